Background: an optimization exercise with open tools, aiming at small area, a short achievable clock period and few clock cycles per item. Do not read the settings as production practice. In this exercise RTL edits were held to simulation tests only and were not proved equivalent to the original. Runs are listed by start time; runs that overlapped did not see each other's results, and the first one shown may already differ from the original design. The series may have gaps, and a smaller design here may also do less where the tests do not look. Power is estimated from default activity; no workload was simulated.

### flow/run.sh
#!/bin/bash
# synth_recipe.tcl (not shown) runs the flow's synth.tcl, then flattens the netlist and writes it again
# the make line also repeats each setting of config.mk as NAME=value (left out here)
make -C /OpenROAD-flow-scripts/flow DESIGN_CONFIG=/design/flow/config.mk WORK_HOME=/design/flow/orfs CLKGATE_MAP_FILE= SYNTH_SCRIPT=/design/flow/synth_recipe.tcl finish
### flow/config.mk
export PLATFORM = sky130hd
export DESIGN_NAME = decision_tree_pipelined
export DESIGN_NICKNAME = decision_tree_pipelined
export VERILOG_FILES = /design/flow/design.v
export SDC_FILE = /design/flow/constraint.sdc
export NUM_CORES = 4
export LEC_CHECK = 0
export CAP_MARGIN = 20
export CORE_MARGIN = 2
export CORE_UTILIZATION = 40
export SLEW_MARGIN = 20
### flow/constraint.sdc
create_clock -name core_clock -period 6.0 [get_ports {clk}]
set_input_delay 1.2000 -clock core_clock [delete_from_list [all_inputs] [get_ports {clk}]]
set_output_delay 1.2000 -clock core_clock [all_outputs]
set_load 0.01 [all_outputs]
### flow/design.v
`timescale 1ns / 1ps
module decision_tree_pipelined #(
    parameter MAX_NODES  = 64,
    parameter MAX_DEPTH  = 6,                     
    parameter ADDR_WIDTH = $clog2(MAX_NODES)
)(
    input  logic         clk,
    input  logic         rst,
    input  logic  [7:0]  market_input,
    input  logic         start,
    output logic  [1:0]  action,
    output logic         action_valid,
    input  logic                  sw_we,
    input  logic [ADDR_WIDTH-1:0] sw_addr,
    input  logic                  sw_data_is_leaf,
    input  logic [7:0]            sw_data_threshold,
    input  logic                  sw_data_less_than,
    input  logic [ADDR_WIDTH-1:0] sw_data_left_idx,
    input  logic [ADDR_WIDTH-1:0] sw_data_right_idx,
    input  logic [1:0]            sw_data_action
);
typedef struct packed {
    logic                  is_leaf;
    logic [7:0]            threshold;
    logic                  less_than;
    logic [ADDR_WIDTH-1:0] left_idx;
    logic [ADDR_WIDTH-1:0] right_idx;
    logic [1:0]            action;
} node_t;
localparam NODE_W = 1 + 8 + 1 + 2*ADDR_WIDTH + 2;           
logic [NODE_W-1:0] tree_mem [0:MAX_NODES-1];    
always_ff @(posedge clk) begin
    if (sw_we) begin
        tree_mem[sw_addr] <= {sw_data_is_leaf, sw_data_threshold,
                              sw_data_less_than, sw_data_left_idx,
                              sw_data_right_idx, sw_data_action};
    end
end
logic                  pipe_valid    [0:MAX_DEPTH];
logic                  pipe_resolved [0:MAX_DEPTH];
logic [ADDR_WIDTH-1:0] pipe_node_idx [0:MAX_DEPTH];
logic [7:0]            pipe_input    [0:MAX_DEPTH];
logic [1:0]            pipe_result   [0:MAX_DEPTH];
always_ff @(posedge clk or posedge rst) begin
    if (rst) begin
        pipe_valid[0]    <= 1'b0;
        pipe_resolved[0] <= 1'b0;
        pipe_node_idx[0] <= '0;
        pipe_input[0]    <= '0;
        pipe_result[0]   <= '0;
    end else begin
        pipe_valid[0]    <= start;
        pipe_resolved[0] <= 1'b0;            
        pipe_node_idx[0] <= '0;              
        pipe_input[0]    <= market_input;    
        pipe_result[0]   <= '0;
    end
end
genvar s;
generate
    for (s = 1; s <= MAX_DEPTH; s++) begin : stage
        node_t                  cur_node;
        logic                   cond;
        logic [ADDR_WIDTH-1:0]  next_idx;
        always_comb begin
            cur_node = tree_mem[pipe_node_idx[s-1]];
            cond     = cur_node.less_than
                         ? (pipe_input[s-1] < cur_node.threshold)
                         : (pipe_input[s-1] > cur_node.threshold);
            next_idx = cond ? cur_node.left_idx : cur_node.right_idx;
        end
        always_ff @(posedge clk or posedge rst) begin
            if (rst) begin
                pipe_valid[s]    <= 1'b0;
                pipe_resolved[s] <= 1'b0;
                pipe_node_idx[s] <= '0;
                pipe_input[s]    <= '0;
                pipe_result[s]   <= '0;
            end else begin
                pipe_valid[s]    <= pipe_valid[s-1];
                pipe_input[s]    <= pipe_input[s-1];
                if (!pipe_valid[s-1]) begin
                    pipe_resolved[s] <= 1'b0;
                    pipe_node_idx[s] <= '0;
                    pipe_result[s]   <= '0;
                end
                else if (pipe_resolved[s-1]) begin
                    pipe_resolved[s] <= 1'b1;
                    pipe_node_idx[s] <= pipe_node_idx[s-1];
                    pipe_result[s]   <= pipe_result[s-1];
                end
                else if (cur_node.is_leaf) begin
                    pipe_resolved[s] <= 1'b1;
                    pipe_node_idx[s] <= pipe_node_idx[s-1];
                    pipe_result[s]   <= cur_node.action;
                end
                else begin
                    pipe_resolved[s] <= 1'b0;
                    pipe_node_idx[s] <= next_idx;
                    pipe_result[s]   <= '0;
                end
            end
        end
    end
endgenerate
always_ff @(posedge clk or posedge rst) begin
    if (rst) begin
        action       <= '0;
        action_valid <= 1'b0;
    end else begin
        action_valid <= pipe_valid[MAX_DEPTH] & pipe_resolved[MAX_DEPTH];
        action       <= pipe_result[MAX_DEPTH];
    end
end
endmodule
==> summary.txt, run 1 <==
- The run finished with no timing, DRC or antenna violations.
- The pin slew with the least headroom to its limit is 1.189 ns.
- The post-route clock skew is 0.03614 ns.
- The number of gates resized after CTS was 0.
- From synthesis to final layout, the design area changed by 11.54%.
- Synthesis inferred 1,634 register bits.
- The tool flagged a number of max-cap violations equal to 0.
- The number of endpoints with negative hold slack in the final report is 0.
- The cell at the slowest stage of the critical path is sky130_fd_sc_hd__dfrtp_4.
- At the end of routability-driven placement, the weighted congestion stood at 0.8751.
- The final HPWL from detailed placement is 219,900 um.
- The library cell used most frequently in the layout, excluding fill and tap cells, is sky130_fd_sc_hd__mux4_2.
- The number of detailed-routing iterations run before antenna repair is 6.
- In this run, placement finished with an instance count of 7,781.
- The floorplan step defined a die boundary enclosing 0.2557 sq mm.
- The worst-case vdd ir drop is 0.3403 mV.
- The signal on the critical path passes through buf_4 -> mux4_2 -> mux4_2 -> mux4_2 -> inv_1 -> ha_1 -> nor2b_1 -> o21a_1 -> o21a_1 -> o21bai_1 -> a21oi_1 -> a21oi_4 -> mux2_2 -> o211a_1.
- The number of buffers inserted by post-CTS setup repair is 0.
- The most used routing layer in global routing is met2.
- The via count of the first global-routing pass is 60,320.
- Dividing total power by cell area gives a power density of 322.9 mW/mm^2.
- The number of distinct library cells after synthesis is 58.
- The met1 layer usage reported by global route is 39.83%.
- No sink is reached through more buffers than the 3 on the longest clock path.
- After the last flow step, the layout net total stands at 4,702.
- The most used flip-flop cell after synthesis is sky130_fd_sc_hd__edfxtp_1.
- In the synthesized netlist the async set-or-reset flop fraction comes to 5.998%.
- The Yosys step of the flow raised 6 warnings.
- The maximum level of the CTS H-tree is 4.
- In this run the most critical hold path is launched from pipe_result[6][0]$_DFF_PP0_.
- Setup violations remaining at the end of the flow were counted as 0.
- The die boundary width is 505.6 um.
- Input and output buffers added on the ports amount to 44.
- The number of DRC markers after the initial detailed-route iteration is 10,400.
- Data arrives at the worst endpoint at 6.01 ns.
- The initial antenna violation count is 25.
- 45 I/O pins were placed.
- Setup repair after global routing left no endpoint under its margin.
- The most numerous cell type found on the critical path is sky130_fd_sc_hd__mux4_2.
- The average wire per cell in the routed design is 47.64 um.
- The met2 track utilization from global routing is 45.58%.
- The filler cell count in the final layout is 20,820.
- The normalized max-slew margin is 20.74%.
- The hold buffer count at CTS is 0.
- Entering global routing, the biggest net connects 111 pins.
- After floorplanning, the core was divided into 184 placement rows.
- The leftover overflow at the end of global routing is 0.
- The post-synth design cell area is 0.1007 sq mm.
- The type of the worst setup path is reg -> reg.
- The count of cells in the finished layout, fillers not included, comes to 8,144.
- The post-place instance area is 0.1060 sq mm.
- The TritonCTS clock tree is built.
- In this run the worst path has a maximum fanout of 18.
- The routed via count divided by cell count is 7.592.
- The largest stage delay on the critical path is 0.73 ns.
- The final instance area is 0.1123 sq mm.
- The remaining antenna violation count after routing is 0.
- The total clock sinks is 1,634.
- The number of flops mapped to enable cells by yosys is 1,536.
- The root buffer selected by CTS is sky130_fd_sc_hd__clkbuf_16.
- The endpoint kind of the worst setup timing path is a flop.
- Clock-pin slew was measured on the worst setup and hold paths at 0.06 ns.
- For this configuration, the core starts out at a cell density of 40.15%.
- The synthesized area per cell is 21.56 sq um.
- The synthesized netlist net count is 4,750.
- The count of mapped cells out of synthesis is 4,668.
- The highest clock frequency the design can meet is 188.8 MHz.
- The launch instance of the worst register-to-register path is pipe_node_idx[3][0]$_DFF_PP0_.
- Leaving out fill and tap cells, the most frequent cells in the layout are sky130_fd_sc_hd__mux4_2 (2,020), sky130_fd_sc_hd__edfxtp_1 (1,536), sky130_fd_sc_hd__clkbuf_16 (187).
- The number of buffers created by CTS is 185.
- In this run the worst setup path begins at pipe_node_idx[3][0]$_DFF_PP0_.
- The required arrival time at the worst endpoint is 6.71 ns.
- For this design the static power due to leakage is 32.27 nW.
- The path class of the tightest hold or removal check is reg -> reg.
- Counting I/O delays and the setup requirement, the final critical path takes 5.297 ns.
- Cells with a size suffix above 1 make up 55.69% of the layout.
- The core outline area is 0.2507 sq mm.
- The clock latency at the later pin of the worst-skew pair is 0.86 ns.
- The global routing usage summed across all routing layers is 30.25%.
- The worst path uses 88.28% of the clock period.
- The count of vias placed by the detailed router is 61,830.
- The die is 505.6 um tall.
- The remaining routing DRC violations is 0.
- Wires add up to 388,000 um.
- The first global-routing pass estimated 526,400 um of wire.
- The worst setup path is launched from a flop.
- After routing, the total negative slack on setup checks comes to 0 ns.
- The met3 global-route usage is 9.665%.
- The sequential share of the synthesized area is 48.26%.
- The number of max-slew violations in the final report is 0.
[flip-flops by register name, summed over array words and instances, names as in the netlist]
| signal | count |
|---|---|
| action | 2 |
| action_valid | 1 |
| pipe_input | 40 |
| pipe_node_idx | 30 |
| pipe_resolved | 6 |
| pipe_result | 12 |
| pipe_valid | 7 |
| tree_mem | 1536 |
[cells by family after synthesis]
| kind of cell | after synthesis | synth area share (%) |
|---|---|---|
| compound gates | 131 | 0.9498 |
| fa+ha+maj | 40 | 0.4972 |
| simple gates | 221 | 1.058 |
| buf+inv | 531 | 2.591 |
| mux | 2111 | 46.64 |
| flops | 1634 | 48.26 |
[Yosys cell counts, types with 2 or more instances]
cell | n | share of area (%)
sky130_fd_sc_hd__mux4_2 | 2020 | 45
sky130_fd_sc_hd__edfxtp_1 | 1536 | 46
sky130_fd_sc_hd__clkbuf_1 | 232 | 0.87
sky130_fd_sc_hd__buf_2 | 131 | 0.65
sky130_fd_sc_hd__dfrtp_1 | 98 | 2.4
sky130_fd_sc_hd__nor2_1 | 81 | 0.30
sky130_fd_sc_hd__buf_1 | 53 | 0.20
sky130_fd_sc_hd__inv_1 | 45 | 0.17
sky130_fd_sc_hd__nand2_1 | 43 | 0.16
sky130_fd_sc_hd__buf_6 | 41 | 0.46
sky130_fd_sc_hd__ha_1 | 40 | 0.50
sky130_fd_sc_hd__mux2i_1 | 37 | 0.37
sky130_fd_sc_hd__a21oi_1 | 25 | 0.12
sky130_fd_sc_hd__mux4_1 | 25 | 0.65
sky130_fd_sc_hd__nand2b_1 | 25 | 0.16
sky130_fd_sc_hd__buf_4 | 23 | 0.17
sky130_fd_sc_hd__mux2_2 | 21 | 0.23
sky130_fd_sc_hd__nor2b_1 | 20 | 0.12
sky130_fd_sc_hd__o21ai_0 | 15 | 0.075
sky130_fd_sc_hd__nand4_1 | 12 | 0.075
sky130_fd_sc_hd__and2_1 | 11 | 0.068
sky130_fd_sc_hd__nand3_1 | 11 | 0.055
sky130_fd_sc_hd__o21a_1 | 11 | 0.082
sky130_fd_sc_hd__a211oi_1 | 10 | 0.075
sky130_fd_sc_hd__o211a_1 | 10 | 0.099
sky130_fd_sc_hd__o211ai_1 | 9 | 0.067
sky130_fd_sc_hd__a21boi_0 | 7 | 0.052
sky130_fd_sc_hd__a22o_1 | 7 | 0.061
sky130_fd_sc_hd__a21o_1 | 6 | 0.045
sky130_fd_sc_hd__mux4_4 | 6 | 0.15
sky130_fd_sc_hd__nor3_1 | 6 | 0.030
sky130_fd_sc_hd__buf_8 | 5 | 0.075
sky130_fd_sc_hd__a22oi_1 | 4 | 0.030
sky130_fd_sc_hd__and3_1 | 4 | 0.025
sky130_fd_sc_hd__a221oi_1 | 3 | 0.026
sky130_fd_sc_hd__nand3b_1 | 3 | 0.022
sky130_fd_sc_hd__o21bai_1 | 3 | 0.022
sky130_fd_sc_hd__o31a_1 | 3 | 0.026
sky130_fd_sc_hd__a211o_1 | 2 | 0.017
sky130_fd_sc_hd__a21boi_1 | 2 | 0.015
sky130_fd_sc_hd__a21oi_4 | 2 | 0.032
sky130_fd_sc_hd__a31oi_1 | 2 | 0.012
sky130_fd_sc_hd__and4b_1 | 2 | 0.020
sky130_fd_sc_hd__o21ai_1 | 2 | 0.0099
[layout make-up]
type / count / area, sq um / area share, %
Clock buffer: 234 / 4976 / 4.432
Clock inverter: 111 / 1237 / 1.102
Antenna cell: 18 / 45.04 / 0.04012
Sequential cell: 1634 / 48670 / 43.35
Tap cell: 3348 / 4189 / 3.731
Inverter: 46 / 178.9 / 0.1594
Multi-Input combinational cell: 2503 / 49950 / 44.49
Timing Repair Buffer: 250 / 3023 / 2.693
[critical path: cells and delay by family, from the launching register on]
| family | cells | cell delay [ns] |
|---|---|---|
| multiplexers | 4 | 2.05 |
| AO/OA/AOI/OAI | 6 | 1.45 |
| flip-flops | 1 | 0.73 |
| buffers and inverters | 2 | 0.53 |
| adder cells (fa/ha/maj) | 1 | 0.23 |
| AND/OR/NAND/NOR | 1 | 0.14 |
[report_power, final]
group	switching, W	total (W)	internal (W)
combinational	0.00555	0.0110	0.00549
clock	0.00497	0.0118	0.00680
sequential	0.000796	0.0134	0.0126
total	0.0113	0.0363	0.0249
[worst paths after layout]
path	to	slack [ns]	cells after the start
hold reg to reg	action[0]$_DFF_PP0_	0.35	0
min in group asynchronous	action[1]$_DFF_PP0_	0.82	2
max in group asynchronous	pipe_input[4][3]$_DFF_PP0_	3.93	3
setup / recovery	pipe_node_idx[4][1]$_DFF_PP0_	0.70	14
setup reg to reg	pipe_node_idx[4][1]$_DFF_PP0_	0.70	14
hold / removal	action[0]$_DFF_PP0_	0.35	0
[metrics by stage]
stage | power (W) | util [%] | setup WS, ns | hold WS (ns)
floorplan | 0.02086 | - | 1.084 | 0.3312
global placement | 0.02456 | 42.26 | 0.8973 | 0.3349
detailed placement | 0.02453 | 42.27 | 0.8462 | 0.3432
CTS | 0.03619 | 44.75 | 0.8036 | 0.3560
global route | 0.03709 | 44.77 | 0.6824 | 0.3638
finish | 0.03625 | 44.78 | 0.7034 | 0.3515
[routing by layer]
layer	part of all wire, %	vias to the layer above
met5	0.023	-
met2	46	5043
met3	13	952
li1	-	21780
met4	5.6	14
met1	35	34040
Testbench counts, summed over its fixed seeds: cycles 21,040, items 20,480.
==> inputs of run 2 (changes only) <==
==> flow/design.v (replaced) <==
`timescale 1ns / 1ps
module decision_tree_pipelined #(
    parameter MAX_NODES  = 64,
    parameter MAX_DEPTH  = 6,
    parameter ADDR_WIDTH = $clog2(MAX_NODES)
)(
    input  logic         clk,
    input  logic         rst,
    input  logic  [7:0]  market_input,
    input  logic         start,
    output logic  [1:0]  action,
    output logic         action_valid,
    input  logic                  sw_we,
    input  logic [ADDR_WIDTH-1:0] sw_addr,
    input  logic                  sw_data_is_leaf,
    input  logic [7:0]            sw_data_threshold,
    input  logic                  sw_data_less_than,
    input  logic [ADDR_WIDTH-1:0] sw_data_left_idx,
    input  logic [ADDR_WIDTH-1:0] sw_data_right_idx,
    input  logic [1:0]            sw_data_action
);
localparam AW = ADDR_WIDTH;
localparam W  = 1 + 8 + 2*AW;           
localparam LV = MAX_DEPTH - 2;          
logic [W-1:0] mem [0:MAX_NODES-1];
logic         w_swap;
logic [7:0]   w_t;
logic [AW-1:0] w_a, w_b;
always_comb begin
    w_swap = !sw_data_less_than && (sw_data_threshold != 8'hff);
    w_t    = sw_data_less_than ? sw_data_threshold : sw_data_threshold + 8'd1;
    w_a    = w_swap ? sw_data_right_idx : sw_data_left_idx;
    w_b    = w_swap ? sw_data_left_idx  : sw_data_right_idx;
    if (sw_data_is_leaf) w_b[1:0] = sw_data_action;
end
genvar i;
generate
    for (i = 0; i < MAX_NODES; i++) begin : word
        always_ff @(posedge clk) begin
            if (sw_we && sw_addr == i)
                mem[i] <= {sw_data_is_leaf, w_t, w_a, w_b};
        end
    end
endgenerate
logic       v_in;
logic [7:0] x_in;
always_ff @(posedge clk or posedge rst) begin
    if (rst) v_in <= 1'b0;
    else     v_in <= start;
end
always_ff @(posedge clk) x_in <= market_input;
logic          c_v   [0:LV];
logic          c_r   [0:LV];      
logic [1:0]    c_act [0:LV];
logic [AW-1:0] c_n   [0:LV];
logic [7:0]    c_x   [0:LV];
logic [W-1:0] n0;
assign n0 = mem[0];
always_ff @(posedge clk or posedge rst) begin
    if (rst) c_v[0] <= 1'b0;
    else     c_v[0] <= v_in;
end
always_ff @(posedge clk) begin
    c_r[0]   <= n0[W-1];
    c_act[0] <= n0[1:0];
    c_n[0]   <= (x_in < n0[W-2 -: 8]) ? n0[2*AW-1 -: AW] : n0[AW-1:0];
    c_x[0]   <= x_in;
end
genvar s;
generate
    for (s = 1; s <= LV; s++) begin : lvl
        logic [MAX_NODES-1:0] sel;
        logic [W-1:0]         rd;
        always_comb begin
            sel = '0;
            sel[c_n[s-1]] = 1'b1;
            rd = '0;
            for (int k = 0; k < MAX_NODES; k++)
                rd = rd | (mem[k] & {W{sel[k]}});
        end
        logic          r_v;
        logic          r_r;
        logic [1:0]    r_act;
        logic [7:0]    r_x;
        logic [W-1:0]  r_d;
        always_ff @(posedge clk or posedge rst) begin
            if (rst) r_v <= 1'b0;
            else     r_v <= c_v[s-1];
        end
        always_ff @(posedge clk) begin
            r_r   <= c_r[s-1];
            r_act <= c_act[s-1];
            r_x   <= c_x[s-1];
            r_d   <= rd;
        end
        always_ff @(posedge clk or posedge rst) begin
            if (rst) c_v[s] <= 1'b0;
            else     c_v[s] <= r_v;
        end
        always_ff @(posedge clk) begin
            c_r[s]   <= r_r | r_d[W-1];
            c_act[s] <= r_r ? r_act : r_d[1:0];
            c_n[s]   <= (r_x < r_d[W-2 -: 8]) ? r_d[2*AW-1 -: AW] : r_d[AW-1:0];
            c_x[s]   <= r_x;
        end
    end
endgenerate
logic [MAX_NODES-1:0] l_sel;
logic                 l_leaf;
logic [1:0]           l_act;
always_comb begin
    l_sel = '0;
    l_sel[c_n[LV]] = 1'b1;
    l_leaf = 1'b0;
    l_act  = '0;
    for (int k = 0; k < MAX_NODES; k++) begin
        l_leaf = l_leaf | (mem[k][W-1] & l_sel[k]);
        l_act  = l_act  | (mem[k][1:0] & {2{l_sel[k]}});
    end
end
always_ff @(posedge clk or posedge rst) begin
    if (rst) begin
        action       <= '0;
        action_valid <= 1'b0;
    end else begin
        action_valid <= c_v[LV] & (c_r[LV] | l_leaf);
        action       <= c_r[LV] ? c_act[LV] : l_act;
    end
end
endmodule
==> run 2 against run 1 <==
Effect of this change: the run now fails in global routing; area after synthesis down 17%; synthesized cell count up 57%.
==> summary.txt, run 2 <==
- In the synthesized netlist, the cells that appear most often are sky130_fd_sc_hd__edfxtp_1 (1,344), sky130_fd_sc_hd__a22oi_1 (1,259), sky130_fd_sc_hd__clkbuf_1 (528), sky130_fd_sc_hd__nand2_1 (452), sky130_fd_sc_hd__a22o_1 (421).
- The leftover overflow at the end of global routing is 5,921.
- The root buffer cell chosen for the clock tree is sky130_fd_sc_hd__clkbuf_16.
- The count of state elements after synthesis was 1,570 (-3.9%).
- The synthesized netlist net count is 7,446 (+57%).
- The count of mapped cells out of synthesis is 7,348 (+57%).
- By instance count, the leading cell after synthesis is sky130_fd_sc_hd__edfxtp_1.
- The count of input and output buffers was 44 (unchanged).
- The synthesized area per cell came to 11.43 sq um (-47%).
- The number of buffers created by CTS came to 181 (-2.2%).
- The post-synth design cell area was 0.08398 sq mm (-17%).
- The first-pass GRT wire length is 1,377,000 um.
- The total of warnings raised by yosys is 7 (+1).
- The maximum level of the CTS H-tree is 4 (unchanged).
- The hold buffer count at CTS is 0 (unchanged).
- The number of buffers inserted by post-CTS setup repair came to 0 (unchanged).
- The die span in y was 462.2 um (-8.6%).
- The final HPWL from detailed placement was 641,500 um (+190%).
- The final weighted congestion in routability-driven placement is 1.429 (+63%).
- The number of distinct library cells after synthesis is 108 (+86%).
- The number of resized instances in the post-cts repair step is 0 (unchanged).
- The number of placed I/O pins is 45 (unchanged).
- The cell type with the largest total area after synthesis is sky130_fd_sc_hd__edfxtp_1.
- The total clock sinks came to 1,570 (-3.9%).
- The last stage reached is global routing.
- The async set-or-reset flop fraction in the synthesized netlist is 0.8280% (-5.2 points).
- The via count of the first global-routing pass was 116,900.
- Across every metal layer, demand over resource in global routing totals 96.13%.
- The flow did not finish.
- By area the synthesized netlist is led by sky130_fd_sc_hd__edfxtp_1 (48%), sky130_fd_sc_hd__a22oi_1 (11%), sky130_fd_sc_hd__dfxtp_1 (5.1%).
- The commonest register cell after synthesis is sky130_fd_sc_hd__edfxtp_1.
- The sequential share of the synthesized area is 53.52% (+5.3 points).
- The number of flops mapped to enable cells by yosys came to 1,344 (-13%).
- The starting density of the core was 40.15% (about the same).
- The first error in the log reads "[ERROR GRT-0116] Global routing finished with congestion. Check the congestion regions in the DRC Viewer".
- The die boundary width is 462.2 um (-8.6%).
- The share of Yosys cell area claimed by the top area cell type is 48.06% (+2.2 points).
- The number of placement rows is 168 (-8.7%).
- The pin count of the biggest net entering global routing is 68.
- The maximum clock path buffer count is 3 (unchanged).
## run 2: logic make-up after synthesis
group	Yosys count	synth area share, %
compound gates	2985	28.49
simple gates	1877	11.99
flops	1570	53.52
buf+inv	716	3.372
mux	119	1.535
fa+ha+maj	56	0.8343
xor+xnor	25	0.2607
## run 2: how the worst min path moves through the flow
stage                             start                       to  slack [ns]  cells past startpoint
CTS                   c_x[0][3]$_DFF_P_    lvl[1].r_x[3]$_DFF_P_        0.33                      0
detailed placement    c_x[1][0]$_DFF_P_    lvl[2].r_x[0]$_DFF_P_        0.31                      0
global placement      c_x[3][2]$_DFF_P_    lvl[4].r_x[2]$_DFF_P_        0.31                      0
floorplan           c_act[0][0]$_DFF_P_  lvl[1].r_act[0]$_DFF_P_        0.31                      0
## run 2: power by group through the flow
stage	combinational (W)	clock, W	sequential, W
global placement	0.0206	0	0.0136
floorplan	0.00824	0	0.0129
detailed placement	0.0207	0	0.0136
CTS	0.0207	0.0122	0.0133
## run 2: per-layer routing
metal	overflow	track usage [%]
met3	1111	92.80
met2	2342	101.3
met4	1253	92.94
met5	170	84.12
met1	1045	96.20
## run 2: through the flow
step | utilization (%) | cells | area (sq um) | worst slack [ns] | hold slack, ns
2_1_floorplan | - | 7348 | 83980 | 0.6434 | 0.3096
3_3_place_gp | 45.30 | 10360 | 94750 | 0.5540 | 0.3103
3_5_place_dp | 45.51 | 10380 | 95190 | 1.011 | 0.3121
4_1_cts | 48.63 | 10730 | 101700 | 1.021 | 0.3251
Testbench counts for the RTL of run 2, summed over its fixed seeds: cycles 21,280, items 20,480.
==> inputs of run 3 (changes only) <==
==> flow/design.v (replaced) <==
`timescale 1ns / 1ps
module decision_tree_pipelined #(
    parameter MAX_NODES  = 64,
    parameter MAX_DEPTH  = 6,
    parameter ADDR_WIDTH = $clog2(MAX_NODES)
)(
    input  logic         clk,
    input  logic         rst,
    input  logic  [7:0]  market_input,
    input  logic         start,
    output logic  [1:0]  action,
    output logic         action_valid,
    input  logic                  sw_we,
    input  logic [ADDR_WIDTH-1:0] sw_addr,
    input  logic                  sw_data_is_leaf,
    input  logic [7:0]            sw_data_threshold,
    input  logic                  sw_data_less_than,
    input  logic [ADDR_WIDTH-1:0] sw_data_left_idx,
    input  logic [ADDR_WIDTH-1:0] sw_data_right_idx,
    input  logic [1:0]            sw_data_action
);
localparam AW = ADDR_WIDTH;               
localparam W  = 1 + 8 + 2*AW;             
localparam LF = W - 1;                    
localparam TH = W - 2;                    
localparam FA = 2*AW - 1;                 
localparam FB = AW - 1;                   
logic [W-1:0] mem [0:MAX_NODES-1];
logic          w_swap;
logic [7:0]    w_t;
logic [AW-1:0] w_a, w_b;
logic [W-1:0]  w_d;
always_comb begin
    w_swap = !sw_data_less_than && (sw_data_threshold != 8'hff);
    w_t    = sw_data_less_than ? sw_data_threshold : sw_data_threshold + 8'd1;
    w_a    = w_swap ? sw_data_right_idx : sw_data_left_idx;
    w_b    = w_swap ? sw_data_left_idx  : sw_data_right_idx;
    if (sw_data_is_leaf) w_b[1:0] = sw_data_action;
    w_d    = {sw_data_is_leaf, w_t, w_a, w_b};
end
genvar i;
generate
    for (i = 0; i < MAX_NODES; i++) begin : word
        always_ff @(posedge clk) begin
            if (sw_we && sw_addr == i)
                mem[i] <= w_d;
        end
    end
endgenerate
logic [15:0] a3, a4, a5;                  
logic [W-1:0] rd3, rd4;
logic [2:0]   rd5;                        
logic [W-1:0] g3, g4;
logic [2:0]   g5;
always_comb begin
    rd3 = '0; rd4 = '0; rd5 = '0;
    for (int h = 0; h < 8; h++) begin
        g3 = '0; g4 = '0; g5 = '0;
        for (int l = 0; l < 8; l++) begin
            g3 = g3 | (mem[8*h+l] & {W{a3[l]}});
            g4 = g4 | (mem[8*h+l] & {W{a4[l]}});
            g5 = g5 | ({mem[8*h+l][LF], mem[8*h+l][1:0]} & {3{a5[l]}});
        end
        rd3 = rd3 | (g3 & {W{a3[8+h]}});
        rd4 = rd4 | (g4 & {W{a4[8+h]}});
        rd5 = rd5 | (g5 & {3{a5[8+h]}});
    end
end
logic q1, q2, q3, q4;
always_ff @(posedge clk) begin
    q1 <= sw_we;
    q2 <= q1 & !sw_we;
    q3 <= q2 & !sw_we;
    q4 <= q3 & !sw_we;
end
logic [W-1:0] c1a, c1b;                   
logic [W-1:0] c2aa, c2ab, c2ba, c2bb;     
always_ff @(posedge clk) begin
    if (q1) begin c1a  <= rd3; c1b  <= rd4; end
    if (q3) begin c2aa <= rd3; c2ab <= rd4; end
    if (q4) begin c2ba <= rd3; c2bb <= rd4; end
end
logic       v_in;
logic [7:0] x_in;
always_ff @(posedge clk or posedge rst) begin
    if (rst) v_in <= 1'b0;
    else     v_in <= start;
end
always_ff @(posedge clk) x_in <= market_input;
logic       e1_c0, e1_c1, e1_r;
logic [1:0] e1_act;
logic [W-1:0] n0, d1;
always_comb begin
    n0 = mem[0];
    e1_c0 = x_in < n0[TH -: 8];
    d1 = e1_c0 ? c1a : c1b;
    e1_c1 = e1_c0 ? (x_in < c1a[TH -: 8]) : (x_in < c1b[TH -: 8]);
    if (n0[LF]) begin
        e1_r = 1'b1; e1_act = n0[1:0];
    end else begin
        e1_r = d1[LF]; e1_act = d1[1:0];
    end
end
logic       s1_v [0:2];
logic       s1_r [0:2];
logic [1:0] s1_act [0:2];
logic [7:0] s1_x [0:2];
logic [1:0] s1_k [0:2];
always_ff @(posedge clk or posedge rst) begin
    if (rst) begin
        s1_v[0] <= 1'b0; s1_v[1] <= 1'b0; s1_v[2] <= 1'b0;
    end else begin
        s1_v[0] <= v_in; s1_v[1] <= s1_v[0]; s1_v[2] <= s1_v[1];
    end
end
always_ff @(posedge clk) begin
    s1_r[0] <= e1_r; s1_act[0] <= e1_act; s1_x[0] <= x_in; s1_k[0] <= {e1_c0, e1_c1};
    for (int k = 1; k < 3; k++) begin
        s1_r[k] <= s1_r[k-1]; s1_act[k] <= s1_act[k-1];
        s1_x[k] <= s1_x[k-1]; s1_k[k] <= s1_k[k-1];
    end
end
logic          e2_r;
logic [1:0]    e2_act;
logic [AW-1:0] e2_n;
logic [W-1:0]  d2;
always_comb begin
    case (s1_k[2])
        2'b11:   d2 = c2aa;
        2'b10:   d2 = c2ab;
        2'b01:   d2 = c2ba;
        default: d2 = c2bb;
    endcase
    e2_n   = (s1_x[2] < d2[TH -: 8]) ? d2[FA -: AW] : d2[FB -: AW];
    e2_r   = s1_r[2] | d2[LF];
    e2_act = s1_r[2] ? s1_act[2] : d2[1:0];
end
logic       s3_v, s3_r;
logic [1:0] s3_act;
logic [7:0] s3_x;
logic       r3_v, r3_r;
logic [1:0] r3_act;
logic [7:0] r3_x;
logic [W-1:0] r3_d;
logic       s4_v, s4_r;
logic [1:0] s4_act;
logic [7:0] s4_x;
logic       r4_v, r4_r;
logic [1:0] r4_act;
logic [7:0] r4_x;
logic [W-1:0] r4_d;
logic       s5_v, s5_r;
logic [1:0] s5_act;
always_ff @(posedge clk or posedge rst) begin
    if (rst) begin
        s3_v <= 1'b0; r3_v <= 1'b0; s4_v <= 1'b0; r4_v <= 1'b0; s5_v <= 1'b0;
    end else begin
        s3_v <= s1_v[2]; r3_v <= s3_v; s4_v <= r3_v; r4_v <= s4_v; s5_v <= r4_v;
    end
end
always_ff @(posedge clk) begin
    s3_r <= e2_r; s3_act <= e2_act; s3_x <= s1_x[2];
    r3_r <= s3_r; r3_act <= s3_act; r3_x <= s3_x; r3_d <= rd3;
    s4_r <= r3_r | r3_d[LF];
    s4_act <= r3_r ? r3_act : r3_d[1:0];
    s4_x <= r3_x;
    r4_r <= s4_r; r4_act <= s4_act; r4_x <= s4_x; r4_d <= rd4;
    s5_r <= r4_r | r4_d[LF];
    s5_act <= r4_r ? r4_act : r4_d[1:0];
end
logic [AW-1:0] n3_nx, n4_nx, n5_nx;
always_comb begin
    if (sw_we) begin
        n3_nx = (sw_addr == '0) ? w_a : mem[0][FA -: AW];
        n4_nx = (sw_addr == '0) ? w_b : mem[0][FB -: AW];
    end else if (q2) begin
        n3_nx = c1a[FA -: AW];
        n4_nx = c1a[FB -: AW];
    end else if (q3) begin
        n3_nx = c1b[FA -: AW];
        n4_nx = c1b[FB -: AW];
    end else begin
        n3_nx = e2_n;
        n4_nx = (r3_x < r3_d[TH -: 8]) ? r3_d[FA -: AW] : r3_d[FB -: AW];
    end
    n5_nx = (r4_x < r4_d[TH -: 8]) ? r4_d[FA -: AW] : r4_d[FB -: AW];
end
always_ff @(posedge clk) begin
    a3 <= {8'd1 << n3_nx[5:3], 8'd1 << n3_nx[2:0]};
    a4 <= {8'd1 << n4_nx[5:3], 8'd1 << n4_nx[2:0]};
    a5 <= {8'd1 << n5_nx[5:3], 8'd1 << n5_nx[2:0]};
end
always_ff @(posedge clk or posedge rst) begin
    if (rst) begin
        action       <= '0;
        action_valid <= 1'b0;
    end else begin
        action_valid <= s5_v & (s5_r | rd5[2]);
        action       <= s5_r ? s5_act : rd5[1:0];
    end
end
endmodule
--- a/flow/config.mk
+++ b/flow/config.mk
@@ -7,5 +7,6 @@
 export LEC_CHECK = 0
 export CAP_MARGIN = 20
 export CORE_MARGIN = 2
-export CORE_UTILIZATION = 40
+export CORE_UTILIZATION = 30
+export SETUP_SLACK_MARGIN = 3.3
 export SLEW_MARGIN = 20
==> run 3 against run 2 <==
Effect of this change: the run now finishes clean; area after synthesis is 19% lower; synthesized cell count decreased by 37%.
==> summary.txt, run 3 <==
- The final weighted congestion in routability-driven placement came to 0.9610 (-33%).
- The routed via count divided by cell count is 6.758.
- The die covers 0.2304 sq mm.
- After detailed routing, the number of remaining DRC violations is 0.
- The post-synthesis adder-cell area fraction is 0.7914% (-0.043 points).
- The met1 routed wirelength after detailed routing is 102,100 um.
- The TritonCTS clock tree is built.
- The total leakage power is 25.65 nW.
- Setup violations remaining at the end of the flow were counted as 0.
- The end of the worst hold path is r3_act[1]$_DFF_P_.
- For this block, the initial DRC count from the detailed router was 12,360.
- Among the stages of the critical path, the cell type that occurs most often is sky130_fd_sc_hd__buf_12.
- The share of the synthesized netlist area taken by xor and xnor gates is 0.09018% (-0.17 points).
- The worst hold path begins at s3_act[1]$_DFF_P_.
- The number of buffer and inverter stages on the critical path is 4.
- The library cell used most frequently in the layout, excluding fill and tap cells, is sky130_fd_sc_hd__a22oi_1.
- In this run the critical register-to-register path is captured at a3[2]$_SDFF_PP0_.
- The cell type with the largest total area after synthesis is sky130_fd_sc_hd__edfxtp_1.
- The post-synth design cell area is 0.06799 sq mm (-19%).
- The synthesized area per cell was 14.77 sq um (+29%).
- The async set-or-reset flop fraction in the synthesized netlist is 0.7186% (-0.11 points).
- The share of Yosys cell area claimed by the top area cell type is 64.93% (+17 points).
- The largest stage delay on the critical path is 0.49 ns.
- Wires add up to 309,400 um.
- Across the routed clock network, the largest skew measured is 0.04557 ns.
- The number of flops mapped to enable cells by yosys is 1,470 (+9.4%).
- After synthesis, the largest family of logic cells by area is compound AO/OA/AOI/OAI gates.
- In the global route stage, overall resource usage came out at 24.52%.
- The number of detailed-routing iterations run before antenna repair is 13.
- Power spread over the standard cell area amounts to 432.3 mW/mm^2.
- Walking the worst path, the cells encountered are buf_12 -> buf_6 -> mux4_2 -> inv_2 -> ha_4 -> nand4_1 -> a21oi_1 -> a211oi_4 -> buf_12 -> mux2i_2 -> a21oi_2 -> a221o_1 -> nor3_2.
- The clock latency at the later pin of the worst-skew pair is 0.87 ns.
- Once detail routing completed, the nets flagged for antenna violations numbered 0.
- The fraction of the mapped netlist area in simple logic gates is 5.580% (-6.4 points).
- In the detailed route, the total length drawn on met2 is 121,500 um.
- The type of the worst setup path is reg -> reg.
- Among all flip-flop cells after synthesis, the most frequent one is sky130_fd_sc_hd__edfxtp_1.
- The launch instance of the worst register-to-register path is s1_k[2][0]$_DFF_P_.
- Setup repair after global routing could not meet its margin everywhere.
- The die boundary width is 480.0 um (+3.9%).
- The total of warnings raised by yosys is 7 (unchanged).
- The initial antenna violation count is 21.
- The largest registers in the layout are mem x1344, s1_x x24.
- From synthesis to final layout, the design area changed by 22.51%.
- By count the netlist is led by sky130_fd_sc_hd__a22oi_1 (1,625), sky130_fd_sc_hd__edfxtp_1 (1,470), sky130_fd_sc_hd__nand4_1 (408), sky130_fd_sc_hd__clkbuf_1 (345), sky130_fd_sc_hd__dfxtp_1 (188).
- In the layout the commonest cells are sky130_fd_sc_hd__a22oi_1 (1,551), sky130_fd_sc_hd__edfxtp_1 (1,470), sky130_fd_sc_hd__nand4_1 (408).
- The number of buffers created by CTS was 171 (-5.5%).
- The core outline area is 0.2251 sq mm.
- The maximum clock path buffer count is 3 (unchanged).
- The run finished with no timing, DRC or antenna violations.
- CTS placed an instance of sky130_fd_sc_hd__clkbuf_16 at the clock tree root.
- At the pin with the least slew margin, the transition time is 1.085 ns.
- The met3 layer wire length in the routed design is 59,150 um.
- The die span in y came to 480.0 um (+3.9%).
- The via count of the first global-routing pass is 48,880.
- The required arrival time at the worst endpoint is 6.76 ns.
- The type of the worst min-delay path is reg -> reg.
- The maximum level of the CTS H-tree is 4 (unchanged).
- The sequential share of the synthesized area is 70.91% (+17 points).
- sky130_fd_sc_hd__a22oi_1 is the most common cell in the netlist.
- The number of placement rows came to 174 (+3.6%).
- After filler insertion, the fill cell instance count of the layout stands at 20,810.
- The synthesized netlist net count is 4,689 (-37%).
- The count of mapped cells out of synthesis is 4,604 (-37%).
- The average wire per cell in the routed design is 38.37 um.
- Clock-pin slew was measured on the worst setup and hold paths at 0.06 ns.
- The worst setup margin is 3.035 ns.
- In this run the worst path has a maximum fanout of 6.
- The highest signal layer in the routed design is met5.
- The final HPWL from detailed placement is 159,900 um (-75%).
- The cell class contributing the biggest share of worst-path delay is compound AO/OA/AOI/OAI gates.
- Entering global routing, the biggest net connects 82 pins.
- Sorting the synthesized cells by area gives the leading types as sky130_fd_sc_hd__edfxtp_1 (65%), sky130_fd_sc_hd__a22oi_1 (18%), sky130_fd_sc_hd__dfxtp_1 (5.5%).
- Data on the critical path arrives at its endpoint at 3.72 ns.
- The routed design could run at a clock period as short as 2.965 ns.
- The normalized max-slew margin is 27.68%.
- The number of distinct library cells after synthesis is 59 (-45%).
- The number of flip-flops in the largest register is 1,344.
- The worst setup slack after placement was 1.512 ns (+0.5013 ns).
- The most flop-heavy register is mem.
- Across all register-to-register paths, the minimum setup slack is 3.04 ns.
- The tool flagged a number of max-cap violations equal to 0.
- STA classifies the critical path startpoint as a flop.
- The starting density of the core was 30.20% (-10 points).
- The first-pass GRT wire length is 399,800 um.
- The number of endpoints with negative hold slack in the final report is 0.
- The total clock sinks is 1,670 (+6.4%).
- The number of placed I/O pins is 45 (unchanged).
- The worst-case vdd ir drop is 0.3377 mV.
- The count of state elements after synthesis came to 1,670 (+6.4%).
- The post-route netlist has 20.42% of its cells at a drive strength greater than 1.
- The complex-gate fraction of the synthesized area was 18.95% (-9.5 points).
- Counting cells, the worst reg-to-reg path comes to 13.
- The final critical path takes up 49.41% of the cycle.
- Counting instances, the worst hold path has a depth of 0.
- The cell at the slowest stage of the critical path is sky130_fd_sc_hd__mux4_2.
- The number of max-slew violations in the final report came to 0.
- Timing would allow up to 337.3 MHz.
- The mux cell area share after synthesis came to 1.294% (-0.24 points).
- The endpoint kind of the worst setup timing path is a flop.
- The count of vias placed by the detailed router is 54,490.
- The final-stage net count is 4,995.
- The count of input and output buffers is 44 (unchanged).
- After routing, the total negative slack on setup checks comes to 0 ns.
- After global routing the overflow that remains totals 0.
[run 3: cell count changes after synthesis, moves of 211 or more]
cell	change
sky130_fd_sc_hd__a22oi_1	+366
sky130_fd_sc_hd__a221oi_1	-358
sky130_fd_sc_hd__a222oi_1	-211
sky130_fd_sc_hd__a22o_1	-421
sky130_fd_sc_hd__nand3_1	-243
sky130_fd_sc_hd__nand2_1	-393
[run 3: per-layer routing]
layer,track usage [%],vias up
met4,14.40,22
met3,11.65,1430
met1,31.01,26700
met5,0.7249,-
met2,33.79,6095
li1,-,20250
[run 3: stage by stage]
stage	util (%)	instances	cell area [sq um]	power, W	hold WS (ns)
after floorplan	-	4604	68510	0.01831	0.3096
after CTS	35.83	7886	80650	0.03410	0.3154
after global routing	36.98	8051	83250	0.03624	0.3187
after global placement	32.35	7412	72820	0.02287	0.3102
final	37.00	8064	83290	0.03601	0.3197
after detailed placement	32.35	7412	72820	0.02295	0.3121
[run 3: cell type report]
cell class              count  area [sq um]  share of cell area (%)
repair inverters            2         15.01                 0.01803
diodes                     18         45.04                 0.05408
well taps                2992          3744                   4.495
clock buffers             220          4712                   5.658
inverters                  52         202.7                  0.2434
flip-flops and latches   1670         48300                   57.99
multi-input cells        2563         20100                   24.13
clock inverters            97         842.1                   1.011
repair buffers            450          5335                   6.406
[run 3: how the worst max path moves through the flow]
stage                          from                    end  slack, ns  cells after the start
5_1_grt          s1_k[2][0]$_DFF_P_       a3[2]$_SDFF_PP0_       2.94                     12
3_3_place_gp                  sw_we   mem[0][12]$_DFFE_PP_       1.60                      5
4_1_cts                       sw_we  mem[53][10]$_DFFE_PP_       2.96                      4
2_1_floorplan  sw_data_threshold[0]       a4[4]$_SDFF_PN0_       2.61                      8
6_report         s1_k[2][0]$_DFF_P_       a3[2]$_SDFF_PP0_       3.04                     13
3_5_place_dp                  sw_we   mem[0][13]$_DFFE_PP_       1.51                      5
[run 3: logic make-up (layout without fill, tap and decap cells)]
group | count (synthesis) | in the layout
muxes | 59 | 64
other | 0 | 18
DFF | 1670 | 1670
adders and majority gates | 43 | 43
buffers and inverters | 425 | 821
AOI/OAI and AO/OA | 1720 | 1721
xor gates and xnor gates | 7 | 9
and+or+nand+nor | 680 | 726
[run 3: what timing repair did]
action	4_1_cts	5_1_grt
endpoints found under the setup margin	2337	1518
cloned	54	25
hold buffers	0	0
setup buffers	103	135
resized for setup	186	172
pin swaps	125	66
[run 3: worst reg2reg max path: stages (launching register included)]
cell	delay (ns)
sky130_fd_sc_hd__dfxtp_4	0.37
sky130_fd_sc_hd__buf_12	0.12
sky130_fd_sc_hd__buf_6	0.09
sky130_fd_sc_hd__mux4_2	0.49
sky130_fd_sc_hd__inv_2	0.08
sky130_fd_sc_hd__ha_4	0.19
sky130_fd_sc_hd__nand4_1	0.10
sky130_fd_sc_hd__a21oi_1	0.09
sky130_fd_sc_hd__a211oi_4	0.25
sky130_fd_sc_hd__buf_12	0.17
sky130_fd_sc_hd__mux2i_2	0.23
sky130_fd_sc_hd__a21oi_2	0.10
sky130_fd_sc_hd__a221o_1	0.38
sky130_fd_sc_hd__nor3_2	0.23
[run 3: where the power goes]
part / internal, W / total, W / switching, W
Clock: 0.00603 / 0.0107 / 0.00465
Sequential: 0.0135 / 0.0140 / 0.000494
Combinational: 0.00328 / 0.0113 / 0.00802
Testbench counts for the RTL of run 3, summed over its fixed seeds: cycles 21,200, items 20,480.
==> inputs of run 4 (changes only) <==
--- a/flow/design.v
+++ b/flow/design.v
@@ -25,6 +25,22 @@
 localparam TH = W - 2;                    
 localparam FA = 2*AW - 1;                 
 localparam FB = AW - 1;                   
+function automatic logic lt8(input logic [7:0] x, input logic [7:0] t);
+    logic [7:0] l1, g1;
+    logic [3:0] l2, g2;
+    logic [1:0] l3, g3;
+    l1 = ~x & t;
+    g1 = x & ~t;
+    for (int b = 0; b < 4; b++) begin
+        l2[b] = l1[2*b+1] | (~g1[2*b+1] & l1[2*b]);
+        g2[b] = g1[2*b+1] | (~l1[2*b+1] & g1[2*b]);
+    end
+    for (int b = 0; b < 2; b++) begin
+        l3[b] = l2[2*b+1] | (~g2[2*b+1] & l2[2*b]);
+        g3[b] = g2[2*b+1] | (~l2[2*b+1] & g2[2*b]);
+    end
+    lt8 = l3[1] | (~g3[1] & l3[0]);
+endfunction
 logic [W-1:0] mem [0:MAX_NODES-1];
 logic          w_swap;
 logic [7:0]    w_t;
@@ -38,12 +54,23 @@
     if (sw_data_is_leaf) w_b[1:0] = sw_data_action;
     w_d    = {sw_data_is_leaf, w_t, w_a, w_b};
 end
+logic          wr_v;
+logic [AW-1:0] wr_addr;
+logic [7:0]    wr_hi, wr_lo;
+logic [W-1:0]  wr_d;
+always_ff @(posedge clk) begin
+    wr_v    <= sw_we;
+    wr_addr <= sw_addr;
+    wr_hi   <= sw_we ? (8'd1 << sw_addr[5:3]) : 8'd0;
+    wr_lo   <= 8'd1 << sw_addr[2:0];
+    wr_d    <= w_d;
+end
 genvar i;
 generate
     for (i = 0; i < MAX_NODES; i++) begin : word
         always_ff @(posedge clk) begin
-            if (sw_we && sw_addr == i)
-                mem[i] <= w_d;
+            if (wr_hi[i/8] && wr_lo[i%8])
+                mem[i] <= wr_d;
         end
     end
 endgenerate
@@ -68,10 +95,10 @@
 end
 logic q1, q2, q3, q4;
 always_ff @(posedge clk) begin
-    q1 <= sw_we;
-    q2 <= q1 & !sw_we;
-    q3 <= q2 & !sw_we;
-    q4 <= q3 & !sw_we;
+    q1 <= wr_v;
+    q2 <= q1 & !wr_v;
+    q3 <= q2 & !wr_v;
+    q4 <= q3 & !wr_v;
 end
 logic [W-1:0] c1a, c1b;                   
 logic [W-1:0] c2aa, c2ab, c2ba, c2bb;     
@@ -87,14 +114,21 @@
     else     v_in <= start;
 end
 always_ff @(posedge clk) x_in <= market_input;
+logic       v_w;
+logic [7:0] x_w;
+always_ff @(posedge clk or posedge rst) begin
+    if (rst) v_w <= 1'b0;
+    else     v_w <= v_in;
+end
+always_ff @(posedge clk) x_w <= x_in;
 logic       e1_c0, e1_c1, e1_r;
 logic [1:0] e1_act;
 logic [W-1:0] n0, d1;
 always_comb begin
     n0 = mem[0];
-    e1_c0 = x_in < n0[TH -: 8];
+    e1_c0 = lt8(x_w, n0[TH -: 8]);
     d1 = e1_c0 ? c1a : c1b;
-    e1_c1 = e1_c0 ? (x_in < c1a[TH -: 8]) : (x_in < c1b[TH -: 8]);
+    e1_c1 = e1_c0 ? lt8(x_w, c1a[TH -: 8]) : lt8(x_w, c1b[TH -: 8]);
     if (n0[LF]) begin
         e1_r = 1'b1; e1_act = n0[1:0];
     end else begin
@@ -110,30 +144,48 @@
     if (rst) begin
         s1_v[0] <= 1'b0; s1_v[1] <= 1'b0; s1_v[2] <= 1'b0;
     end else begin
-        s1_v[0] <= v_in; s1_v[1] <= s1_v[0]; s1_v[2] <= s1_v[1];
-    end
-end
-always_ff @(posedge clk) begin
-    s1_r[0] <= e1_r; s1_act[0] <= e1_act; s1_x[0] <= x_in; s1_k[0] <= {e1_c0, e1_c1};
+        s1_v[0] <= v_w; s1_v[1] <= s1_v[0]; s1_v[2] <= s1_v[1];
+    end
+end
+always_ff @(posedge clk) begin
+    s1_r[0] <= e1_r; s1_act[0] <= e1_act; s1_x[0] <= x_w; s1_k[0] <= {e1_c0, e1_c1};
     for (int k = 1; k < 3; k++) begin
         s1_r[k] <= s1_r[k-1]; s1_act[k] <= s1_act[k-1];
         s1_x[k] <= s1_x[k-1]; s1_k[k] <= s1_k[k-1];
     end
 end
+logic [3:0]    e2_cmp;         
+always_comb begin
+    e2_cmp[3] = lt8(s1_x[2], c2aa[TH -: 8]);
+    e2_cmp[2] = lt8(s1_x[2], c2ab[TH -: 8]);
+    e2_cmp[1] = lt8(s1_x[2], c2ba[TH -: 8]);
+    e2_cmp[0] = lt8(s1_x[2], c2bb[TH -: 8]);
+end
+logic       t2_v, t2_r, t2_c;
+logic [1:0] t2_act, t2_k;
+logic [7:0] t2_x;
+always_ff @(posedge clk or posedge rst) begin
+    if (rst) t2_v <= 1'b0;
+    else     t2_v <= s1_v[2];
+end
+always_ff @(posedge clk) begin
+    t2_r <= s1_r[2]; t2_act <= s1_act[2]; t2_x <= s1_x[2]; t2_k <= s1_k[2];
+    t2_c <= e2_cmp[s1_k[2]];
+end
 logic          e2_r;
 logic [1:0]    e2_act;
 logic [AW-1:0] e2_n;
-logic [W-1:0]  d2;
-always_comb begin
-    case (s1_k[2])
+logic [W-1:0]  d2;             
+always_comb begin
+    case (t2_k)
         2'b11:   d2 = c2aa;
         2'b10:   d2 = c2ab;
         2'b01:   d2 = c2ba;
         default: d2 = c2bb;
     endcase
-    e2_n   = (s1_x[2] < d2[TH -: 8]) ? d2[FA -: AW] : d2[FB -: AW];
-    e2_r   = s1_r[2] | d2[LF];
-    e2_act = s1_r[2] ? s1_act[2] : d2[1:0];
+    e2_n   = t2_c ? d2[FA -: AW] : d2[FB -: AW];
+    e2_r   = t2_r | d2[LF];
+    e2_act = t2_r ? t2_act : d2[1:0];
 end
 logic       s3_v, s3_r;
 logic [1:0] s3_act;
@@ -155,11 +207,11 @@
     if (rst) begin
         s3_v <= 1'b0; r3_v <= 1'b0; s4_v <= 1'b0; r4_v <= 1'b0; s5_v <= 1'b0;
     end else begin
-        s3_v <= s1_v[2]; r3_v <= s3_v; s4_v <= r3_v; r4_v <= s4_v; s5_v <= r4_v;
-    end
-end
-always_ff @(posedge clk) begin
-    s3_r <= e2_r; s3_act <= e2_act; s3_x <= s1_x[2];
+        s3_v <= t2_v; r3_v <= s3_v; s4_v <= r3_v; r4_v <= s4_v; s5_v <= r4_v;
+    end
+end
+always_ff @(posedge clk) begin
+    s3_r <= e2_r; s3_act <= e2_act; s3_x <= t2_x;
     r3_r <= s3_r; r3_act <= s3_act; r3_x <= s3_x; r3_d <= rd3;
     s4_r <= r3_r | r3_d[LF];
     s4_act <= r3_r ? r3_act : r3_d[1:0];
@@ -170,9 +222,9 @@
 end
 logic [AW-1:0] n3_nx, n4_nx, n5_nx;
 always_comb begin
-    if (sw_we) begin
-        n3_nx = (sw_addr == '0) ? w_a : mem[0][FA -: AW];
-        n4_nx = (sw_addr == '0) ? w_b : mem[0][FB -: AW];
+    if (wr_v) begin
+        n3_nx = (wr_addr == '0) ? wr_d[FA -: AW] : mem[0][FA -: AW];
+        n4_nx = (wr_addr == '0) ? wr_d[FB -: AW] : mem[0][FB -: AW];
     end else if (q2) begin
         n3_nx = c1a[FA -: AW];
         n4_nx = c1a[FB -: AW];
@@ -181,9 +233,9 @@
         n4_nx = c1b[FB -: AW];
     end else begin
         n3_nx = e2_n;
-        n4_nx = (r3_x < r3_d[TH -: 8]) ? r3_d[FA -: AW] : r3_d[FB -: AW];
-    end
-    n5_nx = (r4_x < r4_d[TH -: 8]) ? r4_d[FA -: AW] : r4_d[FB -: AW];
+        n4_nx = lt8(r3_x, r3_d[TH -: 8]) ? r3_d[FA -: AW] : r3_d[FB -: AW];
+    end
+    n5_nx = lt8(r4_x, r4_d[TH -: 8]) ? r4_d[FA -: AW] : r4_d[FB -: AW];
 end
 always_ff @(posedge clk) begin
     a3 <= {8'd1 << n3_nx[5:3], 8'd1 << n3_nx[2:0]};
--- a/flow/config.mk
+++ b/flow/config.mk
@@ -8,5 +8,7 @@
 export CAP_MARGIN = 20
 export CORE_MARGIN = 2
 export CORE_UTILIZATION = 30
-export SETUP_SLACK_MARGIN = 3.3
+export CTS_CLUSTER_DIAMETER = 300
+export CTS_CLUSTER_SIZE = 20
+export SETUP_SLACK_MARGIN = 3.6
 export SLEW_MARGIN = 20
==> run 4 against run 3 <==
Effect of this change: sequential power is 6% higher; worst setup slack better by 0.45 ns; routed wire length fell by 7.2%; worst hold slack improved by 0.0018 ns; die area up 2.0%; non-clock buffer count decreased by 186; utilization shrank 3.0 points; clock-buffer cell count shrank 42; fmax up 18%; critical path type unchanged; critical endpoint is now c1b[5]$_DFFE_PP_; largest cell class unchanged.
==> summary.txt, run 4 <==
- The worst-case vdd ir drop was 0.2539 mV (-25%).
- The top cell types in the final layout, fill and taps aside, are sky130_fd_sc_hd__a22oi_1 (1,567), sky130_fd_sc_hd__edfxtp_1 (1,470), sky130_fd_sc_hd__nand4_1 (407).
- The worst setup path is of the reg -> reg kind.
- The synthesized netlist net count is 4,705 (+0.34%).
- The filler cell count in the final layout is 21,890 (+5.2%).
- The normalized max-slew margin is 19.93% (-7.8 points).
- The total clock sinks was 1,738 (+4.1%).
- The hold buffer count at CTS is 0 (unchanged).
- The initial antenna violation count is 21 (unchanged).
- The required arrival time at the worst endpoint is 6.42 ns (-0.34 ns).
- The nature of the critical path startpoint is a flop.
- The via count of the first global-routing pass is 48,350 (-1.1%).
- The die boundary width was 484.9 um (+1.0%).
- The largest registers in the layout are mem x1344, s1_x x24.
- The number of placed I/O pins is 45 (unchanged).
- The post-route setup TNS was 0 ns (unchanged).
- The leftover overflow at the end of global routing is 0 (unchanged).
- The number of flip-flops in the largest register is 1,344 (unchanged).
- The highest clock frequency the design can meet came to 397.4 MHz (+18%).
- After synthesis, the most frequently instantiated cells are sky130_fd_sc_hd__a22oi_1 (1,619), sky130_fd_sc_hd__edfxtp_1 (1,470), sky130_fd_sc_hd__nand4_1 (407), sky130_fd_sc_hd__clkbuf_1 (348), sky130_fd_sc_hd__dfxtp_1 (254).
- The remaining routing DRC violations is 0 (unchanged).
- The power after layout came to 0.03071 W (-15%).
- The number of DRC markers after the initial detailed-route iteration is 10,700 (-13%).
- Setup repair after global routing could not meet its margin everywhere.
- The arrival time of data at the critical path endpoint came to 2.93 ns (-0.79 ns).
- The areal power density over the cells is 392.4 mW/mm^2 (-9.2%).
- The count of input and output buffers came to 44 (unchanged).
- The async set-or-reset flop fraction in the synthesized netlist is 0.8055% (+0.087 points).
- The register clock-pin slew on the reported worst setup and hold paths is 0.09 ns (+0.03 ns).
- The count of state elements after synthesis came to 1,738 (+4.1%).
- The full die area was 0.2351 sq mm (+2.0%).
- The remaining antenna violation count after routing is 0 (unchanged).
- In the post-synthesis netlist, the cell with the most instances is sky130_fd_sc_hd__a22oi_1.
- The proportion of layout cells with a drive suffix above 1 was 10.79% (-9.6 points).
- Relative to the synthesized area, the layout overhead comes to 12.82%.
- Leaving out fill and tap cells, the most frequent cell in the layout is sky130_fd_sc_hd__a22oi_1.
- The number of flops mapped to enable cells by yosys is 1,470 (unchanged).
- The total leakage power is 23.46 nW (-8.5%).
- The worst-path maximum fanout came to 51 (+45).
- The pin count of the biggest net entering global routing came to 82 (unchanged).
- The shortest clock period the worst path allows after layout came to 2.516 ns (-0.4485 ns).
- The synthesized area per cell is 14.88 sq um (+0.78%).
- The final-stage net count is 4,695 (-6.0%).
- The final weighted congestion in routability-driven placement is 0.9389 (-2.3%).
- The flow ran to the end and the layout has no timing, DRC or antenna violations.
- The post-synth design cell area is 0.06938 sq mm (+2.0%).
- The number of distinct library cells after synthesis came to 67 (+14%).
- The number of endpoints with negative hold slack in the final report is 0 (unchanged).
- The type of the worst min-delay path is reg -> reg.
- The commonest register cell after synthesis is sky130_fd_sc_hd__edfxtp_1.
- The final HPWL from detailed placement is 152,500 um (-4.6%).
- The most flop-heavy register is mem.
- The core outline area came to 0.2299 sq mm (+2.1%).
- The cell sitting at the root of the clock tree is a sky130_fd_sc_hd__clkbuf_16.
- The worst setup path is captured at a flop.
- The TritonCTS clock tree is built.
- The cell type with the largest total area after synthesis is sky130_fd_sc_hd__edfxtp_1.
- The number of placement rows is 176 (+1.1%).
- The complex-gate fraction of the synthesized area is 18.56% (-0.39 points).
- The maximum clock path buffer count is 3 (unchanged).
- The count of mapped cells out of synthesis was 4,662 (+1.3%).
- The clock latency at the later pin of the worst-skew pair was 0.77 ns (-0.10 ns).
- The routed via count divided by cell count is 6.640 (-1.7%).
- The pin slew with the least headroom to its limit is 1.201 ns (+0.1163 ns).
- The maximum level of the CTS H-tree is 3 (-1).
- The share of Yosys cell area claimed by the top area cell type is 63.63% (-1.3 points).
- The post-route clock skew came to 0.03746 ns (-0.008113 ns).
- The final instance area is 0.07827 sq mm (-6.0%).
- The die span in y is 484.9 um (+1.0%).
- The count of vias placed by the detailed router came to 51,570 (-5.4%).
- The number of max-slew violations in the final report was 0 (unchanged).
- The first-pass GRT wire length was 383,700 um (-4.0%).
- The average wire per cell in the routed design is 36.99 um (-3.6%).
- The number of detailed-routing iterations run before antenna repair was 8 (-5).
- The number of buffers created by CTS is 96 (-44%).
- The total length of routed wires is 287,300 um (-7.2%).
- The total of warnings raised by yosys is 7 (unchanged).
- By area, the combinational part of the netlist is dominated by compound AO/OA/AOI/OAI gates.
- By area the synthesized netlist is led by sky130_fd_sc_hd__edfxtp_1 (64%), sky130_fd_sc_hd__a22oi_1 (18%), sky130_fd_sc_hd__dfxtp_1 (7.3%).
- The global routing usage summed across all routing layers is 22.84% (-1.7 points).
- The mux cell area share after synthesis is 1.495% (+0.20 points).
- The sequential share of the synthesized area is 71.46% (+0.55 points).
- The post-synthesis adder-cell area fraction is 0.3697% (-0.42 points).
- The starting density of the core is 30.18% (about the same).
- The post-route fraction of the period consumed by the critical path is 41.94% (-7.5 points).
- The share of the synthesized netlist area taken by xor and xnor gates came to 0.08837% (-0.0018 points).
- The setup violation total in the final timing report is 0 (unchanged).
- The post-place instance area was 0.07365 sq mm (+1.1%).
- The fraction of the mapped netlist area in simple logic gates is 5.804% (+0.22 points).
- The number of max-capacitance violations reported is 0 (unchanged).
## run 4: changes by cell type in the layout (fill, tap and decap cells not counted), moves of 46 or more
cell | before | now
sky130_fd_sc_hd__buf_4 | 241 | 136
sky130_fd_sc_hd__clkbuf_16 | 198 | 107
sky130_fd_sc_hd__nor2_4 | 87 | 0
sky130_fd_sc_hd__and2_1 | 1 | 59
sky130_fd_sc_hd__buf_12 | 70 | 23
sky130_fd_sc_hd__clkbuf_1 | 32 | 78
## run 4: repair_timing
| action | CTS | global route |
|---|---|---|
| resized for setup | 86 | 53 |
| endpoints found under the setup margin | 202 | 159 |
| buffers inserted | 28 | 28 |
| pin swaps | 19 | 31 |
| cloned | 9 | 7 |
## run 4: worst paths after layout
kind                                       end  depth (start not counted)  slack [ns]             start
setup / recovery              c1b[5]$_DFFE_PP_                          5        3.48  a4[5]$_SDFF_PN0_
hold / removal                 r4_x[6]$_DFF_P_                          0        0.32   s4_x[6]$_DFF_P_
setup reg to reg              c1b[5]$_DFFE_PP_                          5        3.48  a4[5]$_SDFF_PN0_
hold reg to reg                r4_x[6]$_DFF_P_                          0        0.32   s4_x[6]$_DFF_P_
max in group asynchronous       s4_v$_DFF_PP0_                          2        4.90               rst
min in group asynchronous  action[0]$_DFF_PP0_                          2        0.75               rst
## run 4: metal layers
metal | GRT usage [%] | part of all wire, %
met5 | 0 | 0.056
met4 | 12.48 | 6.6
met3 | 7.627 | 16
met2 | 33.29 | 42
met1 | 29.84 | 35
## run 4: area by class of cell
type | instances | area, sq um | share of cell area, %
diodes | 6 | 15.01 | 0.01918
clock buffers | 178 | 2795 | 3.571
multi-input cells | 2516 | 18610 | 23.78
flip-flops and latches | 1738 | 49710 | 63.51
inverters | 36 | 135.1 | 0.1726
well taps | 3026 | 3786 | 4.837
repair buffers | 264 | 3184 | 4.068
clock inverters | 2 | 33.78 | 0.04316
## run 4: cells by family after synthesis
family	count (synthesis)
compound gates	1721
xor+xnor	7
fa+ha+maj	25
buf+inv	408
flops	1738
mux	84
simple gates	679
## run 4: stage by stage
step,std cells,utilization [%],setup slack (ns),hold slack [ns]
floorplan,4662,-,3.583,0.3096
global placement,7508,32.03,2.602,0.3101
detailed placement,7508,32.04,2.643,0.3121
CTS,7725,33.72,3.414,0.3167
global route,7760,34.04,3.446,0.3192
finish,7766,34.05,3.484,0.3215
## run 4: power breakdown
group / internal, W / leakage, nW / switching, W / total, W
Combinational: 0.00267 / 6.56 / 0.00595 / 0.00862
Clock: 0.00316 / 1.34 / 0.00400 / 0.00716
Sequential: 0.0140 / 15.6 / 0.000918 / 0.0149
Total: 0.0198 / 23.5 / 0.0109 / 0.0307
## run 4: worst max-delay path: stages (launching register included)
cell	delay [ns]
sky130_fd_sc_hd__dfxtp_4	0.51
sky130_fd_sc_hd__buf_12	0.26
sky130_fd_sc_hd__a22oi_1	0.28
sky130_fd_sc_hd__nand4_1	0.12
sky130_fd_sc_hd__a22oi_1	0.47
sky130_fd_sc_hd__nand4_1	0.37
Testbench counts for the RTL of run 4, summed over its fixed seeds: cycles 21,360, items 20,480.
==> inputs of run 5 (changes only) <==
--- a/flow/design.v
+++ b/flow/design.v
@@ -20,39 +20,50 @@
     input  logic [1:0]            sw_data_action
 );
 localparam AW = ADDR_WIDTH;               
-localparam W  = 1 + 8 + 2*AW;             
-localparam LF = W - 1;                    
-localparam TH = W - 2;                    
+localparam W  = 8 + 2*AW;                 
+localparam TH = W - 1;                    
 localparam FA = 2*AW - 1;                 
 localparam FB = AW - 1;                   
 function automatic logic lt8(input logic [7:0] x, input logic [7:0] t);
-    logic [7:0] l1, g1;
-    logic [3:0] l2, g2;
-    logic [1:0] l3, g3;
-    l1 = ~x & t;
-    g1 = x & ~t;
-    for (int b = 0; b < 4; b++) begin
-        l2[b] = l1[2*b+1] | (~g1[2*b+1] & l1[2*b]);
-        g2[b] = g1[2*b+1] | (~l1[2*b+1] & g1[2*b]);
-    end
-    for (int b = 0; b < 2; b++) begin
-        l3[b] = l2[2*b+1] | (~g2[2*b+1] & l2[2*b]);
-        g3[b] = g2[2*b+1] | (~l2[2*b+1] & g2[2*b]);
-    end
-    lt8 = l3[1] | (~g3[1] & l3[0]);
+    logic [7:0] l, e;
+    logic       r, p;
+    l = ~x & t;
+    e = ~(x ^ t);
+    r = 1'b0;
+    for (int i = 0; i < 8; i++) begin
+        p = l[i];
+        for (int j = i + 1; j < 8; j++)
+            p = p & e[j];
+        r = r | p;
+    end
+    lt8 = r;
 endfunction
 logic [W-1:0] mem [0:MAX_NODES-1];
-logic          w_swap;
+logic          w_never;
 logic [7:0]    w_t;
 logic [AW-1:0] w_a, w_b;
 logic [W-1:0]  w_d;
 always_comb begin
-    w_swap = !sw_data_less_than && (sw_data_threshold != 8'hff);
-    w_t    = sw_data_less_than ? sw_data_threshold : sw_data_threshold + 8'd1;
-    w_a    = w_swap ? sw_data_right_idx : sw_data_left_idx;
-    w_b    = w_swap ? sw_data_left_idx  : sw_data_right_idx;
-    if (sw_data_is_leaf) w_b[1:0] = sw_data_action;
-    w_d    = {sw_data_is_leaf, w_t, w_a, w_b};
+    w_never = sw_data_less_than ? (sw_data_threshold == 8'h00)
+                                : (sw_data_threshold == 8'hff);
+    if (sw_data_is_leaf) begin
+        w_t = 8'h00;
+        w_a = sw_data_left_idx;
+        w_b = {sw_data_right_idx[AW-1:2], sw_data_action};
+    end else if (w_never) begin
+        w_t = 8'hff;
+        w_a = sw_data_right_idx;
+        w_b = sw_data_right_idx;
+    end else if (sw_data_less_than) begin
+        w_t = sw_data_threshold;
+        w_a = sw_data_left_idx;
+        w_b = sw_data_right_idx;
+    end else begin
+        w_t = sw_data_threshold + 8'd1;
+        w_a = sw_data_right_idx;
+        w_b = sw_data_left_idx;
+    end
+    w_d = {w_t, w_a, w_b};
 end
 logic          wr_v;
 logic [AW-1:0] wr_addr;
@@ -86,7 +97,7 @@
         for (int l = 0; l < 8; l++) begin
             g3 = g3 | (mem[8*h+l] & {W{a3[l]}});
             g4 = g4 | (mem[8*h+l] & {W{a4[l]}});
-            g5 = g5 | ({mem[8*h+l][LF], mem[8*h+l][1:0]} & {3{a5[l]}});
+            g5 = g5 | ({mem[8*h+l][TH -: 8] == 8'd0, mem[8*h+l][1:0]} & {3{a5[l]}});
         end
         rd3 = rd3 | (g3 & {W{a3[8+h]}});
         rd4 = rd4 | (g4 & {W{a4[8+h]}});
@@ -129,10 +140,10 @@
     e1_c0 = lt8(x_w, n0[TH -: 8]);
     d1 = e1_c0 ? c1a : c1b;
     e1_c1 = e1_c0 ? lt8(x_w, c1a[TH -: 8]) : lt8(x_w, c1b[TH -: 8]);
-    if (n0[LF]) begin
+    if ((n0[TH -: 8] == 8'd0)) begin
         e1_r = 1'b1; e1_act = n0[1:0];
     end else begin
-        e1_r = d1[LF]; e1_act = d1[1:0];
+        e1_r = (d1[TH -: 8] == 8'd0); e1_act = d1[1:0];
     end
 end
 logic       s1_v [0:2];
@@ -161,7 +172,8 @@
     e2_cmp[1] = lt8(s1_x[2], c2ba[TH -: 8]);
     e2_cmp[0] = lt8(s1_x[2], c2bb[TH -: 8]);
 end
-logic       t2_v, t2_r, t2_c;
+logic       t2_v, t2_r;
+logic [3:0] t2_cmp;
 logic [1:0] t2_act, t2_k;
 logic [7:0] t2_x;
 always_ff @(posedge clk or posedge rst) begin
@@ -170,7 +182,7 @@
 end
 always_ff @(posedge clk) begin
     t2_r <= s1_r[2]; t2_act <= s1_act[2]; t2_x <= s1_x[2]; t2_k <= s1_k[2];
-    t2_c <= e2_cmp[s1_k[2]];
+    t2_cmp <= e2_cmp;
 end
 logic          e2_r;
 logic [1:0]    e2_act;
@@ -183,8 +195,8 @@
         2'b01:   d2 = c2ba;
         default: d2 = c2bb;
     endcase
-    e2_n   = t2_c ? d2[FA -: AW] : d2[FB -: AW];
-    e2_r   = t2_r | d2[LF];
+    e2_n   = t2_cmp[t2_k] ? d2[FA -: AW] : d2[FB -: AW];
+    e2_r   = t2_r | (d2[TH -: 8] == 8'd0);
     e2_act = t2_r ? t2_act : d2[1:0];
 end
 logic       s3_v, s3_r;
@@ -213,11 +225,11 @@
 always_ff @(posedge clk) begin
     s3_r <= e2_r; s3_act <= e2_act; s3_x <= t2_x;
     r3_r <= s3_r; r3_act <= s3_act; r3_x <= s3_x; r3_d <= rd3;
-    s4_r <= r3_r | r3_d[LF];
+    s4_r <= r3_r | (r3_d[TH -: 8] == 8'd0);
     s4_act <= r3_r ? r3_act : r3_d[1:0];
     s4_x <= r3_x;
     r4_r <= s4_r; r4_act <= s4_act; r4_x <= s4_x; r4_d <= rd4;
-    s5_r <= r4_r | r4_d[LF];
+    s5_r <= r4_r | (r4_d[TH -: 8] == 8'd0);
     s5_act <= r4_r ? r4_act : r4_d[1:0];
 end
 logic [AW-1:0] n3_nx, n4_nx, n5_nx;
==> run 5 against run 4 <==
Effect of this change: die area down 1.9%; routed wire length down 1.3%; global-route usage up 0.24 points.
==> summary.txt, run 5 <==
- The starting density of the core is 30.23% (+0.048 points).
- The worst setup path is of the reg -> reg kind.
- The initial antenna violation count is 6 (-71%).
- The worst hold path belongs to the class reg -> reg.
- The maximum level of the CTS H-tree is 3 (unchanged).
- The count of vias placed by the detailed router came to 52,040 (+0.91%).
- The average wire per cell in the routed design is 36.26 um (-2.0%).
- The largest registers in the layout are mem x1280, s1_x x24.
- The filler cell count in the final layout is 21,450 (-2.0%).
- The core outline area was 0.2251 sq mm (-2.1%).
- The worst-path maximum fanout is 13 (-75%).
- sky130_fd_sc_hd__edfxtp_1 takes more of the synthesized area than any other cell.
- The leftover overflow at the end of global routing is 0 (unchanged).
- The most used flip-flop cell after synthesis is sky130_fd_sc_hd__edfxtp_1.
- The remaining routing DRC violations is 0 (unchanged).
- The number of max-slew violations in the final report is 0 (unchanged).
- The die span in y is 480.2 um (-0.96%).
- The total clock sinks is 1,668 (-4.0%).
- In this run the critical register-to-register path is launched from a3[7]$_SDFF_PN0_.
- The proportion of layout cells with a drive suffix above 1 came to 12.41% (+1.6 points).
- The setup slack of the worst register-to-register path is 3.45 ns (-0.03 ns).
- The hold buffer count at CTS is 0 (unchanged).
- The number of detailed-routing iterations run before antenna repair was 10 (+2).
- The post-route clock skew is 0.05497 ns (+0.01752 ns).
- The number of placement rows is 174 (-1.1%).
- The number of max-capacitance violations reported is 0 (unchanged).
- The setup violation total in the final timing report came to 0 (unchanged).
- The register clock-pin slew on the reported worst setup and hold paths is 0.09 ns (about the same).
- The global routing usage summed across all routing layers is 23.09% (+0.24 points).
- The number of instances in the placed design is 7,522 (+0.19%).
- The synthesized netlist net count is 4,838 (+2.8%).
- The pin slew with the least headroom to its limit was 1.177 ns (-0.02421 ns).
- The start point of the critical path is a3[7]$_SDFF_PN0_.
- The arrival time of data at the critical path endpoint is 3.06 ns (+0.13 ns).
- The pin count of the biggest net entering global routing came to 77 (-6.1%).
- The number of distinct library cells after synthesis is 58 (-13%).
- The number of buffers created by CTS is 93 (-3.1%).
- STA classifies the critical path startpoint as a flop.
- The remaining antenna violation count after routing is 0 (unchanged).
- The sequential share of the synthesized area is 69.78% (-1.7 points).
- The number of placed I/O pins is 45 (unchanged).
- The required arrival time at the worst endpoint is 6.52 ns (+0.10 ns).
- The count of mapped cells out of synthesis is 4,731 (+1.5%).
- By instance count, the leading cell after synthesis is sky130_fd_sc_hd__a22oi_1.
- The post-route setup TNS is 0 ns (unchanged).
- The post-synthesis to final-layout area growth is 13.73%.
- The worst hold path begins at s4_x[1]$_DFF_P_.
- The area of the multi-input gates came to 0.01984 sq mm (+6.6%).
- The post-route fraction of the period consumed by the critical path was 42.43% (+0.50 points).
- The normalized max-slew margin is 21.54% (+1.6 points).
- The number of DRC markers after the initial detailed-route iteration came to 11,080 (+3.6%).
- The worst-case vdd ir drop was 0.2896 mV (+14%).
- The final-stage net count is 4,852 (+3.3%).
- The root buffer selected by CTS is sky130_fd_sc_hd__clkbuf_16.
- The clock latency at the later pin of the worst-skew pair was 0.80 ns (+0.03 ns).
- The number of flops mapped to enable cells by yosys came to 1,400 (-4.8%).
- The total of warnings raised by yosys was 7 (unchanged).
- After synthesis, the cell types taking the most area are sky130_fd_sc_hd__edfxtp_1 (62%), sky130_fd_sc_hd__a22oi_1 (17%), sky130_fd_sc_hd__dfxtp_1 (7.5%).
- The async set-or-reset flop fraction in the synthesized netlist is 0.8393% (+0.034 points).
- The areal power density over the cells came to 388.9 mW/mm^2 (-0.90%).
- The leading cell type in the layout, fill and taps excluded is sky130_fd_sc_hd__a22oi_1.
- The number of standard cells in the layout, taps in and fillers out was 7,816 (+0.64%).
- The synthesized area per cell came to 14.38 sq um (-3.4%).
- Setup repair after global routing could not meet its margin everywhere.
- The die boundary width is 480.2 um (-0.96%).
- The routed via count divided by cell count was 6.658 (+0.26%).
- The shortest clock period the worst path allows after layout is 2.546 ns (+0.02971 ns).
- The number of instances on the worst hold path was 0 (unchanged).
- The number of flip-flops in the largest register is 1,280 (-4.8%).
- The first-pass GRT wire length was 381,800 um (-0.49%).
- The via count of the first global-routing pass came to 48,880 (+1.1%).
- The total leakage power was 22.87 nW (-2.5%).
- The share of Yosys cell area claimed by the top area cell type came to 61.79% (-1.8 points).
- The end of the worst hold path is r4_x[1]$_DFF_P_.
- The endpoint of the lowest-slack register-to-register path is c2ba[15]$_DFFE_PP_.
- The number of endpoints with negative hold slack in the final report is 0 (unchanged).
- The count of state elements after synthesis came to 1,668 (-4.0%).
- The flip-flop and latch area was 0.04761 sq mm (-4.2%).
- The TritonCTS clock tree is built.
- In the layout the commonest cells are sky130_fd_sc_hd__a22oi_1 (1,449), sky130_fd_sc_hd__edfxtp_1 (1,400), sky130_fd_sc_hd__nand4_1 (458).
- The most flop-heavy register is mem.
- STA classifies the critical path endpoint as a flop.
- The highest clock frequency the design can meet is 392.8 MHz (-1.2%).
- By count the netlist is led by sky130_fd_sc_hd__a22oi_1 (1,514), sky130_fd_sc_hd__edfxtp_1 (1,400), sky130_fd_sc_hd__nand4_1 (458), sky130_fd_sc_hd__clkbuf_1 (341), sky130_fd_sc_hd__dfxtp_1 (254).
- The total length of routed wires is 283,400 um (-1.3%).
- The full die area is 0.2306 sq mm (-1.9%).
- The count of input and output buffers is 44 (unchanged).
- The post-synth design cell area came to 0.06804 sq mm (-1.9%).
- The final HPWL from detailed placement is 159,100 um (+4.3%).
- The depth of the worst register-to-register path came to 6 (+1).
- The final weighted congestion in routability-driven placement is 0.9842 (+4.8%).
- The maximum clock path buffer count came to 3 (unchanged).
- The run finished with no timing, DRC or antenna violations.
-- run 5: changes by cell type in the layout (fill, tap and decap cells not counted), moves of 45 or more --
cell                       before   now
sky130_fd_sc_hd__a22oi_1     1567  1449
sky130_fd_sc_hd__edfxtp_1    1470  1400
sky130_fd_sc_hd__and2_1        59    14
sky130_fd_sc_hd__nor2_1        45   158
sky130_fd_sc_hd__nor4_1         1    81
sky130_fd_sc_hd__ha_1           0    63
sky130_fd_sc_hd__nand4_1      407   458
-- run 5: cell type report --
class,count,share of cell area [%]
diodes,6,0.01940
clock buffers,163,3.430
clock inverters,5,0.1374
inverters,33,0.1601
multi-input cells,2677,25.63
flip-flops and latches,1668,61.52
well taps,2992,4.838
repair buffers,272,4.259
-- run 5: stage by stage --
stage	util [%]	hold WS (ns)	area, sq um	setup WS (ns)	total power, W
after floorplan	-	0.3096	68100	3.298	0.01785
after global placement	32.00	0.3097	72040	2.496	0.02136
after detailed placement	32.00	0.3121	72040	2.514	0.02147
after CTS	33.83	0.3166	76160	3.484	0.02886
after global routing	34.37	0.3215	77370	3.472	0.03047
final	34.37	0.3136	77380	3.454	0.03009
-- run 5: worst max path at each step --
stage | end | cells past startpoint
detailed placement | wr_d[8]$_DFF_P_ | 7
finish | c2ba[15]$_DFFE_PP_ | 6
global route | action_valid | 1
floorplan | wr_d[2]$_DFF_P_ | 8
global placement | wr_d[6]$_DFF_P_ | 7
CTS | action_valid | 1
-- run 5: worst max-delay path: stages, from the launching register on --
cell and delay (ns):
sky130_fd_sc_hd__dfxtp_4 0.49, sky130_fd_sc_hd__buf_12 0.23, sky130_fd_sc_hd__a22oi_1 0.14, sky130_fd_sc_hd__nand4_1 0.50
sky130_fd_sc_hd__a22oi_2 0.55, sky130_fd_sc_hd__nand4_1 0.16, sky130_fd_sc_hd__buf_6 0.17
-- run 5: routing by layer --
metal	GRT usage, %	up-vias	wire length [um]
met5	0.2900	-	26
met1	29.81	25520	98700
met4	12.92	4	20010
met3	8.879	1172	47030
li1	-	19940	-
met2	32.98	5402	117700
-- run 5: kinds of logic (layout without fill, tap and decap cells) --
kind of cell	after synthesis	after routing	synth area share (%)
buffers and inverters	386	473	2.177
XOR/XNOR	7	7	0.09011
multiplexers	68	68	1.293
AND/OR/NAND/NOR	892	892	7.427
AO/OA/AOI/OAI	1645	1645	18.04
other	0	6	0
adder cells (fa/ha/maj)	65	65	1.195
flip-flops	1668	1668	69.78
-- run 5: report_power, final --
| group | internal (W) | total, W | switching, W | leakage (nW) |
|---|---|---|---|---|
| logic | 0.00283 | 0.00888 | 0.00605 | 7.21 |
| clock network | 0.00305 | 0.00695 | 0.00391 | 1.31 |
| registers | 0.0134 | 0.0143 | 0.000851 | 14.3 |
| total | 0.0193 | 0.0301 | 0.0108 | 22.9 |
-- run 5: what timing repair did --
item / 4_1_cts / 5_1_grt
pin swaps: 46 / 51
setup buffers: 63 / 49
endpoints found under the setup margin: 208 / 174
gates cloned: 3 / 5
gates resized for setup: 125 / 111
Testbench counts for the RTL of run 5, summed over its fixed seeds: cycles 21,360, items 20,480.
==> inputs of run 6 (changes only) <==
--- a/flow/design.v
+++ b/flow/design.v
@@ -66,12 +66,12 @@
     w_d = {w_t, w_a, w_b};
 end
 logic          wr_v;
-logic [AW-1:0] wr_addr;
+logic          wr_is0;          
 logic [7:0]    wr_hi, wr_lo;
 logic [W-1:0]  wr_d;
 always_ff @(posedge clk) begin
     wr_v    <= sw_we;
-    wr_addr <= sw_addr;
+    wr_is0  <= (sw_addr == '0);
     wr_hi   <= sw_we ? (8'd1 << sw_addr[5:3]) : 8'd0;
     wr_lo   <= 8'd1 << sw_addr[2:0];
     wr_d    <= w_d;
@@ -111,10 +111,12 @@
     q3 <= q2 & !wr_v;
     q4 <= q3 & !wr_v;
 end
-logic [W-1:0] c1a, c1b;                   
+logic [7:0]   c1a_t;                      
+logic [1:0]   c1a_act;                    
+logic [W-1:0] c1b;                        
 logic [W-1:0] c2aa, c2ab, c2ba, c2bb;     
 always_ff @(posedge clk) begin
-    if (q1) begin c1a  <= rd3; c1b  <= rd4; end
+    if (q1) begin c1a_t <= rd3[TH -: 8]; c1a_act <= rd3[1:0]; c1b <= rd4; end
     if (q3) begin c2aa <= rd3; c2ab <= rd4; end
     if (q4) begin c2ba <= rd3; c2bb <= rd4; end
 end
@@ -134,16 +136,19 @@
 always_ff @(posedge clk) x_w <= x_in;
 logic       e1_c0, e1_c1, e1_r;
 logic [1:0] e1_act;
-logic [W-1:0] n0, d1;
+logic [W-1:0] n0;
+logic [7:0]   d1_t;
+logic [1:0]   d1_act;
 always_comb begin
     n0 = mem[0];
     e1_c0 = lt8(x_w, n0[TH -: 8]);
-    d1 = e1_c0 ? c1a : c1b;
-    e1_c1 = e1_c0 ? lt8(x_w, c1a[TH -: 8]) : lt8(x_w, c1b[TH -: 8]);
+    d1_t   = e1_c0 ? c1a_t   : c1b[TH -: 8];
+    d1_act = e1_c0 ? c1a_act : c1b[1:0];
+    e1_c1 = e1_c0 ? lt8(x_w, c1a_t) : lt8(x_w, c1b[TH -: 8]);
     if ((n0[TH -: 8] == 8'd0)) begin
         e1_r = 1'b1; e1_act = n0[1:0];
     end else begin
-        e1_r = (d1[TH -: 8] == 8'd0); e1_act = d1[1:0];
+        e1_r = (d1_t == 8'd0); e1_act = d1_act;
     end
 end
 logic       s1_v [0:2];
@@ -235,11 +240,11 @@
 logic [AW-1:0] n3_nx, n4_nx, n5_nx;
 always_comb begin
     if (wr_v) begin
-        n3_nx = (wr_addr == '0) ? wr_d[FA -: AW] : mem[0][FA -: AW];
-        n4_nx = (wr_addr == '0) ? wr_d[FB -: AW] : mem[0][FB -: AW];
+        n3_nx = wr_is0 ? wr_d[FA -: AW] : mem[0][FA -: AW];
+        n4_nx = wr_is0 ? wr_d[FB -: AW] : mem[0][FB -: AW];
     end else if (q2) begin
-        n3_nx = c1a[FA -: AW];
-        n4_nx = c1a[FB -: AW];
+        n3_nx = r3_d[FA -: AW];
+        n4_nx = r3_d[FB -: AW];
     end else if (q3) begin
         n3_nx = c1b[FA -: AW];
         n4_nx = c1b[FB -: AW];
@@ -254,13 +259,19 @@
     a4 <= {8'd1 << n4_nx[5:3], 8'd1 << n4_nx[2:0]};
     a5 <= {8'd1 << n5_nx[5:3], 8'd1 << n5_nx[2:0]};
 end
+logic       o_v;
+logic [1:0] o_act;
 always_ff @(posedge clk or posedge rst) begin
     if (rst) begin
+        o_v          <= 1'b0;
+        o_act        <= '0;
         action       <= '0;
         action_valid <= 1'b0;
     end else begin
-        action_valid <= s5_v & (s5_r | rd5[2]);
-        action       <= s5_r ? s5_act : rd5[1:0];
+        o_v          <= s5_v & (s5_r | rd5[2]);
+        o_act        <= s5_r ? s5_act : rd5[1:0];
+        action       <= o_act;
+        action_valid <= o_v;
     end
 end
 endmodule
==> run 6 against run 5 <==
Effect of this change: routed wire length grew 1.7%; design area increased by 0.43%; utilization increased by 0.21 points; critical endpoint is now c2bb[4]$_DFFE_PP_; cell count grew 0.79%; sequential share of layout area is 0.70 points lower; still clean; largest cell class unchanged; clock-buffer cell count is 17 lower; first-iteration DRC count rose by 3.4%.
==> summary.txt, run 6 <==
- The post-route fraction of the period consumed by the critical path is 41.96% (-0.48 points).
- The share of Yosys cell area claimed by the top area cell type is 61.56% (-0.22 points).
- The post-route clock skew is 0.04701 ns (-0.007964 ns).
- The register clock-pin slew on the reported worst setup and hold paths is 0.09 ns (about the same).
- The most flop-heavy register is mem.
- The number of max-capacitance violations reported is 0 (unchanged).
- In this run the worst setup path begins at a4[2]$_SDFF_PP0_.
- The total leakage power is 23.10 nW (+1.0%).
- The worst-case vdd ir drop is 0.2464 mV (-15%).
- The number of max-slew violations in the final report is 0 (unchanged).
- The synthesized area per cell is 14.32 sq um (-0.42%).
- The proportion of layout cells with a drive suffix above 1 is 13.78% (+1.4 points).
- The number of detailed-routing iterations run before antenna repair is 10 (unchanged).
- The post-synthesis to final-layout area growth is 14.62%.
- Of all cell types, the one taking the most synthesized area is sky130_fd_sc_hd__edfxtp_1.
- The die span in y is 479.4 um (-0.18%).
- The library cell used most frequently in the layout, excluding fill and tap cells, is sky130_fd_sc_hd__a22oi_1.
- CTS placed an instance of sky130_fd_sc_hd__clkbuf_16 at the clock tree root.
- The global routing usage summed across all routing layers came to 23.46% (+0.37 points).
- The setup violation total in the final timing report came to 0 (unchanged).
- The number of placed I/O pins was 45 (unchanged).
- The starting density of the core came to 30.18% (-0.049 points).
- TritonCTS built the clock tree.
- The internal power consumption came to 0.01952 W (+1.2%).
- The average wire per cell in the routed design was 36.59 um (+0.90%).
- The areal power density over the cells is 397.0 mW/mm^2 (+2.1%).
- The largest registers in the layout are mem x1280, s1_x x24.
- The net switching power was 0.01133 W (+4.8%).
- The clock latency at the later pin of the worst-skew pair came to 0.80 ns (about the same).
- The initial antenna violation count is 14 (+8).
- The count of vias placed by the detailed router is 52,140 (+0.20%).
- The pin count of the biggest net entering global routing is 95 (+23%).
- The remaining antenna violation count after routing came to 0 (unchanged).
- The remaining routing DRC violations is 0 (unchanged).
- The post-synth design cell area came to 0.06780 sq mm (-0.35%).
- The normalized max-slew margin came to 14.71% (-6.8 points).
- The highest clock frequency the design can meet was 397.2 MHz (+1.1%).
- The number of flip-flops in the largest register was 1,280 (unchanged).
- The filler cell count in the final layout is 21,410 (-0.20%).
- The post-place instance area is 0.07210 sq mm (about the same).
- The most frequently used cell type in the post-synthesis netlist is sky130_fd_sc_hd__a22oi_1.
- The shortest clock period the worst path allows after layout is 2.517 ns (-0.02850 ns).
- The portion of total power attributed to the clock network is 21.8% (-1.3 points).
- The number of DRC markers after the initial detailed-route iteration came to 11,460 (+3.4%).
- The flow ran to the end and the layout has no timing, DRC or antenna violations.
- The largest stage delay on the critical path came to 0.50 ns (-0.05 ns).
- The critical path in this run is classified as reg -> reg.
- The count of mapped cells out of synthesis was 4,734 (+0.063%).
- The total length of routed wires is 288,200 um (+1.7%).
- The total of warnings raised by yosys was 7 (unchanged).
- The count of input and output buffers is 44 (unchanged).
- The number of buffers created by CTS came to 92 (-1.1%).
- The number of instances on the worst hold path came to 0 (unchanged).
- The sequential share of the synthesized area is 69.54% (-0.23 points).
- The largest individual stage delay along the critical path comes from the cell sky130_fd_sc_hd__a22oi_2.
- The number of placement rows is 174 (unchanged).
- The depth of the worst register-to-register path is 7 (+1).
- The final instance area is 0.07771 sq mm (+0.43%).
- The post-route setup TNS was 0 ns (unchanged).
- The die boundary width is 479.4 um (-0.18%).
- The startpoint identified for the worst hold timing path is s1_act[1][0]$_DFF_P_.
- The total clock sinks is 1,656 (-0.72%).
- The worst-path maximum fanout came to 58 (+45).
- The synthesized netlist net count is 4,841 (+0.062%).
- The count of state elements after synthesis came to 1,656 (-0.72%).
- The worst hold slack after final layout is 0.3192 ns (+0.005645 ns).
- The power share of the sequential group is 44.9% (-2.5 points).
- The launch instance of the worst register-to-register path is a4[2]$_SDFF_PP0_.
- The full die area came to 0.2298 sq mm (-0.35%).
- The signal on the critical path passes through buf_6 -> buf_12 -> a22oi_1 -> nand4_1 -> a22oi_2 -> nand4_1 -> buf_4.
- By area the synthesized netlist is led by sky130_fd_sc_hd__edfxtp_1 (62%), sky130_fd_sc_hd__a22oi_1 (17%), sky130_fd_sc_hd__dfxtp_1 (7.4%).
- The number of endpoints with negative hold slack in the final report is 0 (unchanged).
- The routed via count divided by cell count is 6.618 (-0.59%).
- The via count of the first global-routing pass is 48,320 (-1.1%).
- The maximum clock path buffer count came to 3 (unchanged).
- The final weighted congestion in routability-driven placement came to 1.002 (+1.8%).
- The power after layout is 0.03085 W (+2.5%).
- After synthesis, the most frequently instantiated cells are sky130_fd_sc_hd__a22oi_1 (1,518), sky130_fd_sc_hd__edfxtp_1 (1,390), sky130_fd_sc_hd__nand4_1 (458), sky130_fd_sc_hd__clkbuf_1 (339), sky130_fd_sc_hd__dfxtp_1 (249).
- In the layout the commonest cells are sky130_fd_sc_hd__a22oi_1 (1,432), sky130_fd_sc_hd__edfxtp_1 (1,390), sky130_fd_sc_hd__nand4_1 (458).
- The async set-or-reset flop fraction in the synthesized netlist is 1.027% (+0.19 points).
- The final-stage net count came to 4,927 (+1.5%).
- The first-pass GRT wire length is 386,300 um (+1.2%).
- The pin slew with the least headroom to its limit is 1.274 ns (+0.09680 ns).
- The type of the worst min-delay path is reg -> reg.
- The worst setup path is captured at a flop.
- The share of total power consumed by net switching is 36.74% (+0.81 points).
- The cell occurring most often along the worst timing path is sky130_fd_sc_hd__nand4_1.
- The core outline area is 0.2247 sq mm (-0.19%).
- The final HPWL from detailed placement is 166,700 um (+4.8%).
- The part of the power in combinational logic was 33.2% (+3.7 points).
- The maximum level of the CTS H-tree was 3 (unchanged).
- Setup repair after global routing could not meet its margin everywhere.
- The number of flops mapped to enable cells by yosys was 1,390 (-0.71%).
- The number of distinct library cells after synthesis is 61 (+5.2%).
- The arrival time of data at the critical path endpoint is 3.03 ns (-0.03 ns).
- The commonest register cell after synthesis is sky130_fd_sc_hd__edfxtp_1.
- The leftover overflow at the end of global routing is 0 (unchanged).
- The required arrival time at the worst endpoint was 6.51 ns (about the same).
- The worst setup path is launched from a flop.
==> run 6: layout make-up <==
type / count / area [sq um] / share of cell area, %
inverter: 33 / 123.9 / 0.1594
timing repair buffer: 347 / 4049 / 5.210
antenna: 10 / 25.02 / 0.03220
tap: 2992 / 3744 / 4.817
multi-input combinational: 2690 / 19870 / 25.57
clock inverter: 4 / 88.84 / 0.1143
sequential: 1656 / 47260 / 60.82
clock buffer: 146 / 2547 / 3.278
==> run 6: path summary, 6_finish.rpt <==
path | end | slack, ns
worst min-delay path | s1_act[2][0]$_DFF_P_ | 0.32
worst max-delay path | c2bb[4]$_DFFE_PP_ | 3.48
worst max register to register | c2bb[4]$_DFFE_PP_ | 3.48
max in group asynchronous | action[0]$_DFF_PP0_ | 4.80
min in group asynchronous | v_in$_DFF_PP0_ | 0.80
worst min register to register | s1_act[2][0]$_DFF_P_ | 0.32
==> run 6: cell families (layout without fill, tap and decap cells) <==
group | after synthesis | in the layout | share of synthesized area [%]
xor+xnor | 7 | 7 | 0.09043
buf+inv | 388 | 530 | 2.198
mux | 69 | 69 | 1.343
flops | 1656 | 1656 | 69.54
simple gates | 904 | 904 | 7.524
other cells | 0 | 10 | 0
compound gates | 1645 | 1645 | 18.10
fa+ha+maj | 65 | 65 | 1.200
==> run 6: metal layers <==
layer  GRT usage (%)  up-vias  wire, um
met4           13.69        6     20960
li1                -    20050         -
met1           30.00    25530    100900
met3           8.935     1138     47310
met5               0        -        35
met2           33.71     5419    119100
==> run 6: worst max-delay path, delay by kind of cell, from the launching register on <==
kind	cells	cell delay, ns
DFF	1	0.40
and+or+nand+nor	2	0.36
buffers and inverters	3	0.54
AOI/OAI and AO/OA	2	0.78
==> run 6: timing repair <==
item,4_1_cts,5_1_grt
cloned,4,10
hold buffers,0,0
endpoints found under the hold margin,0,0
setup buffers,86,63
setup endpoints to repair,214,166
pin swaps,81,61
gates resized for setup,160,106
==> run 6: metrics by stage <==
step	util (%)	instances	setup WS, ns
6_report	34.59	7878	3.483
5_1_grt	34.58	7868	3.472
4_1_cts	33.96	7795	3.487
3_5_place_dp	32.09	7555	2.431
3_3_place_gp	32.09	7555	2.412
2_1_floorplan	-	4734	3.153
==> run 6: power by group through the flow <==
stage	Clock [W]	Sequential (W)	Combinational (W)
after global routing	0.00718	0.0139	0.0102
after detailed placement	0	0.0143	0.00784
after global placement	0	0.0143	0.00775
after CTS	0.00679	0.0139	0.00887
final	0.00674	0.0139	0.0102
after floorplan	0	0.0139	0.00415
Testbench counts for the RTL of run 6, summed over its fixed seeds: cycles 21,440, items 20,480.
==> inputs of run 7 (changes only) <==
--- a/flow/config.mk
+++ b/flow/config.mk
@@ -9,6 +9,7 @@
 export CORE_MARGIN = 2
 export CORE_UTILIZATION = 30
 export CTS_CLUSTER_DIAMETER = 300
-export CTS_CLUSTER_SIZE = 20
+export CTS_CLUSTER_SIZE = 25
+export PLACE_DENSITY = 0.75
 export SETUP_SLACK_MARGIN = 3.6
 export SLEW_MARGIN = 20
==> run 7 against run 6 <==
Effect of this change: clock power down 8.8%; sequential share of layout area up 0.73 points; worst setup slack worse by 0.31 ns; synthesized cell count unchanged; sequential power about the same; critical path depth down 1; power down 1.7%; utilization down 0.41 points; register-to-register slack worse by 0.31 ns; routed wire length down 3.6%; critical endpoint is now c2bb[17]$_DFFE_PP_; largest power group unchanged.
==> summary.txt, run 7 <==
- The async set-or-reset flop fraction in the synthesized netlist came to 1.027% (unchanged).
- The total clock sinks was 1,656 (unchanged).
- The maximum clock path buffer count is 3 (unchanged).
- The post-synth design cell area came to 0.06780 sq mm (unchanged).
- The most common cell in the synthesized netlist is sky130_fd_sc_hd__a22oi_1.
- The post-route clock skew is 0.08034 ns (+0.03333 ns).
- The number of flip-flops in the largest register is 1,280 (unchanged).
- The total of warnings raised by yosys was 7 (unchanged).
- The worst setup path is of the reg -> reg kind.
- The pin slew with the least headroom to its limit is 1.279 ns (+0.005366 ns).
- The number of distinct library cells after synthesis was 61 (unchanged).
- The total length of routed wires was 277,900 um (-3.6%).
- The final weighted congestion in routability-driven placement is 1.071 (+7.0%).
- The share of Yosys cell area claimed by the top area cell type is 61.56% (unchanged).
- The flow ran to the end and the layout has no timing, DRC or antenna violations.
- The average wire per cell in the routed design came to 35.57 um (-2.8%).
- The path class of the tightest hold or removal check is reg -> reg.
- The number of placed I/O pins is 45 (unchanged).
- The starting density of the core is 30.18% (unchanged).
- The highest clock frequency the design can meet is 353.9 MHz (-11%).
- The full die area is 0.2298 sq mm (unchanged).
- The count of vias placed by the detailed router came to 53,730 (+3.1%).
- The number of buffers created by CTS came to 76 (-17%).
- Among cell families on the critical path, the largest total delay comes from compound AO/OA/AOI/OAI gates.
- The hold buffer count at CTS is 0 (unchanged).
- The die boundary width is 479.4 um (unchanged).
- The leftover overflow at the end of global routing was 0 (unchanged).
- The nature of the critical path startpoint is a flop.
- The synthesized netlist net count came to 4,841 (unchanged).
- Setup repair after global routing could not meet its margin everywhere.
- The clock latency at the later pin of the worst-skew pair is 0.80 ns (about the same).
- The routed via count divided by cell count is 6.877 (+3.9%).
- The arrival time of data at the critical path endpoint is 3.31 ns (+0.28 ns).
- The worst-case vdd ir drop is 0.2353 mV (-4.5%).
- The count of input and output buffers is 44 (unchanged).
- The maximum level of the CTS H-tree came to 3 (unchanged).
- The number of endpoints with negative hold slack in the final report is 0 (unchanged).
- Walking the worst path, the cells encountered are buf_6 -> a22oi_1 -> nand4_1 -> a22oi_1 -> nand4_1 -> buf_4.
- The setup violation total in the final timing report is 0 (unchanged).
- The post-route setup TNS came to 0 ns (unchanged).
- The number of max-slew violations in the final report was 0 (unchanged).
- The total leakage power is 22.65 nW (-1.9%).
- The die span in y is 479.4 um (unchanged).
- The proportion of layout cells with a drive suffix above 1 is 12.68% (-1.1 points).
- The worst hold slack after final layout came to 0.2987 ns (-0.02052 ns).
- The number of placement rows is 174 (unchanged).
- The most flop-heavy register is mem.
- The endpoint kind of the worst setup timing path is a flop.
- The commonest register cell after synthesis is sky130_fd_sc_hd__edfxtp_1.
- The remaining routing DRC violations was 0 (unchanged).
- The TritonCTS clock tree is built.
- The synthesized area per cell was 14.32 sq um (unchanged).
- The final-stage net count is 4,880 (-0.95%).
- Yosys attributes the largest share of cell area to sky130_fd_sc_hd__edfxtp_1 (62%), sky130_fd_sc_hd__a22oi_1 (17%), sky130_fd_sc_hd__dfxtp_1 (7.4%).
- The leading cell type in the layout, fill and taps excluded is sky130_fd_sc_hd__a22oi_1.
- The largest registers in the layout are mem x1280, s1_x x24.
- The post-route fraction of the period consumed by the critical path is 47.09% (+5.1 points).
- The initial antenna violation count came to 11 (-3).
- The cell type with the largest total area after synthesis is sky130_fd_sc_hd__edfxtp_1.
- The count of state elements after synthesis is 1,656 (unchanged).
- The number of flops mapped to enable cells by yosys is 1,390 (unchanged).
- The shortest clock period the worst path allows after layout was 2.826 ns (+0.3082 ns).
- The largest stage delay on the critical path was 0.71 ns (+0.21 ns).
- The global routing usage summed across all routing layers was 22.08% (-1.4 points).
- The sequential share of the synthesized area is 69.54% (unchanged).
- The worst-path maximum fanout is 26 (-55%).
- Leaving out fill and tap cells, the most frequent cells in the layout are sky130_fd_sc_hd__a22oi_1 (1,435), sky130_fd_sc_hd__edfxtp_1 (1,390), sky130_fd_sc_hd__nand4_1 (458).
- The core outline area is 0.2247 sq mm (unchanged).
- The normalized max-slew margin is 14.35% (-0.36 points).
- The via count of the first global-routing pass is 49,750 (+3.0%).
- The pin count of the biggest net entering global routing is 107 (+13%).
- The number of DRC markers after the initial detailed-route iteration came to 12,790 (+12%).
- Ranked by instance count, the synthesized netlist is headed by sky130_fd_sc_hd__a22oi_1 (1,518), sky130_fd_sc_hd__edfxtp_1 (1,390), sky130_fd_sc_hd__nand4_1 (458), sky130_fd_sc_hd__clkbuf_1 (339), sky130_fd_sc_hd__dfxtp_1 (249).
- The areal power density over the cells is 394.9 mW/mm^2 (-0.53%).
- The remaining antenna violation count after routing is 0 (unchanged).
- The cell at the slowest stage of the critical path is sky130_fd_sc_hd__a22oi_1.
- The required arrival time at the worst endpoint is 6.49 ns (-0.02 ns).
- Clock tree synthesis selected as its root buffer the cell sky130_fd_sc_hd__clkbuf_16.
- The first-pass GRT wire length is 370,300 um (-4.2%).
- From synthesis to final layout, the design area changed by 13.24%.
- The count of mapped cells out of synthesis was 4,734 (unchanged).
- The register clock-pin slew on the reported worst setup and hold paths is 0.11 ns (+0.02 ns).
- The number of detailed-routing iterations run before antenna repair was 17 (+7).
- The number of buffer and inverter stages on the critical path is 2 (-1).
- The number of max-capacitance violations reported was 0 (unchanged).
- The final HPWL from detailed placement is 153,400 um (-8.0%).
==> run 7: changes by cell type in the layout (fill, tap and decap cells not counted), moves of 6 or more <==
cell and change:
sky130_fd_sc_hd__buf_12 -13, sky130_fd_sc_hd__buf_4 -11, sky130_fd_sc_hd__diode_2 -6, sky130_fd_sc_hd__and2_2 -15, sky130_fd_sc_hd__dfxtp_2 -7, sky130_fd_sc_hd__clkbuf_16 -20, sky130_fd_sc_hd__dfxtp_1 +7, sky130_fd_sc_hd__and2_1 +15
sky130_fd_sc_hd__clkbuf_1 -14
==> run 7: report_power, final <==
group / leakage, nW / internal [W] / switching, W
clock network: 1.06 / 0.00247 / 0.00368
registers: 14.2 / 0.0133 / 0.000639
logic: 7.36 / 0.00309 / 0.00712
total: 22.7 / 0.0189 / 0.0114
==> run 7: path summary, 6_finish.rpt <==
kind,from,endpoint,slack [ns],depth (start not counted)
min,s3_act[0]$_DFF_P_,r3_act[0]$_DFF_P_,0.30,0
max in group asynchronous,rst,s4_v$_DFF_PP0_,4.76,2
max,a4[1]$_SDFF_PP0_,c2bb[17]$_DFFE_PP_,3.17,6
min in group asynchronous,rst,v_in$_DFF_PP0_,0.82,2
max reg2reg,a4[1]$_SDFF_PP0_,c2bb[17]$_DFFE_PP_,3.17,6
min reg2reg,s3_act[0]$_DFF_P_,r3_act[0]$_DFF_P_,0.30,0
==> run 7: worst reg2reg max path, cell delays in order, from the launching register on <==
cell and delay, ns:
sky130_fd_sc_hd__dfxtp_4 0.53, sky130_fd_sc_hd__buf_6 0.34, sky130_fd_sc_hd__a22oi_1 0.27, sky130_fd_sc_hd__nand4_1 0.23, sky130_fd_sc_hd__a22oi_1 0.71, sky130_fd_sc_hd__nand4_1 0.20
sky130_fd_sc_hd__buf_4 0.25
==> run 7: timing repair <==
item / 4_1_cts / 5_1_grt
gates resized for setup: 103 / 137
endpoints found under the setup margin: 215 / 182
pin swaps: 50 / 62
cloned: 3 / 6
setup buffers: 55 / 72
==> run 7: layout make-up <==
type                            instances  area, sq um
Antenna cell                            4        10.01
Clock buffer                          116         2095
Clock inverter                          6        115.1
Fill cell                           21180       147900
Inverter                               33        123.9
Multi-Input combinational cell       2690        19890
Sequential cell                      1656        47260
Tap cell                             2992         3744
Timing Repair Buffer                  316         3543
==> run 7: cells by family after synthesis <==
logic type	count (synthesis)	share of synthesized area, %
flip-flops	1656	69.54
AO/OA/AOI/OAI	1645	18.10
AND/OR/NAND/NOR	904	7.524
buffers and inverters	388	2.198
multiplexers	69	1.343
adder cells (fa/ha/maj)	65	1.200
XOR/XNOR	7	0.09043
==> run 7: metrics by stage <==
stage,instances,utilization [%],setup WS (ns),total power [W],instance area [sq um]
global placement,7551,32.05,2.356,0.02171,72000
global route,7809,34.17,3.278,0.03042,76770
detailed placement,7551,32.05,2.411,0.02189,72000
CTS,7731,33.49,3.527,0.02843,75230
floorplan,4734,-,3.153,0.01801,67840
finish,7813,34.17,3.174,0.03032,76780
==> run 7: per-layer routing <==
layer | routed length (um) | part of all wire [%] | up-vias | track usage, %
li1 | - | - | 19940 | -
met1 | 87540 | 32 | 25560 | 27.17
met2 | 109200 | 39 | 6469 | 30.96
met3 | 55100 | 20 | 1744 | 10.79
met4 | 25410 | 9.1 | 20 | 13.08
met5 | 621 | 0.22 | - | 1.222
==> inputs of run 8 (changes only) <==
--- a/flow/design.v
+++ b/flow/design.v
@@ -104,21 +104,25 @@
         rd5 = rd5 | (g5 & {3{a5[8+h]}});
     end
 end
-logic q1, q2, q3, q4;
+logic q1, q2, q3, q4, q5;
 always_ff @(posedge clk) begin
     q1 <= wr_v;
     q2 <= q1 & !wr_v;
     q3 <= q2 & !wr_v;
     q4 <= q3 & !wr_v;
-end
-logic [7:0]   c1a_t;                      
-logic [1:0]   c1a_act;                    
-logic [W-1:0] c1b;                        
+    q5 <= q4 & !wr_v;
+end
+logic [W-1:0] r3_d, r4_d;                 
+logic [7:0]   c1a_t, c1b_t;               
+logic [1:0]   c1a_act, c1b_act;           
 logic [W-1:0] c2aa, c2ab, c2ba, c2bb;     
 always_ff @(posedge clk) begin
-    if (q1) begin c1a_t <= rd3[TH -: 8]; c1a_act <= rd3[1:0]; c1b <= rd4; end
-    if (q3) begin c2aa <= rd3; c2ab <= rd4; end
-    if (q4) begin c2ba <= rd3; c2bb <= rd4; end
+    if (q2) begin
+        c1a_t <= r3_d[TH -: 8]; c1a_act <= r3_d[1:0];
+        c1b_t <= r4_d[TH -: 8]; c1b_act <= r4_d[1:0];
+    end
+    if (q4) begin c2aa <= r3_d; c2ba <= r4_d; end
+    if (q5) begin c2ab <= r3_d; c2bb <= r4_d; end
 end
 logic       v_in;
 logic [7:0] x_in;
@@ -127,13 +131,18 @@
     else     v_in <= start;
 end
 always_ff @(posedge clk) x_in <= market_input;
-logic       v_w;
-logic [7:0] x_w;
-always_ff @(posedge clk or posedge rst) begin
-    if (rst) v_w <= 1'b0;
-    else     v_w <= v_in;
-end
-always_ff @(posedge clk) x_w <= x_in;
+logic       v_w0, v_w;
+logic [7:0] x_w0, x_w;
+always_ff @(posedge clk or posedge rst) begin
+    if (rst) begin
+        v_w0 <= 1'b0; v_w <= 1'b0;
+    end else begin
+        v_w0 <= v_in; v_w <= v_w0;
+    end
+end
+always_ff @(posedge clk) begin
+    x_w0 <= x_in; x_w <= x_w0;
+end
 logic       e1_c0, e1_c1, e1_r;
 logic [1:0] e1_act;
 logic [W-1:0] n0;
@@ -142,9 +151,9 @@
 always_comb begin
     n0 = mem[0];
     e1_c0 = lt8(x_w, n0[TH -: 8]);
-    d1_t   = e1_c0 ? c1a_t   : c1b[TH -: 8];
-    d1_act = e1_c0 ? c1a_act : c1b[1:0];
-    e1_c1 = e1_c0 ? lt8(x_w, c1a_t) : lt8(x_w, c1b[TH -: 8]);
+    d1_t   = e1_c0 ? c1a_t   : c1b_t;
+    d1_act = e1_c0 ? c1a_act : c1b_act;
+    e1_c1 = e1_c0 ? lt8(x_w, c1a_t) : lt8(x_w, c1b_t);
     if ((n0[TH -: 8] == 8'd0)) begin
         e1_r = 1'b1; e1_act = n0[1:0];
     end else begin
@@ -210,14 +219,12 @@
 logic       r3_v, r3_r;
 logic [1:0] r3_act;
 logic [7:0] r3_x;
-logic [W-1:0] r3_d;
 logic       s4_v, s4_r;
 logic [1:0] s4_act;
 logic [7:0] s4_x;
 logic       r4_v, r4_r;
 logic [1:0] r4_act;
 logic [7:0] r4_x;
-logic [W-1:0] r4_d;
 logic       s5_v, s5_r;
 logic [1:0] s5_act;
 always_ff @(posedge clk or posedge rst) begin
@@ -239,15 +246,15 @@
 end
 logic [AW-1:0] n3_nx, n4_nx, n5_nx;
 always_comb begin
-    if (wr_v) begin
-        n3_nx = wr_is0 ? wr_d[FA -: AW] : mem[0][FA -: AW];
-        n4_nx = wr_is0 ? wr_d[FB -: AW] : mem[0][FB -: AW];
+    if (wr_v || q1) begin
+        n3_nx = (wr_v && wr_is0) ? wr_d[FA -: AW] : mem[0][FA -: AW];
+        n4_nx = (wr_v && wr_is0) ? wr_d[FB -: AW] : mem[0][FB -: AW];
     end else if (q2) begin
         n3_nx = r3_d[FA -: AW];
-        n4_nx = r3_d[FB -: AW];
+        n4_nx = r4_d[FA -: AW];
     end else if (q3) begin
-        n3_nx = c1b[FA -: AW];
-        n4_nx = c1b[FB -: AW];
+        n3_nx = r3_d[FB -: AW];
+        n4_nx = r4_d[FB -: AW];
     end else begin
         n3_nx = e2_n;
         n4_nx = lt8(r3_x, r3_d[TH -: 8]) ? r3_d[FA -: AW] : r3_d[FB -: AW];
--- a/flow/config.mk
+++ b/flow/config.mk
@@ -11,5 +11,5 @@
 export CTS_CLUSTER_DIAMETER = 300
 export CTS_CLUSTER_SIZE = 25
 export PLACE_DENSITY = 0.75
-export SETUP_SLACK_MARGIN = 3.6
+export SETUP_SLACK_MARGIN = 3.5
 export SLEW_MARGIN = 20
==> run 8 against run 7 <==
Effect of this change: via count is 3.5% lower; sequential share of layout area grew 1.4 points; die area shrank 0.19%; utilization fell by 0.80 points; first-iteration DRC count is 3.9% lower; combinational power is 55% lower; power is 19% lower; fmax grew 4.1%; clock power up 0.7%; non-clock buffer count down 131; area after synthesis is 0.19% lower; sequential cell count did not move; largest power group unchanged; highest routed layer unchanged.
==> summary.txt, run 8 <==
- The run finished with no timing, DRC or antenna violations.
- The shortest clock period the worst path allows after layout is 2.716 ns (-0.1100 ns).
- The core outline area is 0.2245 sq mm (about the same).
- The final HPWL from detailed placement is 147,700 um (-3.7%).
- The die boundary width came to 478.9 um (about the same).
- The type of the worst setup path is reg -> reg.
- After synthesis, the largest family of logic cells by area is compound AO/OA/AOI/OAI gates.
- The leftover overflow at the end of global routing came to 0 (unchanged).
- The maximum clock path buffer count is 3 (unchanged).
- The highest clock frequency the design can meet is 368.2 MHz (+4.1%).
- The worst hold path begins at s1_k[1][0]$_DFF_P_.
- The total clock sinks is 1,656 (unchanged).
- The routed via count divided by cell count is 6.724 (-2.2%).
- The power after layout is 0.02458 W (-19%).
- The number of placed I/O pins came to 45 (unchanged).
- The total leakage power is 21.82 nW (-3.7%).
- The type of the worst min-delay path is reg -> reg.
- The number of flops mapped to enable cells by yosys is 1,380 (-0.72%).
- The post-synthesis adder-cell area fraction is 1.202% (+0.0023 points).
- The average wire per cell in the routed design is 34.50 um (-3.0%).
- The number of DRC markers after the initial detailed-route iteration is 12,290 (-3.9%).
- The launch instance of the worst register-to-register path is a3[1]$_SDFF_PP0_.
- STA classifies the critical path endpoint as a flop.
- The start point of the critical path is a3[1]$_SDFF_PP0_.
- The synthesized netlist net count is 4,840 (-0.021%).
- In the post-synthesis netlist, the cell with the most instances is sky130_fd_sc_hd__a22oi_1.
- The synthesized area per cell is 14.30 sq um (-0.17%).
- The areal power density over the cells is 328.1 mW/mm^2 (-17%).
- The post-synth design cell area came to 0.06767 sq mm (-0.19%).
- The number of max-capacitance violations reported is 0 (unchanged).
- The final weighted congestion in routability-driven placement is 1.017 (-5.1%).
- The total of warnings raised by yosys is 7 (unchanged).
- The clock latency at the later pin of the worst-skew pair is 0.78 ns (-0.02 ns).
- The number of buffers created by CTS is 76 (unchanged).
- The hold buffer count at CTS came to 0 (unchanged).
- The final-stage net count was 4,751 (-2.6%).
- The worst-case vdd ir drop is 0.2766 mV (+18%).
- The post-route clock skew is 0.04689 ns (-0.03344 ns).
- The pin slew with the least headroom to its limit is 1.281 ns (+0.002287 ns).
- By area the synthesized netlist is led by sky130_fd_sc_hd__edfxtp_1 (61%), sky130_fd_sc_hd__a22oi_1 (17%), sky130_fd_sc_hd__dfxtp_1 (7.6%).
- Setup repair after global routing could not meet its margin everywhere.
- The post-place instance area is 0.07175 sq mm (-0.35%).
- The arrival time of data at the critical path endpoint is 3.33 ns (+0.02 ns).
- The setup violation total in the final timing report is 0 (unchanged).
- The fraction of the mapped netlist area in simple logic gates is 7.483% (-0.041 points).
- The TritonCTS clock tree is built.
- The number of flip-flops in the largest register is 1,280 (unchanged).
- The count of vias placed by the detailed router is 51,880 (-3.5%).
- The remaining antenna violation count after routing is 0 (unchanged).
- The number of placement rows is 174 (unchanged).
- The number of distinct library cells after synthesis is 55 (-9.8%).
- The global routing usage summed across all routing layers is 21.48% (-0.60 points).
- The starting density of the core is 30.15% (about the same).
- The final instance area is 0.07492 sq mm (-2.4%).
- The cell type with the largest total area after synthesis is sky130_fd_sc_hd__edfxtp_1.
- The number of endpoints with negative hold slack in the final report is 0 (unchanged).
- The share of the synthesized netlist area taken by xor and xnor gates is 0.09060% (+0.00017 points).
- The first-pass GRT wire length is 359,500 um (-2.9%).
- The most flop-heavy register is mem.
- The initial antenna violation count came to 13 (+2).
- The required arrival time at the worst endpoint is 6.61 ns (+0.12 ns).
- The normalized max-slew margin is 13.67% (-0.68 points).
- The complex-gate fraction of the synthesized area was 18.04% (-0.062 points).
- The full die area was 0.2294 sq mm (-0.19%).
- The number of detailed-routing iterations run before antenna repair came to 17 (unchanged).
- The async set-or-reset flop fraction in the synthesized netlist came to 1.087% (+0.060 points).
- By count the netlist is led by sky130_fd_sc_hd__a22oi_1 (1,512), sky130_fd_sc_hd__edfxtp_1 (1,380), sky130_fd_sc_hd__nand4_1 (459), sky130_fd_sc_hd__clkbuf_1 (339), sky130_fd_sc_hd__dfxtp_1 (258).
- The count of mapped cells out of synthesis is 4,733 (-0.021%).
- The worst-path maximum fanout is 68 (+160%).
- The commonest register cell after synthesis is sky130_fd_sc_hd__edfxtp_1.
- Leaving out fill and tap cells, the most frequent cell in the layout is sky130_fd_sc_hd__a22oi_1.
- The nature of the critical path startpoint is a flop.
- The mux cell area share after synthesis was 1.487% (+0.14 points).
- The post-synthesis to final-layout area growth is 10.71%.
- The pin count of the biggest net entering global routing was 139 (+30%).
- The sequential share of the synthesized area is 69.54% (about the same).
- The largest registers in the layout are mem x1280, s1_x x24.
- The share of Yosys cell area claimed by the top area cell type is 61.24% (-0.33 points).
- The root buffer selected by CTS is sky130_fd_sc_hd__clkbuf_16.
- The count of input and output buffers is 44 (unchanged).
- The total length of routed wires is 266,200 um (-4.2%).
- The count of state elements after synthesis is 1,656 (unchanged).
- The die span in y is 478.9 um (about the same).
- The remaining routing DRC violations was 0 (unchanged).
- The post-route fraction of the period consumed by the critical path is 45.26% (-1.8 points).
- The maximum level of the CTS H-tree is 3 (unchanged).
- In the layout the commonest cells are sky130_fd_sc_hd__a22oi_1 (1,489), sky130_fd_sc_hd__edfxtp_1 (1,380), sky130_fd_sc_hd__nand4_1 (459).
- The register clock-pin slew on the reported worst setup and hold paths came to 0.10 ns (about the same).
- The proportion of layout cells with a drive suffix above 1 is 8.390% (-4.3 points).
- The via count of the first global-routing pass is 48,280 (-3.0%).
- The number of max-slew violations in the final report was 0 (unchanged).
- The post-route setup TNS is 0 ns (unchanged).
## run 8: cell type report
class	instances	area [sq um]
sequential	1656	47180
timing repair buffer	185	2101
clock buffer	134	2120
clock inverter	8	160.2
multi-input combinational	2692	19460
antenna	15	37.54
tap	2992	3744
fill	21190	149500
inverter	33	123.9
## run 8: path summary, 6_finish.rpt
check / cells past startpoint / slack, ns / to
max in group asynchronous: 2 / 4.60 / o_v$_DFF_PP0_
hold reg to reg: 0 / 0.33 / s1_k[2][0]$_DFF_P_
hold / removal: 0 / 0.33 / s1_k[2][0]$_DFF_P_
setup / recovery: 5 / 3.28 / r3_d[4]$_DFF_P_
min in group asynchronous: 2 / 0.90 / v_in$_DFF_PP0_
setup reg to reg: 5 / 3.28 / r3_d[4]$_DFF_P_
## run 8: layer usage
layer	track usage, %	part of all wire (%)	up-vias
li1	-	-	19680
met3	9.112	19	1444
met1	27.03	33	24840
met5	0.06214	0.14	-
met4	12.12	8.1	16
met2	30.88	40	5903
## run 8: through the flow
stage	utilization [%]	hold WS (ns)	setup slack, ns	instances
floorplan	-	0.3096	3.255	4733
global placement	31.96	0.3102	2.599	7527
detailed placement	31.96	0.3121	2.570	7527
CTS	33.07	0.3233	3.471	7678
global route	33.36	0.3348	3.431	7701
finish	33.38	0.3260	3.284	7715
## run 8: power by group
part           internal (W)  leakage (nW)  switching, W  total (W)
combinational       0.00135          6.53       0.00319    0.00455
sequential           0.0130          14.2      0.000877     0.0138
clock               0.00248          1.07       0.00371    0.00619
total                0.0168          21.8       0.00778     0.0246
## run 8: cells by family (layout without fill, tap and decap cells)
kind of cell,Yosys count,count (layout)
adder cells (fa/ha/maj),65,65
XOR/XNOR,7,7
flip-flops,1656,1656
AND/OR/NAND/NOR,902,902
AO/OA/AOI/OAI,1638,1638
other,0,15
buffers and inverters,385,360
multiplexers,80,80
## run 8: critical path, stage by stage (launching register included)
cell                      delay, ns
sky130_fd_sc_hd__dfxtp_4       0.56
sky130_fd_sc_hd__buf_16        0.29
sky130_fd_sc_hd__a22oi_1       0.35
sky130_fd_sc_hd__nand4_1       0.31
sky130_fd_sc_hd__a22oi_1       0.60
sky130_fd_sc_hd__nand4_1       0.23
## run 8: timing repair
action | 4_1_cts | 5_1_grt
resized for setup | 34 | 50
pin swaps | 4 | 15
endpoints found under the setup margin | 82 | 61
setup buffers | 8 | 13
gates cloned | 1 | 9
Testbench counts for the RTL of run 8, summed over its fixed seeds: cycles 21,520, items 20,480.
==> inputs of run 9 (changes only) <==
--- a/flow/config.mk
+++ b/flow/config.mk
@@ -9,7 +9,6 @@
 export CORE_MARGIN = 2
 export CORE_UTILIZATION = 30
 export CTS_CLUSTER_DIAMETER = 300
-export CTS_CLUSTER_SIZE = 25
-export PLACE_DENSITY = 0.75
-export SETUP_SLACK_MARGIN = 3.5
+export CTS_CLUSTER_SIZE = 20
+export SETUP_SLACK_MARGIN = 3.6
 export SLEW_MARGIN = 20
==> run 9 against run 8 <==
Effect of this change: sequential power is essentially flat; clock power grew 11%; still clean on timing, DRC and antenna; worst setup slack gained 0.020 ns; critical endpoint is now r4_d[17]$_DFF_P_; fmax grew 0.75%; sequential cell count is the same; largest cell class unchanged.
==> summary.txt, run 9 <==
- The flow ran to the end and the layout has no timing, DRC or antenna violations.
- The number of max-slew violations in the final report is 0 (unchanged).
- The synthesized netlist net count is 4,840 (unchanged).
- Yosys attributes the largest share of cell area to sky130_fd_sc_hd__edfxtp_1 (61%), sky130_fd_sc_hd__a22oi_1 (17%), sky130_fd_sc_hd__dfxtp_1 (7.6%).
- The power share of the sequential group is 54.4% (-1.9 points).
- The internal power consumption is 0.01745 W (+3.9%).
- The clock latency at the later pin of the worst-skew pair came to 0.80 ns (+0.02 ns).
- The normalized max-slew margin is 19.56% (+5.9 points).
- The final HPWL from detailed placement came to 158,600 um (+7.4%).
- The worst-case vdd ir drop came to 0.2536 mV (-8.3%).
- The total clock sinks is 1,656 (unchanged).
- The number of flip-flops in the largest register was 1,280 (unchanged).
- Leaving out fill and tap cells, the most frequent cells in the layout are sky130_fd_sc_hd__a22oi_1 (1,490), sky130_fd_sc_hd__edfxtp_1 (1,380), sky130_fd_sc_hd__nand4_1 (459).
- The register clock-pin slew on the reported worst setup and hold paths came to 0.09 ns (about the same).
- The number of max-capacitance violations reported is 0 (unchanged).
- Yosys instantiated no cell more often than sky130_fd_sc_hd__a22oi_1.
- The synthesized area per cell is 14.30 sq um (unchanged).
- The final-stage net count is 4,762 (+0.23%).
- The tree is rooted in a sky130_fd_sc_hd__clkbuf_16.
- The final weighted congestion in routability-driven placement was 0.9760 (-4.0%).
- The number of DRC markers after the initial detailed-route iteration is 11,090 (-9.8%).
- The leading cell type in the layout, fill and taps excluded is sky130_fd_sc_hd__a22oi_1.
- The largest registers in the layout are mem x1280, s1_x x24.
- The core outline area came to 0.2245 sq mm (unchanged).
- Ranked by instance count, the synthesized netlist is headed by sky130_fd_sc_hd__a22oi_1 (1,512), sky130_fd_sc_hd__edfxtp_1 (1,380), sky130_fd_sc_hd__nand4_1 (459), sky130_fd_sc_hd__clkbuf_1 (339), sky130_fd_sc_hd__dfxtp_1 (258).
- The sequential share of the synthesized area was 69.54% (unchanged).
- The most flop-heavy register is mem.
- The total length of routed wires was 284,700 um (+6.9%).
- TritonCTS built the clock tree.
- The first-pass GRT wire length is 384,300 um (+6.9%).
- The leftover overflow at the end of global routing was 0 (unchanged).
- The portion of total power attributed to the clock network came to 27.0% (+1.8 points).
- The initial antenna violation count is 10 (-3).
- The average wire per cell in the routed design is 36.83 um (+6.8%).
- The share of total power consumed by net switching is 31.75% (+0.085 points).
- The count of vias placed by the detailed router is 51,550 (-0.64%).
- The maximum clock path buffer count is 3 (unchanged).
- Summed over all instances, the cell type with the most area after synthesis is sky130_fd_sc_hd__edfxtp_1.
- The post-route setup TNS is 0 ns (unchanged).
- The required arrival time at the worst endpoint is 6.51 ns (-0.10 ns).
- The commonest register cell after synthesis is sky130_fd_sc_hd__edfxtp_1.
- The net switching power is 0.008118 W (+4.3%).
- The global routing usage summed across all routing layers came to 23.40% (+1.9 points).
- The highest clock frequency the design can meet was 371.0 MHz (+0.75%).
- The areal power density over the cells was 338.2 mW/mm^2 (+3.1%).
- The share of Yosys cell area claimed by the top area cell type was 61.24% (unchanged).
- The count of mapped cells out of synthesis is 4,733 (unchanged).
- The remaining routing DRC violations is 0 (unchanged).
- Setup repair after global routing could not meet its margin everywhere.
- The proportion of layout cells with a drive suffix above 1 is 10.03% (+1.6 points).
- The arrival time of data at the critical path endpoint is 3.20 ns (-0.13 ns).
- The number of buffers created by CTS came to 92 (+21%).
- The total of warnings raised by yosys is 7 (unchanged).
- The endpoint kind of the worst setup timing path is a flop.
- The nature of the critical path startpoint is a flop.
- The post-route clock skew is 0.06500 ns (+0.01811 ns).
- The via count of the first global-routing pass is 48,520 (+0.50%).
- The post-synth design cell area is 0.06767 sq mm (unchanged).
- The number of endpoints with negative hold slack in the final report is 0 (unchanged).
- The number of standard cells in the layout, taps in and fillers out was 7,728 (+0.17%).
- The shortest clock period the worst path allows after layout is 2.696 ns (-0.02009 ns).
- The number of instances in the placed design came to 7,506 (-0.28%).
- The maximum level of the CTS H-tree is 3 (unchanged).
- The number of placed I/O pins was 45 (unchanged).
- The count of state elements after synthesis came to 1,656 (unchanged).
- The pin slew with the least headroom to its limit was 1.207 ns (-0.07473 ns).
- The number of flops mapped to enable cells by yosys is 1,380 (unchanged).
- The starting density of the core was 30.15% (unchanged).
- The full die area came to 0.2294 sq mm (unchanged).
- The type of the worst setup path is reg -> reg.
- The count of input and output buffers came to 44 (unchanged).
- The worst setup slack after placement came to 2.553 ns (-0.01642 ns).
- The die span in y was 478.9 um (unchanged).
- The routed via count divided by cell count came to 6.670 (-0.81%).
- The part of the power in combinational logic came to 18.7% (+0.2 points).
- The number of placement rows was 174 (unchanged).
- The total leakage power came to 22.04 nW (+1.0%).
- The setup violation total in the final timing report is 0 (unchanged).
- The async set-or-reset flop fraction in the synthesized netlist is 1.087% (unchanged).
- The number of distinct library cells after synthesis is 55 (unchanged).
- The remaining antenna violation count after routing came to 0 (unchanged).
- The number of detailed-routing iterations run before antenna repair is 12 (-5).
- The worst setup margin is 3.304 ns (+0.02009 ns).
- The die boundary width was 478.9 um (unchanged).
- The worst-path maximum fanout is 35 (-49%).
- The hold buffer count at CTS is 0 (unchanged).
- The pin count of the biggest net entering global routing came to 111 (-20%).
- The post-route fraction of the period consumed by the critical path is 44.93% (-0.33 points).
- The power after layout came to 0.02557 W (+4.0%).
- The min-delay analysis places its worst path in the category reg -> reg.
- From synthesis to final layout, the design area changed by 11.73%.
run 9: cell types whose count changed in the layout (fill, tap and decap cells not counted), moves of 10 or more:
cell	delta
sky130_fd_sc_hd__buf_6	+10
sky130_fd_sc_hd__dfxtp_2	+11
sky130_fd_sc_hd__and2_2	+37
sky130_fd_sc_hd__buf_4	-22
sky130_fd_sc_hd__dfxtp_1	-15
sky130_fd_sc_hd__buf_12	+18
sky130_fd_sc_hd__and2_1	-37
run 9: cell type report:
| type | instances | area, sq um |
|---|---|---|
| sequential | 1656 | 47200 |
| clock inverter | 7 | 182.7 |
| clock buffer | 160 | 2579 |
| inverter | 33 | 123.9 |
| timing repair buffer | 179 | 2103 |
| multi-input combinational | 2693 | 19650 |
| tap | 2992 | 3744 |
| fill | 21340 | 148800 |
| antenna | 8 | 20.02 |
run 9: worst max-delay path, stage by stage (launching register included):
cell and delay (ns):
sky130_fd_sc_hd__dfxtp_4 0.51, sky130_fd_sc_hd__buf_8 0.30, sky130_fd_sc_hd__a22oi_1 0.21, sky130_fd_sc_hd__nand4_1 0.39, sky130_fd_sc_hd__a22oi_2 0.57, sky130_fd_sc_hd__nand4_1 0.42
run 9: cell families (layout without fill, tap and decap cells):
logic type      count (synthesis)  in the layout  synth area share [%]
mux                            80             80                 1.487
compound gates               1638           1639                 18.04
xor+xnor                        7              7               0.09060
fa+ha+maj                      65             65                 1.202
buf+inv                       385            379                 2.163
other cells                     0              8                     0
flops                        1656           1656                 69.54
simple gates                  902            902                 7.483
run 9: final timing paths:
kind | start | end | slack, ns | cells after the start
min reg2reg | s1_x[0][4]$_DFF_P_ | s1_x[1][4]$_DFF_P_ | 0.32 | 0
min | s1_x[0][4]$_DFF_P_ | s1_x[1][4]$_DFF_P_ | 0.32 | 0
max reg2reg | a4[3]$_SDFF_PP0_ | r4_d[17]$_DFF_P_ | 3.30 | 5
min in group asynchronous | rst | o_v$_DFF_PP0_ | 0.78 | 2
max in group asynchronous | rst | o_act[0]$_DFF_PP0_ | 4.69 | 3
max | a4[3]$_SDFF_PP0_ | r4_d[17]$_DFF_P_ | 3.30 | 5
run 9: routing by layer:
layer	track usage [%]	wire length (um)	vias to the layer above
li1	-	-	19710
met1	29.90	98560	25190
met5	0.02071	133	-
met4	13.44	21040	12
met3	9.078	47820	1157
met2	33.63	117100	5478
run 9: through the flow:
step / util, % / hold WS, ns / area (sq um)
6_report: 33.69 / 0.3196 / 75610
2_1_floorplan: - / 0.3096 / 67760
4_1_cts: 33.37 / 0.3191 / 74900
5_1_grt: 33.68 / 0.3250 / 75590
3_3_place_gp: 31.93 / 0.3096 / 71670
3_5_place_dp: 31.93 / 0.3121 / 71670
run 9: repair_timing:
| action | in CTS | in global routing |
|---|---|---|
| gates resized for setup | 64 | 73 |
| buffers inserted | 12 | 29 |
| pin swaps | 7 | 36 |
| cloned | 3 | 2 |
| setup endpoints to repair | 102 | 64 |
run 9: power by group through the flow:
stage	Sequential [W]	Clock (W)	Combinational [W]
3_3_place_gp	0.0141	0	0.00396
4_1_cts	0.0138	0.00692	0.00419
6_report	0.0139	0.00689	0.00477
2_1_floorplan	0.0135	0	0.00224
5_1_grt	0.0139	0.00730	0.00477
3_5_place_dp	0.0141	0	0.00400
==> inputs of run 10 (changes only) <==
--- a/flow/config.mk
+++ b/flow/config.mk
@@ -10,5 +10,5 @@
 export CORE_UTILIZATION = 30
 export CTS_CLUSTER_DIAMETER = 300
 export CTS_CLUSTER_SIZE = 20
-export SETUP_SLACK_MARGIN = 3.6
+export SETUP_SLACK_MARGIN = 3.75
 export SLEW_MARGIN = 20
==> run 10 against run 9 <==
Effect of this change: still clean on timing, DRC and antenna; combinational power up 17%; utilization up 1.0 points; area after synthesis unchanged; first-iteration DRC count up 4.7%; critical path depth up 5; global-route usage up 0.83 points; clock skew down 0.0063 ns; worst hold slack worse by 0.015 ns.
==> summary.txt, run 10 <==
- The die boundary width is 478.9 um (unchanged).
- The number of standard cells in the layout, taps in and fillers out was 7,852 (+1.6%).
- The die span in y is 478.9 um (unchanged).
- The areal power density over the cells is 337.0 mW/mm^2 (-0.36%).
- The sequential share of the synthesized area is 69.54% (unchanged).
- The number of endpoints with negative hold slack in the final report is 0 (unchanged).
- The maximum level of the CTS H-tree came to 3 (unchanged).
- The average wire per cell in the routed design was 37.64 um (+2.2%).
- The post-route fraction of the period consumed by the critical path was 41.80% (-3.1 points).
- The TritonCTS clock tree is built.
- The post-route setup TNS came to 0 ns (unchanged).
- The count of state elements after synthesis was 1,656 (unchanged).
- The worst-path maximum fanout is 6 (-83%).
- The clock latency at the later pin of the worst-skew pair was 0.81 ns (about the same).
- The final HPWL from detailed placement is 163,000 um (+2.8%).
- The final instance area is 0.07796 sq mm (+3.1%).
- The worst-case vdd ir drop is 0.2434 mV (-4.0%).
- The number of max-capacitance violations reported is 0 (unchanged).
- Compared with the post-synthesis result, the final layout area differs by 15.21%.
- Setup repair after global routing could not meet its margin everywhere.
- The total leakage power is 23.12 nW (+4.9%).
- The pin count of the biggest net entering global routing is 73 (-34%).
- The portion of total power attributed to the clock network came to 26.3% (-0.7 points).
- The count of input and output buffers is 44 (unchanged).
- By area the synthesized netlist is led by sky130_fd_sc_hd__edfxtp_1 (61%), sky130_fd_sc_hd__a22oi_1 (17%), sky130_fd_sc_hd__dfxtp_1 (7.6%).
- The run finished with no timing, DRC or antenna violations.
- The register clock-pin slew on the reported worst setup and hold paths came to 0.09 ns (about the same).
- The power after layout is 0.02627 W (+2.7%).
- The number of instances in the placed design is 7,529 (+0.31%).
- The number of max-slew violations in the final report was 0 (unchanged).
- The synthesized netlist net count is 4,840 (unchanged).
- The maximum clock path buffer count is 3 (unchanged).
- The number of detailed-routing iterations run before antenna repair is 11 (-1).
- The leading cell type in the layout, fill and taps excluded is sky130_fd_sc_hd__a22oi_1.
- The number of DRC markers after the initial detailed-route iteration is 11,610 (+4.7%).
- The share of total power consumed by net switching came to 32.01% (+0.26 points).
- The pin slew with the least headroom to its limit is 1.132 ns (-0.07504 ns).
- The number of flip-flops in the largest register is 1,280 (unchanged).
- The remaining antenna violation count after routing is 0 (unchanged).
- The normalized max-slew margin is 24.56% (+5.0 points).
- The proportion of layout cells with a drive suffix above 1 is 14.31% (+4.3 points).
- The post-synth design cell area is 0.06767 sq mm (unchanged).
- The type of the worst min-delay path is reg -> reg.
- Clock tree synthesis selected as its root buffer the cell sky130_fd_sc_hd__clkbuf_16.
- The number of placed I/O pins was 45 (unchanged).
- The full die area is 0.2294 sq mm (unchanged).
- The number of distinct library cells after synthesis is 55 (unchanged).
- The post-route clock skew is 0.05867 ns (-0.006333 ns).
- The part of the power in combinational logic was 21.3% (+2.6 points).
- The most flop-heavy register is mem.
- The final-stage net count is 4,895 (+2.8%).
- The core outline area came to 0.2245 sq mm (unchanged).
- The endpoint kind of the worst setup timing path is a flop.
- The number of buffers created by CTS is 92 (unchanged).
- The global routing usage summed across all routing layers is 24.23% (+0.83 points).
- The post-place instance area is 0.07180 sq mm (+0.18%).
- The highest clock frequency the design can meet was 398.8 MHz (+7.5%).
- The largest registers in the layout are mem x1280, s1_x x24.
- The setup violation total in the final timing report came to 0 (unchanged).
- The arrival time of data at the critical path endpoint is 3.22 ns (+0.02 ns).
- The most frequently used cell type in the post-synthesis netlist is sky130_fd_sc_hd__a22oi_1.
- The leftover overflow at the end of global routing is 0 (unchanged).
- The internal power consumption is 0.01786 W (+2.4%).
- The via count of the first global-routing pass is 48,750 (+0.47%).
- The starting density of the core is 30.15% (unchanged).
- The total of warnings raised by yosys is 7 (unchanged).
- The number of flops mapped to enable cells by yosys is 1,380 (unchanged).
- In the synthesized netlist the dominant register cell turns out to be sky130_fd_sc_hd__edfxtp_1.
- The count of mapped cells out of synthesis is 4,733 (unchanged).
- The remaining routing DRC violations is 0 (unchanged).
- The first-pass GRT wire length came to 395,700 um (+3.0%).
- The share of Yosys cell area claimed by the top area cell type is 61.24% (unchanged).
- The total length of routed wires is 295,600 um (+3.8%).
- Leaving out fill and tap cells, the most frequent cells in the layout are sky130_fd_sc_hd__a22oi_1 (1,436), sky130_fd_sc_hd__edfxtp_1 (1,380), sky130_fd_sc_hd__nand4_1 (459).
- The critical path in this run is classified as reg -> reg.
- The count of vias placed by the detailed router is 52,700 (+2.2%).
- The async set-or-reset flop fraction in the synthesized netlist is 1.087% (unchanged).
- The number of placement rows is 174 (unchanged).
- The cell type with the largest total area after synthesis is sky130_fd_sc_hd__edfxtp_1.
- The power share of the sequential group was 52.5% (-1.9 points).
- The routed via count divided by cell count is 6.711 (+0.62%).
- The final weighted congestion in routability-driven placement came to 1.014 (+3.9%).
- The net switching power is 0.008408 W (+3.6%).
- The total clock sinks is 1,656 (unchanged).
- The required arrival time at the worst endpoint is 6.71 ns (+0.20 ns).
- The synthesized area per cell was 14.30 sq um (unchanged).
- The shortest clock period the worst path allows after layout was 2.508 ns (-0.1878 ns).
- The nature of the critical path startpoint is a flop.
- Sorting the synthesized cells by how often they occur yields sky130_fd_sc_hd__a22oi_1 (1,512), sky130_fd_sc_hd__edfxtp_1 (1,380), sky130_fd_sc_hd__nand4_1 (459), sky130_fd_sc_hd__clkbuf_1 (339), sky130_fd_sc_hd__dfxtp_1 (258).
- The initial antenna violation count was 12 (+2).
## run 10: changes by cell type in the layout (fill, tap and decap cells not counted), moves of 9 or more
| cell | before | now |
|---|---|---|
| sky130_fd_sc_hd__nor2_2 | 1 | 10 |
| sky130_fd_sc_hd__buf_4 | 81 | 159 |
| sky130_fd_sc_hd__a22oi_1 | 1490 | 1436 |
| sky130_fd_sc_hd__and2_2 | 54 | 44 |
| sky130_fd_sc_hd__mux2i_4 | 1 | 10 |
| sky130_fd_sc_hd__nor2_1 | 183 | 171 |
| sky130_fd_sc_hd__buf_12 | 33 | 47 |
| sky130_fd_sc_hd__mux2i_1 | 29 | 14 |
| sky130_fd_sc_hd__and2_1 | 12 | 22 |
| sky130_fd_sc_hd__a22oi_2 | 22 | 76 |
| sky130_fd_sc_hd__buf_16 | 4 | 19 |
| sky130_fd_sc_hd__buf_6 | 12 | 24 |
## run 10: power by group through the flow
| stage | registers (W) | clock network, W | logic, W |
|---|---|---|---|
| 3_3_place_gp | 0.0141 | 0 | 0.00399 |
| 4_1_cts | 0.0137 | 0.00690 | 0.00474 |
| 3_5_place_dp | 0.0141 | 0 | 0.00403 |
| 6_report | 0.0138 | 0.00690 | 0.00559 |
| 5_1_grt | 0.0138 | 0.00727 | 0.00555 |
| 2_1_floorplan | 0.0135 | 0 | 0.00224 |
## run 10: final timing paths
path | start | end | slack (ns) | depth (start not counted)
hold reg to reg | t2_x[7]$_DFF_P_ | s3_x[7]$_DFF_P_ | 0.31 | 0
max in group asynchronous | rst | o_act[0]$_DFF_PP0_ | 4.49 | 2
min in group asynchronous | rst | v_in$_DFF_PP0_ | 0.92 | 2
setup / recovery | r3_x[6]$_DFF_P_ | a4[4]$_SDFF_PN0_ | 3.49 | 10
hold / removal | t2_x[7]$_DFF_P_ | s3_x[7]$_DFF_P_ | 0.31 | 0
setup reg to reg | r3_x[6]$_DFF_P_ | a4[4]$_SDFF_PN0_ | 3.49 | 10
## run 10: critical path, cell delays in order, from the launching register on
cell and delay (ns):
sky130_fd_sc_hd__dfxtp_1 0.43, sky130_fd_sc_hd__inv_1 0.07, sky130_fd_sc_hd__ha_1 0.21, sky130_fd_sc_hd__a2111o_1 0.32, sky130_fd_sc_hd__a31oi_4 0.26, sky130_fd_sc_hd__a21o_4 0.21, sky130_fd_sc_hd__buf_6 0.11, sky130_fd_sc_hd__a211oi_2 0.06
sky130_fd_sc_hd__o31a_1 0.43, sky130_fd_sc_hd__buf_4 0.18, sky130_fd_sc_hd__nor3b_2 0.14
## run 10: cell type report
| cell class | instances | area [sq um] |
|---|---|---|
| fill | 21160 | 146500 |
| sequential | 1656 | 47200 |
| multi-input combinational | 2693 | 20250 |
| timing repair buffer | 312 | 3904 |
| tap | 2992 | 3744 |
| clock buffer | 158 | 2614 |
| clock inverter | 5 | 126.4 |
| inverter | 33 | 123.9 |
| antenna | 3 | 7.507 |
## run 10: through the flow
step / worst slack (ns) / hold WS [ns] / utilization, %
final: 3.492 / 0.3051 / 34.73
after global routing: 3.443 / 0.3160 / 34.73
after CTS: 3.483 / 0.2996 / 34.04
after detailed placement: 2.570 / 0.3121 / 31.99
after global placement: 2.568 / 0.3098 / 31.99
after floorplan: 3.255 / 0.3096 / -
## run 10: logic make-up (layout without fill, tap and decap cells)
group	after synthesis	count (layout)	synth area share, %
flip-flops	1656	1656	69.54
AO/OA/AOI/OAI	1638	1639	18.04
AND/OR/NAND/NOR	902	902	7.483
buffers and inverters	385	508	2.163
multiplexers	80	80	1.487
adder cells (fa/ha/maj)	65	65	1.202
XOR/XNOR	7	7	0.09060
other	0	3	0
## run 10: timing repair
item | 4_1_cts | 5_1_grt
buffers inserted | 68 | 71
gates resized for setup | 152 | 175
pin swaps | 43 | 87
endpoints found under the setup margin | 106 | 96
hold buffers | 0 | 0
cloned | 12 | 6
## run 10: layer usage
layer | vias up | GRT usage (%) | wire length (um)
met2 | 5510 | 34.91 | 122300
met3 | 1319 | 9.227 | 48240
met4 | 14 | 14.33 | 23750
li1 | 19990 | - | -
met5 | - | 0.2071 | 425
met1 | 25870 | 30.84 | 100800
==> inputs of run 11 (changes only) <==
==> flow/design.v: back to that of run 5 <==
==> run 11 against run 10 <==
Effect of this change: die area rose by 0.54%; still clean; clock skew fell by 0.016 ns; highest routed layer unchanged; largest power group unchanged; critical path depth shrank 3; critical endpoint is now c1b[19]$_DFFE_PP_; register-to-register slack worse by 0.11 ns; synthesized cell count is essentially flat.
==> summary.txt, run 11 <==
- The part of the power in combinational logic is 33.2% (+12 points).
- The cell type with the largest total area after synthesis is sky130_fd_sc_hd__edfxtp_1.
- The worst hold slack after final layout is 0.3130 ns (+0.007988 ns).
- By instance count, the leading cell after synthesis is sky130_fd_sc_hd__a22oi_1.
- The maximum level of the CTS H-tree is 3 (unchanged).
- The synthesized netlist net count is 4,838 (-0.041%).
- The shortest clock period the worst path allows after layout is 2.618 ns (+0.1105 ns).
- The number of max-slew violations in the final report is 0 (unchanged).
- The critical path starts at a4[1]$_SDFF_PP0_.
- The share of the synthesized netlist area taken by xor and xnor gates is 0.09011% (-0.00049 points).
- The complex-gate fraction of the synthesized area is 18.04% (about the same).
- The arrival time of data at the critical path endpoint is 3.14 ns (-0.08 ns).
- The library cell used most frequently in the layout, excluding fill and tap cells, is sky130_fd_sc_hd__edfxtp_1.
- In the final layout, the registers with the most flip-flops are mem x1280, s1_x x24.
- The total clock sinks is 1,668 (+0.72%).
- The number of instances in the placed design is 7,522 (-0.093%).
- The proportion of layout cells with a drive suffix above 1 is 18.12% (+3.8 points).
- The internal power consumption is 0.02019 W (+13%).
- The net switching power is 0.01163 W (+38%).
- The number of buffers created by CTS was 93 (+1.1%).
- The setup slack of the worst register-to-register path is 3.38 ns (-0.11 ns).
- The final weighted congestion in routability-driven placement is 0.9842 (-3.0%).
- The areal power density over the cells is 394.0 mW/mm^2 (+17%).
- The pin count of the biggest net entering global routing is 77 (+5.5%).
- The count of input and output buffers is 44 (unchanged).
- The final HPWL from detailed placement is 159,100 um (-2.4%).
- The normalized max-slew margin is 21.00% (-3.6 points).
- The number of flip-flops in the largest register is 1,280 (unchanged).
- The total of warnings raised by yosys is 7 (unchanged).
- The power share of the sequential group was 44.9% (-7.6 points).
- In the synthesized netlist the dominant register cell turns out to be sky130_fd_sc_hd__edfxtp_1.
- The end point of the critical path is c1b[19]$_DFFE_PP_.
- The worst-case vdd ir drop came to 0.2478 mV (+1.8%).
- The core outline area is 0.2251 sq mm (+0.29%).
- The pin slew with the least headroom to its limit came to 1.185 ns (+0.05343 ns).
- The number of distinct library cells after synthesis is 58 (+5.5%).
- The setup violation total in the final timing report is 0 (unchanged).
- The register clock-pin slew on the reported worst setup and hold paths is 0.09 ns (about the same).
- The count of state elements after synthesis was 1,668 (+0.72%).
- The starting density of the core is 30.23% (+0.077 points).
- The number of placed I/O pins is 45 (unchanged).
- The slowest stage of the critical path belongs to the cell sky130_fd_sc_hd__nand4_1.
- The first-pass GRT wire length is 392,500 um (-0.80%).
- The critical path in this run is classified as reg -> reg.
- Sorting the synthesized cells by how often they occur yields sky130_fd_sc_hd__a22oi_1 (1,514), sky130_fd_sc_hd__edfxtp_1 (1,400), sky130_fd_sc_hd__nand4_1 (458), sky130_fd_sc_hd__clkbuf_1 (341), sky130_fd_sc_hd__dfxtp_1 (254).
- The worst-path maximum fanout is 14 (+8).
- The depth of the worst register-to-register path is 7 (-3).
- The number of DRC markers after the initial detailed-route iteration was 12,230 (+5.3%).
- The fraction of the mapped netlist area in simple logic gates is 7.427% (-0.055 points).
- The flow ran to the end and the layout has no timing, DRC or antenna violations.
- The TritonCTS clock tree is built.
- The total length of routed wires is 300,800 um (+1.8%).
- The required arrival time at the worst endpoint came to 6.52 ns (-0.19 ns).
- The number of flops mapped to enable cells by yosys is 1,400 (+1.4%).
- The post-route clock skew is 0.04304 ns (-0.01563 ns).
- The initial antenna violation count is 16 (+4).
- The endpoint kind of the worst setup timing path is a flop.
- The final-stage net count came to 4,984 (+1.8%).
- mem holds more flip-flops than any other register.
- The number of standard cells in the layout, taps in and fillers out is 7,952 (+1.3%).
- The mux cell area share after synthesis is 1.293% (-0.19 points).
- The routed via count divided by cell count was 6.779 (+1.0%).
- The portion of total power attributed to the clock network is 21.9% (-4.4 points).
- The sequential share of the synthesized area is 69.78% (+0.24 points).
- The remaining routing DRC violations came to 0 (unchanged).
- The total leakage power is 24.14 nW (+4.4%).
- The count of vias placed by the detailed router is 53,910 (+2.3%).
- Setup repair after global routing could not meet its margin everywhere.
- The clock latency at the later pin of the worst-skew pair is 0.79 ns (-0.02 ns).
- The number of detailed-routing iterations run before antenna repair came to 10 (-1).
- The number of endpoints with negative hold slack in the final report came to 0 (unchanged).
- The global routing usage summed across all routing layers is 23.85% (-0.38 points).
- The signal on the critical path passes through buf_4 -> clkbuf_16 -> a22oi_1 -> nand4_1 -> a22oi_2 -> nand4_1 -> buf_6.
- The full die area is 0.2306 sq mm (+0.54%).
- After synthesis, the cell types taking the most area are sky130_fd_sc_hd__edfxtp_1 (62%), sky130_fd_sc_hd__a22oi_1 (17%), sky130_fd_sc_hd__dfxtp_1 (7.5%).
- The synthesized area per cell is 14.38 sq um (+0.59%).
- The type of the worst min-delay path is reg -> reg.
- The share of Yosys cell area claimed by the top area cell type is 61.79% (+0.55 points).
- The maximum clock path buffer count is 3 (unchanged).
- The via count of the first global-routing pass is 49,900 (+2.4%).
- The share of total power consumed by net switching is 36.55% (+4.5 points).
- The largest stage delay on the critical path was 0.56 ns (+0.13 ns).
- The startpoint identified for the worst register-to-register timing path is a4[1]$_SDFF_PP0_.
- The number of placement rows was 174 (unchanged).
- The root buffer selected by CTS is sky130_fd_sc_hd__clkbuf_16.
- The launch point of the worst hold path is s4_x[1]$_DFF_P_.
- The highest clock frequency the design can meet is 381.9 MHz (-4.2%).
- The worst setup path is launched from a flop.
- The post-synth design cell area is 0.06804 sq mm (+0.55%).
- The endpoint of the lowest-slack register-to-register path is c1b[19]$_DFFE_PP_.
- The leftover overflow at the end of global routing was 0 (unchanged).
- The main combinational cell family by area after synthesis is compound AO/OA/AOI/OAI gates.
- The cell occurring most often along the worst timing path is sky130_fd_sc_hd__nand4_1.
- The die span in y is 480.2 um (+0.27%).
- The remaining antenna violation count after routing was 0 (unchanged).
- The average wire per cell in the routed design is 37.82 um (+0.48%).
- The post-route fraction of the period consumed by the critical path came to 43.64% (+1.8 points).
- The async set-or-reset flop fraction in the synthesized netlist is 0.8393% (-0.25 points).
- Relative to the synthesized area, the layout overhead comes to 18.69%.
- The die boundary width is 480.2 um (+0.27%).
- The post-route setup TNS is 0 ns (unchanged).
- The post-synthesis adder-cell area fraction is 1.195% (-0.0065 points).
- The count of mapped cells out of synthesis is 4,731 (-0.042%).
- The number of max-capacitance violations reported is 0 (unchanged).
- In the layout the commonest cells are sky130_fd_sc_hd__edfxtp_1 (1,400), sky130_fd_sc_hd__a22oi_1 (1,325), sky130_fd_sc_hd__nand4_1 (458).
==> run 11: changes by cell type in the layout (fill, tap and decap cells not counted), moves of 16 or more <==
| cell | change |
|---|---|
| sky130_fd_sc_hd__a22oi_2 | +113 |
| sky130_fd_sc_hd__buf_12 | +22 |
| sky130_fd_sc_hd__a22oi_1 | -111 |
| sky130_fd_sc_hd__edfxtp_1 | +20 |
| sky130_fd_sc_hd__clkbuf_16 | +28 |
| sky130_fd_sc_hd__buf_6 | +22 |
| sky130_fd_sc_hd__buf_16 | +18 |
| sky130_fd_sc_hd__nor2_1 | -16 |
==> run 11: cell families after synthesis <==
| kind of cell | Yosys count |
|---|---|
| compound gates | 1645 |
| xor+xnor | 7 |
| fa+ha+maj | 65 |
| buf+inv | 386 |
| mux | 68 |
| simple gates | 892 |
| flops | 1668 |
==> run 11: worst min-delay path by stage <==
stage | end | slack [ns] | cells past startpoint
global route | r4_x[1]$_DFF_P_ | 0.31 | 0
global placement | r3_x[5]$_DFF_P_ | 0.31 | 0
finish | r4_x[1]$_DFF_P_ | 0.31 | 0
detailed placement | x_w[7]$_DFF_P_ | 0.31 | 0
floorplan | r3_act[0]$_DFF_P_ | 0.31 | 0
CTS | r4_x[1]$_DFF_P_ | 0.32 | 0
==> run 11: power groups by stage <==
stage / logic [W] / registers (W) / clock network [W]
after global placement: 0.00672 / 0.0146 / 0
after CTS: 0.00858 / 0.0142 / 0.00694
final: 0.0106 / 0.0143 / 0.00696
after global routing: 0.0104 / 0.0143 / 0.00735
after floorplan: 0.00391 / 0.0139 / 0
after detailed placement: 0.00682 / 0.0147 / 0
==> run 11: critical path, delay by kind of cell, from the launching register on <==
kind	cells	cell delay, ns
AO/OA/AOI/OAI	2	0.61
buffers and inverters	3	0.59
flip-flops	1	0.41
AND/OR/NAND/NOR	2	0.72
==> run 11: through the flow <==
stage	util (%)	total power [W]	cell area, sq um	setup slack, ns
finish	35.87	0.03181	80760	3.382
floorplan	-	0.01785	68100	3.298
global placement	32.00	0.02136	72040	2.496
global route	35.87	0.03207	80740	3.379
CTS	34.52	0.02975	77700	3.484
detailed placement	32.00	0.02147	72040	2.514
==> run 11: area by class of cell <==
class	instances	area, sq um
timing repair buffer	403	5705
sequential	1668	47630
tap	2992	3744
clock buffer	163	2654
antenna	10	25.02
multi-input combinational	2678	20770
fill	21080	144400
inverter	33	123.9
clock inverter	5	106.4
==> run 11: layer usage <==
metal,vias up,track usage (%),wire [um]
li1,20240,-,-
met2,5891,33.53,121800
met5,-,1.968,575
met1,26360,29.91,101500
met3,1399,10.25,52940
met4,24,14.65,23940
==> run 11: timing repair <==
| action | in CTS | in global routing |
|---|---|---|
| gates resized for setup | 297 | 284 |
| cloned | 15 | 35 |
| pin swaps | 99 | 184 |
| buffers inserted | 102 | 100 |
| hold buffers | 0 | 0 |
| endpoints found under the setup margin | 226 | 202 |
Testbench counts for the RTL of run 11, summed over its fixed seeds: cycles 21,360, items 20,480.
==> inputs of run 12 (changes only) <==
==> flow/design.v: back to that of run 8 <==
--- a/flow/config.mk
+++ b/flow/config.mk
@@ -7,8 +7,8 @@
 export LEC_CHECK = 0
 export CAP_MARGIN = 20
 export CORE_MARGIN = 2
-export CORE_UTILIZATION = 30
+export CORE_UTILIZATION = 25
 export CTS_CLUSTER_DIAMETER = 300
 export CTS_CLUSTER_SIZE = 20
-export SETUP_SLACK_MARGIN = 3.75
+export SETUP_SLACK_MARGIN = 3.7
 export SLEW_MARGIN = 20
==> run 12 against run 11 <==
Effect of this change: cell count is 6.0% higher; utilization shrank 7.0 points; combinational power decreased by 51%; critical path depth up 1; sequential cell count decreased by 12; routed wire length shrank 4.4%; via count down 3.2%; synthesized cell count about the same; non-clock buffer count shrank 100; critical endpoint is now r4_d[18]$_DFF_P_; largest cell class unchanged; highest routed layer unchanged.
==> summary.txt, run 12 <==
- The cell class contributing the biggest share of worst-path delay is simple AND/OR/NAND/NOR gates.
- The sequential share of the synthesized area is 69.54% (-0.24 points).
- The total of warnings raised by yosys is 7 (unchanged).
- The number of buffer and inverter stages on the critical path came to 4 (+1).
- The filler cell count in the final layout is 26,870 (+27%).
- The pin count of the biggest net entering global routing is 105 (+36%).
- The portion of total power attributed to the clock network is 26.5% (+4.6 points).
- The shortest clock period the worst path allows after layout came to 2.474 ns (-0.1439 ns).
- In the final layout, the registers with the most flip-flops are mem x1280, s1_x x24.
- Traced cell by cell, the critical path runs through buf_6 -> buf_12 -> buf_16 -> buf_12 -> a22oi_2 -> nand4_1 -> a22oi_2 -> nand4_1.
- The number of placed I/O pins was 45 (unchanged).
- The largest stage delay on the critical path was 0.43 ns (-0.13 ns).
- The post-synthesis to final-layout area growth is 15.10%.
- The maximum clock path buffer count is 3 (unchanged).
- The power after layout is 0.02583 W (-19%).
- The number of max-slew violations in the final report was 0 (unchanged).
- The power share of the sequential group is 53.3% (+8.4 points).
- The number of max-capacitance violations reported is 0 (unchanged).
- The total length of routed wires was 287,700 um (-4.4%).
- The setup violation total in the final timing report is 0 (unchanged).
- The remaining antenna violation count after routing is 0 (unchanged).
- The run finished with no timing, DRC or antenna violations.
- The maximum level of the CTS H-tree was 3 (unchanged).
- The synthesized netlist net count is 4,840 (+0.041%).
- The count of vias placed by the detailed router is 52,190 (-3.2%).
- The die boundary width is 524.3 um (+9.2%).
- The worst-case vdd ir drop is 0.2193 mV (-11%).
- The register clock-pin slew on the reported worst setup and hold paths is 0.09 ns (about the same).
- The core outline area is 0.2700 sq mm (+20%).
- STA classifies the critical path endpoint as a flop.
- The flip-flop and latch area came to 0.04720 sq mm (-0.91%).
- The leftover overflow at the end of global routing is 0 (unchanged).
- The global routing usage summed across all routing layers is 19.63% (-4.2 points).
- The async set-or-reset flop fraction in the synthesized netlist is 1.087% (+0.25 points).
- The final-stage net count was 4,886 (-2.0%).
- The post-synth design cell area is 0.06767 sq mm (-0.54%).
- The number of detailed-routing iterations run before antenna repair was 13 (+3).
- The full die area is 0.2749 sq mm (+19%).
- The number of placement rows is 191 (+9.8%).
- The pin slew with the least headroom to its limit is 1.068 ns (-0.1175 ns).
- The average wire per cell in the routed design is 34.12 um (-9.8%).
- The via count of the first global-routing pass is 48,930 (-1.9%).
- The final HPWL from detailed placement was 164,000 um (+3.0%).
- The total leakage power is 22.83 nW (-5.4%).
- The arrival time of data at the critical path endpoint was 2.98 ns (-0.16 ns).
- The internal power consumption is 0.01760 W (-13%).
- The biggest area contributor in the post-synthesis netlist is sky130_fd_sc_hd__edfxtp_1.
- The remaining routing DRC violations came to 0 (unchanged).
- The proportion of layout cells with a drive suffix above 1 was 13.20% (-4.9 points).
- The areal power density over the cells was 331.7 mW/mm^2 (-16%).
- The post-route fraction of the period consumed by the critical path is 41.24% (-2.4 points).
- The part of the power in combinational logic was 20.2% (-13 points).
- The die span in y came to 524.3 um (+9.2%).
- The cell at the slowest stage of the critical path is sky130_fd_sc_hd__dfxtp_4.
- By area the synthesized netlist is led by sky130_fd_sc_hd__edfxtp_1 (61%), sky130_fd_sc_hd__a22oi_1 (17%), sky130_fd_sc_hd__dfxtp_1 (7.6%).
- The TritonCTS clock tree is built.
- The worst setup slack after placement is 2.198 ns (-0.3166 ns).
- The number of distinct library cells after synthesis was 55 (-5.2%).
- The net switching power is 0.008237 W (-29%).
- The number of buffers created by CTS is 92 (-1.1%).
- In this run the worst hold path is classified as reg -> reg.
- The number of endpoints with negative hold slack in the final report is 0 (unchanged).
- The worst setup margin is 3.526 ns (+0.1439 ns).
- The leading cell type in the layout, fill and taps excluded is sky130_fd_sc_hd__a22oi_1.
- The number of flops mapped to enable cells by yosys is 1,380 (-1.4%).
- Counting instances in the post-synthesis netlist gives the leading cell types as sky130_fd_sc_hd__a22oi_1 (1,512), sky130_fd_sc_hd__edfxtp_1 (1,380), sky130_fd_sc_hd__nand4_1 (459), sky130_fd_sc_hd__clkbuf_1 (339), sky130_fd_sc_hd__dfxtp_1 (258).
- The most flop-heavy register is mem.
- Leaving out fill and tap cells, the most frequent cells in the layout are sky130_fd_sc_hd__a22oi_1 (1,446), sky130_fd_sc_hd__edfxtp_1 (1,380), sky130_fd_sc_hd__nand4_1 (459).
- The share of total power consumed by net switching is 31.88% (-4.7 points).
- The routed via count divided by cell count is 6.191 (-8.7%).
- The type of the worst setup path is reg -> reg.
- The normalized max-slew margin is 28.83% (+7.8 points).
- The clock latency at the later pin of the worst-skew pair was 0.80 ns (about the same).
- The required arrival time at the worst endpoint came to 6.50 ns (-0.02 ns).
- The highest clock frequency the design can meet was 404.1 MHz (+5.8%).
- The count of mapped cells out of synthesis was 4,733 (+0.042%).
- The post-route setup TNS is 0 ns (unchanged).
- The initial antenna violation count is 15 (-1).
- The hold buffer count at CTS is 0 (unchanged).
- The synthesized area per cell is 14.30 sq um (-0.59%).
- The most frequently used cell type in the post-synthesis netlist is sky130_fd_sc_hd__a22oi_1.
- Setup repair after global routing could not meet its margin everywhere.
- The number of DRC markers after the initial detailed-route iteration is 11,380 (-6.9%).
- The count of input and output buffers is 44 (unchanged).
- The root buffer cell chosen for the clock tree is sky130_fd_sc_hd__clkbuf_16.
- The final weighted congestion in routability-driven placement is 0.9866 (+0.24%).
- The number of flip-flops in the largest register is 1,280 (unchanged).
- The first-pass GRT wire length is 385,400 um (-1.8%).
- The starting density of the core is 25.06% (-5.2 points).
- The area of the multi-input gates is 0.01992 sq mm (-4.1%).
- The total clock sinks came to 1,656 (-0.72%).
- The worst setup path is launched from a flop.
- The share of Yosys cell area claimed by the top area cell type is 61.24% (-0.55 points).
- The commonest register cell after synthesis is sky130_fd_sc_hd__edfxtp_1.
- The post-route clock skew is 0.08003 ns (+0.03699 ns).
- The count of state elements after synthesis is 1,656 (-0.72%).
- The worst-path maximum fanout was 6 (-8).
[run 12: cell types whose count changed after synthesis, sizes merged, moves of 7 or more]
| cell | delta |
|---|---|
| nor3 | -19 |
| mux2i | +7 |
| nor2 | +29 |
| nand2b | -7 |
| edfxtp | -20 |
[run 12: power by group through the flow]
| stage | clock (W) | combinational, W | sequential (W) |
|---|---|---|---|
| finish | 0.00685 | 0.00521 | 0.0138 |
| CTS | 0.00688 | 0.00437 | 0.0137 |
| floorplan | 0 | 0.00224 | 0.0135 |
| detailed placement | 0 | 0.00407 | 0.0141 |
| global placement | 0 | 0.00403 | 0.0141 |
| global route | 0.00730 | 0.00520 | 0.0137 |
[run 12: cell families after synthesis]
family          count (synthesis)  share of synthesized area, %
compound gates               1638                         18.04
xor+xnor                        7                       0.09060
fa+ha+maj                      65                         1.202
buf+inv                       385                         2.163
flops                        1656                         69.54
mux                            80                         1.487
simple gates                  902                         7.483
[run 12: worst paths after layout]
kind | start | to | slack, ns | depth (start not counted)
worst max-delay path | a4[5]$_SDFF_PN0_ | r4_d[18]$_DFF_P_ | 3.53 | 8
worst min-delay path | s1_k[2][1]$_DFF_P_ | t2_k[1]$_DFF_P_ | 0.32 | 0
worst max register to register | a4[5]$_SDFF_PN0_ | r4_d[18]$_DFF_P_ | 3.53 | 8
worst min register to register | s1_k[2][1]$_DFF_P_ | t2_k[1]$_DFF_P_ | 0.32 | 0
max in group asynchronous | rst | s1_v[1]$_DFF_PP0_ | 4.54 | 2
min in group asynchronous | rst | action_valid$_DFF_PP0_ | 0.91 | 2
[run 12: layout make-up]
type,instances,area share (%)
sequential,1656,60.60
multi-input combinational,2693,25.58
timing repair buffer,303,4.387
inverter,33,0.1590
clock inverter,7,0.2121
antenna,12,0.03855
clock buffer,156,3.292
tap,3570,5.735
[run 12: per-layer routing]
layer / wire, um / global-route usage (%)
met1: 98780 / 24.73
met2: 117500 / 28.54
met3: 47800 / 7.630
met4: 23460 / 11.21
met5: 164 / 0
[run 12: metrics by stage]
stage	utilization, %	cells	hold WS [ns]	cell area (sq um)
2_1_floorplan	-	4733	0.3096	67760
3_3_place_gp	26.89	8126	0.3099	72610
3_5_place_dp	26.89	8126	0.3121	72620
4_1_cts	28.21	8325	0.3269	76180
5_1_grt	28.83	8419	0.3363	77860
6_report	28.84	8430	0.3235	77890
[run 12: timing repair]
item | 4_1_cts | 5_1_grt
endpoints found under the setup margin | 112 | 82
gates resized for setup | 119 | 151
setup buffers | 35 | 83
cloned | 1 | 10
pin swaps | 30 | 91
Testbench counts for the RTL of run 12, summed over its fixed seeds: cycles 21,520, items 20,480.

-- separate check: timing with driven ports --
Ports are ideal in the flow. The routed layouts listed here were re-timed in OpenROAD.
Step 1 (the two cells are an assumption about what drives the block):
set clk [get_ports {clk}]
set_driving_cell -lib_cell sky130_fd_sc_hd__clkbuf_16 $clk
set_driving_cell -lib_cell sky130_fd_sc_hd__buf_2 [delete_from_list [all_inputs] $clk]
Step 2 moves the port delays by t, midway between the first and last clock arrival at a register: inputs arrive t later, outputs are due t later. That takes back most of the time a late clock gives input paths.
Three values: ideal, step 1, step 2; two values: the first two.
run	t, ns	slack for setup (ns)	hold WS [ns]
run 1	0.946	0.703 / 0.703 / 0.703	0.351 / 0.351 / 0.351
run 3	0.931	3.035 / 3.035 / 2.183	0.320 / 0.320 / 0.320
run 4	0.837	3.484 / 3.408 / 2.967	0.321 / 0.321 / 0.321
run 5	0.868	3.454 / 3.447 / 2.859	0.314 / 0.314 / 0.314
run 6	0.866	3.483 / 3.448 / 2.858	0.319 / 0.319 / 0.319
run 7	0.842	3.174 / 3.174 / 2.824	0.299 / 0.299 / 0.299
run 8	0.847	3.284 / 3.284 / 2.921	0.326 / 0.326 / 0.326
run 9	0.855	3.304 / 3.304 / 2.891	0.320 / 0.320 / 0.320
run 10	0.866	3.492 / 3.436 / 3.005	0.305 / 0.305 / 0.305
run 11	0.863	3.382 / 3.382 / 3.011	0.313 / 0.313 / 0.313
run 12	0.858	3.526 / 3.443 / 2.954	0.324 / 0.324 / 0.324
After both steps setup and hold are still met in every run listed. For run 3, which loses most, drivers alone change the setup slack by 0.000 ns; drivers and shift together by -0.852 ns.
